From an optimization exercise on the open Yosys and OpenROAD flow, aimed at small area, a short achievable clock period and few clock cycles; shortcuts taken in it are not production practice.
RTL that was checked went through simulation tests only; none was proved equivalent to the original.
The runs stand in the order in which they began. Some may have run side by side, so a run need not build on the results above it, and the first need not be the original design.
The series may have gaps, and a smaller design here may also do less where the tests do not look.
Only the layout flow was run in runs 5, 6, 10, 11, 15 and 19; the RTL was not checked for function there.

## design/flow/config.mk

```make
export PLATFORM = sky130hd
export DESIGN_NAME = sha_top
export DESIGN_NICKNAME = sha_top
export VERILOG_FILES = /design/flow/design.v
export SDC_FILE = /design/flow/constraint.sdc
export NUM_CORES = 4
export LEC_CHECK = 0
export CAP_MARGIN = 20
export CORE_MARGIN = 2
export CORE_UTILIZATION = 45
export PLACE_DENSITY = 0.6
export SLEW_MARGIN = 20
```

## design/flow/constraint.sdc

```tcl
create_clock -name core_clock -period 13.0 [get_ports {clk}]
set_input_delay 2.6000 -clock core_clock [delete_from_list [all_inputs] [get_ports {clk}]]
set_output_delay 2.6000 -clock core_clock [all_outputs]
set_load 0.01 [all_outputs]
```

## design/flow/run.sh

```bash
#!/bin/bash
# synth_recipe.tcl (not shown) runs the flow's synth.tcl, then flattens the netlist and writes it again
# the make line also repeats each setting of config.mk as NAME=value (left out here)
make -C /OpenROAD-flow-scripts/flow DESIGN_CONFIG=/design/flow/config.mk WORK_HOME=/design/flow/orfs CLKGATE_MAP_FILE= SYNTH_SCRIPT=/design/flow/synth_recipe.tcl finish
```

## design/flow/design.v

```verilog
module sha_top
(
  input                 clk,
  input                 rst,
  input  logic [32-1:0] stop_sig,
  input  logic [8-1:0]  datain,
  output logic [32-1:0] st_tra,
  output logic          FINISH_FLAG,
  output logic [255:0]  hash
);
function automatic logic [31:0] k(input logic [5:0] n);
  case (n)
    6'd0: k = 32'h428a2f98;
    6'd1: k = 32'h71374491;
    6'd2: k = 32'hb5c0fbcf;
    6'd3: k = 32'he9b5dba5;
    6'd4: k = 32'h3956c25b;
    6'd5: k = 32'h59f111f1;
    6'd6: k = 32'h923f82a4;
    6'd7: k = 32'hab1c5ed5;
    6'd8: k = 32'hd807aa98;
    6'd9: k = 32'h12835b01;
    6'd10: k = 32'h243185be;
    6'd11: k = 32'h550c7dc3;
    6'd12: k = 32'h72be5d74;
    6'd13: k = 32'h80deb1fe;
    6'd14: k = 32'h9bdc06a7;
    6'd15: k = 32'hc19bf174;
    6'd16: k = 32'he49b69c1;
    6'd17: k = 32'hefbe4786;
    6'd18: k = 32'h0fc19dc6;
    6'd19: k = 32'h240ca1cc;
    6'd20: k = 32'h2de92c6f;
    6'd21: k = 32'h4a7484aa;
    6'd22: k = 32'h5cb0a9dc;
    6'd23: k = 32'h76f988da;
    6'd24: k = 32'h983e5152;
    6'd25: k = 32'ha831c66d;
    6'd26: k = 32'hb00327c8;
    6'd27: k = 32'hbf597fc7;
    6'd28: k = 32'hc6e00bf3;
    6'd29: k = 32'hd5a79147;
    6'd30: k = 32'h06ca6351;
    6'd31: k = 32'h14292967;
    6'd32: k = 32'h27b70a85;
    6'd33: k = 32'h2e1b2138;
    6'd34: k = 32'h4d2c6dfc;
    6'd35: k = 32'h53380d13;
    6'd36: k = 32'h650a7354;
    6'd37: k = 32'h766a0abb;
    6'd38: k = 32'h81c2c92e;
    6'd39: k = 32'h92722c85;
    6'd40: k = 32'ha2bfe8a1;
    6'd41: k = 32'ha81a664b;
    6'd42: k = 32'hc24b8b70;
    6'd43: k = 32'hc76c51a3;
    6'd44: k = 32'hd192e819;
    6'd45: k = 32'hd6990624;
    6'd46: k = 32'hf40e3585;
    6'd47: k = 32'h106aa070;
    6'd48: k = 32'h19a4c116;
    6'd49: k = 32'h1e376c08;
    6'd50: k = 32'h2748774c;
    6'd51: k = 32'h34b0bcb5;
    6'd52: k = 32'h391c0cb3;
    6'd53: k = 32'h4ed8aa4a;
    6'd54: k = 32'h5b9cca4f;
    6'd55: k = 32'h682e6ff3;
    6'd56: k = 32'h748f82ee;
    6'd57: k = 32'h78a5636f;
    6'd58: k = 32'h84c87814;
    6'd59: k = 32'h8cc70208;
    6'd60: k = 32'h90befffa;
    6'd61: k = 32'ha4506ceb;
    6'd62: k = 32'hbef9a3f7;
    6'd63: k = 32'hc67178f2;
    default: k = 32'h0;
  endcase
endfunction
function automatic logic [63:0] csa(input logic [31:0] x, input logic [31:0] y, input logic [31:0] z);
  logic [31:0] s, c;
  s = x ^ y ^ z;
  c = (x & y) | (x & z) | (y & z);
  csa = {s, c[30:0], 1'b0};
endfunction
logic       in_byte, in_fin;
logic [7:0] in_data;
always_ff @(posedge clk) begin
  if (rst) begin
    in_byte <= 1'b0;
    in_fin  <= 1'b0;
  end else begin
    in_byte <= (stop_sig == 32'd0);
    in_fin  <= (stop_sig == 32'd2);
  end
  in_data <= datain;
end
logic [60:0] cnt;         
logic [23:0] wbuf;        
logic        padm;        
logic        pwdone;      
logic        nolen;       
logic        final_blk;   
logic        padding;
logic        src_valid;
logic [31:0] src_word;
logic [31:0] padword;
assign padding = padm | in_fin;
always_comb begin
  case (cnt[1:0])
    2'd0: padword = 32'h8000_0000;
    2'd1: padword = {wbuf[7:0], 24'h80_0000};
    2'd2: padword = {wbuf[15:0], 16'h8000};
    default: padword = {wbuf[23:0], 8'h80};
  endcase
end
logic [5:0]  t0;           
logic [0:15][31:0] win;    
logic        blk_busy;     
logic        fin_act;      
logic [1:0]  fin_cnt;
logic        init;         
logic        acc;          
logic        v1, l1, v2, l2;
logic [5:0]  kidx;
logic [31:0] p, q;
logic [31:0] a, b, c, d, e, f, g, h;
logic [0:3][31:0] ha, he;  
logic        fin_last;
logic        s0_adv;
logic [31:0] wnew, wsched;
assign fin_last = fin_act & (fin_cnt == 2'd3);
always_comb begin
  if (!padding) begin
    src_valid = in_byte & (cnt[1:0] == 2'd3);
    src_word  = {wbuf, in_data};
  end else begin
    src_valid = !final_blk;
    if (!pwdone)                              src_word = padword;
    else if (t0[3:0] == 4'd14 && !nolen)      src_word = cnt[60:29];
    else if (t0[3:0] == 4'd15 && !nolen)      src_word = {cnt[28:0], 3'b000};
    else                                      src_word = 32'd0;
  end
end
logic [31:0] sg0, sg1;
logic [63:0] ws1, ws2;
assign sg0 = {win[1][6:0], win[1][31:7]} ^ {win[1][17:0], win[1][31:18]} ^ {3'b000, win[1][31:3]};
assign sg1 = {win[14][16:0], win[14][31:17]} ^ {win[14][18:0], win[14][31:19]} ^ {10'b0, win[14][31:10]};
assign ws1 = csa(win[0], win[9], sg0);
assign ws2 = csa(ws1[63:32], ws1[31:0], sg1);
assign wsched = ws2[63:32] + ws2[31:0];
assign s0_adv = t0[5] | t0[4] |
                (src_valid & ((t0 != 6'd0) | !blk_busy | fin_last));
assign wnew = (t0[5] | t0[4]) ? wsched : src_word;
logic [31:0] hsel, dsel, kv;
logic [63:0] ps1, qs2;
assign hsel = v2 ? g : h;
assign dsel = v2 ? c : d;
assign kv   = k(kidx);
assign ps1  = csa(win[15], kv, hsel);
assign qs2  = csa(ps1[63:32], ps1[31:0], dsel);
logic [31:0] bs1, bs0, ch, maj, anew, enew;
logic [63:0] ac1, ac2, ac3, ec1;
assign bs1 = {e[5:0], e[31:6]} ^ {e[10:0], e[31:11]} ^ {e[24:0], e[31:25]};
assign bs0 = {a[1:0], a[31:2]} ^ {a[12:0], a[31:13]} ^ {a[21:0], a[31:22]};
assign ch  = (e & f) ^ (~e & g);
assign maj = (a & b) ^ (a & c) ^ (b & c);
assign ec1 = csa(q, bs1, ch);
assign enew = ec1[63:32] + ec1[31:0];
assign ac1 = csa(p, ch, maj);
assign ac2 = csa(ac1[63:32], bs1, bs0);
assign ac3 = csa(ac1[31:0], ac2[63:32], ac2[31:0]);
assign anew = ac3[63:32] + ac3[31:0];
logic [31:0] suma, sume;
assign suma = ha[0] + (init ? 32'd0 : d);
assign sume = he[0] + (init ? 32'd0 : h);
always_ff @(posedge clk) begin
  if (rst) begin
    cnt       <= '0;
    padm      <= 1'b0;
    pwdone    <= 1'b0;
    nolen     <= 1'b0;
    final_blk <= 1'b0;
    t0        <= 6'd0;
    blk_busy  <= 1'b1;
    fin_act   <= 1'b1;
    fin_cnt   <= 2'd0;
    init      <= 1'b1;
    acc       <= 1'b0;
    v1 <= 1'b0; l1 <= 1'b0; v2 <= 1'b0; l2 <= 1'b0;
    FINISH_FLAG <= 1'b0;
    ha <= {32'ha54ff53a, 32'h3c6ef372, 32'hbb67ae85, 32'h6a09e667};
    he <= {32'h5be0cd19, 32'h1f83d9ab, 32'h9b05688c, 32'h510e527f};
  end else begin
    if (in_byte) begin
      cnt  <= cnt + 61'd1;
      acc  <= 1'b0;
    end
    if (in_fin) padm <= 1'b1;
    if (s0_adv) begin
      t0 <= t0 + 6'd1;
      if (t0 == 6'd63) begin
        blk_busy <= 1'b1;
        acc      <= 1'b1;
        nolen    <= 1'b0;
      end
      if (padding && !(t0[5] | t0[4])) begin
        if (!pwdone) begin
          pwdone <= 1'b1;
          if (t0[3:1] == 3'b111) nolen <= 1'b1;
        end else if (t0[3:0] == 4'd15 && !nolen) begin
          final_blk <= 1'b1;
        end
      end
    end
    v1 <= s0_adv;
    l1 <= s0_adv & (t0 == 6'd63);
    v2 <= v1;
    l2 <= l1;
    if (v2 & l2) begin
      fin_act <= 1'b1;
      fin_cnt <= 2'd0;
    end else if (fin_act) begin
      fin_cnt <= fin_cnt + 2'd1;
      if (fin_last) begin
        fin_act  <= 1'b0;
        init     <= 1'b0;
        blk_busy <= 1'b0;
        if (final_blk) FINISH_FLAG <= 1'b1;
      end
    end
    if (fin_act) begin
      ha <= {ha[1], ha[2], ha[3], suma};
      he <= {he[1], he[2], he[3], sume};
    end
  end
end
always_ff @(posedge clk) begin
  if (in_byte) wbuf <= {wbuf[15:0], in_data};
  if (s0_adv) win <= {win[1:15], wnew};
  kidx <= t0;
  p <= ps1[63:32] + ps1[31:0];
  q <= qs2[63:32] + qs2[31:0];
  if (v2) begin
    a <= anew; b <= a; c <= b; d <= c;
    e <= enew; f <= e; g <= f; h <= g;
  end else if (fin_act) begin
    a <= suma; b <= a; c <= b; d <= c;
    e <= sume; f <= e; g <= f; h <= g;
  end
end
assign st_tra = {30'd0, acc, acc};
assign hash = {ha[3], ha[2], ha[1], ha[0], he[3], he[2], he[1], he[0]};
endmodule
```

==> flow_metrics.env, run 1 <==
export IMPL_avgSynthCellArea_um2=11.6
export IMPL_startpoint="v2$_SDFF_PP0_"
export IMPL_start_util=0.454
export IMPL_clock_skew_final_ps=33.3
export IMPL_outcome="complete, no violations"
export IMPL_via_per_inst=5.48
export IMPL_drv_cap=0
export IMPL_drt_total_wl_mm=186
export IMPL_clkSinkCount=1236
export IMPL_hold_start="win[323]$_DFFE_PN_"
export IMPL_hp_class="reg2reg"
export IMPL_tritoncts="yes"
export IMPL_ctsRootBufferMaster="clkbuf_16"
export IMPL_clkLatencyLatePin_ps=780
export IMPL_synth_edff_count=792
export IMPL_final_nets=6259
export IMPL_synthesis_area_um2=63300
export IMPL_syn_to_final_growth_pct=15.0
export IMPL_cts_buffer_depth=3
export IMPL_antenna_found_initial=4
export IMPL_max_freq_mhz=164
export IMPL_gp_congestion=1.03
export IMPL_wire_per_inst_um=24.1
export IMPL_die_y_um=379
export IMPL_synth_cells=5452
export IMPL_cts_buffers=139
export IMPL_ys_seq_elements=1236
export IMPL_fin_tns_setup_ps=0
export IMPL_synth_area_leaders="edfxtp_1, dfxtp_1, fa_1"
export IMPL_synth_cell_types=88
export IMPL_core_rowCount=137
export IMPL_slew_headroom=0.248
export IMPL_hold_viol=0
export IMPL_cts_repair_resized=0
export IMPL_setup_viol=0
export IMPL_maxSlewViolCount=0
export IMPL_yosys_area_top_type_share=0.376
export IMPL_fin_crit_ps=6110
export IMPL_drc_errors=0
export IMPL_cp_arrival_ps=6810
export IMPL_postRouteAntennaNets=0
export IMPL_startpoint_type="flop"
export IMPL_post_cts_buffers=0
export IMPL_grt_usage=0.259
export IMPL_io_buffers=300
export IMPL_cp_required_ps=13700
export IMPL_die_w_um=379
export IMPL_htree_levels=4
export IMPL_synth_top_flop_cell="edfxtp_1"
export IMPL_dpl_hpwl_mm=142
export IMPL_path_class="reg2reg"
export IMPL_worst_slew_pin_slew_ps=1100
export IMPL_crit_path_end_kind="flop"
export IMPL_first_pass_iters=6
export IMPL_grt_start_max_net_pins=201
export IMPL_pin_count=331
export IMPL_cp_max_fo=44
export IMPL_synth_top_area_cell="edfxtp_1"
export IMPL_grt_setup_unrepaired="no"
export IMPL_path_clk_slew_ps=60
export IMPL_final_layout_size_suffix_gt1_frac=0.0565
export IMPL_grt_pass1_wl_mm=273
export IMPL_drt_iter0_markers=4571
export IMPL_ys_warn_count=1
export IMPL_grt_ovfl_total=0
export IMPL_cts_hold_buffers_added=0
export IMPL_grt_pass1_vias=40406
export IMPL_fin_crit_sh=0.470
export IMPL_synth_seq_area_share=0.516
export IMPL_via_count=42270
export IMPL_async_reset_ff_frac=0
export IMPL_reg2reg_from="v2$_SDFF_PP0_"
export IMPL_core_area_um2=140000
export IMPL_dieArea_um2=144000
sequential cells by signal (all words and copies together), names as in the netlist, 61 cells and up:
| signal | flops |
|---|---|
| cnt | 61 |
| ha | 128 |
| he | 128 |
| win | 512 |
critical path, stage by stage, from the launching register on:
cell,delay [ps]
dfxtp_4,880
buf_4,610
mux2i_1,240
fa_1,400
inv_1,100
fa_1,420
ha_1,240
inv_1,80
fa_1,220
nor2b_1,70
o31a_1,300
o311ai_1,490
a21oi_1,190
o31ai_1,700
o21ai_0,300
nand4b_1,270
a2111o_1,390
o211ai_1,90
final cells by class:
cell class / instances / area (um^2)
clock buffer: 188 / 3820
multi-input combinational: 3574 / 28100
inverter: 440 / 1660
timing repair buffer: 335 / 3290
antenna: 1 / 2.50
fill: 12333 / 66700
sequential: 1236 / 32700
clock inverter: 63 / 848
tap: 1876 / 2350
cell usage in the layout (no fill, tap or decap), types with 35 or more instances in the layout:
cell / n
and3_1: 35
nand3_1: 82
a21o_1: 107
nor2_1: 362
a21oi_1: 246
dfxtp_1: 437
o21a_1: 43
nand2_1: 378
ha_1: 239
a211oi_1: 50
xnor2_1: 338
clkbuf_1: 36
a31oi_1: 36
fa_1: 252
xor2_1: 154
o21ai_0: 263
nor2b_1: 98
clkdlybuf4s50_1: 299
edfxtp_1: 792
inv_1: 434
clkbuf_16: 142
nor3_1: 65
mux2i_1: 304
kinds of logic after synthesis:
| family | after synthesis | share of synthesized area |
|---|---|---|
| compound gates | 1014 | 0.103 |
| xor+xnor | 492 | 0.0681 |
| fa+ha+maj | 492 | 0.127 |
| buf+inv | 671 | 0.0417 |
| flops | 1236 | 0.516 |
| mux | 341 | 0.0561 |
| other cells | 1 | 0.0000592 |
| simple gates | 1205 | 0.0882 |
final timing paths:
check	endpoint	slack [ps]	cells after the start
max	q[31]$_DFF_P_	6890	17
min	win[355]$_DFFE_PN_	410	0
max reg2reg	q[31]$_DFF_P_	6890	17
min reg2reg	win[355]$_DFFE_PN_	410	0
cells in the mapped netlist (all sizes together), types with 7 or more instances:
master  count
a31oi      38
clkbuf    167
o22ai      13
o311ai     13
dfxtp     444
o31a       10
and4        9
xnor2     338
a311oi     11
nand3      83
a211o      14
inv       437
o21a       43
nor4       19
fa        252
and2       23
a21boi      7
a21o      107
nand4      32
edfxtp    792
a221oi     29
mux2       29
nor3       67
o21ai     268
nor2      363
a211oi     50
and3       36
o31ai      18
nand2b     31
o21bai     24
nand2     380
a22oi      29
buf        64
mux2i     304
xor2      154
a21oi     246
o211ai     27
nand3b      9
o221ai     14
ha        239
mux4        8
nor2b      98
or2        16
or3        23
through the flow:
stage                     cell area [um^2]  hold slack [ps]  utilization  setup WS (ps)  std cells
after detailed placement             68100              405        0.488           6990       7461
after floorplan                      63400              400            -            328       5481
after CTS                            72800              405        0.522           6970       7712
final                                72800              408        0.522           6890       7713
after global routing                 72800              412        0.522           6750       7712
after global placement               68100              400        0.488           7000       7461
routing by layer:
layer  routed length, um  vias to the layer above  global-route usage
met1               89700                    20814               0.398
met3               15000                      222              0.0581
met2               76300                     1523               0.363
met4                5100                        0              0.0762
li1                    -                    19711                   -
met5                   0                        -                   0
Testbench counts, summed over its fixed seeds: cycles 63,908.
Power of run 1 is not shown: the default activity estimate is doubtful for this run.
==> run 2, diff against run 1 <==
--- a/design/flow/config.mk
+++ b/design/flow/config.mk
@@ -5,6 +5,7 @@
 export SDC_FILE = /design/flow/constraint.sdc
 export NUM_CORES = 4
 export LEC_CHECK = 0
+export ABC_CLOCK_PERIOD_IN_PS = 3000
 export CAP_MARGIN = 20
 export CORE_MARGIN = 2
 export CORE_UTILIZATION = 45
==> run 2 against run 1 <==
Highest routed layer unchanged. Cell count did not move. Register-to-register slack hardly changed. Still clean on timing, DRC and antenna. Critical endpoint unchanged. Synthesized cell count unchanged.
==> flow_metrics.env, run 2 <==
export IMPL_tritoncts="yes"
export IMPL_maxSlewViolCount=0
export IMPL_synth_top_area_cell="edfxtp_1"
export IMPL_startpoint_type="flop"
export IMPL_first_pass_iters=6
export IMPL_drc_errors=0
export IMPL_htree_levels=4
export IMPL_fin_tns_setup_ps=0
export IMPL_clkLatencyLatePin_ps=780
export IMPL_start_util=0.454
export IMPL_grt_ovfl_total=0
export IMPL_critPathBufInv=3
export IMPL_via_per_inst=5.48
export IMPL_max_freq_mhz=164
export IMPL_cp_max_fo=44
export IMPL_io_buffers=300
export IMPL_max_stage_delay_ps=880
export IMPL_clkSinkCount=1236
export IMPL_synth_cell_types=88
export IMPL_core_area_um2=140000
export IMPL_grt_setup_unrepaired="no"
export IMPL_wire_per_inst_um=24.1
export IMPL_synth_cells=5452
export IMPL_crit_cells=17
export IMPL_yosys_area_share_xor_xnor=0.0681
export IMPL_cp_top_family="compound AO/OA/AOI/OAI gates"
export IMPL_top_register="win"
export IMPL_cp_required_ps=13700
export IMPL_largest_reg_flops=512
export IMPL_ys_seq_elements=1236
export IMPL_avgSynthCellArea_um2=11.6
export IMPL_cp_arrival_ps=6810
export IMPL_layout_top_registers="win x512, ha x128, he x128"
export IMPL_cp_slowest_cell="dfxtp_4"
export IMPL_path_class="reg2reg"
export IMPL_slew_headroom=0.248
export IMPL_cts_buffer_depth=3
export IMPL_yosys_area_top_type_share=0.376
export IMPL_async_reset_ff_frac=0
export IMPL_grt_pass1_vias=40406
export IMPL_synthesis_area_um2=63300
export IMPL_path_cells="buf_4 > mux2i_1 > fa_1 > inv_1 > fa_1 > ha_1 > inv_1 > fa_1 > nor2b_1 > o31a_1 > o311ai_1 > a21oi_1 > o31ai_1 > o21ai_0 > nand4b_1 > a2111o_1 > o211ai_1"
export IMPL_postRouteAntennaNets=0
export IMPL_hold_path_depth=0
export IMPL_synth_area_leaders="edfxtp_1, dfxtp_1, fa_1"
export IMPL_outcome="complete, no violations"
export IMPL_cts_hold_buffers_added=0
export IMPL_drt_total_wl_mm=186
export IMPL_core_rowCount=137
export IMPL_gp_congestion=1.03
export IMPL_drt_iter0_markers=4571
export IMPL_pin_count=331
export IMPL_die_y_um=379
export IMPL_via_count=42270
export IMPL_ys_warn_count=1
export IMPL_synth_seq_area_share=0.516
export IMPL_layout_commonest_cell="edfxtp_1"
export IMPL_rrSetupSlack_ps=6890
export IMPL_grt_pass1_wl_mm=273
export IMPL_dieArea_um2=144000
export IMPL_synthAdderAreaFrac=0.127
export IMPL_syn_to_final_growth_pct=15.0
export IMPL_post_cts_buffers=0
export IMPL_clock_skew_final_ps=33.3
export IMPL_final_layout_size_suffix_gt1_frac=0.0565
export IMPL_synth_edff_count=792
export IMPL_antenna_found_initial=4
export IMPL_grt_usage=0.259
export IMPL_cts_buffers=139
export IMPL_cts_repair_resized=0
export IMPL_drv_cap=0
export IMPL_worst_slew_pin_slew_ps=1100
export IMPL_crit_path_end_kind="flop"
export IMPL_final_nets=6259
export IMPL_mostFrequentLayoutCells="edfxtp_1, dfxtp_1, inv_1"
export IMPL_synth_compound_area_share=0.103
export IMPL_synth_top_family_by_area="adder cells"
export IMPL_path_clk_slew_ps=60
export IMPL_fin_crit_sh=0.470
export IMPL_setup_viol=0
export IMPL_yosysMostFrequentCell="edfxtp_1"
export IMPL_hold_viol=0
export IMPL_die_w_um=379
export IMPL_yosys_area_share_simple=0.0882
export IMPL_reg2regPathDepth=17
export IMPL_dpl_hpwl_mm=142
export IMPL_grt_start_max_net_pins=201
export IMPL_synth_top_flop_cell="edfxtp_1"
export IMPL_crit_top_cell="fa_1"
export IMPL_fin_crit_ps=6110
export IMPL_ctsRootBufferMaster="clkbuf_16"
export IMPL_synthMuxAreaShare=0.0561
export IMPL_netlist_top_cells_count="edfxtp_1, dfxtp_1, inv_1"
export IMPL_hp_class="reg2reg"
-- run 2: cell counts in the layout (fill, tap and decap cells not counted) --
No cell type changed its count.
-- run 2: area by class of cell --
| type | count | area [um^2] |
|---|---|---|
| Sequential cell | 1236 | 32700 |
| Tap cell | 1876 | 2350 |
| Multi-Input combinational cell | 3574 | 28100 |
| Fill cell | 12333 | 66700 |
| Antenna cell | 1 | 2.50 |
| Clock inverter | 63 | 848 |
| Inverter | 440 | 1660 |
| Timing Repair Buffer | 335 | 3290 |
| Clock buffer | 188 | 3820 |
-- run 2: worst paths after layout --
kind	startpoint	endpoint
worst max-delay path	v2$_SDFF_PP0_	q[31]$_DFF_P_
worst min-delay path	win[323]$_DFFE_PN_	win[355]$_DFFE_PN_
worst max register to register	v2$_SDFF_PP0_	q[31]$_DFF_P_
worst min register to register	win[323]$_DFFE_PN_	win[355]$_DFFE_PN_
-- run 2: logic make-up after synthesis --
| kind of cell | after synthesis |
|---|---|
| muxes | 341 |
| adders and majority gates | 492 |
| AOI/OAI and AO/OA | 1014 |
| other | 1 |
| and+or+nand+nor | 1205 |
| buffers and inverters | 671 |
| xor gates and xnor gates | 492 |
| DFF | 1236 |
-- run 2: per-layer routing --
| layer | GRT usage | part of all wire | wire (um) | up-vias |
|---|---|---|---|---|
| li1 | - | - | - | 19711 |
| met3 | 0.0581 | 0.080 | 15000 | 222 |
| met5 | 0 | 0 | 0 | - |
| met4 | 0.0762 | 0.027 | 5100 | 0 |
| met2 | 0.363 | 0.41 | 76300 | 1523 |
| met1 | 0.398 | 0.48 | 89700 | 20814 |
-- run 2: stage by stage --
stage,util,cells,instance area (um^2),hold WS (ps),worst slack [ps]
floorplan,-,5481,63400,400,328
global placement,0.488,7461,68100,400,7000
detailed placement,0.488,7461,68100,405,6990
CTS,0.522,7712,72800,405,6970
global route,0.522,7712,72800,412,6750
finish,0.522,7713,72800,408,6890
Power of run 2 is not shown: the default activity estimate is doubtful for this run.
==> run 3, diff against run 2 <==
==> design/flow/flow/run.sh (new file) <==
#!/bin/bash
# Standard ORFS layout, with timing repair aimed at a setup slack margin of 7 ns
# (the clock period and constraints are unchanged).
set -euo pipefail
bash standard.sh SETUP_SLACK_MARGIN=7 finish > standard_flow.log 2>&1
==> design/flow/standard.sh (new file) <==
#!/bin/bash
# synth_recipe.tcl (not shown) runs the flow's synth.tcl, then flattens the netlist and writes it again
# the make line also repeats each setting of config.mk as NAME=value (left out here)
make -C /OpenROAD-flow-scripts/flow DESIGN_CONFIG=/design/flow/config.mk WORK_HOME=/design/flow/orfs CLKGATE_MAP_FILE= SYNTH_SCRIPT=/design/flow/synth_recipe.tcl "${@:-finish}"
--- a/design/flow/config.mk
+++ b/design/flow/config.mk
@@ -5,7 +5,6 @@
 export SDC_FILE = /design/flow/constraint.sdc
 export NUM_CORES = 4
 export LEC_CHECK = 0
-export ABC_CLOCK_PERIOD_IN_PS = 3000
 export CAP_MARGIN = 20
 export CORE_MARGIN = 2
 export CORE_UTILIZATION = 45
removed: design/flow/run.sh
==> run 3 against run 2 <==
Still clean on timing, DRC and antenna. First-iteration DRC count is 5.3% lower. Wire length is 0.43% lower. Non-clock buffer count is 1 higher. Register-to-register slack better by 380 ps. Highest routed layer is now met5. Critical endpoint unchanged. Via count is 0.14% higher. Synthesized cell count stayed put. Clock skew is 27 ps higher.
==> flow_metrics.env, run 3 <==
export IMPL_outcome="complete, no violations"
export IMPL_rrSetupSlack_ps=7270
export IMPL_drt_iter0_markers=4328
export IMPL_final_cells=7718
export IMPL_path_cells="buf_16 > mux2i_1 > fa_1 > inv_1 > fa_1 > ha_1 > inv_1 > fa_1 > nor2b_1 > o31a_1 > o311ai_1 > a21oi_1 > o31ai_2 > o21ai_0 > nand4b_1 > a2111o_1 > o211ai_1"
export IMPL_final_nets=6260
export IMPL_layout_commonest_cell="edfxtp_1"
export IMPL_reg2reg_from="v2$_SDFF_PP0_"
export IMPL_io_buffers=300
export IMPL_fin_tns_setup_ps=0
export IMPL_ys_warn_count=1
export IMPL_synth_area_leaders="edfxtp_1, dfxtp_1, fa_1"
export IMPL_drc_errors=0
export IMPL_synth_top_area_cell="edfxtp_1"
export IMPL_grt_start_max_net_pins=194
export IMPL_clkSinkCount=1236
export IMPL_grt_setup_unrepaired="no"
export IMPL_drt_total_wl_mm=185
export IMPL_grt_pass1_vias=40707
export IMPL_startpoint_type="flop"
export IMPL_synthesis_area_um2=63300
export IMPL_cp_top_family="compound AO/OA/AOI/OAI gates"
export IMPL_grt_pass1_wl_mm=272
export IMPL_synth_seq_area_share=0.516
export IMPL_cp_max_fo=105
export IMPL_max_freq_mhz=174
export IMPL_min_to="win[124]$_DFFE_PN_"
export IMPL_grt_usage=0.258
export IMPL_diodes=0
export IMPL_fin_crit_sh=0.441
export IMPL_crit_path_end_kind="flop"
export IMPL_ctsRootBufferMaster="clkbuf_16"
export IMPL_top_register="win"
export IMPL_synth_cells=5452
export IMPL_fin_util=0.523
export IMPL_hp_class="reg2reg"
export IMPL_r2r_end="q[31]$_DFF_P_"
export IMPL_core_rowCount=137
export IMPL_synth_top_flop_cell="edfxtp_1"
export IMPL_ys_seq_elements=1236
export IMPL_dpl_hpwl_mm=140
export IMPL_critPathBufInv=3
export IMPL_die_w_um=379
export IMPL_cts_buffers=139
export IMPL_antenna_found_initial=4
export IMPL_via_count=42328
export IMPL_hold_viol=0
export IMPL_avgSynthCellArea_um2=11.6
export IMPL_max_stage_delay_ps=780
export IMPL_clock_skew_final_ps=60.4
export IMPL_worst_slew_pin_slew_ps=1080
export IMPL_hold_start="win[92]$_DFFE_PN_"
export IMPL_clkLatencyLatePin_ps=810
export IMPL_dp_cells=7461
export IMPL_final_layout_size_suffix_gt1_frac=0.0591
export IMPL_htree_levels=4
export IMPL_slew_headroom=0.277
export IMPL_cp_required_ps=13700
export IMPL_cp_slowest_cell="dfxtp_4"
export IMPL_die_y_um=379
export IMPL_cts_hold_buffers_added=0
export IMPL_largest_reg_flops=512
export IMPL_postRouteAntennaNets=0
export IMPL_gp_congestion=0.973
export IMPL_fill_cells=12247
export IMPL_first_pass_iters=5
export IMPL_drv_cap=0
export IMPL_pin_count=331
export IMPL_synth_cell_types=88
export IMPL_yosys_area_top_type_share=0.376
export IMPL_maxSlewViolCount=0
export IMPL_yosysMostFrequentCell="edfxtp_1"
export IMPL_netlist_top_cells_count="edfxtp_1, dfxtp_1, inv_1"
export IMPL_cp_arrival_ps=6440
export IMPL_fin_crit_ps=5730
export IMPL_grt_ovfl_total=0
export IMPL_tritoncts="yes"
export IMPL_start_util=0.454
export IMPL_path_class="reg2reg"
export IMPL_setup_viol=0
export IMPL_crit_top_cell="fa_1"
export IMPL_async_reset_ff_frac=0
export IMPL_synth_edff_count=792
export IMPL_mostFrequentLayoutCells="edfxtp_1, dfxtp_1, inv_1"
export IMPL_syn_to_final_growth_pct=15.2
export IMPL_cts_buffer_depth=3
export IMPL_holdWs_ps=383
export IMPL_hold_path_depth=0
export IMPL_via_per_inst=5.48
export IMPL_core_area_um2=140000
export IMPL_layout_top_registers="win x512, ha x128, he x128"
export IMPL_wire_per_inst_um=24.0
export IMPL_post_cts_buffers=0
export IMPL_path_clk_slew_ps=70
export IMPL_reg2regPathDepth=17
export IMPL_dieArea_um2=144000
==> run 3: metrics by stage <==
stage / cell area, um^2 / setup slack, ps
floorplan: 63500 / 3410
global placement: 68200 / 7070
detailed placement: 68200 / 6960
CTS: 72900 / 7220
global route: 72900 / 7030
finish: 72900 / 7270
==> run 3: how the worst max path moves through the flow <==
stage                     slack, ps  cells past startpoint                from          endpoint
after floorplan                3410                      8  t0[1]$_SDFFE_PP0N_  win[0]$_DFFE_PN_
after global placement         7070                     17       v2$_SDFF_PP0_     q[31]$_DFF_P_
after detailed placement       6960                     17       v2$_SDFF_PP0_     q[31]$_DFF_P_
after CTS                      7220                     16      e[2]$_DFFE_PP_   a[28]$_DFFE_PP_
after global routing           7030                     17       v2$_SDFF_PP0_     q[31]$_DFF_P_
final                          7270                     17       v2$_SDFF_PP0_     q[31]$_DFF_P_
==> run 3: worst reg2reg max path: stages (launching register included) <==
cell,delay (ps)
dfxtp_4,780
buf_16,550
mux2i_1,400
fa_1,440
inv_1,100
fa_1,430
ha_1,250
inv_1,90
fa_1,220
nor2b_1,70
o31a_1,290
o311ai_1,410
a21oi_1,190
o31ai_2,460
o21ai_0,240
nand4b_1,260
a2111o_1,400
o211ai_1,90
==> run 3: timing repair <==
action                     in CTS  in global routing
gates cloned                    0                  0
pin swaps                       0                  0
gates resized for setup         2                  1
hold endpoints to repair        0                  0
setup endpoints to repair       1                  4
==> run 3: cell type report <==
cell class / count / area (um^2) / share of cell area
Multi-Input combinational cell: 3574 / 28200 / 0.386
Clock inverter: 83 / 1000 / 0.0137
Timing Repair Buffer: 336 / 3330 / 0.0456
Clock buffer: 173 / 3720 / 0.0510
Inverter: 440 / 1670 / 0.0230
Tap cell: 1876 / 2350 / 0.0322
Sequential cell: 1236 / 32700 / 0.448
==> run 3: cells by family after synthesis <==
group                    share of synthesized area
flip-flops                                   0.516
AND/OR/NAND/NOR                             0.0882
AO/OA/AOI/OAI                                0.103
buffers and inverters                       0.0417
adder cells (fa/ha/maj)                      0.127
XOR/XNOR                                    0.0681
multiplexers                                0.0561
other                                    0.0000592
==> run 3: routing by layer <==
layer  part of all wire  GRT usage  vias to the layer above  routed length (um)
met5           0.000059          0                        -                  11
met4              0.027     0.0731                        2                4920
met3              0.077     0.0492                      210               14300
met2               0.42      0.367                     1536               77000
met1               0.48      0.397                    20854               89000
li1                   -          -                    19726                   -
Power of run 3 is not shown: the default activity estimate is doubtful for this run.
==> run 4, diff against run 3 <==
==> design/flow/flow/run.sh (replaced) <==
#!/bin/bash
# Standard ORFS layout, with timing repair aimed at a setup slack margin of 8.5 ns
# (the clock period and constraints are unchanged).
set -euo pipefail
bash standard.sh SETUP_SLACK_MARGIN=8.5 finish > standard_flow.log 2>&1
==> run 4 against run 3 <==
Area after synthesis did not move. First-iteration DRC count rose by 2.5%. Wire length rose by 2.4%. Count of clock-buffer cells in the layout rose by 12. Sequential share of layout area fell by 2.0 points. Synthesized cell count did not move. Flip-flop and latch count did not move.
==> flow_metrics.env, run 4 <==
export IMPL_fin_tns_setup_ps=0
export IMPL_yosysMostFrequentCell="edfxtp_1"
export IMPL_startpoint_type="flop"
export IMPL_drv_cap=0
export IMPL_synth_seq_area_share=0.516
export IMPL_topRoutingLayerUsed="met4"
export IMPL_pin_count=331
export IMPL_top_register="win"
export IMPL_cts_buffers=138
export IMPL_synth_cell_types=88
export IMPL_met3WireLength_mm=13.6
export IMPL_synth_top_area_cell="edfxtp_1"
export IMPL_postRouteAntennaNets=0
export IMPL_ys_warn_count=1
export IMPL_grt_pass1_wl_mm=278
export IMPL_die_w_um=379
export IMPL_reg2reg_from="e[23]$_DFFE_PP_"
export IMPL_dieArea_um2=144000
export IMPL_via_per_inst=5.50
export IMPL_drt_iter0_markers=4436
export IMPL_core_area_um2=140000
export IMPL_path_class="reg2reg"
export IMPL_hold_start="win[147]$_DFFE_PN_"
export IMPL_ys_seq_elements=1236
export IMPL_die_y_um=379
export IMPL_hp_class="reg2reg"
export IMPL_placed_area_um2=68300
export IMPL_drc_errors=0
export IMPL_max_freq_mhz=213
export IMPL_clock_skew_final_ps=65.9
export IMPL_synth_edff_count=792
export IMPL_cp_slowest_cell="edfxtp_1"
export IMPL_first_pass_iters=6
export IMPL_clkSinkCount=1236
export IMPL_grt_ovfl_total=0
export IMPL_path_clk_slew_ps=60
export IMPL_async_reset_ff_frac=0
export IMPL_cts_buffer_depth=3
export IMPL_design_area_um2=76300
export IMPL_mostFrequentLayoutCells="edfxtp_1, dfxtp_1, inv_1"
export IMPL_setup_viol=0
export IMPL_cp_top_family="adder cells"
export IMPL_avgSynthCellArea_um2=11.6
export IMPL_crit_top_cell="fa_1"
export IMPL_ctsRootBufferMaster="clkbuf_16"
export IMPL_yosys_area_top_type_share=0.376
export IMPL_grt_usage=0.261
export IMPL_fin_crit_ps=4690
export IMPL_fill_cells=12009
export IMPL_htree_levels=4
export IMPL_wl_met1_mm=88.1
export IMPL_via_count=43544
export IMPL_tritoncts="yes"
export IMPL_worst_slew_pin_slew_ps=1120
export IMPL_gp_congestion=0.945
export IMPL_wl_met2_mm=82.1
export IMPL_hold_viol=0
export IMPL_syn_to_final_growth_pct=20.5
export IMPL_grt_pass1_vias=42040
export IMPL_fin_crit_sh=0.361
export IMPL_critPathBufInv=1
export IMPL_max_stage_delay_ps=660
export IMPL_final_layout_size_suffix_gt1_frac=0.128
export IMPL_cp_arrival_ps=5230
export IMPL_layout_top_registers="win x512, ha x128, he x128"
export IMPL_cts_hold_buffers_added=0
export IMPL_core_rowCount=137
export IMPL_netlist_top_cells_count="edfxtp_1, dfxtp_1, inv_1"
export IMPL_drt_total_wl_mm=190
export IMPL_clkLatencyLatePin_ps=810
export IMPL_grt_setup_unrepaired="yes"
export IMPL_layout_commonest_cell="edfxtp_1"
export IMPL_maxSlewViolCount=0
export IMPL_cp_required_ps=13540
export IMPL_synthesis_area_um2=63300
export IMPL_synth_area_leaders="edfxtp_1, dfxtp_1, fa_1"
export IMPL_wire_per_inst_um=24.0
export IMPL_dpl_hpwl_mm=139
export IMPL_synth_top_flop_cell="edfxtp_1"
export IMPL_crit_path_end_kind="flop"
export IMPL_synth_cells=5452
export IMPL_antenna_found_initial=6
export IMPL_grt_start_max_net_pins=191
export IMPL_path_cells="mux2i_2 > fa_1 > inv_1 > fa_1 > fa_1 > ha_1 > a21o_1 > a211oi_1 > o21ai_2 > a41oi_2 > xnor2_1 > mux2_2"
export IMPL_startpoint="e[23]$_DFFE_PP_"
export IMPL_outcome="complete, no violations"
export IMPL_final_nets=6455
export IMPL_start_util=0.454
export IMPL_io_buffers=300
export IMPL_cp_max_fo=5
export IMPL_largest_reg_flops=512
export IMPL_slew_headroom=0.245
-- run 4: cell counts after synthesis --
No cell type changed its count.
-- run 4: stage by stage --
step | util | hold WS (ps) | std cells | setup WS [ps]
2_1_floorplan | - | 400 | 5481 | 3410
6_report | 0.547 | 405 | 7914 | 8310
3_5_place_dp | 0.489 | 405 | 7465 | 7330
3_3_place_gp | 0.489 | 400 | 7465 | 7380
5_1_grt | 0.547 | 410 | 7910 | 8140
4_1_cts | 0.537 | 399 | 7842 | 8380
-- run 4: kinds of logic (layout without fill, tap and decap cells) --
group / Yosys count / in the layout / synth area share
DFF: 1236 / 1236 / 0.516
and+or+nand+nor: 1205 / 1205 / 0.0882
AOI/OAI and AO/OA: 1014 / 1014 / 0.103
buffers and inverters: 671 / 1224 / 0.0417
adders and majority gates: 492 / 492 / 0.127
xor gates and xnor gates: 492 / 492 / 0.0681
muxes: 341 / 341 / 0.0561
other: 1 / 34 / 0.0000592
-- run 4: path summary, 6_finish.rpt --
| path | cells after the start | slack [ps] | end |
|---|---|---|---|
| setup / recovery | 12 | 8310 | a[28]$_DFFE_PP_ |
| hold / removal | 0 | 410 | win[179]$_DFFE_PN_ |
| setup reg to reg | 12 | 8310 | a[28]$_DFFE_PP_ |
| hold reg to reg | 0 | 410 | win[179]$_DFFE_PN_ |
-- run 4: cell type report --
| cell class | count | area [um^2] | share of cell area |
|---|---|---|---|
| well taps | 1876 | 2350 | 0.0308 |
| repair buffers | 532 | 5020 | 0.0658 |
| multi-input cells | 3574 | 30000 | 0.393 |
| diodes | 4 | 10.0 | 0.000131 |
| clock inverters | 67 | 846 | 0.0111 |
| inverters | 440 | 1670 | 0.0219 |
| clock buffers | 185 | 3750 | 0.0492 |
| flip-flops and latches | 1236 | 32700 | 0.428 |
-- run 4: worst register-to-register path: stages (launching register included) --
cell and delay (ps):
edfxtp_1 660, mux2i_2 480, fa_1 490, inv_1 80, fa_1 440, fa_1 500
ha_1 390, a21o_1 210, a211oi_1 450, o21ai_2 150, a41oi_2 230, xnor2_1 90
mux2_2 260
-- run 4: routing by layer --
metal,track usage,vias up
met5,0,-
met3,0.0493,293
li1,-,20103
met4,0.0761,0
met1,0.391,21598
met2,0.383,1550
-- run 4: what timing repair did --
action                                  CTS  global route
cloned                                    2             2
endpoints found under the setup margin  168           142
pin swaps                                80           118
setup buffers                           123            66
resized for setup                       209           160
hold endpoints to repair                  0             0
Power of run 4 is not shown: the default activity estimate is doubtful for this run.
==> run 5, diff against run 4 <==
--- a/design/flow/design.v
+++ b/design/flow/design.v
@@ -123,7 +123,8 @@
 logic        acc;          
 logic        v1, l1, v2, l2;
 logic [5:0]  kidx;
-logic [31:0] p, q;
+logic [31:0] p;
+logic        hsl;          
 logic [31:0] a, b, c, d, e, f, g, h;
 logic [0:3][31:0] ha, he;  
 logic        fin_last;
@@ -150,30 +151,37 @@
 assign ws2 = csa(ws1[63:32], ws1[31:0], sg1);
 assign wsched = ws2[63:32] + ws2[31:0];
 assign s0_adv = t0[5] | t0[4] |
-                (src_valid & ((t0 != 6'd0) | !blk_busy | fin_last));
+                (src_valid & ((t0 != 6'd0) | !blk_busy | (fin_act & fin_cnt[1])));
 assign wnew = (t0[5] | t0[4]) ? wsched : src_word;
-logic [31:0] hsel, dsel, kv;
-logic [63:0] ps1, qs2;
-assign hsel = v2 ? g : h;
-assign dsel = v2 ? c : d;
+logic [31:0] hsel, kv;
+logic [63:0] ps1;
+assign hsel = hsl ? g : h;
 assign kv   = k(kidx);
 assign ps1  = csa(win[15], kv, hsel);
-assign qs2  = csa(ps1[63:32], ps1[31:0], dsel);
 logic [31:0] bs1, bs0, ch, maj, anew, enew;
-logic [63:0] ac1, ac2, ac3, ec1;
+logic [63:0] ac1, ac2, ac3, ec1, ec2;
 assign bs1 = {e[5:0], e[31:6]} ^ {e[10:0], e[31:11]} ^ {e[24:0], e[31:25]};
 assign bs0 = {a[1:0], a[31:2]} ^ {a[12:0], a[31:13]} ^ {a[21:0], a[31:22]};
 assign ch  = (e & f) ^ (~e & g);
 assign maj = (a & b) ^ (a & c) ^ (b & c);
-assign ec1 = csa(q, bs1, ch);
-assign enew = ec1[63:32] + ec1[31:0];
+assign ec1 = csa(p, d, ch);
+assign ec2 = csa(ec1[63:32], ec1[31:0], bs1);
+assign enew = ec2[63:32] + ec2[31:0];
 assign ac1 = csa(p, ch, maj);
 assign ac2 = csa(ac1[63:32], bs1, bs0);
 assign ac3 = csa(ac1[31:0], ac2[63:32], ac2[31:0]);
 assign anew = ac3[63:32] + ac3[31:0];
-logic [31:0] suma, sume;
-assign suma = ha[0] + (init ? 32'd0 : d);
-assign sume = he[0] + (init ? 32'd0 : h);
+logic [31:0] suma, sume, iva, ive;
+always_comb begin
+  case (fin_cnt)
+    2'd0: begin iva = 32'ha54ff53a; ive = 32'h5be0cd19; end
+    2'd1: begin iva = 32'h3c6ef372; ive = 32'h1f83d9ab; end
+    2'd2: begin iva = 32'hbb67ae85; ive = 32'h9b05688c; end
+    default: begin iva = 32'h6a09e667; ive = 32'h510e527f; end
+  endcase
+end
+assign suma = init ? iva : ha[0] + d;
+assign sume = init ? ive : he[0] + h;
 always_ff @(posedge clk) begin
   if (rst) begin
     cnt       <= '0;
@@ -189,8 +197,7 @@
     acc       <= 1'b0;
     v1 <= 1'b0; l1 <= 1'b0; v2 <= 1'b0; l2 <= 1'b0;
     FINISH_FLAG <= 1'b0;
-    ha <= {32'ha54ff53a, 32'h3c6ef372, 32'hbb67ae85, 32'h6a09e667};
-    he <= {32'h5be0cd19, 32'h1f83d9ab, 32'h9b05688c, 32'h510e527f};
+    hsl       <= 1'b1;
   end else begin
     if (in_byte) begin
       cnt  <= cnt + 61'd1;
@@ -199,9 +206,9 @@
     if (in_fin) padm <= 1'b1;
     if (s0_adv) begin
       t0 <= t0 + 6'd1;
+      if (t0 == 6'd62) acc <= 1'b1;
       if (t0 == 6'd63) begin
         blk_busy <= 1'b1;
-        acc      <= 1'b1;
         nolen    <= 1'b0;
       end
       if (padding && !(t0[5] | t0[4])) begin
@@ -229,10 +236,7 @@
         if (final_blk) FINISH_FLAG <= 1'b1;
       end
     end
-    if (fin_act) begin
-      ha <= {ha[1], ha[2], ha[3], suma};
-      he <= {he[1], he[2], he[3], sume};
-    end
+    hsl <= v1 | (v2 & l2) | (fin_act & !fin_last);
   end
 end
 always_ff @(posedge clk) begin
@@ -240,7 +244,10 @@
   if (s0_adv) win <= {win[1:15], wnew};
   kidx <= t0;
   p <= ps1[63:32] + ps1[31:0];
-  q <= qs2[63:32] + qs2[31:0];
+  if (fin_act) begin
+    ha <= {ha[1], ha[2], ha[3], suma};
+    he <= {he[1], he[2], he[3], sume};
+  end
   if (v2) begin
     a <= anew; b <= a; c <= b; d <= c;
     e <= enew; f <= e; g <= f; h <= g;
==> run 5 against run 4 <==
Still clean. Die area decreased by 6.3%. Count of clock-buffer cells in the layout decreased by 21. Utilization decreased by 0.19 points. Wire length decreased by 9.7%. Fmax decreased by 3.8%.
==> flow_metrics.env, run 5 <==
export IMPL_synthesis_area_um2=59300
export IMPL_tritoncts="yes"
export IMPL_grt_setup_unrepaired="yes"
export IMPL_via_per_inst=5.56
export IMPL_hold_start="win[308]$_DFFE_PN_"
export IMPL_layout_top_registers="win x512, ha x128, he x128"
export IMPL_rrSetupSlack_ps=8130
export IMPL_r2r_end="win[30]$_DFFE_PN_"
export IMPL_ctsRootBufferMaster="clkbuf_16"
export IMPL_grt_ovfl_total=0
export IMPL_hp_class="reg2reg"
export IMPL_cts_hold_buffers_added=0
export IMPL_syn_to_final_growth_pct=20.5
export IMPL_cp_required_ps=13490
export IMPL_io_buffers=300
export IMPL_cp_max_fo=4
export IMPL_mostFrequentLayoutCells="edfxtp_1, clkdlybuf4s50_1, xnor2_1"
export IMPL_drt_total_wl_mm=171
export IMPL_dieArea_um2=135000
export IMPL_cp_arrival_ps=5360
export IMPL_grt_usage=0.252
export IMPL_synth_cells=4441
export IMPL_synth_top_flop_cell="edfxtp_1"
export IMPL_fill_cells=10981
export IMPL_wl_met1_mm=73.0
export IMPL_startpoint_type="flop"
export IMPL_avgSynthCellArea_um2=13.4
export IMPL_synth_seq_area_share=0.584
export IMPL_grt_pass1_vias=36966
export IMPL_multi_input_area_um2=24300
export IMPL_antenna_found_initial=7
export IMPL_ys_warn_count=1
export IMPL_drv_cap=0
export IMPL_core_area_um2=131000
export IMPL_fin_util=0.545
export IMPL_wl_met2_mm=78.1
export IMPL_hold_viol=0
export IMPL_outcome="complete, no violations"
export IMPL_topRoutingLayerUsed="met5"
export IMPL_core_rowCount=133
export IMPL_drc_errors=0
export IMPL_pin_count=331
export IMPL_via_count=37741
export IMPL_final_layout_size_suffix_gt1_frac=0.140
export IMPL_yosysMostFrequentCell="edfxtp_1"
export IMPL_synth_top_area_cell="edfxtp_1"
export IMPL_dpl_hpwl_mm=124
export IMPL_gp_congestion=0.917
export IMPL_synth_edff_count=1048
export IMPL_holdWs_ps=399
export IMPL_yosys_area_top_type_share=0.531
export IMPL_seqCellArea_um2=34600
export IMPL_die_w_um=367
export IMPL_crit_path_end_kind="flop"
export IMPL_clock_skew_final_ps=35.4
export IMPL_top_register="win"
export IMPL_largest_reg_flops=512
export IMPL_reg2reg_from="win[468]$_DFFE_PN_"
export IMPL_worst_slew_pin_slew_ps=1180
export IMPL_max_freq_mhz=205
export IMPL_placed_area_um2=64200
export IMPL_path_class="reg2reg"
export IMPL_die_y_um=367
export IMPL_met3WireLength_mm=14.1
export IMPL_final_nets=5442
export IMPL_layout_commonest_cell="edfxtp_1"
export IMPL_cts_buffer_depth=3
export IMPL_postRouteAntennaNets=0
export IMPL_grt_pass1_wl_mm=248
export IMPL_synth_area_leaders="edfxtp_1, fa_1, dfxtp_1"
export IMPL_htree_levels=4
export IMPL_min_to="win[340]$_DFFE_PN_"
export IMPL_first_pass_iters=8
export IMPL_clkLatencyLatePin_ps=780
export IMPL_wire_per_inst_um=25.2
export IMPL_maxSlewViolCount=0
export IMPL_fin_tns_setup_ps=0
export IMPL_cts_buffers=132
export IMPL_slew_headroom=0.217
export IMPL_netlist_top_cells_count="edfxtp_1, xnor2_1, nor2_1"
export IMPL_reg2regPathDepth=16
export IMPL_fin_crit_ps=4870
export IMPL_grt_start_max_net_pins=190
export IMPL_fin_crit_sh=0.375
export IMPL_design_area_um2=71500
export IMPL_setup_viol=0
export IMPL_ys_seq_elements=1205
export IMPL_clkSinkCount=1205
export IMPL_hold_path_depth=0
export IMPL_async_reset_ff_frac=0
export IMPL_synth_cell_types=100
export IMPL_path_clk_slew_ps=60
export IMPL_start_util=0.452
export IMPL_drt_iter0_markers=4075
-- run 5: worst max-delay path, cell delays in order (launching register included) --
cell and delay, ps:
edfxtp_1 520, xnor2_2 220, xnor2_2 170, fa_1 560, fa_2 610, ha_4 210
a211oi_1 260, nor2_1 130, o31a_1 400, a31oi_4 260, o21ai_4 90, a31oi_4 230
nor3_2 60, or3_1 330, a31oi_1 200, xor2_1 230, o21ai_1 90
-- run 5: worst max-delay path by stage --
stage | start | to | slack (ps) | cells after the start
finish | win[468]$_DFFE_PN_ | win[30]$_DFFE_PN_ | 8130 | 16
floorplan | fin_act$_SDFF_PP1_ | win[0]$_DFFE_PN_ | 3070 | 4
global placement | e[1]$_DFFE_PP_ | e[31]$_DFFE_PP_ | 7680 | 17
detailed placement | e[1]$_DFFE_PP_ | e[31]$_DFFE_PP_ | 7600 | 17
global route | win[468]$_DFFE_PN_ | win[30]$_DFFE_PN_ | 8010 | 16
CTS | win[458]$_DFFE_PN_ | win[30]$_DFFE_PN_ | 8190 | 16
-- run 5: per-stage QoR --
step                      setup slack, ps  std cells
final                                8130       6793
after global routing                 8010       6792
after CTS                            8190       6739
after detailed placement             7600       6380
after global placement               7680       6380
after floorplan                      3070       4470
-- run 5: cells by family (layout without fill, tap and decap cells) --
| logic type | Yosys count | count (layout) | synth area share |
|---|---|---|---|
| compound gates | 943 | 943 | 0.103 |
| fa+ha+maj | 470 | 470 | 0.131 |
| simple gates | 788 | 788 | 0.0626 |
| mux | 99 | 99 | 0.0188 |
| buf+inv | 468 | 1035 | 0.0317 |
| xor+xnor | 467 | 467 | 0.0690 |
| flops | 1205 | 1205 | 0.584 |
| other cells | 1 | 31 | 0.0000632 |
-- run 5: repair_timing --
item / 4_1_cts / 5_1_grt
gates cloned: 1 / 1
buffers inserted: 119 / 52
pin swaps: 72 / 116
resized for setup: 151 / 125
endpoints found under the setup margin: 150 / 136
-- run 5: per-layer routing --
metal  vias to the layer above  track usage
li1                      17031            -
met1                     18960        0.351
met2                      1456        0.386
met3                       290       0.0622
met4                         4       0.0839
met5                         -            0
-- run 5: cell type report --
cell class / count / share of cell area
flip-flops and latches: 1205 / 0.485
multi-input cells: 2797 / 0.340
repair buffers: 507 / 0.0657
clock buffers: 164 / 0.0491
well taps: 1755 / 0.0307
inverters: 288 / 0.0152
clock inverters: 75 / 0.0142
repair inverters: 1 / 0.0000700
diodes: 1 / 0.0000350
Power of run 5 is left out: the tool's default activity adds up to more than one toggle a clock period on the data nets, which glitch-free logic cannot reach.
==> run 6, diff against run 5 <==
==> design/flow/flow/run.sh (replaced) <==
#!/bin/bash
# Standard ORFS layout, with timing repair aimed at a setup slack margin of 9.5 ns
# (the clock period and constraints are unchanged).
set -euo pipefail
bash standard.sh SETUP_SLACK_MARGIN=9.5 finish > standard_flow.log 2>&1
==> run 6 against run 5 <==
Area after synthesis unchanged. Fmax rose by 0.82%. Clock skew increased by 12 ps. Setup slack better by 40 ps. Utilization rose by 1.4 points. Highest routed layer unchanged. Cell area up 2.7%. Hold slack gained 9.4 ps. Critical path depth grew 2.
==> flow_metrics.env, run 6 <==
export IMPL_hold_viol=0
export IMPL_outcome="complete, no violations"
export IMPL_grt_usage=0.257
export IMPL_drc_errors=0
export IMPL_ys_warn_count=1
export IMPL_hp_class="reg2reg"
export IMPL_mostFrequentLayoutCells="edfxtp_1, buf_4, xnor2_1"
export IMPL_layout_commonest_cell="edfxtp_1"
export IMPL_dpl_hpwl_mm=124
export IMPL_gp_congestion=0.922
export IMPL_async_reset_ff_frac=0
export IMPL_hold_start="win[72]$_DFFE_PN_"
export IMPL_path_cells="xnor2_1 > xnor2_1 > fa_1 > inv_1 > fa_1 > inv_1 > ha_1 > o21a_1 > o211ai_1 > a21o_1 > o21ai_4 > a31oi_4 > a2bb2oi_4 > a41oi_2 > o21ai_1 > a21o_1 > xnor2_1 > mux2_2"
export IMPL_cp_arrival_ps=5370
export IMPL_grt_ovfl_total=0
export IMPL_fin_tns_setup_ps=0
export IMPL_cts_buffer_depth=3
export IMPL_synth_edff_count=1048
export IMPL_path_class="reg2reg"
export IMPL_via_per_inst=5.51
export IMPL_worst_slew_pin_slew_ps=1170
export IMPL_core_area_um2=131000
export IMPL_synth_area_leaders="edfxtp_1, fa_1, dfxtp_1"
export IMPL_max_stage_delay_ps=580
export IMPL_final_layout_size_suffix_gt1_frac=0.255
export IMPL_hold_path_depth=0
export IMPL_final_nets=5657
export IMPL_largest_reg_flops=512
export IMPL_syn_to_final_growth_pct=23.7
export IMPL_startpoint_type="flop"
export IMPL_reg2reg_from="a[30]$_DFFE_PP_"
export IMPL_clkLatencyLatePin_ps=790
export IMPL_clock_skew_final_ps=47.4
export IMPL_grt_start_max_net_pins=96
export IMPL_htree_levels=4
export IMPL_netlist_top_cells_count="edfxtp_1, xnor2_1, nor2_1"
export IMPL_tritoncts="yes"
export IMPL_synth_seq_area_share=0.584
export IMPL_start_util=0.452
export IMPL_path_clk_slew_ps=60
export IMPL_ys_seq_elements=1205
export IMPL_yosysMostFrequentCell="edfxtp_1"
export IMPL_antenna_found_initial=8
export IMPL_top_register="win"
export IMPL_layout_top_registers="win x512, ha x128, he x128"
export IMPL_clkSinkCount=1205
export IMPL_slew_headroom=0.214
export IMPL_max_freq_mhz=207
export IMPL_grt_setup_unrepaired="yes"
export IMPL_synth_cell_types=100
export IMPL_via_count=38639
export IMPL_synth_top_area_cell="edfxtp_1"
export IMPL_synth_top_flop_cell="edfxtp_1"
export IMPL_synth_cells=4441
export IMPL_pin_count=331
export IMPL_rrSetupSlack_ps=8160
export IMPL_cts_buffers=131
export IMPL_first_pass_iters=6
export IMPL_grt_pass1_wl_mm=254
export IMPL_ctsRootBufferMaster="clkbuf_16"
export IMPL_avgSynthCellArea_um2=13.4
export IMPL_drt_total_wl_mm=176
export IMPL_cp_slowest_cell="edfxtp_1"
export IMPL_min_to="win[104]$_DFFE_PN_"
export IMPL_wire_per_inst_um=25.2
export IMPL_fin_crit_sh=0.372
export IMPL_cts_hold_buffers_added=0
export IMPL_setup_viol=0
export IMPL_r2r_end="a[31]$_DFFE_PP_"
export IMPL_maxSlewViolCount=0
export IMPL_grt_pass1_vias=37746
export IMPL_core_rowCount=133
export IMPL_reg2regPathDepth=18
export IMPL_die_w_um=367
export IMPL_cp_required_ps=13530
export IMPL_postRouteAntennaNets=0
export IMPL_yosys_area_top_type_share=0.531
export IMPL_synthesis_area_um2=59300
export IMPL_io_buffers=300
export IMPL_fin_crit_ps=4840
export IMPL_cp_max_fo=5
export IMPL_drt_iter0_markers=3877
export IMPL_dieArea_um2=135000
export IMPL_drv_cap=0
export IMPL_die_y_um=367
export IMPL_crit_top_cell="xnor2_1"
export IMPL_crit_path_end_kind="flop"
==> run 6: logic make-up (layout without fill, tap and decap cells) <==
logic type | after synthesis | after routing | share of synthesized area
fa+ha+maj | 470 | 470 | 0.131
simple gates | 788 | 789 | 0.0626
flops | 1205 | 1205 | 0.584
xor+xnor | 467 | 467 | 0.0690
compound gates | 943 | 943 | 0.103
mux | 99 | 99 | 0.0188
buf+inv | 468 | 1249 | 0.0317
other cells | 1 | 32 | 0.0000632
==> run 6: critical path: cells and delay by family (launching register included) <==
kind | cells | cell delay (ps)
AO/OA/AOI/OAI | 9 | 1590
XOR/XNOR | 3 | 650
adder cells (fa/ha/maj) | 3 | 1390
buffers and inverters | 2 | 100
flip-flops | 1 | 580
multiplexers | 1 | 270
==> run 6: cell type report <==
type	instances	area, um^2
Timing Repair inverter	1	5.00
Sequential cell	1205	34600
Clock buffer	167	3540
Tap cell	1755	2200
Inverter	288	1090
Timing Repair Buffer	722	5510
Multi-Input combinational cell	2798	25400
Clock inverter	71	973
Antenna cell	2	5.00
Fill cell	10895	57800
==> run 6: stage by stage <==
stage	instance area [um^2]	cells	worst slack (ps)	util	hold slack [ps]
floorplan	59700	4470	3070	-	400
global placement	64300	6383	7770	0.491	400
detailed placement	64300	6383	7810	0.491	405
CTS	71200	6872	8240	0.543	404
global route	73400	7007	8030	0.559	414
finish	73400	7009	8160	0.559	409
==> run 6: timing repair <==
action / CTS / global route
setup endpoints to repair: 959 / 780
buffers inserted: 245 / 135
pin swaps: 176 / 169
gates cloned: 6 / 0
resized for setup: 1354 / 254
==> run 6: worst max-delay path by stage <==
stage | from | end | slack, ps | cells after the start
2_1_floorplan | fin_act$_SDFF_PP1_ | win[0]$_DFFE_PN_ | 3070 | 4
3_3_place_gp | win[467]$_DFFE_PN_ | win[29]$_DFFE_PN_ | 7770 | 18
3_5_place_dp | win[467]$_DFFE_PN_ | win[29]$_DFFE_PN_ | 7810 | 18
4_1_cts | win[472]$_DFFE_PN_ | win[31]$_DFFE_PN_ | 8240 | 16
5_1_grt | win[474]$_DFFE_PN_ | win[31]$_DFFE_PN_ | 8030 | 17
6_report | a[30]$_DFFE_PP_ | a[31]$_DFFE_PP_ | 8160 | 18
==> run 6: routing by layer <==
layer | vias up | global-route usage | routed length [um] | share of wire
li1 | 17431 | - | - | -
met1 | 19540 | 0.366 | 76600 | 0.43
met2 | 1442 | 0.399 | 82100 | 0.47
met3 | 224 | 0.0544 | 13400 | 0.076
met4 | 2 | 0.0716 | 4380 | 0.025
met5 | - | 0 | 10 | 0.000057
Power of run 6 is left out for the same reason.
==> run 7, diff against run 6 <==
--- a/design/flow/design.v
+++ b/design/flow/design.v
@@ -85,6 +85,7 @@
 endfunction
 logic       in_byte, in_fin;
 logic [7:0] in_data;
+logic       rst_q;
 always_ff @(posedge clk) begin
   if (rst) begin
     in_byte <= 1'b0;
@@ -94,6 +95,7 @@
     in_fin  <= (stop_sig == 32'd2);
   end
   in_data <= datain;
+  rst_q   <= rst;
 end
 logic [60:0] cnt;         
 logic [23:0] wbuf;        
@@ -153,6 +155,13 @@
 assign s0_adv = t0[5] | t0[4] |
                 (src_valid & ((t0 != 6'd0) | !blk_busy | (fin_act & fin_cnt[1])));
 assign wnew = (t0[5] | t0[4]) ? wsched : src_word;
+logic        sel_sched, sel_src, sel_whold;
+logic [31:0] win15_d;
+assign sel_sched = t0[5] | t0[4];
+assign sel_src   = s0_adv & !sel_sched;
+assign sel_whold = !s0_adv;
+assign win15_d = ({32{sel_sched}} & wsched) | ({32{sel_src}} & src_word) |
+                 ({32{sel_whold}} & win[15]);
 logic [31:0] hsel, kv;
 logic [63:0] ps1;
 assign hsel = hsl ? g : h;
@@ -182,8 +191,15 @@
 end
 assign suma = init ? iva : ha[0] + d;
 assign sume = init ? ive : he[0] + h;
-always_ff @(posedge clk) begin
-  if (rst) begin
+logic        sel_rnd, sel_fin, sel_hold;
+logic [31:0] a_d, e_d;
+assign sel_rnd  = v2;
+assign sel_fin  = fin_act & !v2;
+assign sel_hold = !v2 & !fin_act;
+assign a_d = ({32{sel_rnd}} & anew) | ({32{sel_fin}} & suma) | ({32{sel_hold}} & a);
+assign e_d = ({32{sel_rnd}} & enew) | ({32{sel_fin}} & sume) | ({32{sel_hold}} & e);
+always_ff @(posedge clk) begin
+  if (rst_q) begin
     cnt       <= '0;
     padm      <= 1'b0;
     pwdone    <= 1'b0;
@@ -196,7 +212,6 @@
     init      <= 1'b1;
     acc       <= 1'b0;
     v1 <= 1'b0; l1 <= 1'b0; v2 <= 1'b0; l2 <= 1'b0;
-    FINISH_FLAG <= 1'b0;
     hsl       <= 1'b1;
   end else begin
     if (in_byte) begin
@@ -233,27 +248,30 @@
         fin_act  <= 1'b0;
         init     <= 1'b0;
         blk_busy <= 1'b0;
-        if (final_blk) FINISH_FLAG <= 1'b1;
       end
     end
     hsl <= v1 | (v2 & l2) | (fin_act & !fin_last);
   end
 end
 always_ff @(posedge clk) begin
+  if (rst) FINISH_FLAG <= 1'b0;
+  else if (!rst_q && fin_last && final_blk) FINISH_FLAG <= 1'b1;
+end
+always_ff @(posedge clk) begin
   if (in_byte) wbuf <= {wbuf[15:0], in_data};
-  if (s0_adv) win <= {win[1:15], wnew};
+  if (s0_adv) win[0:14] <= win[1:15];
+  win[15] <= win15_d;
   kidx <= t0;
   p <= ps1[63:32] + ps1[31:0];
   if (fin_act) begin
     ha <= {ha[1], ha[2], ha[3], suma};
     he <= {he[1], he[2], he[3], sume};
   end
-  if (v2) begin
-    a <= anew; b <= a; c <= b; d <= c;
-    e <= enew; f <= e; g <= f; h <= g;
-  end else if (fin_act) begin
-    a <= suma; b <= a; c <= b; d <= c;
-    e <= sume; f <= e; g <= f; h <= g;
+  a <= a_d;
+  e <= e_d;
+  if (v2 | fin_act) begin
+    b <= a; c <= b; d <= c;
+    f <= e; g <= f; h <= g;
   end
 end
 assign st_tra = {30'd0, acc, acc};
==> design/flow/flow/run.sh (replaced) <==
#!/bin/bash
# Standard ORFS layout, with timing repair aimed at a setup slack margin of 9 ns
# (the clock period and constraints are unchanged).
set -euo pipefail
bash standard.sh SETUP_SLACK_MARGIN=9 finish > standard_flow.log 2>&1
==> run 7 against run 6 <==
Critical path depth is 3 higher. Die area rose by 1.3%. Hold slack better by 1.6 ps. Global-route usage up 0.64 points. Count of clock-buffer cells in the layout is 6 higher. Critical endpoint is now a[24]$_DFF_P_. Setup slack got worse by 41 ps. Cell count is 2.0% higher. Wire length up 3.1%. Synthesized cell count rose by 7.9%. Utilization fell by 2.2 points. Area after synthesis grew 1.3%. Flip-flop and latch count rose by 1.
==> flow_metrics.env, run 7 <==
export IMPL_synthesis_area_um2=60100
export IMPL_drt_total_wl_mm=182
export IMPL_yosys_area_top_type_share=0.476
export IMPL_cts_hold_buffers_added=0
export IMPL_die_w_um=369
export IMPL_reg2reg_from="b[2]$_DFFE_PP_"
export IMPL_synth_top_area_cell="edfxtp_1"
export IMPL_cp_top_family="adder cells"
export IMPL_mostFrequentLayoutCells="edfxtp_1, xnor2_1, inv_1"
export IMPL_design_area_um2=71500
export IMPL_top_register="win"
export IMPL_startpoint="b[2]$_DFFE_PP_"
export IMPL_postRouteAntennaNets=0
export IMPL_grt_pass1_wl_mm=263
export IMPL_synth_cell_types=92
export IMPL_cp_arrival_ps=5500
export IMPL_wire_per_inst_um=25.4
export IMPL_grt_pass1_vias=39176
export IMPL_syn_to_final_growth_pct=18.9
export IMPL_path_cells="a21o_1 > o21ai_2 > fa_1 > inv_1 > fa_1 > inv_2 > fa_1 > inv_2 > ha_4 > inv_2 > fa_2 > nand2b_4 > a21oi_4 > o31a_1 > or4b_4 > a21oi_4 > nor2_1 > o21a_1 > o21ai_2 > mux2i_1 > a31oi_1"
export IMPL_drc_errors=0
export IMPL_cp_max_fo=3
export IMPL_dieArea_um2=136000
export IMPL_synth_top_flop_cell="edfxtp_1"
export IMPL_die_y_um=369
export IMPL_cts_buffer_depth=3
export IMPL_fin_util=0.537
export IMPL_path_class="reg2reg"
export IMPL_endpoint="a[24]$_DFF_P_"
export IMPL_netlist_top_cells_count="edfxtp_1, xnor2_1, o21ai_0"
export IMPL_seqCellArea_um2=33800
export IMPL_top_usage_layer="met2"
export IMPL_clkSinkCount=1206
export IMPL_synth_area_leaders="edfxtp_1, dfxtp_1, fa_1"
export IMPL_drv_cap=0
export IMPL_fin_tns_setup_ps=0
export IMPL_grt_ovfl_total=0
export IMPL_layout_commonest_cell="edfxtp_1"
export IMPL_synth_edff_count=952
export IMPL_dpl_hpwl_mm=132
export IMPL_cp_slowest_cell="fa_1"
export IMPL_core_area_um2=133000
export IMPL_placed_area_um2=64800
export IMPL_startpoint_type="flop"
export IMPL_clock_skew_final_ps=29.8
export IMPL_slew_headroom=0.183
export IMPL_r2r_end="a[24]$_DFF_P_"
export IMPL_io_buffers=300
export IMPL_avgSynthCellArea_um2=12.5
export IMPL_hold_viol=0
export IMPL_grt_start_max_net_pins=184
export IMPL_htree_levels=4
export IMPL_use_met3=0.0477
export IMPL_fin_crit_sh=0.375
export IMPL_crit_path_end_kind="flop"
export IMPL_cts_buffers=135
export IMPL_max_stage_delay_ps=540
export IMPL_final_layout_size_suffix_gt1_frac=0.197
export IMPL_layout_top_registers="win x512, ha x128, he x128"
export IMPL_path_clk_slew_ps=60
export IMPL_drt_iter0_markers=4421
export IMPL_fin_crit_ps=4880
export IMPL_maxSlewViolCount=0
export IMPL_via_count=40525
export IMPL_fill_cells=11346
export IMPL_tritoncts="yes"
export IMPL_yosysMostFrequentCell="edfxtp_1"
export IMPL_use_met1=0.369
export IMPL_ys_seq_elements=1206
export IMPL_antenna_found_initial=6
export IMPL_multi_input_area_um2=25900
export IMPL_final_nets=5777
export IMPL_grt_usage=0.263
export IMPL_critPathBufInv=4
export IMPL_start_util=0.452
export IMPL_largest_reg_flops=512
export IMPL_worst_slew_pin_slew_ps=1220
export IMPL_synth_seq_area_share=0.560
export IMPL_synth_cells=4794
export IMPL_ctsRootBufferMaster="clkbuf_16"
export IMPL_rrSetupSlack_ps=8120
export IMPL_via_per_inst=5.67
export IMPL_clkLatencyLatePin_ps=780
export IMPL_grt_setup_unrepaired="yes"
export IMPL_gp_congestion=0.939
export IMPL_max_freq_mhz=205
export IMPL_pin_count=331
export IMPL_cp_required_ps=13620
export IMPL_first_pass_iters=8
export IMPL_core_rowCount=134
export IMPL_async_reset_ff_frac=0
export IMPL_reg2regPathDepth=21
export IMPL_ys_warn_count=1
export IMPL_crit_cells=21
export IMPL_setup_viol=0
export IMPL_hp_class="reg2reg"
export IMPL_gr_usage_met2=0.416
export IMPL_outcome="complete, no violations"
-- run 7: changes by cell type in the layout (fill, tap and decap cells not counted), moves of 36 or more --
cell	before	now
buf_4	366	233
nand2_1	163	276
edfxtp_1	1048	952
o21ai_0	160	243
a21oi_1	199	256
dfxtp_1	148	200
buf_6	78	32
mux2i_1	18	54
-- run 7: what timing repair did --
item,CTS,global route
endpoints found under the setup margin,822,420
pin swaps,105,82
resized for setup,1373,109
gates cloned,3,0
buffers inserted,175,41
-- run 7: kinds of logic (layout without fill, tap and decap cells) --
logic type                 Yosys count  count (layout)  share of synthesized area
AOI/OAI and AO/OA                 1091            1091                      0.115
xor gates and xnor gates           454             454                     0.0662
and+or+nand+nor                    908             908                     0.0713
adders and majority gates          466             466                      0.128
other                                1              33                  0.0000624
muxes                              121             121                     0.0224
buffers and inverters              547            1103                     0.0364
DFF                               1206            1206                      0.560
-- run 7: area by class of cell --
cell class                 count  area share
sequential                  1206       0.473
multi-input combinational   3070       0.362
timing repair buffer         566      0.0564
clock buffer                 173      0.0513
tap                         1768      0.0310
inverter                     294      0.0157
clock inverter                68      0.0102
timing repair inverter         2    0.000175
antenna                        3    0.000105
-- run 7: metrics by stage --
stage          hold WS [ps]  std cells  setup WS (ps)
5_1_grt                 418       7147           8020
6_report                410       7150           8120
3_3_place_gp            400       6687           7580
4_1_cts                 412       7106           8070
3_5_place_dp            405       6687           7440
2_1_floorplan           400       4823           3090
-- run 7: worst min path at each step --
stage / from / to / slack (ps) / cells past startpoint
after CTS: win[144]$_DFFE_PP_ / win[176]$_DFFE_PP_ / 410 / 0
after detailed placement: win[75]$_DFFE_PP_ / win[107]$_DFFE_PP_ / 400 / 0
after floorplan: win[68]$_DFFE_PP_ / win[100]$_DFFE_PP_ / 400 / 0
after global routing: win[143]$_DFFE_PP_ / win[175]$_DFFE_PP_ / 420 / 0
after global placement: win[190]$_DFFE_PP_ / win[222]$_DFFE_PP_ / 400 / 0
final: win[391]$_DFFE_PP_ / win[423]$_DFFE_PP_ / 410 / 0
-- run 7: routing by layer --
metal	vias up	wire length, um
met1	20507	78300
li1	18175	-
met3	295	13000
met2	1546	84800
met5	-	13
met4	2	5840
Testbench counts for the RTL of run 7, summed over its fixed seeds: cycles 63,502.
Power of run 7 is left out for the same reason.
==> run 8, diff against run 7 <==
==> design/flow/flow/run.sh (replaced) <==
#!/bin/bash
# Standard ORFS layout, with timing repair aimed at a setup slack margin of 8.5 ns
# (the clock period and constraints are unchanged).
set -euo pipefail
bash standard.sh SETUP_SLACK_MARGIN=8.5 finish > standard_flow.log 2>&1
==> run 8 against run 7 <==
Critical path type unchanged. Fmax is 0.31% higher. Hold slack worse by 1.3 ps. Critical path depth stayed put. Critical endpoint unchanged. Area after synthesis did not move.
==> flow_metrics.env, run 8 <==
export IMPL_synth_area_leaders="edfxtp_1, dfxtp_1, fa_1"
export IMPL_cp_max_fo=3
export IMPL_cp_arrival_ps=5480
export IMPL_dpl_hpwl_mm=132
export IMPL_cp_required_ps=13620
export IMPL_fin_tns_setup_ps=0
export IMPL_grt_start_max_net_pins=184
export IMPL_via_per_inst=5.68
export IMPL_max_freq_mhz=206
export IMPL_final_layout_size_suffix_gt1_frac=0.108
export IMPL_path_cells="a21o_1 > o21ai_2 > fa_1 > inv_1 > fa_1 > inv_2 > fa_1 > inv_2 > ha_4 > inv_2 > fa_2 > nand2b_4 > a21oi_4 > o31a_1 > or4b_4 > a21oi_4 > nor2_1 > o21a_1 > o21ai_2 > mux2i_1 > a31oi_1"
export IMPL_clkSinkCount=1206
export IMPL_fin_crit_sh=0.374
export IMPL_clock_skew_final_ps=27.0
export IMPL_grt_pass1_wl_mm=260
export IMPL_core_rowCount=134
export IMPL_drt_total_wl_mm=180
export IMPL_synth_edff_count=952
export IMPL_fin_crit_ps=4860
export IMPL_maxSlewViolCount=0
export IMPL_layout_commonest_cell="edfxtp_1"
export IMPL_synthesis_area_um2=60100
export IMPL_setup_viol=0
export IMPL_placed_area_um2=64800
export IMPL_worst_slew_pin_slew_ps=1310
export IMPL_critPathBufInv=4
export IMPL_ys_warn_count=1
export IMPL_cp_slowest_cell="fa_1"
export IMPL_avgSynthCellArea_um2=12.5
export IMPL_cp_top_family="adder cells"
export IMPL_yosys_area_top_type_share=0.476
export IMPL_max_stage_delay_ps=540
export IMPL_path_class="reg2reg"
export IMPL_outcome="complete, no violations"
export IMPL_cts_buffer_depth=3
export IMPL_netlist_top_cells_count="edfxtp_1, xnor2_1, o21ai_0"
export IMPL_grt_usage=0.260
export IMPL_cts_hold_buffers_added=0
export IMPL_top_register="win"
export IMPL_synth_top_flop_cell="edfxtp_1"
export IMPL_seqCellArea_um2=33800
export IMPL_grt_ovfl_total=0
export IMPL_clkLatencyLatePin_ps=770
export IMPL_final_nets=5645
export IMPL_ctsRootBufferMaster="clkbuf_16"
export IMPL_io_buffers=300
export IMPL_multi_input_area_um2=25200
export IMPL_start_util=0.452
export IMPL_first_pass_iters=7
export IMPL_path_clk_slew_ps=60
export IMPL_synth_top_area_cell="edfxtp_1"
export IMPL_drv_cap=0
export IMPL_drt_iter0_markers=4238
export IMPL_dieArea_um2=136000
export IMPL_grt_pass1_vias=38452
export IMPL_pin_count=331
export IMPL_drc_errors=0
export IMPL_synth_cell_types=92
export IMPL_largest_reg_flops=512
export IMPL_cts_buffers=135
export IMPL_hp_class="reg2reg"
export IMPL_yosysMostFrequentCell="edfxtp_1"
export IMPL_slew_headroom=0.120
export IMPL_startpoint_type="flop"
export IMPL_die_w_um=369
export IMPL_mostFrequentLayoutCells="edfxtp_1, xnor2_1, clkdlybuf4s50_1"
export IMPL_fill_cells=11334
export IMPL_crit_path_end_kind="flop"
export IMPL_async_reset_ff_frac=0
export IMPL_htree_levels=4
export IMPL_ys_seq_elements=1206
export IMPL_antenna_found_initial=8
export IMPL_tritoncts="yes"
export IMPL_layout_top_registers="win x512, ha x128, he x128"
export IMPL_postRouteAntennaNets=0
export IMPL_hold_viol=0
export IMPL_syn_to_final_growth_pct=17.9
export IMPL_design_area_um2=70900
export IMPL_synth_seq_area_share=0.560
export IMPL_core_area_um2=133000
export IMPL_synth_cells=4794
export IMPL_die_y_um=369
export IMPL_gp_congestion=0.939
export IMPL_wire_per_inst_um=25.6
export IMPL_grt_setup_unrepaired="yes"
export IMPL_via_count=39900
[run 8: cell type report]
class | instances | area share
sequential | 1206 | 0.477
multi-input combinational | 3070 | 0.355
timing repair buffer | 434 | 0.0589
clock buffer | 173 | 0.0517
tap | 1768 | 0.0312
inverter | 294 | 0.0158
clock inverter | 68 | 0.0103
antenna | 6 | 0.000212
timing repair inverter | 2 | 0.000141
[run 8: stage by stage]
| stage | setup slack, ps | instances | utilization | hold WS [ps] |
|---|---|---|---|---|
| after floorplan | 3090 | 4823 | - | 400 |
| after global routing | 8030 | 7015 | 0.533 | 418 |
| after detailed placement | 7440 | 6687 | 0.487 | 405 |
| final | 8140 | 7021 | 0.533 | 409 |
| after CTS | 8060 | 6982 | 0.528 | 412 |
| after global placement | 7580 | 6687 | 0.487 | 400 |
[run 8: cell families (layout without fill, tap and decap cells)]
kind of cell             count (synthesis)  count (layout)  share of synthesized area
AO/OA/AOI/OAI                         1091            1091                      0.115
multiplexers                           121             121                     0.0224
other                                    1              36                  0.0000624
AND/OR/NAND/NOR                        908             908                     0.0713
buffers and inverters                  547             971                     0.0364
flip-flops                            1206            1206                      0.560
XOR/XNOR                               454             454                     0.0662
adder cells (fa/ha/maj)                466             466                      0.128
[run 8: routing by layer]
metal  track usage  share of wire  up-vias
li1              -              -    17934
met1         0.364           0.43    20153
met2         0.410           0.46     1514
met3        0.0525          0.074      293
met4        0.0802          0.032        6
met5             0        0.00019        -
[run 8: worst paths after layout]
path	slack, ps	end	cells past startpoint	startpoint
worst max-delay path	8140	a[24]$_DFF_P_	21	b[2]$_DFFE_PP_
worst min-delay path	410	win[423]$_DFFE_PP_	0	win[391]$_DFFE_PP_
worst max register to register	8140	a[24]$_DFF_P_	21	b[2]$_DFFE_PP_
worst min register to register	410	win[423]$_DFFE_PP_	0	win[391]$_DFFE_PP_
[run 8: timing repair]
action                                  4_1_cts  5_1_grt
gates cloned                                  2        1
endpoints found under the setup margin      517      332
resized for setup                           156       88
pin swaps                                    38       51
buffers inserted                             52       31
Power of run 8 is left out for the same reason.
==> run 9, diff against run 8 <==
--- a/design/flow/config.mk
+++ b/design/flow/config.mk
@@ -7,6 +7,6 @@
 export LEC_CHECK = 0
 export CAP_MARGIN = 20
 export CORE_MARGIN = 2
-export CORE_UTILIZATION = 45
-export PLACE_DENSITY = 0.6
+export CORE_UTILIZATION = 60
+export PLACE_DENSITY = 0.75
 export SLEW_MARGIN = 20
==> run 9 against run 8 <==
Sequential share of layout area increased by 0.57 points. Hold slack worse by 1.5 ps. Cell count decreased by 7.1%. Via count rose by 2.6%. Critical path depth fell by 6. Setup slack lost 86 ps. Flip-flop and latch count stayed put. Global-route usage is 8.3 points higher. First-iteration DRC count is 24% higher. Synthesized cell count stayed put. Highest routed layer unchanged.
==> flow_metrics.env, run 9 <==
export IMPL_cp_max_fo=4
export IMPL_crit_path_end_kind="flop"
export IMPL_fin_crit_ps=4950
export IMPL_htree_levels=4
export IMPL_antenna_found_initial=11
export IMPL_reg2regPathDepth=15
export IMPL_core_rowCount=116
export IMPL_gp_congestion=0.965
export IMPL_async_reset_ff_frac=0
export IMPL_synth_cells=4794
export IMPL_syn_to_final_growth_pct=16.6
export IMPL_clkSinkCount=1206
export IMPL_outcome="complete, no violations"
export IMPL_netlist_top_cells_count="edfxtp_1, xnor2_1, o21ai_0"
export IMPL_fill_cells=6821
export IMPL_synth_cell_types=92
export IMPL_grt_pass1_wl_mm=258
export IMPL_clock_skew_final_ps=29.6
export IMPL_hold_path_depth=0
export IMPL_path_class="reg2reg"
export IMPL_pin_count=331
export IMPL_synth_area_leaders="edfxtp_1, dfxtp_1, fa_1"
export IMPL_cts_buffer_depth=3
export IMPL_cp_arrival_ps=5560
export IMPL_drt_iter0_markers=5275
export IMPL_clkLatencyLatePin_ps=750
export IMPL_die_y_um=320
export IMPL_avgSynthCellArea_um2=12.5
export IMPL_final_nets=5619
export IMPL_max_freq_mhz=202
export IMPL_hold_start="win[287]$_DFFE_PP_"
export IMPL_cts_hold_buffers_added=0
export IMPL_grt_setup_unrepaired="yes"
export IMPL_dpl_hpwl_mm=127
export IMPL_tritoncts="yes"
export IMPL_synthesis_area_um2=60100
export IMPL_layout_commonest_cell="edfxtp_1"
export IMPL_via_count=40924
export IMPL_wire_per_inst_um=27.4
export IMPL_ys_warn_count=1
export IMPL_drv_cap=0
export IMPL_synth_seq_area_share=0.560
export IMPL_io_buffers=300
export IMPL_mostFrequentLayoutCells="edfxtp_1, clkdlybuf4s50_1, xnor2_1"
export IMPL_cts_buffers=130
export IMPL_largest_reg_flops=512
export IMPL_hp_class="reg2reg"
export IMPL_yosysMostFrequentCell="edfxtp_1"
export IMPL_fin_crit_sh=0.381
export IMPL_multi_input_area_um2=25300
export IMPL_seqCellArea_um2=33800
export IMPL_fin_tns_setup_ps=0
export IMPL_synth_edff_count=952
export IMPL_core_area_um2=99700
export IMPL_path_clk_slew_ps=60
export IMPL_startpoint_type="flop"
export IMPL_via_per_inst=6.28
export IMPL_maxSlewViolCount=0
export IMPL_grt_start_max_net_pins=143
export IMPL_synth_top_area_cell="edfxtp_1"
export IMPL_start_util=0.603
export IMPL_rrSetupSlack_ps=8050
export IMPL_ctsRootBufferMaster="clkbuf_16"
export IMPL_setup_viol=0
export IMPL_grt_ovfl_total=0
export IMPL_grt_pass1_vias=39351
export IMPL_synth_top_flop_cell="edfxtp_1"
export IMPL_ys_seq_elements=1206
export IMPL_grt_usage=0.344
export IMPL_reg2reg_from="win[457]$_DFFE_PP_"
export IMPL_r2r_end="win[29]$_DFF_P_"
export IMPL_drt_total_wl_mm=178
export IMPL_cp_required_ps=13610
export IMPL_final_layout_size_suffix_gt1_frac=0.107
export IMPL_yosys_area_top_type_share=0.476
export IMPL_die_w_um=320
export IMPL_worst_slew_pin_slew_ps=1230
export IMPL_drc_errors=0
export IMPL_dieArea_um2=103000
export IMPL_postRouteAntennaNets=0
export IMPL_first_pass_iters=7
export IMPL_min_to="win[319]$_DFFE_PP_"
export IMPL_hold_viol=0
export IMPL_top_register="win"
export IMPL_slew_headroom=0.171
export IMPL_layout_top_registers="win x512, ha x128, he x128"
## run 9: cell counts after synthesis
No cell type changed its count.
## run 9: metrics by stage
step	area, um^2	std cells	utilization	setup slack, ps	hold slack, ps
2_1_floorplan	60200	4823	-	3090	400
3_3_place_gp	64100	6210	0.643	7490	400
3_5_place_dp	64100	6210	0.643	7310	405
4_1_cts	69400	6485	0.696	8070	406
5_1_grt	70100	6517	0.703	7950	407
6_report	70100	6520	0.703	8050	407
## run 9: critical path, stage by stage (launching register included)
cell,delay (ps)
edfxtp_1,540
xnor2_2,240
xnor2_2,300
fa_1,500
fa_1,540
fa_2,390
a21o_1,200
a221oi_4,300
nand3_2,130
a31o_1,220
a31o_1,210
o41a_1,370
a221o_1,370
o21a_1,220
xnor2_2,170
a21oi_1,90
## run 9: metal layers
| layer | GRT usage | wire length (um) |
|---|---|---|
| met1 | 0.509 | 73800 |
| met4 | 0.117 | 6500 |
| met5 | 0 | 66 |
| met3 | 0.0714 | 19100 |
| met2 | 0.508 | 79000 |
## run 9: worst max path at each step
stage / startpoint / end / slack [ps]
CTS: b[2]$_DFFE_PP_ / a[28]$_DFF_P_ / 8070
finish: win[457]$_DFFE_PP_ / win[29]$_DFF_P_ / 8050
detailed placement: t0[4]$_SDFFE_PP0P_ / win[475]$_DFFE_PP_ / 7310
global placement: t0[4]$_SDFFE_PP0P_ / win[409]$_DFFE_PP_ / 7490
global route: win[457]$_DFFE_PP_ / win[29]$_DFF_P_ / 7950
floorplan: fin_act$_SDFF_PP1_ / win[100]$_DFFE_PP_ / 3090
## run 9: timing repair
action	4_1_cts	5_1_grt
setup endpoints to repair	533	382
cloned	2	1
pin swaps	46	55
endpoints found under the hold margin	0	0
resized for setup	166	96
setup buffers	39	30
## run 9: kinds of logic after synthesis
kind of cell | Yosys count | synth area share
AO/OA/AOI/OAI | 1091 | 0.115
adder cells (fa/ha/maj) | 466 | 0.128
multiplexers | 121 | 0.0224
AND/OR/NAND/NOR | 908 | 0.0713
other | 1 | 0.0000624
XOR/XNOR | 454 | 0.0662
buffers and inverters | 547 | 0.0364
flip-flops | 1206 | 0.560
## run 9: final cells by class
cell class,count,area share
clock inverters,66,0.00964
well taps,1298,0.0232
inverters,294,0.0160
repair buffers,414,0.0574
diodes,3,0.000107
multi-input cells,3070,0.361
flip-flops and latches,1206,0.482
repair inverters,1,0.0000714
clock buffers,168,0.0505
Power of run 9 is left out for the same reason.
==> run 10, diff against run 9 <==
--- a/design/flow/design.v
+++ b/design/flow/design.v
@@ -83,6 +83,20 @@
   c = (x & y) | (x & z) | (y & z);
   csa = {s, c[30:0], 1'b0};
 endfunction
+function automatic logic [31:0] ksadd(input logic [31:0] x, input logic [31:0] y);
+  logic [31:0] g, p, gn, pn;
+  g = x & y;
+  p = x ^ y;
+  for (int s = 1; s < 32; s = s * 2) begin
+    gn = g; pn = p;
+    for (int i = s; i < 32; i++) begin
+      gn[i] = g[i] | (p[i] & g[i-s]);
+      pn[i] = p[i] & p[i-s];
+    end
+    g = gn; p = pn;
+  end
+  ksadd = (x ^ y) ^ {g[30:0], 1'b0};
+endfunction
 logic       in_byte, in_fin;
 logic [7:0] in_data;
 logic       rst_q;
@@ -127,6 +141,7 @@
 logic [5:0]  kidx;
 logic [31:0] p;
 logic        hsl;          
+logic        w0ok;         
 logic [31:0] a, b, c, d, e, f, g, h;
 logic [0:3][31:0] ha, he;  
 logic        fin_last;
@@ -151,9 +166,8 @@
 assign sg1 = {win[14][16:0], win[14][31:17]} ^ {win[14][18:0], win[14][31:19]} ^ {10'b0, win[14][31:10]};
 assign ws1 = csa(win[0], win[9], sg0);
 assign ws2 = csa(ws1[63:32], ws1[31:0], sg1);
-assign wsched = ws2[63:32] + ws2[31:0];
-assign s0_adv = t0[5] | t0[4] |
-                (src_valid & ((t0 != 6'd0) | !blk_busy | (fin_act & fin_cnt[1])));
+assign wsched = ksadd(ws2[63:32], ws2[31:0]);
+assign s0_adv = t0[5] | t0[4] | (src_valid & ((t0 != 6'd0) | w0ok));
 assign wnew = (t0[5] | t0[4]) ? wsched : src_word;
 logic        sel_sched, sel_src, sel_whold;
 logic [31:0] win15_d;
@@ -175,11 +189,11 @@
 assign maj = (a & b) ^ (a & c) ^ (b & c);
 assign ec1 = csa(p, d, ch);
 assign ec2 = csa(ec1[63:32], ec1[31:0], bs1);
-assign enew = ec2[63:32] + ec2[31:0];
+assign enew = ksadd(ec2[63:32], ec2[31:0]);
 assign ac1 = csa(p, ch, maj);
 assign ac2 = csa(ac1[63:32], bs1, bs0);
 assign ac3 = csa(ac1[31:0], ac2[63:32], ac2[31:0]);
-assign anew = ac3[63:32] + ac3[31:0];
+assign anew = ksadd(ac3[63:32], ac3[31:0]);
 logic [31:0] suma, sume, iva, ive;
 always_comb begin
   case (fin_cnt)
@@ -196,6 +210,11 @@
 assign sel_rnd  = v2;
 assign sel_fin  = fin_act & !v2;
 assign sel_hold = !v2 & !fin_act;
+logic       blk_busy_n, fin_act_n;
+logic [1:0] fin_cnt_n;
+assign blk_busy_n = (t0 == 6'd63) | (blk_busy & !fin_last);
+assign fin_act_n  = (v2 & l2) | (fin_act & !fin_last);
+assign fin_cnt_n  = (v2 & l2) ? 2'd0 : fin_act ? fin_cnt + 2'd1 : fin_cnt;
 assign a_d = ({32{sel_rnd}} & anew) | ({32{sel_fin}} & suma) | ({32{sel_hold}} & a);
 assign e_d = ({32{sel_rnd}} & enew) | ({32{sel_fin}} & sume) | ({32{sel_hold}} & e);
 always_ff @(posedge clk) begin
@@ -213,6 +232,7 @@
     acc       <= 1'b0;
     v1 <= 1'b0; l1 <= 1'b0; v2 <= 1'b0; l2 <= 1'b0;
     hsl       <= 1'b1;
+    w0ok      <= 1'b0;
   end else begin
     if (in_byte) begin
       cnt  <= cnt + 61'd1;
@@ -250,7 +270,8 @@
         blk_busy <= 1'b0;
       end
     end
-    hsl <= v1 | (v2 & l2) | (fin_act & !fin_last);
+    hsl  <= v1 | fin_act_n;
+    w0ok <= !blk_busy_n | (fin_act_n & fin_cnt_n[1]);
   end
 end
 always_ff @(posedge clk) begin
@@ -262,7 +283,7 @@
   if (s0_adv) win[0:14] <= win[1:15];
   win[15] <= win15_d;
   kidx <= t0;
-  p <= ps1[63:32] + ps1[31:0];
+  p <= ksadd(ps1[63:32], ps1[31:0]);
   if (fin_act) begin
     ha <= {ha[1], ha[2], ha[3], suma};
     he <= {he[1], he[2], he[3], sume};
--- a/design/flow/config.mk
+++ b/design/flow/config.mk
@@ -7,6 +7,6 @@
 export LEC_CHECK = 0
 export CAP_MARGIN = 20
 export CORE_MARGIN = 2
-export CORE_UTILIZATION = 60
-export PLACE_DENSITY = 0.75
+export CORE_UTILIZATION = 45
+export PLACE_DENSITY = 0.6
 export SLEW_MARGIN = 20
==> run 10 against run 9 <==
Still clean on timing, DRC and antenna. First-iteration DRC count shrank 30%. Sequential share of layout area shrank 0.92 points. Setup slack gained 240 ps. Count of clock-buffer cells in the layout shrank 4.
==> flow_metrics.env, run 10 <==
export IMPL_wire_per_inst_um=25.2
export IMPL_synth_top_area_cell="edfxtp_1"
export IMPL_cts_buffers=136
export IMPL_top_register="win"
export IMPL_crit_top_cell="fa_1"
export IMPL_synth_area_leaders="edfxtp_1, dfxtp_1, fa_1"
export IMPL_hp_class="reg2reg"
export IMPL_startpoint="g[3]$_DFFE_PP_"
export IMPL_clock_skew_final_ps=47.5
export IMPL_cts_buffer_depth=3
export IMPL_core_area_um2=133000
export IMPL_fin_tns_setup_ps=0
export IMPL_first_pass_iters=8
export IMPL_path_clk_slew_ps=60
export IMPL_max_stage_delay_ps=580
export IMPL_synth_edff_count=952
export IMPL_mostFrequentLayoutCells="edfxtp_1, inv_1, clkdlybuf4s50_1"
export IMPL_die_w_um=370
export IMPL_seqCellArea_um2=33800
export IMPL_drc_errors=0
export IMPL_cp_top_family="adder cells"
export IMPL_drt_total_wl_mm=178
export IMPL_endpoint="a[27]$_DFF_P_"
export IMPL_drv_cap=0
export IMPL_yosys_area_top_type_share=0.475
export IMPL_dieArea_um2=137000
export IMPL_layout_top_registers="win x512, ha x128, he x128"
export IMPL_r2r_end="a[27]$_DFF_P_"
export IMPL_critPathBufInv=4
export IMPL_via_per_inst=5.58
export IMPL_maxSlewViolCount=0
export IMPL_fill_cells=11306
export IMPL_outcome="complete, no violations"
export IMPL_dpl_hpwl_mm=129
export IMPL_final_nets=5683
export IMPL_avgSynthCellArea_um2=12.5
export IMPL_ctsRootBufferMaster="clkbuf_16"
export IMPL_via_count=39378
export IMPL_final_layout_size_suffix_gt1_frac=0.126
export IMPL_cp_max_fo=3
export IMPL_synth_cells=4807
export IMPL_tritoncts="yes"
export IMPL_grt_start_max_net_pins=175
export IMPL_grt_setup_unrepaired="yes"
export IMPL_reg2reg_from="g[3]$_DFFE_PP_"
export IMPL_path_cells="mux2_4 > fa_1 > inv_1 > fa_1 > fa_2 > inv_2 > ha_4 > a211oi_4 > o21ai_2 > a21boi_4 > o211ai_1 > buf_4 > a211o_1 > a31oi_4 > buf_6 > xor2_1 > nand2_1 > o21ai_1 > a31oi_1"
export IMPL_fin_crit_sh=0.362
export IMPL_gp_congestion=0.965
export IMPL_synth_cell_types=88
export IMPL_io_buffers=300
export IMPL_largest_reg_flops=512
export IMPL_drt_iter0_markers=3694
export IMPL_crit_path_end_kind="flop"
export IMPL_clkLatencyLatePin_ps=780
export IMPL_synth_seq_area_share=0.560
export IMPL_grt_pass1_wl_mm=257
export IMPL_grt_pass1_vias=38592
export IMPL_reg2regPathDepth=19
export IMPL_rrSetupSlack_ps=8290
export IMPL_cp_arrival_ps=5320
export IMPL_start_util=0.452
export IMPL_pin_count=331
export IMPL_worst_slew_pin_slew_ps=1140
export IMPL_max_freq_mhz=212
export IMPL_grt_usage=0.257
export IMPL_core_rowCount=134
export IMPL_slew_headroom=0.240
export IMPL_synthesis_area_um2=60100
export IMPL_ys_seq_elements=1207
export IMPL_setup_viol=0
export IMPL_startpoint_type="flop"
export IMPL_htree_levels=4
export IMPL_cp_required_ps=13620
export IMPL_crit_cells=19
export IMPL_die_y_um=370
export IMPL_grt_ovfl_total=0
export IMPL_async_reset_ff_frac=0
export IMPL_hold_viol=0
export IMPL_netlist_top_cells_count="edfxtp_1, inv_1, nand2_1"
export IMPL_yosysMostFrequentCell="edfxtp_1"
export IMPL_fin_crit_ps=4710
export IMPL_clkSinkCount=1207
export IMPL_antenna_found_initial=8
export IMPL_ys_warn_count=1
export IMPL_cp_slowest_cell="fa_2"
export IMPL_postRouteAntennaNets=0
export IMPL_multi_input_area_um2=25000
export IMPL_layout_commonest_cell="edfxtp_1"
export IMPL_synth_top_flop_cell="edfxtp_1"
export IMPL_path_class="reg2reg"
export IMPL_syn_to_final_growth_pct=18.9
## run 10: through the flow
step / utilization / area, um^2 / cells / hold slack [ps] / setup slack, ps
after detailed placement: 0.488 / 64900 / 6701 / 405 / 7630
after floorplan: - / 60500 / 4836 / 400 / 3940
final: 0.537 / 71500 / 7060 / 410 / 8290
after global routing: 0.537 / 71500 / 7058 / 422 / 8140
after global placement: 0.488 / 64900 / 6701 / 400 / 7740
after CTS: 0.529 / 70500 / 7004 / 409 / 8250
## run 10: logic make-up (layout without fill, tap and decap cells)
group | count (synthesis) | after routing | synth area share
DFF | 1207 | 1207 | 0.560
AOI/OAI and AO/OA | 991 | 991 | 0.104
and+or+nand+nor | 908 | 908 | 0.0708
buffers and inverters | 617 | 1071 | 0.0409
adders and majority gates | 490 | 490 | 0.132
xor gates and xnor gates | 458 | 458 | 0.0667
muxes | 135 | 135 | 0.0252
other | 1 | 32 | 0.0000623
## run 10: worst min-delay path by stage
stage	startpoint	endpoint	slack (ps)	depth (start not counted)
2_1_floorplan	win[68]$_DFFE_PP_	win[100]$_DFFE_PP_	400	0
3_3_place_gp	win[125]$_DFFE_PP_	win[157]$_DFFE_PP_	400	0
3_5_place_dp	win[79]$_DFFE_PP_	win[111]$_DFFE_PP_	400	0
4_1_cts	win[164]$_DFFE_PP_	win[196]$_DFFE_PP_	410	0
5_1_grt	win[300]$_DFFE_PP_	win[332]$_DFFE_PP_	420	0
6_report	win[356]$_DFFE_PP_	win[388]$_DFFE_PP_	410	0
## run 10: area by class of cell
type	instances	share of cell area
Clock buffer	164	0.0501
Sequential cell	1207	0.473
Timing Repair inverter	2	0.000140
Multi-Input combinational cell	3012	0.350
Antenna cell	2	0.0000700
Clock inverter	83	0.0157
Timing Repair Buffer	450	0.0599
Inverter	372	0.0198
Tap cell	1768	0.0309
## run 10: repair_timing
| item | CTS | global route |
|---|---|---|
| endpoints found under the setup margin | 517 | 208 |
| setup buffers | 53 | 53 |
| gates cloned | 3 | 1 |
| pin swaps | 40 | 98 |
| resized for setup | 125 | 139 |
| hold buffers | 0 | 0 |
## run 10: routing by layer
| layer | up-vias | share of wire | GRT usage |
|---|---|---|---|
| li1 | 17875 | - | - |
| met1 | 19804 | 0.43 | 0.346 |
| met2 | 1403 | 0.47 | 0.413 |
| met3 | 290 | 0.065 | 0.0486 |
| met4 | 6 | 0.039 | 0.0944 |
| met5 | - | 0.00021 | 0 |
Power of run 10 is left out for the same reason.
==> run 11, diff against run 10 <==
--- a/design/flow/design.v
+++ b/design/flow/design.v
@@ -189,11 +189,11 @@
 assign maj = (a & b) ^ (a & c) ^ (b & c);
 assign ec1 = csa(p, d, ch);
 assign ec2 = csa(ec1[63:32], ec1[31:0], bs1);
-assign enew = ksadd(ec2[63:32], ec2[31:0]);
+cpa32 u_ecpa (.x(ec2[63:32]), .y(ec2[31:0]), .s(enew));
 assign ac1 = csa(p, ch, maj);
 assign ac2 = csa(ac1[63:32], bs1, bs0);
 assign ac3 = csa(ac1[31:0], ac2[63:32], ac2[31:0]);
-assign anew = ksadd(ac3[63:32], ac3[31:0]);
+cpa32 u_acpa (.x(ac3[63:32]), .y(ac3[31:0]), .s(anew));
 logic [31:0] suma, sume, iva, ive;
 always_comb begin
   case (fin_cnt)
@@ -298,3 +298,23 @@
 assign st_tra = {30'd0, acc, acc};
 assign hash = {ha[3], ha[2], ha[1], ha[0], he[3], he[2], he[1], he[0]};
 endmodule
+module cpa32 (input logic [31:0] x, input logic [31:0] y, output logic [31:0] s);
+  logic [31:0] g [0:5];
+  logic [31:0] p [0:5];
+  always_comb begin
+    g[0] = x & y;
+    p[0] = x ^ y;
+    for (int l = 0; l < 5; l++) begin
+      for (int i = 0; i < 32; i++) begin
+        if (i >= (1 << l)) begin
+          g[l+1][i] = g[l][i] | (p[l][i] & g[l][i-(1<<l)]);
+          p[l+1][i] = p[l][i] & p[l][i-(1<<l)];
+        end else begin
+          g[l+1][i] = g[l][i];
+          p[l+1][i] = p[l][i];
+        end
+      end
+    end
+    s = (x ^ y) ^ {g[5][30:0], 1'b0};
+  end
+endmodule
--- a/design/flow/config.mk
+++ b/design/flow/config.mk
@@ -10,3 +10,5 @@
 export CORE_UTILIZATION = 45
 export PLACE_DENSITY = 0.6
 export SLEW_MARGIN = 20
+export SYNTH_HIERARCHICAL = 1
+export SYNTH_MINIMUM_KEEP_SIZE = 0
==> run 11 against run 10 <==
Hold slack worse by 7.7 ps. Utilization decreased by 0.16 points. Sequential share of layout area decreased by 0.70 points. Die area rose by 2.2%. Wire length grew 1.9%. Clock skew decreased by 12 ps. Critical endpoint is now a[30]$_DFF_P_.
==> flow_metrics.env, run 11 <==
export IMPL_outcome="complete, no violations"
export IMPL_grt_pass1_vias=39470
export IMPL_synth_cell_types=95
export IMPL_max_freq_mhz=221
export IMPL_final_layout_size_suffix_gt1_frac=0.121
export IMPL_yosysMostFrequentCell="edfxtp_1"
export IMPL_first_pass_iters=6
export IMPL_async_reset_ff_frac=0
export IMPL_path_clk_slew_ps=60
export IMPL_synth_area_leaders="edfxtp_1, dfxtp_1, fa_1"
export IMPL_synthesis_area_um2=61500
export IMPL_ys_warn_count=10
export IMPL_drt_iter0_markers=4276
export IMPL_yosys_area_top_type_share=0.465
export IMPL_grt_ovfl_total=0
export IMPL_drc_errors=0
export IMPL_cp_arrival_ps=5120
export IMPL_cp_max_fo=7
export IMPL_synth_top_area_cell="edfxtp_1"
export IMPL_path_class="reg2reg"
export IMPL_final_cells=7251
export IMPL_setup_viol=0
export IMPL_via_count=41027
export IMPL_pin_count=331
export IMPL_die_y_um=374
export IMPL_clkSinkCount=1207
export IMPL_layout_top_registers="win x512, ha x128, he x128"
export IMPL_cts_hold_buffers_added=0
export IMPL_netlist_top_cells_count="edfxtp_1, inv_1, xnor2_1"
export IMPL_synth_cells=5031
export IMPL_fin_tns_setup_ps=0
export IMPL_antenna_found_initial=8
export IMPL_drt_total_wl_mm=181
export IMPL_wire_per_inst_um=25.0
export IMPL_via_per_inst=5.66
export IMPL_die_w_um=374
export IMPL_io_buffers=300
export IMPL_core_rowCount=135
export IMPL_gp_congestion=0.949
export IMPL_fill_cells=11614
export IMPL_grt_pass1_wl_mm=264
export IMPL_ctsRootBufferMaster="clkbuf_16"
export IMPL_fin_crit_ps=4520
export IMPL_dp_cells=6917
export IMPL_grt_start_max_net_pins=191
export IMPL_syn_to_final_growth_pct=18.1
export IMPL_cts_buffers=134
export IMPL_slew_headroom=0.215
export IMPL_top_register="win"
export IMPL_crit_path_end_kind="flop"
export IMPL_startpoint_type="flop"
export IMPL_htree_levels=4
export IMPL_hp_class="reg2reg"
export IMPL_synth_top_flop_cell="edfxtp_1"
export IMPL_core_area_um2=136000
export IMPL_start_util=0.453
export IMPL_clock_skew_final_ps=35.2
export IMPL_mostFrequentLayoutCells="edfxtp_1, inv_1, clkdlybuf4s50_1"
export IMPL_tritoncts="yes"
export IMPL_drv_cap=0
export IMPL_synth_edff_count=952
export IMPL_dieArea_um2=140000
export IMPL_dpl_hpwl_mm=133
export IMPL_final_nets=5873
export IMPL_clkLatencyLatePin_ps=780
export IMPL_avgSynthCellArea_um2=12.2
export IMPL_cp_required_ps=13600
export IMPL_layout_commonest_cell="edfxtp_1"
export IMPL_grt_usage=0.255
export IMPL_postRouteAntennaNets=0
export IMPL_grt_setup_unrepaired="yes"
export IMPL_maxSlewViolCount=0
export IMPL_worst_slew_pin_slew_ps=1180
export IMPL_largest_reg_flops=512
export IMPL_fin_crit_sh=0.347
export IMPL_rrSetupSlack_ps=8480
export IMPL_cts_buffer_depth=3
export IMPL_hold_viol=0
export IMPL_synth_seq_area_share=0.548
export IMPL_ys_seq_elements=1207
## run 11: cell count changes after synthesis, sizes merged, moves of 16 or more
| cell | before | now |
|---|---|---|
| inv | 369 | 460 |
| xor2 | 203 | 167 |
| a21o | 76 | 103 |
| o21a | 33 | 17 |
| nand4 | 31 | 50 |
| nand3 | 60 | 76 |
| mux2i | 66 | 85 |
| mux2 | 62 | 35 |
| or3 | 36 | 19 |
| xnor2 | 255 | 303 |
| nand2 | 283 | 299 |
| o211ai | 31 | 59 |
## run 11: worst max-delay path, stage by stage, from the launching register on
cell and delay (ps):
dfxtp_2 420, maj3_1 420, fa_1 510, inv_1 60
fa_1 500, inv_1 50, fa_1 450, ha_1 440
nand2_2 200, nor3_2 90, a221oi_1 270, nand2_1 130
a221o_1 320, a211o_1 260, o22ai_1 150, a31oi_1 70
## run 11: metal layers
| metal | GRT usage | vias to the layer above | wire length, um | part of all wire |
|---|---|---|---|---|
| met5 | 0 | - | 28 | 0.00015 |
| met4 | 0.0731 | 2 | 5000 | 0.028 |
| met3 | 0.0455 | 251 | 12800 | 0.071 |
| met2 | 0.391 | 1600 | 82300 | 0.45 |
| met1 | 0.371 | 20664 | 81200 | 0.45 |
| li1 | - | 18510 | - | - |
## run 11: path summary, 6_finish.rpt
path / startpoint / to / cells past startpoint
setup reg to reg: a[24]$_DFF_P_ / a[30]$_DFF_P_ / 15
hold reg to reg: win[70]$_DFFE_PP_ / win[102]$_DFFE_PP_ / 0
hold / removal: win[70]$_DFFE_PP_ / win[102]$_DFFE_PP_ / 0
setup / recovery: a[24]$_DFF_P_ / a[30]$_DFF_P_ / 15
## run 11: cell families (layout without fill, tap and decap cells)
group,after synthesis,count (layout),synth area share
flops,1207,1207,0.548
xor+xnor,470,470,0.0669
buf+inv,730,1134,0.0470
simple gates,939,939,0.0722
other cells,1,36,0.0000610
mux,126,126,0.0224
fa+ha+maj,499,499,0.131
compound gates,1059,1059,0.113
## run 11: what timing repair did
action,in CTS,in global routing
resized for setup,152,153
buffers inserted,30,61
cloned,1,0
setup endpoints to repair,266,235
pin swaps,19,72
## run 11: stage by stage
stage / util / cell area (um^2) / setup WS [ps] / hold WS, ps
6_report: 0.535 / 72600 / 8480 / 402
5_1_grt: 0.535 / 72600 / 8310 / 415
4_1_cts: 0.527 / 71400 / 8340 / 409
3_5_place_dp: 0.488 / 66100 / 7940 / 405
3_3_place_gp: 0.488 / 66100 / 7960 / 401
2_1_floorplan: - / 61700 / 4150 / 400
## run 11: modules after synthesis, one instance, submodules excluded
module,cells,copies in the design,cell area [um^2]
sha_top,4541,1,57900
cpa32,245,2,1820
## run 11: layout make-up
cell class                 count  area (um^2)  share of cell area
inverter                     464         1780              0.0245
clock inverter                63          796              0.0110
clock buffer                 177         3670              0.0505
timing repair buffer         430         4070              0.0560
sequential                  1207        33900               0.466
tap                         1781         2230              0.0307
multi-input combinational   3127        26200               0.361
antenna                        2         5.00           0.0000689
Power of run 11 is left out for the same reason.
==> run 12, diff against run 11 <==
--- a/design/flow/design.v
+++ b/design/flow/design.v
@@ -141,7 +141,6 @@
 logic [5:0]  kidx;
 logic [31:0] p;
 logic        hsl;          
-logic        w0ok;         
 logic [31:0] a, b, c, d, e, f, g, h;
 logic [0:3][31:0] ha, he;  
 logic        fin_last;
@@ -167,7 +166,8 @@
 assign ws1 = csa(win[0], win[9], sg0);
 assign ws2 = csa(ws1[63:32], ws1[31:0], sg1);
 assign wsched = ksadd(ws2[63:32], ws2[31:0]);
-assign s0_adv = t0[5] | t0[4] | (src_valid & ((t0 != 6'd0) | w0ok));
+assign s0_adv = t0[5] | t0[4] |
+                (src_valid & ((t0 != 6'd0) | !blk_busy | (fin_act & fin_cnt[1])));
 assign wnew = (t0[5] | t0[4]) ? wsched : src_word;
 logic        sel_sched, sel_src, sel_whold;
 logic [31:0] win15_d;
@@ -189,11 +189,11 @@
 assign maj = (a & b) ^ (a & c) ^ (b & c);
 assign ec1 = csa(p, d, ch);
 assign ec2 = csa(ec1[63:32], ec1[31:0], bs1);
-cpa32 u_ecpa (.x(ec2[63:32]), .y(ec2[31:0]), .s(enew));
+assign enew = ksadd(ec2[63:32], ec2[31:0]);
 assign ac1 = csa(p, ch, maj);
 assign ac2 = csa(ac1[63:32], bs1, bs0);
 assign ac3 = csa(ac1[31:0], ac2[63:32], ac2[31:0]);
-cpa32 u_acpa (.x(ac3[63:32]), .y(ac3[31:0]), .s(anew));
+assign anew = ksadd(ac3[63:32], ac3[31:0]);
 logic [31:0] suma, sume, iva, ive;
 always_comb begin
   case (fin_cnt)
@@ -210,11 +210,6 @@
 assign sel_rnd  = v2;
 assign sel_fin  = fin_act & !v2;
 assign sel_hold = !v2 & !fin_act;
-logic       blk_busy_n, fin_act_n;
-logic [1:0] fin_cnt_n;
-assign blk_busy_n = (t0 == 6'd63) | (blk_busy & !fin_last);
-assign fin_act_n  = (v2 & l2) | (fin_act & !fin_last);
-assign fin_cnt_n  = (v2 & l2) ? 2'd0 : fin_act ? fin_cnt + 2'd1 : fin_cnt;
 assign a_d = ({32{sel_rnd}} & anew) | ({32{sel_fin}} & suma) | ({32{sel_hold}} & a);
 assign e_d = ({32{sel_rnd}} & enew) | ({32{sel_fin}} & sume) | ({32{sel_hold}} & e);
 always_ff @(posedge clk) begin
@@ -232,7 +227,6 @@
     acc       <= 1'b0;
     v1 <= 1'b0; l1 <= 1'b0; v2 <= 1'b0; l2 <= 1'b0;
     hsl       <= 1'b1;
-    w0ok      <= 1'b0;
   end else begin
     if (in_byte) begin
       cnt  <= cnt + 61'd1;
@@ -270,8 +264,7 @@
         blk_busy <= 1'b0;
       end
     end
-    hsl  <= v1 | fin_act_n;
-    w0ok <= !blk_busy_n | (fin_act_n & fin_cnt_n[1]);
+    hsl <= v1 | (v2 & l2) | (fin_act & !fin_last);
   end
 end
 always_ff @(posedge clk) begin
@@ -298,23 +291,3 @@
 assign st_tra = {30'd0, acc, acc};
 assign hash = {ha[3], ha[2], ha[1], ha[0], he[3], he[2], he[1], he[0]};
 endmodule
-module cpa32 (input logic [31:0] x, input logic [31:0] y, output logic [31:0] s);
-  logic [31:0] g [0:5];
-  logic [31:0] p [0:5];
-  always_comb begin
-    g[0] = x & y;
-    p[0] = x ^ y;
-    for (int l = 0; l < 5; l++) begin
-      for (int i = 0; i < 32; i++) begin
-        if (i >= (1 << l)) begin
-          g[l+1][i] = g[l][i] | (p[l][i] & g[l][i-(1<<l)]);
-          p[l+1][i] = p[l][i] & p[l][i-(1<<l)];
-        end else begin
-          g[l+1][i] = g[l][i];
-          p[l+1][i] = p[l][i];
-        end
-      end
-    end
-    s = (x ^ y) ^ {g[5][30:0], 1'b0};
-  end
-endmodule
--- a/design/flow/config.mk
+++ b/design/flow/config.mk
@@ -10,5 +10,3 @@
 export CORE_UTILIZATION = 45
 export PLACE_DENSITY = 0.6
 export SLEW_MARGIN = 20
-export SYNTH_HIERARCHICAL = 1
-export SYNTH_MINIMUM_KEEP_SIZE = 0
==> run 12 against run 11 <==
Critical path type unchanged. Largest cell class unchanged. Global-route usage up 0.32 points. Via count down 2.8%. Setup slack worse by 130 ps. Non-clock buffer count down 17. First-iteration DRC count up 0.47%. Cell count down 2.2%. Synthesized cell count down 2.9%. Count of clock-buffer cells in the layout down 11. Highest routed layer unchanged. Clock skew down 12 ps.
==> flow_metrics.env, run 12 <==
export IMPL_fin_crit_sh=0.357
export IMPL_ys_seq_elements=1206
export IMPL_clock_skew_final_ps=23.3
export IMPL_synth_cell_types=99
export IMPL_fill_cells=11414
export IMPL_cp_slowest_cell="fa_2"
export IMPL_dpl_hpwl_mm=131
export IMPL_top_register="win"
export IMPL_via_per_inst=5.62
export IMPL_synthesis_area_um2=60500
export IMPL_setup_viol=0
export IMPL_max_freq_mhz=216
export IMPL_layout_commonest_cell="edfxtp_1"
export IMPL_cts_hold_buffers_added=0
export IMPL_pin_count=331
export IMPL_via_count=39882
export IMPL_grt_start_max_net_pins=152
export IMPL_fin_tns_setup_ps=0
export IMPL_max_stage_delay_ps=570
export IMPL_cp_arrival_ps=5310
export IMPL_drc_errors=0
export IMPL_hp_class="reg2reg"
export IMPL_syn_to_final_growth_pct=17.4
export IMPL_async_reset_ff_frac=0
export IMPL_tritoncts="yes"
export IMPL_path_clk_slew_ps=60
export IMPL_wire_per_inst_um=25.1
export IMPL_fin_crit_ps=4640
export IMPL_slew_headroom=0.220
export IMPL_post_place_ws_ps=7750
export IMPL_synth_cells=4883
export IMPL_layout_top_registers="win x512, ha x128, he x128"
export IMPL_cts_buffer_depth=3
export IMPL_synth_edff_count=952
export IMPL_drv_cap=0
export IMPL_avgSynthCellArea_um2=12.4
export IMPL_drt_total_wl_mm=178
export IMPL_path_cells="mux2_4 > fa_1 > inv_2 > fa_2 > fa_1 > inv_2 > ha_4 > inv_2 > fa_2 > nand2b_4 > a21oi_4 > o32ai_4 > nand3_2 > nand3_4 > o21a_4 > o21ai_4 > a311oi_2 > xnor2_1 > a22o_1"
export IMPL_core_rowCount=134
export IMPL_final_layout_size_suffix_gt1_frac=0.114
export IMPL_outcome="complete, no violations"
export IMPL_synth_seq_area_share=0.556
export IMPL_cp_max_fo=3
export IMPL_yosys_area_top_type_share=0.472
export IMPL_first_pass_iters=8
export IMPL_maxSlewViolCount=0
export IMPL_startpoint_type="flop"
export IMPL_dieArea_um2=137000
export IMPL_drt_iter0_markers=4296
export IMPL_gp_congestion=0.943
export IMPL_grt_usage=0.258
export IMPL_path_class="reg2reg"
export IMPL_htree_levels=4
export IMPL_wl_met2_mm=83.3
export IMPL_met3WireLength_mm=12.4
export IMPL_yosysMostFrequentCell="edfxtp_1"
export IMPL_synth_top_area_cell="edfxtp_1"
export IMPL_layout_setup_ws_ps=8360
export IMPL_netlist_top_cells_count="edfxtp_1, inv_1, nor2_1"
export IMPL_synth_area_leaders="edfxtp_1, dfxtp_1, fa_1"
export IMPL_ctsRootBufferMaster="clkbuf_16"
export IMPL_crit_path_end_kind="flop"
export IMPL_clkSinkCount=1206
export IMPL_mostFrequentLayoutCells="edfxtp_1, inv_1, clkdlybuf4s50_1"
export IMPL_postRouteAntennaNets=0
export IMPL_grt_setup_unrepaired="yes"
export IMPL_grt_pass1_vias=38757
export IMPL_cts_buffers=133
export IMPL_die_y_um=371
export IMPL_io_buffers=300
export IMPL_seqCellArea_um2=33800
export IMPL_largest_reg_flops=512
export IMPL_antenna_found_initial=7
export IMPL_multi_input_area_um2=25200
export IMPL_holdWs_ps=411
export IMPL_final_nets=5714
export IMPL_worst_slew_pin_slew_ps=1160
export IMPL_die_w_um=371
export IMPL_cp_required_ps=13670
export IMPL_grt_pass1_wl_mm=260
export IMPL_grt_ovfl_total=0
export IMPL_hold_viol=0
export IMPL_start_util=0.453
export IMPL_ys_warn_count=1
export IMPL_core_area_um2=133000
export IMPL_topRoutingLayerUsed="met5"
export IMPL_crit_top_cell="inv_2"
export IMPL_clkLatencyLatePin_ps=780
export IMPL_synth_top_flop_cell="edfxtp_1"
export IMPL_wl_met1_mm=76.5
## run 12: changes by cell type in the layout (fill, tap and decap cells not counted), moves of 15 or more
cell	before	now
a21oi_1	250	273
inv_1	454	366
mux2i_4	22	1
xor2_1	162	191
nand2_1	296	251
dfxtp_4	31	15
nor2_1	248	288
ha_4	23	8
dfxtp_1	189	204
buf_4	123	100
mux2_2	35	53
xnor2_1	291	257
## run 12: cells by family (layout without fill, tap and decap cells)
family,after synthesis,count (layout),synth area share
DFF,1206,1206,0.556
AOI/OAI and AO/OA,1033,1033,0.108
and+or+nand+nor,946,946,0.0743
buffers and inverters,626,1037,0.0411
adders and majority gates,490,490,0.131
xor gates and xnor gates,465,465,0.0673
muxes,116,116,0.0215
other,1,32,0.0000620
## run 12: worst max-delay path: cells and delay by family (launching register included)
kind,cells,cell delay (ps)
multiplexers,1,320
AO/OA/AOI/OAI,6,1110
AND/OR/NAND/NOR,3,380
adder cells (fa/ha/maj),5,2000
XOR/XNOR,1,150
buffers and inverters,3,170
flip-flops,1,390
## run 12: layout make-up
type / count / area share
timing repair buffer: 413 / 0.0565
multi-input combinational: 3080 / 0.355
inverter: 378 / 0.0201
clock inverter: 80 / 0.0123
clock buffer: 166 / 0.0499
sequential: 1206 / 0.475
tap: 1768 / 0.0311
antenna: 2 / 0.0000705
## run 12: worst paths after layout
path	slack, ps	startpoint	to	depth (start not counted)
worst min register to register	410	win[278]$_DFFE_PP_	win[310]$_DFFE_PP_	0
worst min-delay path	410	win[278]$_DFFE_PP_	win[310]$_DFFE_PP_	0
worst max-delay path	8360	g[2]$_DFFE_PP_	a[30]$_DFF_P_	19
worst max register to register	8360	g[2]$_DFFE_PP_	a[30]$_DFF_P_	19
## run 12: repair_timing
item / in CTS / in global routing
gates resized for setup: 117 / 97
cloned: 2 / 0
pin swaps: 48 / 45
buffers inserted: 52 / 18
endpoints found under the setup margin: 385 / 364
## run 12: metrics by stage
stage	util	instance area, um^2	cells
CTS	0.528	70500	7073
global placement	0.489	65200	6773
floorplan	-	60700	4912
detailed placement	0.489	65200	6773
finish	0.532	71000	7093
global route	0.532	71000	7091
## run 12: metal layers
layer	track usage	up-vias
met5	0	-
met1	0.361	20025
li1	-	18071
met2	0.408	1510
met4	0.0846	2
met3	0.0474	274
Testbench counts for the RTL of run 12, summed over its fixed seeds: cycles 63,502.
Power of run 12 is left out for the same reason.
==> run 13, diff against run 12 <==
==> design/flow/flow/run.sh (replaced) <==
#!/bin/bash
# Standard ORFS layout, with timing repair aimed at a setup slack margin of 8.5 ns
# (the clock period and constraints are unchanged) and plain buf_2 cells as the
# port buffers.
set -euo pipefail
bash standard.sh SETUP_SLACK_MARGIN=8.5 "BUFFER_PORTS_ARGS=-buffer_cell sky130_fd_sc_hd__buf_2" finish > standard_flow.log 2>&1
--- a/design/flow/config.mk
+++ b/design/flow/config.mk
@@ -8,5 +8,7 @@
 export CAP_MARGIN = 20
 export CORE_MARGIN = 2
 export CORE_UTILIZATION = 45
+export CTS_BUF_LIST = sky130_fd_sc_hd__clkbuf_8
+export CTS_CLUSTER_SIZE = 30
 export PLACE_DENSITY = 0.6
 export SLEW_MARGIN = 20
==> run 13 against run 12 <==
Still clean on timing, DRC and antenna. Area after synthesis unchanged. Via count up 0.17%. Count of clock-buffer cells in the layout up 46. Register-to-register slack worse by 20 ps. Utilization down 1.6 points. Global-route usage down 0.21 points. Fmax down 0.40%. Setup slack worse by 19 ps. Largest cell class unchanged.
==> flow_metrics.env, run 13 <==
export IMPL_final_nets=5762
export IMPL_ys_warn_count=1
export IMPL_rrSetupSlack_ps=8340
export IMPL_pin_count=331
export IMPL_drv_cap=0
export IMPL_synth_cells=4883
export IMPL_hold_viol=0
export IMPL_dieArea_um2=137000
export IMPL_postRouteAntennaNets=0
export IMPL_crit_path_end_kind="flop"
export IMPL_largest_reg_flops=512
export IMPL_crit_top_cell="fa_1"
export IMPL_tritoncts="yes"
export IMPL_hp_class="reg2reg"
export IMPL_topRoutingLayerUsed="met4"
export IMPL_wl_met1_mm=76.5
export IMPL_synthesis_area_um2=60500
export IMPL_wl_met2_mm=81.6
export IMPL_synth_area_leaders="edfxtp_1, dfxtp_1, fa_1"
export IMPL_clkLatencyLatePin_ps=930
export IMPL_gp_congestion=0.916
export IMPL_core_area_um2=133000
export IMPL_top_register="win"
export IMPL_via_per_inst=5.55
export IMPL_ys_seq_elements=1206
export IMPL_die_y_um=371
export IMPL_startpoint_type="flop"
export IMPL_synth_edff_count=952
export IMPL_grt_start_max_net_pins=209
export IMPL_cts_buffer_depth=3
export IMPL_cp_required_ps=13810
export IMPL_drc_errors=0
export IMPL_via_count=39949
export IMPL_clkSinkCount=1206
export IMPL_seqCellArea_um2=33800
export IMPL_ctsRootBufferMaster="clkbuf_8"
export IMPL_clock_skew_final_ps=57.5
export IMPL_drt_iter0_markers=3970
export IMPL_netlist_top_cells_count="edfxtp_1, inv_1, nor2_1"
export IMPL_grt_ovfl_total=0
export IMPL_syn_to_final_growth_pct=13.7
export IMPL_fin_crit_ps=4660
export IMPL_fin_util=0.516
export IMPL_layout_top_registers="win x512, ha x128, he x128"
export IMPL_synth_cell_types=99
export IMPL_core_rowCount=134
export IMPL_io_buffers=300
export IMPL_start_util=0.453
export IMPL_maxSlewViolCount=0
export IMPL_htree_levels=4
export IMPL_cp_arrival_ps=5470
export IMPL_max_freq_mhz=215
export IMPL_worst_slew_pin_slew_ps=1180
export IMPL_mostFrequentLayoutCells="edfxtp_1, inv_1, buf_2"
export IMPL_drt_total_wl_mm=177
export IMPL_slew_headroom=0.208
export IMPL_synth_top_flop_cell="edfxtp_1"
export IMPL_path_clk_slew_ps=60
export IMPL_grt_usage=0.256
export IMPL_outcome="complete, no violations"
export IMPL_setup_viol=0
export IMPL_dpl_hpwl_mm=130
export IMPL_antenna_found_initial=9
export IMPL_yosys_area_top_type_share=0.472
export IMPL_cts_buffers=198
export IMPL_met3WireLength_mm=12.7
export IMPL_path_class="reg2reg"
export IMPL_synth_top_area_cell="edfxtp_1"
export IMPL_fin_tns_setup_ps=0
export IMPL_avgSynthCellArea_um2=12.4
export IMPL_synth_seq_area_share=0.556
export IMPL_max_stage_delay_ps=510
export IMPL_grt_pass1_vias=39286
export IMPL_die_w_um=371
export IMPL_path_cells="mux2_2 > fa_1 > inv_1 > fa_1 > fa_1 > buf_4 > buf_6 > fa_2 > nand2b_4 > a21oi_4 > o32ai_4 > nand3_2 > nand3_4 > o21a_4 > o21ai_4 > buf_4 > o41ai_2 > xnor2_1 > a22o_1"
export IMPL_first_pass_iters=8
export IMPL_cp_max_fo=6
export IMPL_fill_cells=11736
export IMPL_grt_pass1_wl_mm=259
export IMPL_grt_setup_unrepaired="yes"
export IMPL_wire_per_inst_um=24.6
export IMPL_cts_hold_buffers_added=0
export IMPL_final_layout_size_suffix_gt1_frac=0.174
export IMPL_fin_crit_sh=0.358
export IMPL_async_reset_ff_frac=0
export IMPL_layout_commonest_cell="edfxtp_1"
export IMPL_multi_input_area_um2=25100
export IMPL_cp_slowest_cell="fa_1"
export IMPL_yosysMostFrequentCell="edfxtp_1"
-- run 13: cell count changes in the layout (fill, tap and decap cells not counted), sizes merged, moves of 2 or more --
cell / previous run / this run
inv: 385 / 460
buf: 111 / 394
clkinv: 55 / 58
clkdlybuf4s50: 297 / 0
diode: 2 / 8
clkbuf: 166 / 213
dlygate4sd2: 2 / 0
bufinv: 12 / 8
-- run 13: worst max-delay path, delay by kind of cell (launching register included) --
| family | cells | cell delay, ps |
|---|---|---|
| compound gates | 6 | 970 |
| fa+ha+maj | 4 | 1840 |
| buf+inv | 4 | 460 |
| mux | 1 | 390 |
| xor+xnor | 1 | 130 |
| flops | 1 | 390 |
| simple gates | 3 | 390 |
-- run 13: kinds of logic after synthesis --
kind of cell	synth area share
xor gates and xnor gates	0.0673
buffers and inverters	0.0411
DFF	0.556
adders and majority gates	0.131
other	0.0000620
AOI/OAI and AO/OA	0.108
muxes	0.0215
and+or+nand+nor	0.0743
-- run 13: path summary, 6_finish.rpt --
kind / cells after the start / end / start
setup / recovery: 19 / a[28]$_DFF_P_ / e[3]$_DFF_P_
hold / removal: 0 / win[397]$_DFFE_PP_ / win[365]$_DFFE_PP_
setup reg to reg: 19 / a[28]$_DFF_P_ / e[3]$_DFF_P_
hold reg to reg: 0 / win[397]$_DFFE_PP_ / win[365]$_DFFE_PP_
-- run 13: layer usage --
metal,up-vias,global-route usage
met3,280,0.0571
met5,-,0
met2,1406,0.396
met4,0,0.102
met1,20071,0.351
li1,18192,-
-- run 13: through the flow --
| step | hold slack (ps) | worst slack, ps | instance area (um^2) | instances |
|---|---|---|---|---|
| after global placement | 400 | 7730 | 63700 | 6774 |
| after CTS | 395 | 8370 | 68300 | 7176 |
| after floorplan | 400 | 3090 | 60700 | 4912 |
| after detailed placement | 405 | 7610 | 63700 | 6775 |
| after global routing | 409 | 8230 | 68800 | 7196 |
| final | 399 | 8340 | 68800 | 7202 |
-- run 13: area by class of cell --
type	count	share of cell area
Clock buffer	212	0.0424
Clock inverter	154	0.0144
Tap cell	1768	0.0321
Inverter	378	0.0207
Sequential cell	1206	0.491
Antenna cell	8	0.000291
Multi-Input combinational cell	3080	0.365
Timing Repair Buffer	396	0.0343
-- run 13: repair_timing --
| action | CTS | global route |
|---|---|---|
| buffers inserted | 34 | 17 |
| setup endpoints to repair | 304 | 424 |
| gates cloned | 1 | 0 |
| pin swaps | 35 | 38 |
| gates resized for setup | 104 | 95 |
Power of run 13 is left out for the same reason.
==> run 14, diff against run 13 <==
--- a/design/flow/design.v
+++ b/design/flow/design.v
@@ -141,6 +141,7 @@
 logic [5:0]  kidx;
 logic [31:0] p;
 logic        hsl;          
+logic        w0ok;         
 logic [31:0] a, b, c, d, e, f, g, h;
 logic [0:3][31:0] ha, he;  
 logic        fin_last;
@@ -165,9 +166,8 @@
 assign sg1 = {win[14][16:0], win[14][31:17]} ^ {win[14][18:0], win[14][31:19]} ^ {10'b0, win[14][31:10]};
 assign ws1 = csa(win[0], win[9], sg0);
 assign ws2 = csa(ws1[63:32], ws1[31:0], sg1);
-assign wsched = ksadd(ws2[63:32], ws2[31:0]);
-assign s0_adv = t0[5] | t0[4] |
-                (src_valid & ((t0 != 6'd0) | !blk_busy | (fin_act & fin_cnt[1])));
+cpa32 u_wcpa (.x(ws2[63:32]), .y(ws2[31:0]), .s(wsched));
+assign s0_adv = t0[5] | t0[4] | (src_valid & ((t0 != 6'd0) | w0ok));
 assign wnew = (t0[5] | t0[4]) ? wsched : src_word;
 logic        sel_sched, sel_src, sel_whold;
 logic [31:0] win15_d;
@@ -189,11 +189,11 @@
 assign maj = (a & b) ^ (a & c) ^ (b & c);
 assign ec1 = csa(p, d, ch);
 assign ec2 = csa(ec1[63:32], ec1[31:0], bs1);
-assign enew = ksadd(ec2[63:32], ec2[31:0]);
+cpa32 u_ecpa (.x(ec2[63:32]), .y(ec2[31:0]), .s(enew));
 assign ac1 = csa(p, ch, maj);
 assign ac2 = csa(ac1[63:32], bs1, bs0);
 assign ac3 = csa(ac1[31:0], ac2[63:32], ac2[31:0]);
-assign anew = ksadd(ac3[63:32], ac3[31:0]);
+cpa32 u_acpa (.x(ac3[63:32]), .y(ac3[31:0]), .s(anew));
 logic [31:0] suma, sume, iva, ive;
 always_comb begin
   case (fin_cnt)
@@ -210,6 +210,11 @@
 assign sel_rnd  = v2;
 assign sel_fin  = fin_act & !v2;
 assign sel_hold = !v2 & !fin_act;
+logic       blk_busy_n, fin_act_n;
+logic [1:0] fin_cnt_n;
+assign blk_busy_n = (t0 == 6'd63) | (blk_busy & !fin_last);
+assign fin_act_n  = (v2 & l2) | (fin_act & !fin_last);
+assign fin_cnt_n  = (v2 & l2) ? 2'd0 : fin_act ? fin_cnt + 2'd1 : fin_cnt;
 assign a_d = ({32{sel_rnd}} & anew) | ({32{sel_fin}} & suma) | ({32{sel_hold}} & a);
 assign e_d = ({32{sel_rnd}} & enew) | ({32{sel_fin}} & sume) | ({32{sel_hold}} & e);
 always_ff @(posedge clk) begin
@@ -227,6 +232,7 @@
     acc       <= 1'b0;
     v1 <= 1'b0; l1 <= 1'b0; v2 <= 1'b0; l2 <= 1'b0;
     hsl       <= 1'b1;
+    w0ok      <= 1'b0;
   end else begin
     if (in_byte) begin
       cnt  <= cnt + 61'd1;
@@ -264,7 +270,8 @@
         blk_busy <= 1'b0;
       end
     end
-    hsl <= v1 | (v2 & l2) | (fin_act & !fin_last);
+    hsl  <= v1 | fin_act_n;
+    w0ok <= !blk_busy_n | (fin_act_n & fin_cnt_n[1]);
   end
 end
 always_ff @(posedge clk) begin
@@ -291,3 +298,23 @@
 assign st_tra = {30'd0, acc, acc};
 assign hash = {ha[3], ha[2], ha[1], ha[0], he[3], he[2], he[1], he[0]};
 endmodule
+module cpa32 (input logic [31:0] x, input logic [31:0] y, output logic [31:0] s);
+  logic [31:0] g [0:5];
+  logic [31:0] p [0:5];
+  always_comb begin
+    g[0] = x & y;
+    p[0] = x ^ y;
+    for (int l = 0; l < 5; l++) begin
+      for (int i = 0; i < 32; i++) begin
+        if ((i >> l) & 1) begin
+          g[l+1][i] = g[l][i] | (p[l][i] & g[l][((i >> l) << l) - 1]);
+          p[l+1][i] = p[l][i] & p[l][((i >> l) << l) - 1];
+        end else begin
+          g[l+1][i] = g[l][i];
+          p[l+1][i] = p[l][i];
+        end
+      end
+    end
+    s = (x ^ y) ^ {g[5][30:0], 1'b0};
+  end
+endmodule
==> design/flow/flow/run.sh (replaced) <==
#!/bin/bash
# Standard ORFS layout, with timing repair aimed at a setup slack margin of 9 ns
# (the clock period and constraints are unchanged) and plain buf_2 cells as the
# port buffers.
set -euo pipefail
bash standard.sh SETUP_SLACK_MARGIN=9 "BUFFER_PORTS_ARGS=-buffer_cell sky130_fd_sc_hd__buf_2" finish > standard_flow.log 2>&1
--- a/design/flow/config.mk
+++ b/design/flow/config.mk
@@ -8,7 +8,9 @@
 export CAP_MARGIN = 20
 export CORE_MARGIN = 2
 export CORE_UTILIZATION = 45
-export CTS_BUF_LIST = sky130_fd_sc_hd__clkbuf_8
-export CTS_CLUSTER_SIZE = 30
+export CTS_CLUSTER_DIAMETER = 100
+export CTS_CLUSTER_SIZE = 20
 export PLACE_DENSITY = 0.6
 export SLEW_MARGIN = 20
+export SYNTH_HIERARCHICAL = 1
+export SYNTH_MINIMUM_KEEP_SIZE = 0
==> run 14 against run 13 <==
Via count shrank 1.1%. Cell area grew 0.52%. Wire length is essentially flat. Sequential share of layout area shrank 0.16 points. Die area grew 0.25%. Fmax grew 5.8%. Critical endpoint is now a[26]$_DFF_P_. Non-clock buffer count grew 122. Global-route usage shrank 0.32 points. Critical path depth shrank 3. First-iteration DRC count grew 12%.
==> flow_metrics.env, run 14 <==
export IMPL_outcome="complete, no violations"
export IMPL_synth_cells=4853
export IMPL_crit_cells=16
export IMPL_final_layout_size_suffix_gt1_frac=0.186
export IMPL_synth_top_area_cell="edfxtp_1"
export IMPL_grt_setup_unrepaired="yes"
export IMPL_first_pass_iters=9
export IMPL_hp_class="reg2reg"
export IMPL_cp_arrival_ps=5020
export IMPL_htree_levels=3
export IMPL_core_area_um2=134000
export IMPL_reg2regPathDepth=16
export IMPL_clock_skew_final_ps=63.1
export IMPL_syn_to_final_growth_pct=14.1
export IMPL_ys_warn_count=10
export IMPL_async_reset_ff_frac=0
export IMPL_layout_top_registers="win x512, ha x128, he x128"
export IMPL_path_class="reg2reg"
export IMPL_fin_crit_ps=4400
export IMPL_synth_top_flop_cell="edfxtp_1"
export IMPL_yosys_area_top_type_share=0.471
export IMPL_clkLatencyLatePin_ps=730
export IMPL_max_stage_delay_ps=560
export IMPL_worst_slew_pin_slew_ps=1160
export IMPL_hold_path_depth=0
export IMPL_largest_reg_flops=512
export IMPL_dpl_hpwl_mm=131
export IMPL_fin_crit_sh=0.339
export IMPL_cp_required_ps=13610
export IMPL_crit_top_cell="fa_1"
export IMPL_drv_cap=0
export IMPL_final_cells=7042
export IMPL_crit_path_end_kind="flop"
export IMPL_cp_slowest_cell="fa_1"
export IMPL_grt_start_max_net_pins=164
export IMPL_placed_area_um2=64000
export IMPL_final_nets=5742
export IMPL_synth_edff_count=952
export IMPL_grt_pass1_wl_mm=254
export IMPL_layout_commonest_cell="edfxtp_1"
export IMPL_start_util=0.454
export IMPL_via_per_inst=5.61
export IMPL_avgSynthCellArea_um2=12.5
export IMPL_mostFrequentLayoutCells="edfxtp_1, inv_1, buf_2"
export IMPL_antenna_found_initial=7
export IMPL_io_buffers=300
export IMPL_hold_viol=0
export IMPL_setup_viol=0
export IMPL_yosysMostFrequentCell="edfxtp_1"
export IMPL_design_area_um2=69200
export IMPL_cts_buffers=72
export IMPL_tritoncts="yes"
export IMPL_wire_per_inst_um=25.2
export IMPL_dp_cells=6736
export IMPL_drt_iter0_markers=4461
export IMPL_ctsRootBufferMaster="clkbuf_16"
export IMPL_cp_max_fo=4
export IMPL_cts_buffer_depth=3
export IMPL_drt_total_wl_mm=177
export IMPL_netlist_top_cells_count="edfxtp_1, inv_1, xnor2_1"
export IMPL_via_count=39497
export IMPL_startpoint_type="flop"
export IMPL_grt_ovfl_total=0
export IMPL_synth_area_leaders="edfxtp_1, fa_1, dfxtp_1"
export IMPL_critPathBufInv=4
export IMPL_dieArea_um2=138000
export IMPL_gp_congestion=0.925
export IMPL_slew_headroom=0.227
export IMPL_top_register="win"
export IMPL_synthesis_area_um2=60700
export IMPL_postRouteAntennaNets=0
export IMPL_grt_usage=0.253
export IMPL_fin_tns_setup_ps=0
export IMPL_grt_pass1_vias=37761
export IMPL_max_freq_mhz=227
export IMPL_pin_count=331
export IMPL_path_clk_slew_ps=90
export IMPL_die_y_um=371
export IMPL_ys_seq_elements=1207
export IMPL_cp_top_family="adder cells"
export IMPL_maxSlewViolCount=0
export IMPL_path_cells="maj3_2 > fa_1 > inv_1 > fa_1 > inv_1 > fa_1 > ha_4 > o211ai_1 > o211ai_1 > buf_4 > a211oi_4 > a21oi_4 > buf_4 > a311o_1 > a22oi_1 > nand2_1"
export IMPL_synth_cell_types=101
export IMPL_die_w_um=371
export IMPL_rrSetupSlack_ps=8600
export IMPL_synth_seq_area_share=0.555
export IMPL_drc_errors=0
export IMPL_clkSinkCount=1207
export IMPL_core_rowCount=134
==> run 14: final timing paths <==
| path | start | end |
|---|---|---|
| worst max-delay path | c[3]$_DFFE_PP_ | a[26]$_DFF_P_ |
| worst min-delay path | win[123]$_DFFE_PP_ | win[155]$_DFFE_PP_ |
| worst max register to register | c[3]$_DFFE_PP_ | a[26]$_DFF_P_ |
| worst min register to register | win[123]$_DFFE_PP_ | win[155]$_DFFE_PP_ |
==> run 14: logic make-up after synthesis <==
family,synth area share
other,0.0000618
adders and majority gates,0.136
AOI/OAI and AO/OA,0.104
muxes,0.0227
DFF,0.555
xor gates and xnor gates,0.0680
and+or+nand+nor,0.0717
buffers and inverters,0.0419
==> run 14: final cells by class <==
type | instances | area, um^2
Clock buffer | 110 | 1970
Multi-Input combinational cell | 3041 | 26100
Antenna cell | 2 | 5.00
Inverter | 382 | 1450
Sequential cell | 1207 | 33800
Fill cell | 11534 | 64400
Clock inverter | 13 | 204
Timing Repair Buffer | 518 | 3410
Tap cell | 1768 | 2210
Timing Repair inverter | 1 | 5.00
==> run 14: metrics by stage <==
step,setup slack [ps],hold WS [ps],util
3_5_place_dp,8030,405,0.479
4_1_cts,8660,378,0.510
3_3_place_gp,8140,400,0.479
5_1_grt,8420,393,0.518
6_report,8600,378,0.518
2_1_floorplan,3910,400,-
==> run 14: routing by layer <==
metal  share of wire  GRT usage  vias to the layer above  wire, um
li1                -          -                    17914         -
met1            0.45      0.379                    19970     80200
met2            0.45      0.388                     1405     80300
met3           0.070     0.0345                      208     12400
met4           0.025     0.0649                        0      4450
met5               0          0                        -         0
==> run 14: timing repair <==
action,4_1_cts,5_1_grt
pin swaps,85,94
setup endpoints to repair,542,290
hold buffers,0,0
resized for setup,224,126
setup buffers,131,46
cloned,2,1
==> run 14: per-module statistics from Yosys, one instance, submodules excluded <==
module / times used / flops+latches
sha_top: 1 / 1207
cpa32: 3 / 0
Testbench counts for the RTL of run 14, summed over its fixed seeds: cycles 63,502.
Power of run 14 is left out for the same reason.
==> run 15, diff against run 14 <==
--- a/design/flow/design.v
+++ b/design/flow/design.v
@@ -134,7 +134,9 @@
 logic [0:15][31:0] win;    
 logic        blk_busy;     
 logic        fin_act;      
-logic [1:0]  fin_cnt;
+logic [1:0]  ph;           
+logic        fin_pend;     
+logic        acc_pend;     
 logic        init;         
 logic        acc;          
 logic        v1, l1, v2, l2;
@@ -147,7 +149,7 @@
 logic        fin_last;
 logic        s0_adv;
 logic [31:0] wnew, wsched;
-assign fin_last = fin_act & (fin_cnt == 2'd3);
+assign fin_last = fin_act & (ph == 2'd3);
 always_comb begin
   if (!padding) begin
     src_valid = in_byte & (cnt[1:0] == 2'd3);
@@ -196,7 +198,7 @@
 cpa32 u_acpa (.x(ac3[63:32]), .y(ac3[31:0]), .s(anew));
 logic [31:0] suma, sume, iva, ive;
 always_comb begin
-  case (fin_cnt)
+  case (ph)
     2'd0: begin iva = 32'ha54ff53a; ive = 32'h5be0cd19; end
     2'd1: begin iva = 32'h3c6ef372; ive = 32'h1f83d9ab; end
     2'd2: begin iva = 32'hbb67ae85; ive = 32'h9b05688c; end
@@ -210,11 +212,10 @@
 assign sel_rnd  = v2;
 assign sel_fin  = fin_act & !v2;
 assign sel_hold = !v2 & !fin_act;
-logic       blk_busy_n, fin_act_n;
-logic [1:0] fin_cnt_n;
+logic       blk_busy_n, fin_act_n, fin_req;
 assign blk_busy_n = (t0 == 6'd63) | (blk_busy & !fin_last);
-assign fin_act_n  = (v2 & l2) | (fin_act & !fin_last);
-assign fin_cnt_n  = (v2 & l2) ? 2'd0 : fin_act ? fin_cnt + 2'd1 : fin_cnt;
+assign fin_req    = fin_pend | (v2 & l2);
+assign fin_act_n  = (ph == 2'd3) ? fin_req : fin_act;
 assign a_d = ({32{sel_rnd}} & anew) | ({32{sel_fin}} & suma) | ({32{sel_hold}} & a);
 assign e_d = ({32{sel_rnd}} & enew) | ({32{sel_fin}} & sume) | ({32{sel_hold}} & e);
 always_ff @(posedge clk) begin
@@ -227,7 +228,9 @@
     t0        <= 6'd0;
     blk_busy  <= 1'b1;
     fin_act   <= 1'b1;
-    fin_cnt   <= 2'd0;
+    ph        <= 2'd0;
+    fin_pend  <= 1'b0;
+    acc_pend  <= 1'b0;
     init      <= 1'b1;
     acc       <= 1'b0;
     v1 <= 1'b0; l1 <= 1'b0; v2 <= 1'b0; l2 <= 1'b0;
@@ -241,7 +244,6 @@
     if (in_fin) padm <= 1'b1;
     if (s0_adv) begin
       t0 <= t0 + 6'd1;
-      if (t0 == 6'd62) acc <= 1'b1;
       if (t0 == 6'd63) begin
         blk_busy <= 1'b1;
         nolen    <= 1'b0;
@@ -259,19 +261,21 @@
     l1 <= s0_adv & (t0 == 6'd63);
     v2 <= v1;
     l2 <= l1;
-    if (v2 & l2) begin
-      fin_act <= 1'b1;
-      fin_cnt <= 2'd0;
-    end else if (fin_act) begin
-      fin_cnt <= fin_cnt + 2'd1;
-      if (fin_last) begin
-        fin_act  <= 1'b0;
-        init     <= 1'b0;
-        blk_busy <= 1'b0;
-      end
+    if ((acc_pend || (s0_adv && t0 == 6'd62)) && ph == 2'd0) begin
+      acc      <= 1'b1;
+      acc_pend <= 1'b0;
+    end else if (s0_adv && t0 == 6'd62) begin
+      acc_pend <= 1'b1;
+    end
+    ph       <= ph + 2'd1;
+    fin_act  <= fin_act_n;
+    fin_pend <= fin_req & (ph != 2'd3);
+    if (fin_last) begin
+      init     <= 1'b0;
+      blk_busy <= 1'b0;
     end
     hsl  <= v1 | fin_act_n;
-    w0ok <= !blk_busy_n | (fin_act_n & fin_cnt_n[1]);
+    w0ok <= !blk_busy_n | (fin_act_n & (ph[0] ^ ph[1]));
   end
 end
 always_ff @(posedge clk) begin
@@ -284,10 +288,8 @@
   win[15] <= win15_d;
   kidx <= t0;
   p <= ksadd(ps1[63:32], ps1[31:0]);
-  if (fin_act) begin
-    ha <= {ha[1], ha[2], ha[3], suma};
-    he <= {he[1], he[2], he[3], sume};
-  end
+  ha <= {ha[1], ha[2], ha[3], fin_act ? suma : ha[0]};
+  he <= {he[1], he[2], he[3], fin_act ? sume : he[0]};
   a <= a_d;
   e <= e_d;
   if (v2 | fin_act) begin
==> design/flow/flow/run.sh (replaced) <==
#!/bin/bash
# Standard ORFS layout, with timing repair aimed at a setup slack margin of 8.5 ns
# (the clock period and constraints are unchanged) and plain buf_2 cells as the
# port buffers.
set -euo pipefail
bash standard.sh SETUP_SLACK_MARGIN=8.5 "BUFFER_PORTS_ARGS=-buffer_cell sky130_fd_sc_hd__buf_2" finish > standard_flow.log 2>&1
==> run 15 against run 14 <==
Wire length shrank 7.5%. Clock skew down 13 ps. Critical path type unchanged. Synthesized cell count grew 1.8%. Die area fell by 3.5%.
==> flow_metrics.env, run 15 <==
export IMPL_outcome="complete, no violations"
export IMPL_path_clk_slew_ps=100
export IMPL_grt_setup_unrepaired="yes"
export IMPL_crit_path_end_kind="flop"
export IMPL_largest_reg_flops=512
export IMPL_worst_slew_pin_slew_ps=1170
export IMPL_final_nets=5678
export IMPL_layout_commonest_cell="edfxtp_1"
export IMPL_maxSlewViolCount=0
export IMPL_setup_viol=0
export IMPL_die_w_um=365
export IMPL_layout_top_registers="win x512, ha x128, he x128"
export IMPL_yosysMostFrequentCell="edfxtp_1"
export IMPL_ctsRootBufferMaster="clkbuf_16"
export IMPL_grt_pass1_vias=36275
export IMPL_dieArea_um2=133000
export IMPL_fin_crit_sh=0.346
export IMPL_grt_start_max_net_pins=196
export IMPL_clkLatencyLatePin_ps=720
export IMPL_wire_per_inst_um=23.6
export IMPL_grt_usage=0.244
export IMPL_drv_cap=0
export IMPL_final_layout_size_suffix_gt1_frac=0.134
export IMPL_core_area_um2=129000
export IMPL_slew_headroom=0.212
export IMPL_clkSinkCount=1209
export IMPL_synth_cells=4938
export IMPL_synth_cell_types=102
export IMPL_hold_start="ha[89]$_DFF_P_"
export IMPL_cp_required_ps=13640
export IMPL_cp_max_fo=6
export IMPL_startpoint="a[21]$_DFF_P_"
export IMPL_grt_pass1_wl_mm=239
export IMPL_cp_arrival_ps=5130
export IMPL_cts_buffer_depth=3
export IMPL_reg2reg_from="a[21]$_DFF_P_"
export IMPL_via_per_inst=5.57
export IMPL_synth_area_leaders="edfxtp_1, dfxtp_1, fa_1"
export IMPL_grt_ovfl_total=0
export IMPL_dpl_hpwl_mm=122
export IMPL_synthesis_area_um2=58500
export IMPL_design_area_um2=64700
export IMPL_synth_top_flop_cell="edfxtp_1"
export IMPL_ys_seq_elements=1209
export IMPL_syn_to_final_growth_pct=10.6
export IMPL_synth_edff_count=696
export IMPL_postRouteAntennaNets=0
export IMPL_via_count=38795
export IMPL_async_reset_ff_frac=0
export IMPL_cts_buffers=72
export IMPL_pin_count=331
export IMPL_max_freq_mhz=222
export IMPL_synth_top_area_cell="edfxtp_1"
export IMPL_drt_total_wl_mm=164
export IMPL_netlist_top_cells_count="edfxtp_1, dfxtp_1, inv_1"
export IMPL_drc_errors=0
export IMPL_start_util=0.453
export IMPL_io_buffers=300
export IMPL_synth_seq_area_share=0.533
export IMPL_mostFrequentLayoutCells="edfxtp_1, dfxtp_1, inv_1"
export IMPL_htree_levels=3
export IMPL_tritoncts="yes"
export IMPL_first_pass_iters=9
export IMPL_die_y_um=365
export IMPL_fin_tns_setup_ps=0
export IMPL_startpoint_type="flop"
export IMPL_core_rowCount=132
export IMPL_fin_crit_ps=4500
export IMPL_hold_viol=0
export IMPL_cts_hold_buffers_added=0
export IMPL_antenna_found_initial=7
export IMPL_path_class="reg2reg"
export IMPL_top_register="win"
export IMPL_drt_iter0_markers=4090
export IMPL_gp_congestion=0.952
export IMPL_avgSynthCellArea_um2=11.9
export IMPL_ys_warn_count=10
export IMPL_placed_area_um2=61700
export IMPL_clock_skew_final_ps=50.6
export IMPL_yosys_area_top_type_share=0.357
export IMPL_holdWs_ps=326
export IMPL_hp_class="reg2reg"
-- run 15: cell types whose count changed after synthesis, moves of 10 or more --
cell / change
nor2b_1: +12
nand4_1: -12
a21o_1: -10
a222oi_1: +10
mux2i_1: -38
dfxtp_1: +258
a21oi_1: +32
edfxtp_1: -256
o31ai_1: +16
o21a_1: +29
nor2_1: +60
-- run 15: Yosys stat by module, one instance, submodules excluded --
module / cells / times used / flops+latches / cell area (um^2)
sha_top: 4380 / 1 / 1209 / 54200
cpa32: 186 / 3 / 0 / 1450
-- run 15: area by class of cell --
type / instances / area, um^2
clock buffers: 120 / 2030
repair buffers: 355 / 1950
inverters: 382 / 1470
multi-input cells: 3136 / 25600
diodes: 4 / 10.0
well taps: 1742 / 2180
fillers: 11557 / 64600
flip-flops and latches: 1209 / 31300
clock inverters: 12 / 173
-- run 15: cell families (layout without fill, tap and decap cells) --
kind of cell / Yosys count / after routing / synth area share
muxes: 97 / 97 / 0.0199
AOI/OAI and AO/OA: 1022 / 1022 / 0.113
adders and majority gates: 512 / 512 / 0.142
other: 1 / 38 / 0.0000641
buffers and inverters: 626 / 869 / 0.0425
and+or+nand+nor: 1006 / 1006 / 0.0804
DFF: 1209 / 1209 / 0.533
xor gates and xnor gates: 465 / 465 / 0.0696
-- run 15: what timing repair did --
item / 4_1_cts / 5_1_grt
pin swaps: 18 / 21
endpoints found under the setup margin: 132 / 331
setup buffers: 10 / 10
resized for setup: 103 / 75
-- run 15: metal layers --
metal	global-route usage	wire length, um
met4	0.0592	4080
met1	0.370	75300
met2	0.357	70900
met3	0.0473	13800
met5	0	36
-- run 15: worst max-delay path, cell delays in order (launching register included) --
cell      delay (ps)
dfxtp_1          440
maj3_1           420
fa_1             500
inv_1             50
fa_1             500
inv_1             50
fa_1             460
ha_1             380
a21oi_1          210
o21ai_2          140
a211oi_4         330
a21oi_4          130
a221o_2          410
mux2i_1          160
o22ai_1           90
a21oi_1          140
-- run 15: metrics by stage --
step / instances / utilization / setup slack [ps]
final: 6960 / 0.501 / 8500
after floorplan: 4971 / - / 3940
after global routing: 6957 / 0.500 / 8370
after detailed placement: 6804 / 0.477 / 7970
after global placement: 6804 / 0.477 / 8010
after CTS: 6946 / 0.497 / 8500
-- run 15: path summary, 6_finish.rpt --
| path | to | slack (ps) | cells after the start |
|---|---|---|---|
| max | a[31]$_DFF_P_ | 8500 | 15 |
| min | ha[121]$_DFF_P_ | 330 | 0 |
| max reg2reg | a[31]$_DFF_P_ | 8500 | 15 |
| min reg2reg | ha[121]$_DFF_P_ | 330 | 0 |
Power of run 15 is not shown: the default activity estimate is doubtful for this run.
==> run 16, diff against run 15 <==
==> design/flow/design.v: back to that of run 14 <==
==> run 16 against run 15 <==
Utilization grew 0.32 points. Fmax grew 0.51%. Clock skew grew 9.6 ps. Critical endpoint unchanged. Highest routed layer unchanged.
==> flow_metrics.env, run 16 <==
export IMPL_cp_arrival_ps=5110
export IMPL_via_per_inst=5.66
export IMPL_ys_seq_elements=1207
export IMPL_htree_levels=3
export IMPL_wire_per_inst_um=25.8
export IMPL_path_class="reg2reg"
export IMPL_hold_path_depth=0
export IMPL_drc_errors=0
export IMPL_avgSynthCellArea_um2=12.5
export IMPL_gp_congestion=0.933
export IMPL_drt_total_wl_mm=179
export IMPL_reg2reg_from="c[2]$_DFFE_PP_"
export IMPL_synth_seq_area_share=0.555
export IMPL_pin_count=331
export IMPL_synth_cell_types=101
export IMPL_synth_top_area_cell="edfxtp_1"
export IMPL_mostFrequentLayoutCells="edfxtp_1, inv_1, xnor2_1"
export IMPL_ys_warn_count=10
export IMPL_grt_setup_unrepaired="yes"
export IMPL_synth_cells=4853
export IMPL_dieArea_um2=138000
export IMPL_start_util=0.454
export IMPL_grt_start_max_net_pins=141
export IMPL_min_to="win[217]$_DFFE_PP_"
export IMPL_clock_skew_final_ps=60.2
export IMPL_grt_pass1_wl_mm=257
export IMPL_cts_buffers=73
export IMPL_netlist_top_cells_count="edfxtp_1, inv_1, xnor2_1"
export IMPL_fill_cells=11582
export IMPL_yosys_area_top_type_share=0.471
export IMPL_drv_cap=0
export IMPL_rrSetupSlack_ps=8530
export IMPL_first_pass_iters=7
export IMPL_final_cells=6917
export IMPL_clkSinkCount=1207
export IMPL_grt_usage=0.256
export IMPL_final_layout_size_suffix_gt1_frac=0.145
export IMPL_drt_iter0_markers=4429
export IMPL_reg2regPathDepth=15
export IMPL_layout_commonest_cell="edfxtp_1"
export IMPL_seqCellArea_um2=33800
export IMPL_crit_top_cell="fa_1"
export IMPL_fin_crit_ps=4470
export IMPL_dp_cells=6744
export IMPL_worst_slew_pin_slew_ps=1240
export IMPL_postRouteAntennaNets=0
export IMPL_grt_ovfl_total=0
export IMPL_setup_viol=0
export IMPL_path_clk_slew_ps=90
export IMPL_synth_top_flop_cell="edfxtp_1"
export IMPL_fin_crit_sh=0.344
export IMPL_cp_max_fo=5
export IMPL_ctsRootBufferMaster="clkbuf_16"
export IMPL_final_nets=5622
export IMPL_die_y_um=371
export IMPL_path_cells="maj3_2 > fa_1 > inv_1 > fa_1 > inv_1 > fa_1 > ha_4 > o211ai_1 > o211ai_1 > buf_4 > a211oi_4 > a21oi_4 > a221o_2 > mux2i_1 > a22o_1"
export IMPL_hold_start="win[185]$_DFFE_PP_"
export IMPL_largest_reg_flops=512
export IMPL_startpoint_type="flop"
export IMPL_cp_slowest_cell="fa_1"
export IMPL_core_rowCount=134
export IMPL_cp_required_ps=13640
export IMPL_core_area_um2=134000
export IMPL_cts_hold_buffers_added=0
export IMPL_clkLatencyLatePin_ps=740
export IMPL_crit_path_end_kind="flop"
export IMPL_synthesis_area_um2=60700
export IMPL_cts_buffer_depth=3
export IMPL_multi_input_area_um2=25300
export IMPL_grt_pass1_vias=37447
export IMPL_r2r_end="a[31]$_DFF_P_"
export IMPL_syn_to_final_growth_pct=10.9
export IMPL_antenna_found_initial=9
export IMPL_max_freq_mhz=224
export IMPL_synth_edff_count=952
export IMPL_tritoncts="yes"
export IMPL_max_stage_delay_ps=510
export IMPL_fin_util=0.504
export IMPL_post_place_ws_ps=7850
export IMPL_layout_top_registers="win x512, ha x128, he x128"
export IMPL_maxSlewViolCount=0
export IMPL_slew_headroom=0.166
export IMPL_outcome="complete, no violations"
export IMPL_synth_area_leaders="edfxtp_1, fa_1, dfxtp_1"
export IMPL_dpl_hpwl_mm=134
export IMPL_yosysMostFrequentCell="edfxtp_1"
export IMPL_io_buffers=300
export IMPL_hold_viol=0
export IMPL_die_w_um=371
export IMPL_via_count=39133
export IMPL_top_register="win"
export IMPL_layout_setup_ws_ps=8530
export IMPL_fin_tns_setup_ps=0
export IMPL_async_reset_ff_frac=0
export IMPL_hp_class="reg2reg"
## run 16: modules after synthesis (local to each module, per instance)
| module | cell area, um^2 | times used | flops+latches |
|---|---|---|---|
| cpa32 | 1450 | 3 | 0 |
| sha_top | 56300 | 1 | 1207 |
## run 16: critical path, delay by kind of cell, from the launching register on
kind                     cells  cell delay [ps]
flip-flops                   1              410
AO/OA/AOI/OAI                6             1460
multiplexers                 1              130
buffers and inverters        3              300
adder cells (fa/ha/maj)      5             2090
## run 16: final cells by class
cell class | instances | share of cell area
Sequential cell | 1207 | 0.503
Multi-Input combinational cell | 3041 | 0.376
Timing Repair Buffer | 398 | 0.0342
Tap cell | 1768 | 0.0329
Clock buffer | 106 | 0.0296
Inverter | 382 | 0.0216
Clock inverter | 12 | 0.00309
Antenna cell | 3 | 0.000112
## run 16: stage by stage
step	area, um^2	hold slack (ps)
floorplan	60900	400
global route	67300	417
CTS	66500	396
detailed placement	63800	405
finish	67300	397
global placement	63800	400
## run 16: timing repair
item | in CTS | in global routing
cloned | 0 | 0
setup buffers | 6 | 46
gates resized for setup | 113 | 102
pin swaps | 7 | 41
setup endpoints to repair | 275 | 280
## run 16: metal layers
layer  wire [um]  GRT usage  up-vias
met5          11          0        -
met1       81600      0.382    19819
met4        4280     0.0632        2
met2       81300      0.392     1417
li1            -          -    17697
met3       11600     0.0387      198
## run 16: worst max-delay path by stage
| stage | slack (ps) | from | end |
|---|---|---|---|
| floorplan | 3910 | t0[4]$_SDFFE_PP0P_ | win[100]$_DFFE_PP_ |
| global placement | 7920 | e[14]$_DFF_P_ | a[19]$_DFF_P_ |
| detailed placement | 7850 | e[5]$_DFF_P_ | a[13]$_DFF_P_ |
| CTS | 8460 | e[13]$_DFF_P_ | a[19]$_DFF_P_ |
| global route | 8410 | f[3]$_DFFE_PP_ | a[31]$_DFF_P_ |
| finish | 8530 | c[2]$_DFFE_PP_ | a[31]$_DFF_P_ |
## run 16: logic make-up after synthesis
| logic type | after synthesis | synth area share |
|---|---|---|
| DFF | 1207 | 0.555 |
| AOI/OAI and AO/OA | 965 | 0.104 |
| and+or+nand+nor | 935 | 0.0717 |
| buffers and inverters | 638 | 0.0419 |
| adders and majority gates | 509 | 0.136 |
| xor gates and xnor gates | 471 | 0.0680 |
| muxes | 127 | 0.0227 |
| other | 1 | 0.0000618 |
Testbench counts for the RTL of run 16, summed over its fixed seeds: cycles 63,502.
Power of run 16 is not shown: default switching activity piles up to over one toggle a cycle in this logic, so the estimate is an artifact.
==> run 17, diff against run 16 <==
--- a/design/flow/design.v
+++ b/design/flow/design.v
@@ -134,7 +134,9 @@
 logic [0:15][31:0] win;    
 logic        blk_busy;     
 logic        fin_act;      
-logic [1:0]  fin_cnt;
+logic [1:0]  ph;           
+logic        fin_pend;     
+logic        acc_pend;     
 logic        init;         
 logic        acc;          
 logic        v1, l1, v2, l2;
@@ -147,7 +149,7 @@
 logic        fin_last;
 logic        s0_adv;
 logic [31:0] wnew, wsched;
-assign fin_last = fin_act & (fin_cnt == 2'd3);
+assign fin_last = fin_act & (ph == 2'd3);
 always_comb begin
   if (!padding) begin
     src_valid = in_byte & (cnt[1:0] == 2'd3);
@@ -190,13 +192,13 @@
 assign ec1 = csa(p, d, ch);
 assign ec2 = csa(ec1[63:32], ec1[31:0], bs1);
 cpa32 u_ecpa (.x(ec2[63:32]), .y(ec2[31:0]), .s(enew));
-assign ac1 = csa(p, ch, maj);
-assign ac2 = csa(ac1[63:32], bs1, bs0);
-assign ac3 = csa(ac1[31:0], ac2[63:32], ac2[31:0]);
+csa32 u_ac1 (.x(p), .y(ch), .z(maj), .s(ac1[63:32]), .c(ac1[31:0]));
+csa32 u_ac2 (.x(ac1[63:32]), .y(bs1), .z(bs0), .s(ac2[63:32]), .c(ac2[31:0]));
+csa32 u_ac3 (.x(ac1[31:0]), .y(ac2[63:32]), .z(ac2[31:0]), .s(ac3[63:32]), .c(ac3[31:0]));
 cpa32 u_acpa (.x(ac3[63:32]), .y(ac3[31:0]), .s(anew));
 logic [31:0] suma, sume, iva, ive;
 always_comb begin
-  case (fin_cnt)
+  case (ph)
     2'd0: begin iva = 32'ha54ff53a; ive = 32'h5be0cd19; end
     2'd1: begin iva = 32'h3c6ef372; ive = 32'h1f83d9ab; end
     2'd2: begin iva = 32'hbb67ae85; ive = 32'h9b05688c; end
@@ -210,11 +212,10 @@
 assign sel_rnd  = v2;
 assign sel_fin  = fin_act & !v2;
 assign sel_hold = !v2 & !fin_act;
-logic       blk_busy_n, fin_act_n;
-logic [1:0] fin_cnt_n;
+logic       blk_busy_n, fin_act_n, fin_req;
 assign blk_busy_n = (t0 == 6'd63) | (blk_busy & !fin_last);
-assign fin_act_n  = (v2 & l2) | (fin_act & !fin_last);
-assign fin_cnt_n  = (v2 & l2) ? 2'd0 : fin_act ? fin_cnt + 2'd1 : fin_cnt;
+assign fin_req    = fin_pend | (v2 & l2);
+assign fin_act_n  = (ph == 2'd3) ? fin_req : fin_act;
 assign a_d = ({32{sel_rnd}} & anew) | ({32{sel_fin}} & suma) | ({32{sel_hold}} & a);
 assign e_d = ({32{sel_rnd}} & enew) | ({32{sel_fin}} & sume) | ({32{sel_hold}} & e);
 always_ff @(posedge clk) begin
@@ -227,7 +228,9 @@
     t0        <= 6'd0;
     blk_busy  <= 1'b1;
     fin_act   <= 1'b1;
-    fin_cnt   <= 2'd0;
+    ph        <= 2'd0;
+    fin_pend  <= 1'b0;
+    acc_pend  <= 1'b0;
     init      <= 1'b1;
     acc       <= 1'b0;
     v1 <= 1'b0; l1 <= 1'b0; v2 <= 1'b0; l2 <= 1'b0;
@@ -241,7 +244,6 @@
     if (in_fin) padm <= 1'b1;
     if (s0_adv) begin
       t0 <= t0 + 6'd1;
-      if (t0 == 6'd62) acc <= 1'b1;
       if (t0 == 6'd63) begin
         blk_busy <= 1'b1;
         nolen    <= 1'b0;
@@ -259,19 +261,21 @@
     l1 <= s0_adv & (t0 == 6'd63);
     v2 <= v1;
     l2 <= l1;
-    if (v2 & l2) begin
-      fin_act <= 1'b1;
-      fin_cnt <= 2'd0;
-    end else if (fin_act) begin
-      fin_cnt <= fin_cnt + 2'd1;
-      if (fin_last) begin
-        fin_act  <= 1'b0;
-        init     <= 1'b0;
-        blk_busy <= 1'b0;
-      end
+    if ((acc_pend || (s0_adv && t0 == 6'd62)) && ph == 2'd0) begin
+      acc      <= 1'b1;
+      acc_pend <= 1'b0;
+    end else if (s0_adv && t0 == 6'd62) begin
+      acc_pend <= 1'b1;
+    end
+    ph       <= ph + 2'd1;
+    fin_act  <= fin_act_n;
+    fin_pend <= fin_req & (ph != 2'd3);
+    if (fin_last) begin
+      init     <= 1'b0;
+      blk_busy <= 1'b0;
     end
     hsl  <= v1 | fin_act_n;
-    w0ok <= !blk_busy_n | (fin_act_n & fin_cnt_n[1]);
+    w0ok <= !blk_busy_n | (fin_act_n & (ph[0] ^ ph[1]));
   end
 end
 always_ff @(posedge clk) begin
@@ -284,10 +288,8 @@
   win[15] <= win15_d;
   kidx <= t0;
   p <= ksadd(ps1[63:32], ps1[31:0]);
-  if (fin_act) begin
-    ha <= {ha[1], ha[2], ha[3], suma};
-    he <= {he[1], he[2], he[3], sume};
-  end
+  ha <= {ha[1], ha[2], ha[3], fin_act ? suma : ha[0]};
+  he <= {he[1], he[2], he[3], fin_act ? sume : he[0]};
   a <= a_d;
   e <= e_d;
   if (v2 | fin_act) begin
@@ -318,3 +320,16 @@
     s = (x ^ y) ^ {g[5][30:0], 1'b0};
   end
 endmodule
+module csa32 (input logic [31:0] x, input logic [31:0] y, input logic [31:0] z,
+              output logic [31:0] s, output logic [31:0] c);
+  logic [31:0] cc;
+  xor3w u_s (.x(x), .y(y), .z(z), .o(s));
+  maj3w u_c (.x(x), .y(y), .z(z), .o(cc));
+  assign c = {cc[30:0], 1'b0};
+endmodule
+module xor3w (input logic [31:0] x, input logic [31:0] y, input logic [31:0] z, output logic [31:0] o);
+  assign o = x ^ y ^ z;
+endmodule
+module maj3w (input logic [31:0] x, input logic [31:0] y, input logic [31:0] z, output logic [31:0] o);
+  assign o = (x & y) | (x & z) | (y & z);
+endmodule
==> run 17 against run 16 <==
Setup slack better by 140 ps. Synthesized cell count increased by 1.3%. Largest cell class unchanged. Flip-flop and latch count rose by 2. Still clean. Critical endpoint is now a[29]$_DFF_P_. Global-route usage down 0.53 points. Wire length fell by 3.9%. Fmax rose by 3.1%. First-iteration DRC count shrank 11%. Die area down 2.0%. Hold slack lost 62 ps.
==> flow_metrics.env, run 17 <==
export IMPL_fin_crit_ps=4340
export IMPL_mostFrequentLayoutCells="edfxtp_1, dfxtp_1, nor2_1"
export IMPL_worst_slew_pin_slew_ps=1140
export IMPL_postRouteAntennaNets=0
export IMPL_clkLatencyLatePin_ps=730
export IMPL_hold_viol=0
export IMPL_htree_levels=3
export IMPL_cp_required_ps=13580
export IMPL_layout_commonest_cell="edfxtp_1"
export IMPL_reg2reg_from="e[2]$_DFF_P_"
export IMPL_grt_start_max_net_pins=213
export IMPL_die_w_um=367
export IMPL_io_buffers=300
export IMPL_via_count=38810
export IMPL_layout_setup_ws_ps=8660
export IMPL_clkSinkCount=1209
export IMPL_grt_setup_unrepaired="no"
export IMPL_wire_per_inst_um=24.8
export IMPL_fill_cells=11716
export IMPL_fin_tns_setup_ps=0
export IMPL_drc_errors=0
export IMPL_synthesis_area_um2=59400
export IMPL_antenna_found_initial=5
export IMPL_drv_cap=0
export IMPL_final_layout_size_suffix_gt1_frac=0.137
export IMPL_ctsRootBufferMaster="clkbuf_16"
export IMPL_via_per_inst=5.59
export IMPL_cp_max_fo=6
export IMPL_largest_reg_flops=512
export IMPL_setup_viol=0
export IMPL_startpoint="e[2]$_DFF_P_"
export IMPL_avgSynthCellArea_um2=12.1
export IMPL_ys_warn_count=10
export IMPL_outcome="complete, no violations"
export IMPL_grt_pass1_wl_mm=251
export IMPL_final_nets=5550
export IMPL_placed_area_um2=62600
export IMPL_hold_start="he[87]$_DFF_P_"
export IMPL_slew_headroom=0.242
export IMPL_synth_cells=4916
export IMPL_grt_pass1_vias=37217
export IMPL_drt_iter0_markers=3951
export IMPL_grt_ovfl_total=0
export IMPL_post_place_ws_ps=8160
export IMPL_fin_crit_sh=0.334
export IMPL_cts_buffer_depth=3
export IMPL_startpoint_type="flop"
export IMPL_max_freq_mhz=231
export IMPL_drt_total_wl_mm=172
export IMPL_design_area_um2=65100
export IMPL_dpl_hpwl_mm=130
export IMPL_core_area_um2=131000
export IMPL_maxSlewViolCount=0
export IMPL_grt_usage=0.251
export IMPL_pin_count=331
export IMPL_first_pass_iters=8
export IMPL_rrSetupSlack_ps=8660
export IMPL_cp_arrival_ps=4920
export IMPL_layout_top_registers="win x512, ha x128, he x128"
export IMPL_path_class="reg2reg"
export IMPL_syn_to_final_growth_pct=9.48
export IMPL_hp_class="reg2reg"
export IMPL_top_register="win"
export IMPL_cts_buffers=72
export IMPL_fin_util=0.496
export IMPL_tritoncts="yes"
export IMPL_core_rowCount=133
export IMPL_path_clk_slew_ps=80
export IMPL_gp_congestion=0.940
export IMPL_start_util=0.453
export IMPL_dieArea_um2=135000
export IMPL_clock_skew_final_ps=38.6
export IMPL_crit_path_end_kind="flop"
export IMPL_die_y_um=367
-- run 17: what timing repair did --
action,CTS,global route
endpoints found under the hold margin,0,0
hold buffers,0,0
pin swaps,2,7
setup buffers,3,12
gates resized for setup,7,39
endpoints found under the setup margin,24,133
-- run 17: critical path, stage by stage, from the launching register on --
cell and delay (ps):
dfxtp_2 480, mux2_2 420, xor3_1 430, xor3_1 400
xor3_1 420, ha_1 210, a211oi_1 240, o211ai_1 140
buf_4 160, buf_4 160, a211oi_4 280, a21oi_2 140
a221o_2 420, xor2_1 150, nand2_1 60, o31ai_1 80
-- run 17: per-stage QoR --
| stage | hold slack, ps | std cells |
|---|---|---|
| after floorplan | 382 | 4947 |
| after global routing | 346 | 6934 |
| after detailed placement | 330 | 6785 |
| final | 335 | 6938 |
| after global placement | 328 | 6785 |
| after CTS | 337 | 6921 |
-- run 17: routing by layer --
metal	routed length (um)	track usage
met5	14	0
met4	3480	0.0539
met3	11400	0.0396
met2	79300	0.396
met1	77600	0.364
-- run 17: cell type report --
cell class | count | area (um^2) | share of cell area
diodes | 4 | 10.0 | 0.000154
clock inverters | 13 | 188 | 0.00288
multi-input cells | 3220 | 26500 | 0.407
repair buffers | 355 | 1990 | 0.0306
clock buffers | 120 | 1980 | 0.0305
inverters | 262 | 997 | 0.0153
flip-flops and latches | 1209 | 31200 | 0.480
well taps | 1755 | 2200 | 0.0337
-- run 17: path summary, 6_finish.rpt --
kind	endpoint	depth (start not counted)
worst max-delay path	a[29]$_DFF_P_	15
worst min-delay path	he[119]$_DFF_P_	0
worst min register to register	he[119]$_DFF_P_	0
worst max register to register	a[29]$_DFF_P_	15
Testbench counts for the RTL of run 17, summed over its fixed seeds: cycles 64,800.
Power of run 17 is not shown: the default activity estimate is doubtful for this run.
==> run 18, diff against run 17 <==
==> design/flow/flow/run.sh (replaced) <==
#!/bin/bash
# Standard ORFS layout, with timing repair aimed at a setup slack margin of 9 ns
# (the clock period and constraints are unchanged) and plain buf_2 cells as the
# port buffers.
set -euo pipefail
bash standard.sh SETUP_SLACK_MARGIN=9 "BUFFER_PORTS_ARGS=-buffer_cell sky130_fd_sc_hd__buf_2" finish > standard_flow.log 2>&1
==> run 18 against run 17 <==
Cell area up 3.6%. Synthesized cell count did not move. Flip-flop and latch count stayed put. Register-to-register slack improved by 270 ps. Largest cell class unchanged.
==> flow_metrics.env, run 18 <==
export IMPL_syn_to_final_growth_pct=13.4
export IMPL_cts_hold_buffers_added=0
export IMPL_path_cells="mux2_4 > fa_1 > inv_2 > fa_1 > inv_1 > fa_2 > a211oi_4 > o211ai_1 > buf_4 > a211oi_4 > a21oi_4 > a221o_2 > mux2i_1 > o21ai_1 > o41ai_1"
export IMPL_start_util=0.453
export IMPL_clkLatencyLatePin_ps=720
export IMPL_via_per_inst=5.64
export IMPL_layout_commonest_cell="edfxtp_1"
export IMPL_drc_errors=0
export IMPL_post_place_ws_ps=8360
export IMPL_core_area_um2=131000
export IMPL_fin_crit_sh=0.313
export IMPL_via_count=39684
export IMPL_startpoint_type="flop"
export IMPL_tritoncts="yes"
export IMPL_grt_usage=0.247
export IMPL_dieArea_um2=135000
export IMPL_first_pass_iters=8
export IMPL_core_rowCount=133
export IMPL_grt_ovfl_total=0
export IMPL_grt_setup_unrepaired="yes"
export IMPL_grt_pass1_wl_mm=248
export IMPL_seqCellArea_um2=31400
export IMPL_max_stage_delay_ps=500
export IMPL_layout_top_registers="win x512, ha x128, he x128"
export IMPL_fin_tns_setup_ps=0
export IMPL_largest_reg_flops=512
export IMPL_die_w_um=367
export IMPL_cp_required_ps=13570
export IMPL_hp_class="reg2reg"
export IMPL_synth_cells=4916
export IMPL_cp_max_fo=4
export IMPL_dpl_hpwl_mm=128
export IMPL_die_y_um=367
export IMPL_fin_util=0.513
export IMPL_path_class="reg2reg"
export IMPL_setup_viol=0
export IMPL_ys_warn_count=10
export IMPL_worst_slew_pin_slew_ps=1160
export IMPL_ctsRootBufferMaster="clkbuf_16"
export IMPL_top_register="win"
export IMPL_hold_viol=0
export IMPL_cp_arrival_ps=4640
export IMPL_final_nets=5649
export IMPL_drt_iter0_markers=4056
export IMPL_postRouteAntennaNets=0
export IMPL_synthesis_area_um2=59400
export IMPL_grt_start_max_net_pins=197
export IMPL_drt_total_wl_mm=172
export IMPL_gp_congestion=0.927
export IMPL_avgSynthCellArea_um2=12.1
export IMPL_cts_buffers=72
export IMPL_antenna_found_initial=9
export IMPL_drv_cap=0
export IMPL_dp_cells=6784
export IMPL_outcome="complete, no violations"
export IMPL_final_cells=7033
export IMPL_final_layout_size_suffix_gt1_frac=0.197
export IMPL_grt_pass1_vias=37083
export IMPL_max_freq_mhz=246
export IMPL_layout_setup_ws_ps=8930
export IMPL_clkSinkCount=1209
export IMPL_fill_cells=11390
export IMPL_maxSlewViolCount=0
export IMPL_cp_slowest_cell="fa_1"
export IMPL_crit_path_end_kind="flop"
export IMPL_pin_count=331
export IMPL_clock_skew_final_ps=52.0
export IMPL_path_clk_slew_ps=80
export IMPL_htree_levels=3
export IMPL_cts_buffer_depth=3
export IMPL_wire_per_inst_um=24.5
export IMPL_mostFrequentLayoutCells="edfxtp_1, dfxtp_1, nor2_1"
export IMPL_slew_headroom=0.217
export IMPL_io_buffers=300
export IMPL_fin_crit_ps=4070
export IMPL_multi_input_area_um2=27800
run 18: final cells by class:
type | instances | area share
Clock buffer | 116 | 0.0292
Timing Repair Buffer | 454 | 0.0420
Tap cell | 1755 | 0.0326
Inverter | 262 | 0.0148
Clock inverter | 13 | 0.00299
Antenna cell | 4 | 0.000149
Sequential cell | 1209 | 0.465
Multi-Input combinational cell | 3220 | 0.413
run 18: metrics by stage:
step                hold WS [ps]  cell area, um^2
global route                 347            67400
floorplan                    382            59600
global placement             328            62500
CTS                          339            65700
finish                       338            67400
detailed placement           330            62500
run 18: path summary, 6_finish.rpt:
check	from	endpoint	slack, ps	cells past startpoint
setup reg to reg	g[1]$_DFFE_PP_	e[31]$_DFF_P_	8930	15
hold reg to reg	he[55]$_DFF_P_	he[87]$_DFF_P_	340	0
hold / removal	he[55]$_DFF_P_	he[87]$_DFF_P_	340	0
setup / recovery	g[1]$_DFFE_PP_	e[31]$_DFF_P_	8930	15
run 18: critical path, delay by kind of cell (launching register included):
family | cells | cell delay [ps]
buffers and inverters | 3 | 280
AO/OA/AOI/OAI | 7 | 1440
multiplexers | 2 | 450
adder cells (fa/ha/maj) | 3 | 1370
flip-flops | 1 | 420
run 18: repair_timing:
| action | 4_1_cts | 5_1_grt |
|---|---|---|
| setup endpoints to repair | 198 | 169 |
| gates cloned | 0 | 1 |
| pin swaps | 43 | 97 |
| setup buffers | 45 | 70 |
| gates resized for setup | 162 | 233 |
run 18: layer usage:
layer	vias to the layer above	global-route usage	wire length, um
li1	18126	-	-
met1	19856	0.357	76100
met2	1486	0.391	79400
met3	216	0.0378	12100
met4	0	0.0625	4750
met5	-	0	0
Power of run 18 is not shown: the default activity estimate is doubtful for this run.
==> run 19, diff against run 18 <==
--- a/design/flow/design.v
+++ b/design/flow/design.v
@@ -166,8 +166,8 @@
 logic [63:0] ws1, ws2;
 assign sg0 = {win[1][6:0], win[1][31:7]} ^ {win[1][17:0], win[1][31:18]} ^ {3'b000, win[1][31:3]};
 assign sg1 = {win[14][16:0], win[14][31:17]} ^ {win[14][18:0], win[14][31:19]} ^ {10'b0, win[14][31:10]};
-assign ws1 = csa(win[0], win[9], sg0);
-assign ws2 = csa(ws1[63:32], ws1[31:0], sg1);
+csa32 u_ws1 (.x(win[0]), .y(win[9]), .z(sg0), .s(ws1[63:32]), .c(ws1[31:0]));
+csa32 u_ws2 (.x(ws1[63:32]), .y(ws1[31:0]), .z(sg1), .s(ws2[63:32]), .c(ws2[31:0]));
 cpa32 u_wcpa (.x(ws2[63:32]), .y(ws2[31:0]), .s(wsched));
 assign s0_adv = t0[5] | t0[4] | (src_valid & ((t0 != 6'd0) | w0ok));
 assign wnew = (t0[5] | t0[4]) ? wsched : src_word;
@@ -182,15 +182,17 @@
 logic [63:0] ps1;
 assign hsel = hsl ? g : h;
 assign kv   = k(kidx);
-assign ps1  = csa(win[15], kv, hsel);
+csa32 u_ps1 (.x(win[15]), .y(kv), .z(hsel), .s(ps1[63:32]), .c(ps1[31:0]));
+logic [31:0] pnew;
+cpa32 u_pcpa (.x(ps1[63:32]), .y(ps1[31:0]), .s(pnew));
 logic [31:0] bs1, bs0, ch, maj, anew, enew;
 logic [63:0] ac1, ac2, ac3, ec1, ec2;
 assign bs1 = {e[5:0], e[31:6]} ^ {e[10:0], e[31:11]} ^ {e[24:0], e[31:25]};
 assign bs0 = {a[1:0], a[31:2]} ^ {a[12:0], a[31:13]} ^ {a[21:0], a[31:22]};
 assign ch  = (e & f) ^ (~e & g);
 assign maj = (a & b) ^ (a & c) ^ (b & c);
-assign ec1 = csa(p, d, ch);
-assign ec2 = csa(ec1[63:32], ec1[31:0], bs1);
+csa32 u_ec1 (.x(p), .y(d), .z(ch), .s(ec1[63:32]), .c(ec1[31:0]));
+csa32 u_ec2 (.x(ec1[63:32]), .y(ec1[31:0]), .z(bs1), .s(ec2[63:32]), .c(ec2[31:0]));
 cpa32 u_ecpa (.x(ec2[63:32]), .y(ec2[31:0]), .s(enew));
 csa32 u_ac1 (.x(p), .y(ch), .z(maj), .s(ac1[63:32]), .c(ac1[31:0]));
 csa32 u_ac2 (.x(ac1[63:32]), .y(bs1), .z(bs0), .s(ac2[63:32]), .c(ac2[31:0]));
@@ -287,7 +289,7 @@
   if (s0_adv) win[0:14] <= win[1:15];
   win[15] <= win15_d;
   kidx <= t0;
-  p <= ksadd(ps1[63:32], ps1[31:0]);
+  p <= pnew;
   ha <= {ha[1], ha[2], ha[3], fin_act ? suma : ha[0]};
   he <= {he[1], he[2], he[3], fin_act ? sume : he[0]};
   a <= a_d;
==> run 19 against run 18 <==
Still clean on timing, DRC and antenna. Cell count down 0.27%. Setup slack worse by 38 ps. Die area up 2.9%. First-iteration DRC count down 12%. Non-clock buffer count down 14. Critical path type unchanged.
==> flow_metrics.env, run 19 <==
export IMPL_io_buffers=300
export IMPL_die_y_um=373
export IMPL_clkLatencyLatePin_ps=740
export IMPL_pin_count=331
export IMPL_cp_arrival_ps=4770
export IMPL_slew_headroom=0.272
export IMPL_grt_pass1_wl_mm=260
export IMPL_dieArea_um2=139000
export IMPL_reg2reg_from="e[23]$_DFF_P_"
export IMPL_antenna_found_initial=1
export IMPL_largest_reg_flops=512
export IMPL_grt_pass1_vias=38111
export IMPL_clock_skew_final_ps=46.9
export IMPL_mostFrequentLayoutCells="edfxtp_1, dfxtp_1, nor2_1"
export IMPL_drt_total_wl_mm=179
export IMPL_fill_cells=11859
export IMPL_final_layout_size_suffix_gt1_frac=0.222
export IMPL_die_w_um=373
export IMPL_hold_start="ha[82]$_DFF_P_"
export IMPL_ys_warn_count=10
export IMPL_path_clk_slew_ps=90
export IMPL_synth_cells=4887
export IMPL_startpoint="e[23]$_DFF_P_"
export IMPL_cts_buffers=75
export IMPL_hold_viol=0
export IMPL_outcome="complete, no violations"
export IMPL_layout_setup_ws_ps=8890
export IMPL_layout_top_registers="win x512, ha x128, he x128"
export IMPL_start_util=0.453
export IMPL_avgSynthCellArea_um2=12.5
export IMPL_cts_hold_buffers_added=0
export IMPL_grt_ovfl_total=0
export IMPL_fin_crit_sh=0.316
export IMPL_wire_per_inst_um=25.6
export IMPL_syn_to_final_growth_pct=12.3
export IMPL_gp_congestion=0.957
export IMPL_grt_start_max_net_pins=90
export IMPL_hp_class="reg2reg"
export IMPL_postRouteAntennaNets=0
export IMPL_crit_path_end_kind="flop"
export IMPL_fin_tns_setup_ps=0
export IMPL_startpoint_type="flop"
export IMPL_fin_crit_ps=4110
export IMPL_grt_setup_unrepaired="yes"
export IMPL_path_class="reg2reg"
export IMPL_max_freq_mhz=243
export IMPL_cts_buffer_depth=3
export IMPL_dpl_hpwl_mm=135
export IMPL_core_rowCount=135
export IMPL_worst_slew_pin_slew_ps=1090
export IMPL_final_nets=5445
export IMPL_via_count=39664
export IMPL_synthesis_area_um2=61200
export IMPL_htree_levels=3
export IMPL_top_register="win"
export IMPL_clkSinkCount=1209
export IMPL_via_per_inst=5.65
export IMPL_drt_iter0_markers=3567
export IMPL_maxSlewViolCount=0
export IMPL_core_area_um2=135000
export IMPL_drv_cap=0
export IMPL_drc_errors=0
export IMPL_grt_usage=0.252
export IMPL_cp_required_ps=13660
export IMPL_cp_max_fo=6
export IMPL_tritoncts="yes"
export IMPL_ctsRootBufferMaster="clkbuf_16"
export IMPL_layout_commonest_cell="edfxtp_1"
export IMPL_first_pass_iters=7
export IMPL_setup_viol=0
export IMPL_rrSetupSlack_ps=8890
export IMPL_post_place_ws_ps=7890
[run 19: through the flow]
step | area, um^2 | util | hold slack, ps | cells
after floorplan | 61400 | - | 382 | 4916
after CTS | 67500 | 0.500 | 337 | 6953
final | 68700 | 0.508 | 338 | 7014
after global placement | 64300 | 0.475 | 327 | 6774
after detailed placement | 64300 | 0.476 | 330 | 6775
after global routing | 68700 | 0.508 | 340 | 7013
[run 19: timing repair]
item,4_1_cts,5_1_grt
setup buffers,37,60
gates resized for setup,167,152
setup endpoints to repair,547,274
gates cloned,2,0
pin swaps,53,99
[run 19: metal layers]
layer	vias to the layer above	routed length [um]	global-route usage
met1	19728	75500	0.327
met4	0	8490	0.108
li1	18443	-	-
met3	268	8840	0.0287
met2	1225	86600	0.428
met5	-	0	0
[run 19: worst max-delay path, stage by stage, from the launching register on]
cell and delay [ps]:
dfxtp_4 450, mux2_2 430, xor3_1 440, xor3_1 400, xor3_1 380, ha_1 340, a21oi_2 200, o21ai_4 110
a211oi_4 320, a21oi_2 120, a221o_2 410, mux2i_1 150, inv_1 70, a221oi_2 220
[run 19: worst paths after layout]
path	end	cells past startpoint
max	a[31]$_DFF_P_	13
min	ha[114]$_DFF_P_	0
max reg2reg	a[31]$_DFF_P_	13
min reg2reg	ha[114]$_DFF_P_	0
[run 19: area by class of cell]
type / instances / area (um^2) / area share
Clock inverter: 18 / 246 / 0.00359
Inverter: 104 / 403 / 0.00586
Multi-Input combinational cell: 3339 / 29700 / 0.432
Sequential cell: 1209 / 31300 / 0.456
Timing Repair inverter: 1 / 5.00 / 0.0000729
Antenna cell: 1 / 2.50 / 0.0000364
Timing Repair Buffer: 440 / 2690 / 0.0392
Clock buffer: 121 / 2080 / 0.0303
Tap cell: 1781 / 2230 / 0.0324
Power of run 19 is not shown: the default activity estimate is doubtful for this run.
==> run 20, diff against run 19 <==
--- a/design/flow/design.v
+++ b/design/flow/design.v
@@ -166,8 +166,8 @@
 logic [63:0] ws1, ws2;
 assign sg0 = {win[1][6:0], win[1][31:7]} ^ {win[1][17:0], win[1][31:18]} ^ {3'b000, win[1][31:3]};
 assign sg1 = {win[14][16:0], win[14][31:17]} ^ {win[14][18:0], win[14][31:19]} ^ {10'b0, win[14][31:10]};
-csa32 u_ws1 (.x(win[0]), .y(win[9]), .z(sg0), .s(ws1[63:32]), .c(ws1[31:0]));
-csa32 u_ws2 (.x(ws1[63:32]), .y(ws1[31:0]), .z(sg1), .s(ws2[63:32]), .c(ws2[31:0]));
+assign ws1 = csa(win[0], win[9], sg0);
+assign ws2 = csa(ws1[63:32], ws1[31:0], sg1);
 cpa32 u_wcpa (.x(ws2[63:32]), .y(ws2[31:0]), .s(wsched));
 assign s0_adv = t0[5] | t0[4] | (src_valid & ((t0 != 6'd0) | w0ok));
 assign wnew = (t0[5] | t0[4]) ? wsched : src_word;
@@ -182,17 +182,15 @@
 logic [63:0] ps1;
 assign hsel = hsl ? g : h;
 assign kv   = k(kidx);
-csa32 u_ps1 (.x(win[15]), .y(kv), .z(hsel), .s(ps1[63:32]), .c(ps1[31:0]));
-logic [31:0] pnew;
-cpa32 u_pcpa (.x(ps1[63:32]), .y(ps1[31:0]), .s(pnew));
+assign ps1  = csa(win[15], kv, hsel);
 logic [31:0] bs1, bs0, ch, maj, anew, enew;
 logic [63:0] ac1, ac2, ac3, ec1, ec2;
 assign bs1 = {e[5:0], e[31:6]} ^ {e[10:0], e[31:11]} ^ {e[24:0], e[31:25]};
 assign bs0 = {a[1:0], a[31:2]} ^ {a[12:0], a[31:13]} ^ {a[21:0], a[31:22]};
 assign ch  = (e & f) ^ (~e & g);
 assign maj = (a & b) ^ (a & c) ^ (b & c);
-csa32 u_ec1 (.x(p), .y(d), .z(ch), .s(ec1[63:32]), .c(ec1[31:0]));
-csa32 u_ec2 (.x(ec1[63:32]), .y(ec1[31:0]), .z(bs1), .s(ec2[63:32]), .c(ec2[31:0]));
+assign ec1 = csa(p, d, ch);
+assign ec2 = csa(ec1[63:32], ec1[31:0], bs1);
 cpa32 u_ecpa (.x(ec2[63:32]), .y(ec2[31:0]), .s(enew));
 csa32 u_ac1 (.x(p), .y(ch), .z(maj), .s(ac1[63:32]), .c(ac1[31:0]));
 csa32 u_ac2 (.x(ac1[63:32]), .y(bs1), .z(bs0), .s(ac2[63:32]), .c(ac2[31:0]));
@@ -207,8 +205,11 @@
     default: begin iva = 32'h6a09e667; ive = 32'h510e527f; end
   endcase
 end
-assign suma = init ? iva : ha[0] + d;
-assign sume = init ? ive : he[0] + h;
+logic [31:0] hda, hde;
+add32bk u_hada (.x(ha[0]), .y(d), .s(hda));
+add32bk u_hade (.x(he[0]), .y(h), .s(hde));
+assign suma = init ? iva : hda;
+assign sume = init ? ive : hde;
 logic        sel_rnd, sel_fin, sel_hold;
 logic [31:0] a_d, e_d;
 assign sel_rnd  = v2;
@@ -289,7 +290,7 @@
   if (s0_adv) win[0:14] <= win[1:15];
   win[15] <= win15_d;
   kidx <= t0;
-  p <= pnew;
+  p <= ksadd(ps1[63:32], ps1[31:0]);
   ha <= {ha[1], ha[2], ha[3], fin_act ? suma : ha[0]};
   he <= {he[1], he[2], he[3], fin_act ? sume : he[0]};
   a <= a_d;
@@ -335,3 +336,21 @@
 module maj3w (input logic [31:0] x, input logic [31:0] y, input logic [31:0] z, output logic [31:0] o);
   assign o = (x & y) | (x & z) | (y & z);
 endmodule
+module add32bk (input logic [31:0] x, input logic [31:0] y, output logic [31:0] s);
+  logic [31:0] g, p, c;
+  always_comb begin
+    g = x & y;
+    p = x ^ y;
+    for (int d = 1; d < 32; d = d * 2)
+      for (int i = 2 * d - 1; i < 32; i += 2 * d) begin
+        g[i] = g[i] | (p[i] & g[i - d]);
+        p[i] = p[i] & p[i - d];
+      end
+    for (int d = 8; d >= 1; d = d / 2)
+      for (int i = 3 * d - 1; i < 32; i += 2 * d) begin
+        g[i] = g[i] | (p[i] & g[i - d]);
+        p[i] = p[i] & p[i - d];
+      end
+    s = (x ^ y) ^ {g[30:0], 1'b0};
+  end
+endmodule
==> run 20 against run 19 <==
Cell count fell by 1.9%. Via count fell by 3.5%. Clock skew down 15 ps. Synthesized cell count shrank 2.4%. Sequential share of layout area grew 1.2 points. Critical path type unchanged.
==> flow_metrics.env, run 20 <==
export IMPL_outcome="complete, no violations"
export IMPL_avgSynthCellArea_um2=12.4
export IMPL_largest_reg_flops=512
export IMPL_mostFrequentLayoutCells="edfxtp_1, dfxtp_1, xnor2_1"
export IMPL_postRouteAntennaNets=0
export IMPL_multi_input_area_um2=27100
export IMPL_final_layout_size_suffix_gt1_frac=0.205
export IMPL_fin_tns_setup_ps=0
export IMPL_holdWs_ps=337
export IMPL_grt_pass1_vias=36524
export IMPL_clock_skew_final_ps=32.3
export IMPL_path_class="reg2reg"
export IMPL_first_pass_iters=10
export IMPL_grt_pass1_wl_mm=245
export IMPL_drt_iter0_markers=4127
export IMPL_grt_setup_unrepaired="yes"
export IMPL_path_clk_slew_ps=90
export IMPL_final_nets=5545
export IMPL_setup_viol=0
export IMPL_hold_path_depth=0
export IMPL_drv_cap=0
export IMPL_antenna_found_initial=8
export IMPL_hold_start="ha[90]$_DFF_P_"
export IMPL_top_register="win"
export IMPL_ys_warn_count=11
export IMPL_rrSetupSlack_ps=8870
export IMPL_cp_top_family="adder cells"
export IMPL_startpoint_type="flop"
export IMPL_max_stage_delay_ps=590
export IMPL_fin_util=0.516
export IMPL_tritoncts="yes"
export IMPL_drc_errors=0
export IMPL_hold_viol=0
export IMPL_grt_usage=0.247
export IMPL_reg2regPathDepth=17
export IMPL_core_area_um2=130000
export IMPL_min_to="ha[122]$_DFF_P_"
export IMPL_dpl_hpwl_mm=126
export IMPL_hp_class="reg2reg"
export IMPL_maxSlewViolCount=0
export IMPL_layout_top_registers="win x512, ha x128, he x128"
export IMPL_die_w_um=366
export IMPL_die_y_um=366
export IMPL_crit_path_end_kind="flop"
export IMPL_layout_commonest_cell="edfxtp_1"
export IMPL_htree_levels=3
export IMPL_max_freq_mhz=242
export IMPL_start_util=0.455
export IMPL_ctsRootBufferMaster="clkbuf_16"
export IMPL_pin_count=331
export IMPL_via_count=38293
export IMPL_gp_congestion=0.926
export IMPL_grt_ovfl_total=0
export IMPL_critPathBufInv=5
export IMPL_crit_top_cell="fa_2"
export IMPL_clkLatencyLatePin_ps=710
export IMPL_syn_to_final_growth_pct=13.3
export IMPL_seqCellArea_um2=31400
export IMPL_slew_headroom=0.191
export IMPL_cp_slowest_cell="fa_2"
export IMPL_cts_buffers=73
export IMPL_cp_required_ps=13570
export IMPL_cts_buffer_depth=3
export IMPL_fin_crit_ps=4130
export IMPL_io_buffers=300
export IMPL_final_cells=6884
export IMPL_worst_slew_pin_slew_ps=1210
export IMPL_fill_cells=11423
export IMPL_synthesis_area_um2=59100
export IMPL_cp_arrival_ps=4700
export IMPL_grt_start_max_net_pins=95
export IMPL_r2r_end="win[16]$_DFF_P_"
export IMPL_dp_cells=6629
export IMPL_clkSinkCount=1209
export IMPL_cp_max_fo=4
export IMPL_path_cells="xnor2_2 > xnor2_2 > fa_2 > fa_2 > ha_4 > o211ai_1 > buf_4 > o211ai_4 > buf_4 > buf_6 > nand2_4 > nand2_4 > inv_2 > fa_2 > inv_1 > nand2_1 > o21ai_1"
export IMPL_drt_total_wl_mm=169
export IMPL_wire_per_inst_um=24.6
export IMPL_dieArea_um2=134000
export IMPL_via_per_inst=5.56
export IMPL_synth_cells=4771
export IMPL_fin_crit_sh=0.317
export IMPL_reg2reg_from="win[469]$_DFFE_PP_"
export IMPL_core_rowCount=132
-- run 20: through the flow --
step           worst slack, ps  area [um^2]
2_1_floorplan             3950        59300
3_3_place_gp              8310        62100
3_5_place_dp              8230        62100
4_1_cts                   8920        65500
5_1_grt                   8760        66900
6_report                  8870        66900
-- run 20: cell type report --
class,instances,share of cell area
antenna,1,0.0000374
clock buffer,110,0.0299
clock inverter,13,0.00235
inverter,302,0.0171
multi-input combinational,3036,0.405
sequential,1209,0.468
tap,1742,0.0326
timing repair buffer,471,0.0448
-- run 20: how the worst max path moves through the flow --
stage,cells past startpoint,slack [ps],to,start
finish,17,8870,win[16]$_DFF_P_,win[469]$_DFFE_PP_
floorplan,9,3950,win[100]$_DFFE_PP_,t0[0]$_SDFFE_PP0P_
global route,17,8760,win[16]$_DFF_P_,win[469]$_DFFE_PP_
CTS,14,8920,win[31]$_DFF_P_,win[468]$_DFFE_PP_
global placement,8,8310,win[365]$_DFFE_PP_,in_byte$_SDFF_PP0_
detailed placement,9,8230,win[379]$_DFFE_PP_,cnt[0]$_SDFFE_PP0P_
-- run 20: metal layers --
layer	wire [um]	share of wire	GRT usage
met1	73400	0.43	0.342
met2	78600	0.46	0.392
met3	12400	0.073	0.0526
met4	5040	0.030	0.0689
met5	0	0	0
-- run 20: worst reg2reg max path, delay by kind of cell, from the launching register on --
| kind | cells | cell delay [ps] |
|---|---|---|
| adder cells (fa/ha/maj) | 4 | 1850 |
| buffers and inverters | 5 | 500 |
| AO/OA/AOI/OAI | 3 | 480 |
| XOR/XNOR | 2 | 500 |
| flip-flops | 1 | 520 |
| AND/OR/NAND/NOR | 3 | 150 |
-- run 20: repair_timing --
item	in CTS	in global routing
endpoints found under the setup margin	364	251
pin swaps	62	115
setup buffers	56	72
resized for setup	184	183
hold buffers	0	0
gates cloned	2	0
Testbench counts for the RTL of run 20, summed over its fixed seeds: cycles 64,800.
Power of run 20 is not shown: the default activity estimate is doubtful for this run.
==> run 21, diff against run 20 <==
==> design/flow/flow/run.sh (replaced) <==
#!/bin/bash
# Standard ORFS layout, with timing repair aimed at a setup slack margin of 8.8 ns
# (the clock period and constraints are unchanged) and plain buf_2 cells as the
# port buffers.
set -euo pipefail
bash standard.sh SETUP_SLACK_MARGIN=8.8 "BUFFER_PORTS_ARGS=-buffer_cell sky130_fd_sc_hd__buf_2" finish > standard_flow.log 2>&1
==> run 21 against run 20 <==
Clock skew grew 1.6 ps. Flip-flop and latch count is the same. First-iteration DRC count shrank 3.1%. Via count shrank 1.5%. Area after synthesis unchanged. Sequential share of layout area up 0.97 points. Wire length decreased by 1.2%. Largest cell class unchanged. Still clean. Critical path depth decreased by 3.
==> flow_metrics.env, run 21 <==
export IMPL_grt_pass1_vias=36159
export IMPL_antenna_found_initial=7
export IMPL_critPathBufInv=2
export IMPL_tritoncts="yes"
export IMPL_cp_max_fo=6
export IMPL_cp_slowest_cell="fa_1"
export IMPL_pin_count=331
export IMPL_core_rowCount=132
export IMPL_drt_iter0_markers=3999
export IMPL_cp_required_ps=13640
export IMPL_path_cells="mux2_2 > fa_1 > inv_1 > fa_1 > inv_1 > fa_2 > a211oi_4 > o211ai_4 > a211oi_4 > a211oi_4 > a21oi_2 > mux2i_1 > nand2_1 > o21ai_0"
export IMPL_grt_ovfl_total=0
export IMPL_gp_congestion=0.926
export IMPL_drt_total_wl_mm=167
export IMPL_setup_viol=0
export IMPL_avgSynthCellArea_um2=12.4
export IMPL_worst_slew_pin_slew_ps=1220
export IMPL_final_nets=5465
export IMPL_cts_buffer_depth=3
export IMPL_startpoint_type="flop"
export IMPL_via_per_inst=5.54
export IMPL_crit_path_end_kind="flop"
export IMPL_fin_crit_sh=0.319
export IMPL_clock_skew_final_ps=33.9
export IMPL_first_pass_iters=9
export IMPL_cp_top_family="adder cells"
export IMPL_dieArea_um2=134000
export IMPL_path_class="reg2reg"
export IMPL_fin_tns_setup_ps=0
export IMPL_syn_to_final_growth_pct=10.8
export IMPL_final_layout_size_suffix_gt1_frac=0.170
export IMPL_hp_class="reg2reg"
export IMPL_fin_crit_ps=4150
export IMPL_cp_arrival_ps=4790
export IMPL_grt_pass1_wl_mm=243
export IMPL_dpl_hpwl_mm=126
export IMPL_rrSetupSlack_ps=8850
export IMPL_holdWs_ps=344
export IMPL_hold_path_depth=0
export IMPL_grt_usage=0.245
export IMPL_synth_cells=4771
export IMPL_maxSlewViolCount=0
export IMPL_design_area_um2=65500
export IMPL_min_to="he[114]$_DFF_P_"
export IMPL_layout_commonest_cell="edfxtp_1"
export IMPL_largest_reg_flops=512
export IMPL_placed_area_um2=62100
export IMPL_hold_viol=0
export IMPL_hold_start="he[82]$_DFF_P_"
export IMPL_io_buffers=300
export IMPL_core_area_um2=130000
export IMPL_ctsRootBufferMaster="clkbuf_16"
export IMPL_outcome="complete, no violations"
export IMPL_reg2reg_from="e[1]$_DFF_P_"
export IMPL_top_register="win"
export IMPL_drv_cap=0
export IMPL_path_clk_slew_ps=90
export IMPL_crit_top_cell="a211oi_4"
export IMPL_die_w_um=366
export IMPL_layout_top_registers="win x512, ha x128, he x128"
export IMPL_mostFrequentLayoutCells="edfxtp_1, dfxtp_1, xnor2_1"
export IMPL_slew_headroom=0.184
export IMPL_grt_start_max_net_pins=95
export IMPL_drc_errors=0
export IMPL_die_y_um=366
export IMPL_reg2regPathDepth=14
export IMPL_grt_setup_unrepaired="yes"
export IMPL_wire_per_inst_um=24.6
export IMPL_clkLatencyLatePin_ps=710
export IMPL_ys_warn_count=11
export IMPL_postRouteAntennaNets=0
export IMPL_clkSinkCount=1209
export IMPL_max_freq_mhz=241
export IMPL_r2r_end="e[31]$_DFF_P_"
export IMPL_max_stage_delay_ps=500
export IMPL_start_util=0.455
export IMPL_synthesis_area_um2=59100
export IMPL_htree_levels=3
export IMPL_cts_buffers=73
export IMPL_via_count=37713
run 21: cell types whose count changed in the layout (fill, tap and decap cells not counted), sizes merged:
cell	delta
bufbuf	-1
buf	-79
run 21: what timing repair did:
| item | CTS | global route |
|---|---|---|
| buffers inserted | 7 | 42 |
| gates resized for setup | 52 | 127 |
| endpoints found under the setup margin | 318 | 235 |
| pin swaps | 7 | 44 |
| gates cloned | 1 | 0 |
| hold buffers | 0 | 0 |
run 21: worst max-delay path by stage:
| stage | end | cells after the start | slack (ps) | startpoint |
|---|---|---|---|---|
| floorplan | win[100]$_DFFE_PP_ | 9 | 3950 | t0[0]$_SDFFE_PP0P_ |
| global placement | win[365]$_DFFE_PP_ | 8 | 8310 | in_byte$_SDFF_PP0_ |
| detailed placement | win[379]$_DFFE_PP_ | 9 | 8230 | cnt[0]$_SDFFE_PP0P_ |
| CTS | a[23]$_DFF_P_ | 13 | 8800 | e[17]$_DFF_P_ |
| global route | win[23]$_DFF_P_ | 13 | 8740 | win[456]$_DFFE_PP_ |
| finish | e[31]$_DFF_P_ | 14 | 8850 | e[1]$_DFF_P_ |
run 21: cell type report:
cell class	instances	area [um^2]
Sequential cell	1209	31300
Multi-Input combinational cell	3036	26400
Timing Repair Buffer	391	2280
Clock inverter	13	158
Clock buffer	110	2000
Tap cell	1742	2180
Fill cell	11548	64400
Antenna cell	1	2.50
Inverter	302	1140
run 21: metal layers:
layer | global-route usage | vias to the layer above | part of all wire
met5 | 0 | - | 0
met4 | 0.0676 | 0 | 0.028
met3 | 0.0532 | 205 | 0.076
met2 | 0.388 | 1312 | 0.46
met1 | 0.340 | 18882 | 0.43
li1 | - | 17314 | -
run 21: per-stage QoR:
step	utilization	worst slack (ps)	instances
6_report	0.504	8850	6804
5_1_grt	0.504	8740	6803
4_1_cts	0.497	8800	6760
3_5_place_dp	0.479	8230	6629
3_3_place_gp	0.479	8310	6629
2_1_floorplan	-	3950	4802
Power of run 21 is not shown: the default activity estimate is doubtful for this run.
==> run 22, diff against run 21 <==
--- a/design/flow/config.mk
+++ b/design/flow/config.mk
@@ -9,7 +9,7 @@
 export CORE_MARGIN = 2
 export CORE_UTILIZATION = 45
 export CTS_CLUSTER_DIAMETER = 100
-export CTS_CLUSTER_SIZE = 20
+export CTS_CLUSTER_SIZE = 25
 export PLACE_DENSITY = 0.6
 export SLEW_MARGIN = 20
 export SYNTH_HIERARCHICAL = 1
==> run 22 against run 21 <==
Area after synthesis unchanged. Sequential share of layout area grew 0.34 points. Clock skew rose by 14 ps. Cell area decreased by 0.70%. Register-to-register slack barely moved. Non-clock buffer count shrank 3. First-iteration DRC count is 1.1% lower. Critical path depth did not move. Flip-flop and latch count is the same. Hold slack lost 21 ps. Critical path type unchanged.
==> flow_metrics.env, run 22 <==
export IMPL_gp_congestion=0.926
export IMPL_cts_buffer_depth=3
export IMPL_die_w_um=366
export IMPL_clock_skew_final_ps=48.3
export IMPL_cp_arrival_ps=4800
export IMPL_fin_crit_sh=0.318
export IMPL_worst_slew_pin_slew_ps=1240
export IMPL_syn_to_final_growth_pct=10.0
export IMPL_max_freq_mhz=242
export IMPL_top_register="win"
export IMPL_mostFrequentLayoutCells="edfxtp_1, dfxtp_1, xnor2_1"
export IMPL_synth_cells=4771
export IMPL_postRouteAntennaNets=0
export IMPL_avgSynthCellArea_um2=12.4
export IMPL_outcome="complete, no violations"
export IMPL_grt_usage=0.242
export IMPL_layout_commonest_cell="edfxtp_1"
export IMPL_path_clk_slew_ps=100
export IMPL_crit_path_end_kind="flop"
export IMPL_tritoncts="yes"
export IMPL_core_area_um2=130000
export IMPL_grt_ovfl_total=0
export IMPL_dpl_hpwl_mm=126
export IMPL_fin_tns_setup_ps=0
export IMPL_first_pass_iters=9
export IMPL_layout_top_registers="win x512, ha x128, he x128"
export IMPL_clkSinkCount=1209
export IMPL_clkLatencyLatePin_ps=730
export IMPL_startpoint_type="flop"
export IMPL_final_nets=5446
export IMPL_grt_start_max_net_pins=95
export IMPL_fill_cells=11572
export IMPL_via_per_inst=5.53
export IMPL_htree_levels=2
export IMPL_ys_warn_count=11
export IMPL_path_class="reg2reg"
export IMPL_ctsRootBufferMaster="clkbuf_16"
export IMPL_hp_class="reg2reg"
export IMPL_final_layout_size_suffix_gt1_frac=0.165
export IMPL_synthesis_area_um2=59100
export IMPL_cp_required_ps=13660
export IMPL_grt_pass1_vias=35868
export IMPL_fin_crit_ps=4140
export IMPL_dieArea_um2=134000
export IMPL_hold_viol=0
export IMPL_cts_buffers=57
export IMPL_setup_viol=0
export IMPL_cts_hold_buffers_added=0
export IMPL_maxSlewViolCount=0
export IMPL_grt_pass1_wl_mm=241
export IMPL_start_util=0.455
export IMPL_cp_max_fo=4
export IMPL_slew_headroom=0.177
export IMPL_die_y_um=366
export IMPL_pin_count=331
export IMPL_wire_per_inst_um=24.6
export IMPL_via_count=37503
export IMPL_drc_errors=0
export IMPL_antenna_found_initial=6
export IMPL_drv_cap=0
export IMPL_drt_iter0_markers=3955
export IMPL_grt_setup_unrepaired="yes"
export IMPL_io_buffers=300
export IMPL_largest_reg_flops=512
export IMPL_core_rowCount=132
export IMPL_drt_total_wl_mm=167
## run 22: cell count changes in the layout (fill, tap and decap cells not counted), moves of 3 or more
cell,before,now
ha_2,3,6
clkbuf_16,74,58
clkinv_8,4,1
ha_4,17,13
buf_4,82,76
dfxtp_2,33,30
## run 22: critical path, cell delays in order, from the launching register on
cell and delay [ps]:
edfxtp_1 560, xnor2_1 200, xnor2_1 290, fa_1 530
fa_1 480, ha_1 360, o21ai_2 100, a2111oi_4 440
buf_4 200, a211oi_4 80, a211oi_4 310, a21oi_2 120
mux2i_1 210, nand2_1 80, nand3_1 100
## run 22: path summary, 6_finish.rpt
| check | start | endpoint | slack, ps | depth (start not counted) |
|---|---|---|---|---|
| worst min register to register | he[86]$_DFF_P_ | he[118]$_DFF_P_ | 320 | 0 |
| worst min-delay path | he[86]$_DFF_P_ | he[118]$_DFF_P_ | 320 | 0 |
| worst max register to register | win[473]$_DFFE_PP_ | win[31]$_DFF_P_ | 8860 | 14 |
| worst max-delay path | win[473]$_DFFE_PP_ | win[31]$_DFF_P_ | 8860 | 14 |
## run 22: repair_timing
action | in CTS | in global routing
pin swaps | 6 | 52
gates resized for setup | 50 | 124
setup endpoints to repair | 317 | 269
setup buffers | 7 | 39
hold endpoints to repair | 0 | 0
cloned | 1 | 0
## run 22: layout make-up
cell class                      instances  area, um^2  share of cell area
Multi-Input combinational cell       3036       26300               0.405
Tap cell                             1742        2180              0.0335
Timing Repair Buffer                  388        2280              0.0351
Antenna cell                            3        7.51            0.000116
Inverter                              302        1140              0.0176
Sequential cell                      1209       31300               0.481
Clock inverter                         12         169             0.00260
Clock buffer                           94        1600              0.0246
## run 22: per-layer routing
layer / global-route usage / up-vias / wire length [um]
li1: - / 17256 / -
met2: 0.384 / 1280 / 77000
met3: 0.0492 / 174 / 12600
met1: 0.339 / 18793 / 72500
met4: 0.0666 / 0 / 4570
met5: 0 / - / 0
## run 22: per-stage QoR
stage / hold WS (ps) / setup slack (ps) / std cells / util / cell area [um^2]
final: 323 / 8860 / 6786 / 0.501 / 65000
after global routing: 340 / 8730 / 6783 / 0.501 / 65000
after CTS: 329 / 8800 / 6743 / 0.494 / 64100
after detailed placement: 332 / 8230 / 6629 / 0.479 / 62100
after global placement: 330 / 8310 / 6629 / 0.479 / 62100
after floorplan: 382 / 3950 / 4802 / - / 59300
Power of run 22 is not shown: the default activity estimate is doubtful for this run.
==> run 23, diff against run 22 <==
--- a/design/flow/config.mk
+++ b/design/flow/config.mk
@@ -7,10 +7,10 @@
 export LEC_CHECK = 0
 export CAP_MARGIN = 20
 export CORE_MARGIN = 2
-export CORE_UTILIZATION = 45
+export CORE_UTILIZATION = 50
 export CTS_CLUSTER_DIAMETER = 100
-export CTS_CLUSTER_SIZE = 25
-export PLACE_DENSITY = 0.6
+export CTS_CLUSTER_SIZE = 20
+export PLACE_DENSITY = 0.65
 export SLEW_MARGIN = 20
 export SYNTH_HIERARCHICAL = 1
 export SYNTH_MINIMUM_KEEP_SIZE = 0
==> run 23 against run 22 <==
Setup slack gained 9.3 ps. Sequential share of layout area increased by 0.20 points. Count of clock-buffer cells in the layout grew 28. Flip-flop and latch count stayed put. Wire length fell by 2.3%.
==> flow_metrics.env, run 23 <==
export IMPL_outcome="complete, no violations"
export IMPL_critPathBufInv=1
export IMPL_reg2reg_from="g[8]$_DFFE_PP_"
export IMPL_slew_headroom=0.241
export IMPL_final_layout_size_suffix_gt1_frac=0.155
export IMPL_maxSlewViolCount=0
export IMPL_fin_crit_ps=4130
export IMPL_final_nets=5437
export IMPL_hold_start="he[32]$_DFF_P_"
export IMPL_via_per_inst=5.73
export IMPL_clkSinkCount=1209
export IMPL_die_y_um=348
export IMPL_drv_cap=0
export IMPL_dieArea_um2=121000
export IMPL_drt_iter0_markers=3949
export IMPL_path_cells="buf_2"
export IMPL_crit_path_end_kind="output pin"
export IMPL_cts_buffer_depth=3
export IMPL_core_rowCount=126
export IMPL_startpoint_type="flop"
export IMPL_mostFrequentLayoutCells="edfxtp_1, dfxtp_1, xnor2_1"
export IMPL_drt_total_wl_mm=163
export IMPL_pin_count=331
export IMPL_layout_top_registers="win x512, ha x128, he x128"
export IMPL_cts_buffers=70
export IMPL_grt_setup_unrepaired="yes"
export IMPL_start_util=0.502
export IMPL_top_register="win"
export IMPL_fin_crit_sh=0.317
export IMPL_wire_per_inst_um=24.7
export IMPL_placed_area_um2=61900
export IMPL_cp_max_fo=3
export IMPL_path_class="reg2out"
export IMPL_avgSynthCellArea_um2=12.4
export IMPL_r2r_end="a[26]$_DFF_P_"
export IMPL_ctsRootBufferMaster="clkbuf_16"
export IMPL_cp_arrival_ps=1530
export IMPL_hp_class="reg2reg"
export IMPL_synth_cells=4771
export IMPL_clock_skew_final_ps=43.4
export IMPL_grt_pass1_vias=36743
export IMPL_holdWs_ps=340
export IMPL_postRouteAntennaNets=0
export IMPL_layout_commonest_cell="edfxtp_1"
export IMPL_clkLatencyLatePin_ps=690
export IMPL_design_area_um2=64700
export IMPL_setup_viol=0
export IMPL_via_count=37736
export IMPL_cts_hold_buffers_added=0
export IMPL_die_w_um=348
export IMPL_cp_slowest_cell="dfxtp_1"
export IMPL_syn_to_final_growth_pct=9.51
export IMPL_ys_warn_count=11
export IMPL_tritoncts="yes"
export IMPL_gp_congestion=0.941
export IMPL_grt_start_max_net_pins=89
export IMPL_synthesis_area_um2=59100
export IMPL_max_freq_mhz=242
export IMPL_antenna_found_initial=6
export IMPL_io_buffers=300
export IMPL_cp_top_family="flip-flops"
export IMPL_dpl_hpwl_mm=123
export IMPL_grt_pass1_wl_mm=240
export IMPL_first_pass_iters=8
export IMPL_fin_tns_setup_ps=0
export IMPL_grt_usage=0.267
export IMPL_grt_ovfl_total=0
export IMPL_rrSetupSlack_ps=8890
export IMPL_reg2regPathDepth=15
export IMPL_htree_levels=3
export IMPL_largest_reg_flops=512
export IMPL_core_area_um2=118000
export IMPL_drc_errors=0
export IMPL_min_to="he[64]$_DFF_P_"
export IMPL_post_place_ws_ps=8220
export IMPL_hold_path_depth=0
export IMPL_hold_viol=0
export IMPL_cp_required_ps=10400
export IMPL_path_clk_slew_ps=80
export IMPL_worst_slew_pin_slew_ps=1130
export IMPL_layout_setup_ws_ps=8870
export IMPL_max_stage_delay_ps=630
run 23: worst max-delay path by stage:
stage,slack [ps],start,cells past startpoint,endpoint
after floorplan,3950,t0[0]$_SDFFE_PP0P_,9,win[100]$_DFFE_PP_
after global placement,8290,t0[1]$_SDFFE_PP0P_,10,win[191]$_DFFE_PP_
after detailed placement,8220,t0[2]$_SDFFE_PP0P_,9,win[443]$_DFFE_PP_
after CTS,8800,e[1]$_DFF_P_,13,e[30]$_DFF_P_
after global routing,8750,cnt[1]$_SDFFE_PP0P_,9,win[137]$_DFFE_PP_
final,8870,he[115]$_DFF_P_,1,hash[19]
run 23: stage by stage:
step,cells,utilization
CTS,6555,0.545
global placement,6422,0.526
floorplan,4802,-
finish,6580,0.550
global route,6577,0.550
detailed placement,6422,0.526
run 23: what timing repair did:
action,4_1_cts,5_1_grt
resized for setup,31,81
setup buffers,4,21
pin swaps,2,18
setup endpoints to repair,279,251
gates cloned,1,0
run 23: cell type report:
class / count / area, um^2
Tap cell: 1536 / 1920
Inverter: 302 / 1140
Fill cell: 9962 / 52900
Clock inverter: 6 / 105
Sequential cell: 1209 / 31300
Antenna cell: 3 / 7.51
Multi-Input combinational cell: 3036 / 26100
Clock buffer: 122 / 2030
Timing Repair Buffer: 366 / 2090
run 23: layer usage:
metal | global-route usage | routed length (um)
met4 | 0.0831 | 5660
met2 | 0.427 | 75500
met5 | 0 | 27
met3 | 0.0401 | 11000
met1 | 0.376 | 70600
Power of run 23 is not shown: the default activity estimate is doubtful for this run.
==> run 24, diff against run 23 <==
--- a/design/flow/config.mk
+++ b/design/flow/config.mk
@@ -7,10 +7,10 @@
 export LEC_CHECK = 0
 export CAP_MARGIN = 20
 export CORE_MARGIN = 2
-export CORE_UTILIZATION = 50
+export CORE_UTILIZATION = 55
 export CTS_CLUSTER_DIAMETER = 100
 export CTS_CLUSTER_SIZE = 20
-export PLACE_DENSITY = 0.65
+export PLACE_DENSITY = 0.7
 export SLEW_MARGIN = 20
 export SYNTH_HIERARCHICAL = 1
 export SYNTH_MINIMUM_KEEP_SIZE = 0
==> run 24 against run 23 <==
Still clean on timing, DRC and antenna. Die area is 9.0% lower. Clock skew grew 12 ps. Register-to-register slack lost 40 ps.
==> flow_metrics.env, run 24 <==
export IMPL_path_clk_slew_ps=80
export IMPL_core_rowCount=120
export IMPL_mostFrequentLayoutCells="edfxtp_1, dfxtp_1, xnor2_1"
export IMPL_synth_cells=4771
export IMPL_hp_class="reg2reg"
export IMPL_fin_tns_setup_ps=0
export IMPL_maxSlewViolCount=0
export IMPL_antenna_found_initial=4
export IMPL_tritoncts="yes"
export IMPL_final_nets=5438
export IMPL_core_area_um2=107000
export IMPL_grt_usage=0.289
export IMPL_path_class="reg2reg"
export IMPL_clock_skew_final_ps=55.8
export IMPL_htree_levels=3
export IMPL_grt_start_max_net_pins=211
export IMPL_drv_cap=0
export IMPL_largest_reg_flops=512
export IMPL_reg2reg_from="win[456]$_DFFE_PP_"
export IMPL_layout_commonest_cell="edfxtp_1"
export IMPL_start_util=0.553
export IMPL_slew_headroom=0.206
export IMPL_via_per_inst=5.92
export IMPL_hold_start="he[66]$_DFF_P_"
export IMPL_setup_viol=0
export IMPL_die_w_um=332
export IMPL_holdWs_ps=344
export IMPL_cp_arrival_ps=4760
export IMPL_grt_ovfl_total=0
export IMPL_drc_errors=0
export IMPL_grt_pass1_vias=36278
export IMPL_die_y_um=332
export IMPL_fin_crit_ps=4150
export IMPL_grt_pass1_wl_mm=237
export IMPL_fin_crit_sh=0.319
export IMPL_dieArea_um2=110000
export IMPL_ctsRootBufferMaster="clkbuf_16"
export IMPL_synthesis_area_um2=59100
export IMPL_startpoint_type="flop"
export IMPL_crit_path_end_kind="flop"
export IMPL_drt_total_wl_mm=161
export IMPL_avgSynthCellArea_um2=12.4
export IMPL_syn_to_final_growth_pct=9.36
export IMPL_cts_hold_buffers_added=0
export IMPL_postRouteAntennaNets=0
export IMPL_cp_required_ps=13610
export IMPL_grt_setup_unrepaired="yes"
export IMPL_io_buffers=300
export IMPL_first_pass_iters=9
export IMPL_wire_per_inst_um=25.0
export IMPL_worst_slew_pin_slew_ps=1180
export IMPL_cp_max_fo=4
export IMPL_clkLatencyLatePin_ps=690
export IMPL_startpoint="win[456]$_DFFE_PP_"
export IMPL_hold_viol=0
export IMPL_gp_congestion=0.953
export IMPL_top_register="win"
export IMPL_layout_top_registers="win x512, ha x128, he x128"
export IMPL_cts_buffers=71
export IMPL_outcome="complete, no violations"
export IMPL_max_freq_mhz=241
export IMPL_clkSinkCount=1209
export IMPL_final_layout_size_suffix_gt1_frac=0.158
export IMPL_drt_iter0_markers=4411
export IMPL_cts_buffer_depth=3
export IMPL_ys_warn_count=11
export IMPL_dpl_hpwl_mm=121
export IMPL_pin_count=331
export IMPL_via_count=38140
==> run 24: routing by layer <==
metal | vias to the layer above | track usage | part of all wire
met1 | 19056 | 0.425 | 0.44
met4 | 4 | 0.0750 | 0.027
met5 | - | 0 | 0.00017
met2 | 1607 | 0.448 | 0.45
met3 | 225 | 0.0476 | 0.085
li1 | 17248 | - | -
==> run 24: critical path, cell delays in order, from the launching register on <==
cell	delay [ps]
edfxtp_1	530
xnor2_2	220
xnor2_2	300
fa_1	490
fa_1	480
fa_2	400
a211oi_4	300
o211ai_4	150
a211oi_4	360
a211oi_4	120
a21oi_2	220
mux2i_2	310
nand2_1	80
nand3_1	100
==> run 24: final cells by class <==
cell class / instances / area, um^2
inverter: 302 / 1140
sequential: 1209 / 31300
tap: 1403 / 1760
fill: 8488 / 42200
clock buffer: 114 / 1990
clock inverter: 8 / 133
multi-input combinational: 3037 / 26200
timing repair buffer: 365 / 2070
antenna: 1 / 2.50
==> run 24: through the flow <==
step                      setup slack, ps  cells  instance area [um^2]   util
after CTS                            8800   6411                 64000  0.599
after global placement               8170   6283                 61700  0.578
after floorplan                      3950   4802                 59300      -
after global routing                 8700   6438                 64600  0.605
after detailed placement             8110   6283                 61700  0.578
final                                8850   6439                 64600  0.605
==> run 24: repair_timing <==
item,4_1_cts,5_1_grt
buffers inserted,6,24
setup endpoints to repair,132,143
gates resized for setup,38,91
gates cloned,0,1
pin swaps,5,36
==> run 24: worst paths after layout <==
check,to,slack [ps],cells past startpoint
worst max-delay path,win[31]$_DFF_P_,8850,13
worst min-delay path,he[98]$_DFF_P_,340,0
worst max register to register,win[31]$_DFF_P_,8850,13
worst min register to register,he[98]$_DFF_P_,340,0
Power of run 24 is not shown: the default activity estimate is doubtful for this run.
==> run 25, diff against run 24 <==
==> design/flow/flow/run.sh (replaced) <==
#!/bin/bash
# Standard ORFS layout, with timing repair aimed at a setup slack margin of 9 ns
# (the clock period and constraints are unchanged) and plain buf_2 cells as the
# port buffers.
set -euo pipefail
bash standard.sh SETUP_SLACK_MARGIN=9 "BUFFER_PORTS_ARGS=-buffer_cell sky130_fd_sc_hd__buf_2" finish > standard_flow.log 2>&1
--- a/design/flow/config.mk
+++ b/design/flow/config.mk
@@ -7,10 +7,10 @@
 export LEC_CHECK = 0
 export CAP_MARGIN = 20
 export CORE_MARGIN = 2
-export CORE_UTILIZATION = 55
+export CORE_UTILIZATION = 50
 export CTS_CLUSTER_DIAMETER = 100
 export CTS_CLUSTER_SIZE = 20
-export PLACE_DENSITY = 0.7
+export PLACE_DENSITY = 0.65
 export SLEW_MARGIN = 20
 export SYNTH_HIERARCHICAL = 1
 export SYNTH_MINIMUM_KEEP_SIZE = 0
==> run 25 against run 24 <==
Still clean on timing, DRC and antenna. Cell count increased by 3.3%. Fmax increased by 4.1%. Global-route usage down 2.1 points. Clock skew is 13 ps lower. Non-clock buffer count increased by 72. Critical path type unchanged.
==> flow_metrics.env, run 25 <==
export IMPL_cts_hold_buffers_added=0
export IMPL_cp_slowest_cell="edfxtp_1"
export IMPL_path_class="reg2reg"
export IMPL_grt_pass1_vias=37048
export IMPL_cp_max_fo=4
export IMPL_path_clk_slew_ps=90
export IMPL_ys_warn_count=11
export IMPL_die_y_um=348
export IMPL_top_usage_layer="met2"
export IMPL_fill_cells=9801
export IMPL_die_w_um=348
export IMPL_ctsRootBufferMaster="clkbuf_16"
export IMPL_outcome="complete, no violations"
export IMPL_clkLatencyLatePin_ps=690
export IMPL_hold_start="he[32]$_DFF_P_"
export IMPL_drt_iter0_markers=3973
export IMPL_htree_levels=3
export IMPL_final_nets=5508
export IMPL_slew_headroom=0.252
export IMPL_grt_ovfl_total=0
export IMPL_cp_arrival_ps=4600
export IMPL_use_met1=0.377
export IMPL_rrSetupSlack_ps=9020
export IMPL_drv_cap=0
export IMPL_min_to="he[64]$_DFF_P_"
export IMPL_maxSlewViolCount=0
export IMPL_mostFrequentLayoutCells="edfxtp_1, dfxtp_1, xnor2_1"
export IMPL_fin_tns_setup_ps=0
export IMPL_placed_area_um2=61900
export IMPL_dpl_hpwl_mm=123
export IMPL_r2r_end="win[31]$_DFF_P_"
export IMPL_core_area_um2=118000
export IMPL_clock_skew_final_ps=42.9
export IMPL_hold_path_depth=0
export IMPL_setup_viol=0
export IMPL_design_area_um2=66000
export IMPL_critPathBufInv=2
export IMPL_layout_top_registers="win x512, ha x128, he x128"
export IMPL_cts_buffer_depth=3
export IMPL_via_per_inst=5.73
export IMPL_final_layout_size_suffix_gt1_frac=0.189
export IMPL_grt_usage=0.268
export IMPL_wire_per_inst_um=24.7
export IMPL_synth_cells=4771
export IMPL_core_rowCount=126
export IMPL_avgSynthCellArea_um2=12.4
export IMPL_grt_pass1_wl_mm=241
export IMPL_clkSinkCount=1209
export IMPL_gr_usage_met2=0.430
export IMPL_fin_crit_sh=0.306
export IMPL_io_buffers=300
export IMPL_multi_input_area_um2=26800
export IMPL_reg2reg_from="win[456]$_DFFE_PP_"
export IMPL_hp_class="reg2reg"
export IMPL_cp_required_ps=13620
export IMPL_start_util=0.502
export IMPL_via_count=38121
export IMPL_layout_commonest_cell="edfxtp_1"
export IMPL_use_met3=0.0396
export IMPL_largest_reg_flops=512
export IMPL_tritoncts="yes"
export IMPL_drc_errors=0
export IMPL_cts_buffers=70
export IMPL_max_stage_delay_ps=540
export IMPL_seqCellArea_um2=31300
export IMPL_hold_viol=0
export IMPL_grt_setup_unrepaired="yes"
export IMPL_reg2regPathDepth=15
export IMPL_syn_to_final_growth_pct=11.8
export IMPL_gp_congestion=0.941
export IMPL_synthesis_area_um2=59100
export IMPL_drt_total_wl_mm=164
export IMPL_fin_crit_ps=3980
export IMPL_startpoint_type="flop"
export IMPL_worst_slew_pin_slew_ps=1110
export IMPL_cp_top_family="adder cells"
export IMPL_top_register="win"
export IMPL_crit_path_end_kind="flop"
export IMPL_postRouteAntennaNets=0
export IMPL_dieArea_um2=121000
export IMPL_pin_count=331
export IMPL_max_freq_mhz=251
export IMPL_path_cells="xnor2_2 > xnor2_2 > fa_1 > fa_1 > fa_2 > a211oi_2 > o211ai_2 > buf_6 > a211oi_4 > buf_6 > a211oi_4 > a21oi_2 > mux2i_1 > nand2_1 > nand3_1"
export IMPL_grt_start_max_net_pins=89
export IMPL_antenna_found_initial=5
export IMPL_first_pass_iters=8
==> run 25: worst max-delay path by stage <==
| stage | startpoint | end | slack [ps] | cells past startpoint |
|---|---|---|---|---|
| 2_1_floorplan | t0[0]$_SDFFE_PP0P_ | win[100]$_DFFE_PP_ | 3950 | 9 |
| 5_1_grt | win[456]$_DFFE_PP_ | win[31]$_DFF_P_ | 8920 | 15 |
| 4_1_cts | hsl$_SDFF_PP1_ | p[25]$_DFF_P_ | 8980 | 14 |
| 6_report | win[456]$_DFFE_PP_ | win[31]$_DFF_P_ | 9020 | 15 |
| 3_5_place_dp | t0[2]$_SDFFE_PP0P_ | win[443]$_DFFE_PP_ | 8220 | 9 |
| 3_3_place_gp | t0[1]$_SDFFE_PP0P_ | win[191]$_DFFE_PP_ | 8290 | 10 |
==> run 25: what timing repair did <==
| item | CTS | global route |
|---|---|---|
| pin swaps | 45 | 96 |
| setup buffers | 41 | 54 |
| cloned | 1 | 1 |
| endpoints found under the hold margin | 0 | 0 |
| gates resized for setup | 139 | 150 |
| setup endpoints to repair | 324 | 306 |
==> run 25: metrics by stage <==
stage	hold slack, ps	setup slack (ps)	instances	utilization
final	338	9020	6649	0.561
after global routing	346	8920	6648	0.561
after CTS	338	8980	6592	0.552
after detailed placement	330	8220	6422	0.526
after global placement	327	8290	6422	0.526
after floorplan	382	3950	4802	-
==> run 25: per-layer routing <==
layer,share of wire,vias up,wire [um]
met4,0.035,2,5740
li1,-,17410,-
met2,0.46,1400,76300
met5,0.000079,-,13
met3,0.066,250,10900
met1,0.44,19059,71600
==> run 25: worst register-to-register path, delay by kind of cell (launching register included) <==
kind                       cells  cell delay [ps]
buffers and inverters          2              300
xor gates and xnor gates       2              480
AOI/OAI and AO/OA              5              880
muxes                          1              270
and+or+nand+nor                2              180
DFF                            1              540
adders and majority gates      3             1310
==> run 25: cell type report <==
cell class	instances	share of cell area
multi-input combinational	3036	0.405
timing repair buffer	437	0.0410
inverter	302	0.0173
sequential	1209	0.475
clock buffer	122	0.0308
antenna	1	0.0000379
clock inverter	6	0.00159
tap	1536	0.0291
Power of run 25 is not shown: the default activity estimate is doubtful for this run.

## re-timing with driven ports
In the flow no input, the clock included, has a driving cell. The finished layouts below were timed again as built, in two steps. Step 1, drivers: a clkbuf_16 drives clk and a buf_2 each remaining input, both assumed. Step 2 times the ports against the registers' clock, not the clock port: input delays grow and output delays shrink by t, the midpoint of the rising clock arrivals with the driver on. Slacks: ideal ports / drivers / drivers and shift; pairs: ideal ports / drivers.
| run | shift t [ns] | setup WS [ns] | hold slack, ns | worst data-port slew with drivers (ns) |
|---|---|---|---|---|
| run 1 | 0.848 | 6.889 / 6.889 / 6.889 | 0.408 / 0.408 / 0.408 | 0.04 |
| run 2 | 0.848 | 6.889 / 6.889 / 6.889 | 0.408 / 0.408 / 0.408 | 0.04 |
| run 3 | 0.847 | 7.268 / 7.268 / 7.268 | 0.383 / 0.383 / 0.383 | 0.04 |
| run 4 | 0.865 | 8.308 / 8.308 / 7.916 | 0.405 / 0.405 / 0.405 | 0.04 |
| run 5 | 0.839 | 8.125 / 8.125 / 8.125 | 0.399 / 0.399 / 0.399 | 0.05 |
| run 6 | 0.847 | 8.165 / 8.165 / 8.165 | 0.409 / 0.409 / 0.409 | 0.05 |
| run 7 | 0.851 | 8.123 / 8.123 / 8.123 | 0.410 / 0.410 / 0.410 | 0.04 |
| run 8 | 0.847 | 8.138 / 8.138 / 8.138 | 0.409 / 0.409 / 0.409 | 0.04 |
| run 9 | 0.817 | 8.053 / 8.053 / 8.053 | 0.407 / 0.407 / 0.407 | 0.04 |
| run 10 | 0.834 | 8.291 / 8.291 / 8.291 | 0.410 / 0.410 / 0.410 | 0.05 |
| run 11 | 0.841 | 8.485 / 8.482 / 8.485 | 0.402 / 0.402 / 0.402 | 0.04 |
| run 12 | 0.853 | 8.360 / 8.360 / 8.360 | 0.411 / 0.411 / 0.411 | 0.04 |
| run 13 | 0.991 | 8.341 / 8.341 / 8.341 | 0.399 / 0.399 / 0.399 | 0.03 |
| run 14 | 0.778 | 8.598 / 8.598 / 8.598 | 0.378 / 0.378 / 0.378 | 0.04 |
| run 15 | 0.766 | 8.504 / 8.504 / 8.504 | 0.326 / 0.326 / 0.326 | 0.03 |
| run 16 | 0.789 | 8.527 / 8.527 / 8.527 | 0.397 / 0.397 / 0.397 | 0.03 |
| run 17 | 0.790 | 8.662 / 8.662 / 8.662 | 0.335 / 0.335 / 0.335 | 0.04 |
| run 18 | 0.777 | 8.930 / 8.930 / 8.930 | 0.338 / 0.338 / 0.338 | 0.03 |
| run 19 | 0.793 | 8.892 / 8.892 / 8.892 | 0.338 / 0.338 / 0.338 | 0.04 |
| run 20 | 0.768 | 8.874 / 8.874 / 8.874 | 0.337 / 0.337 / 0.337 | 0.03 |
| run 21 | 0.776 | 8.851 / 8.790 / 8.851 | 0.344 / 0.344 / 0.344 | 0.03 |
| run 22 | 0.780 | 8.864 / 8.803 / 8.864 | 0.323 / 0.323 / 0.323 | 0.03 |
| run 23 | 0.743 | 8.873 / 8.797 / 8.890 | 0.340 / 0.340 / 0.340 | 0.04 |
| run 24 | 0.735 | 8.852 / 8.835 / 8.852 | 0.344 / 0.344 / 0.344 | 0.03 |
| run 25 | 0.744 | 9.017 / 8.965 / 9.017 | 0.338 / 0.338 / 0.338 | 0.04 |
After both steps every run listed still meets setup and hold. The setup slack of run 4, which loses most, moves by 0.000 ns with the drivers and by -0.392 ns with both steps.
